This is an optimization exercise on Yosys and OpenROAD, whose aim is small area and a short achievable clock period, not a production implementation. RTL that was checked went through simulation tests only; none was proved equivalent to the original. The runs stand in the order in which they began. Some may have run side by side, so a run need not build on the results above it, and the first need not be the original design. Some runs may be left out. An edit can pass the tests and still lose a function that they never use. The RTL of runs 6, 7, 13, 18 and 25 was laid out without a check of its function. Power and IR drop assume default switching activity.

[flow/run.sh]
#!/bin/bash
# synth_recipe.tcl (not shown) runs the flow's synth.tcl, then flattens the netlist and writes it again
# the make line also repeats each setting of config.mk as NAME=value (left out here)
make -C /OpenROAD-flow-scripts/flow DESIGN_CONFIG=/design/flow/config.mk WORK_HOME=/design/flow/orfs CLKGATE_MAP_FILE= SYNTH_SCRIPT=/design/flow/synth_recipe.tcl finish
[flow/config.mk]
export PLATFORM = sky130hd
export DESIGN_NAME = pipelined_fpadder
export DESIGN_NICKNAME = pipelined_fpadder
export VERILOG_FILES = /design/flow/design.v
export SDC_FILE = /design/flow/constraint.sdc
export NUM_CORES = 4
export LEC_CHECK = 0
export CAP_MARGIN = 20
export CORE_MARGIN = 2
export CORE_UTILIZATION = 40
export SETUP_SLACK_MARGIN = 0.3
export SLEW_MARGIN = 20
[flow/constraint.sdc]
create_clock -name core_clock -period 7.0 [get_ports {clk}]
set_input_delay 1.4000 -clock core_clock [delete_from_list [all_inputs] [get_ports {clk}]]
set_output_delay 1.4000 -clock core_clock [all_outputs]
set_load 0.01 [all_outputs]
[flow/design.v]
`timescale 1ns / 1ps
module fadd_align (a,b,sub,s_is_nan,s_is_inf,inf_nan_frac,sign,temp_exp,
op_sub,large_frac24,small_frac24);  
	input [15:0] a,b;
	input sub;
	output [10:0] small_frac24;
	output [10:0] large_frac24;
	output [9:0] inf_nan_frac;
	output [4:0] temp_exp;
	output s_is_nan;
	output s_is_inf;
	output sign;
	output op_sub;
	wire [15:0] fp_large =  a;
	wire [15:0] fp_small =  b;
	wire fp_large_hidden_bit = |fp_large[14:10];
	wire fp_small_hidden_bit = |fp_small[14:10];
	wire [10:0] large_frac24 = {fp_large_hidden_bit,fp_large[9:0]};
	wire [10:0] small_frac24 = {fp_small_hidden_bit,fp_small[9:0]};
	assign temp_exp = fp_large[14:10]+fp_small[14:10]-15;
	assign sign =b[15] ^ a[15];
	wire fp_large_expo_is_ff = &fp_large[14:10];  
	wire fp_small_expo_is_ff = &fp_small[14:10];
	wire fp_large_frac_is_00 = ~|fp_large[9:0];  
	wire fp_small_frac_is_00 = ~|fp_small[9:0];
	wire fp_large_is_inf=fp_large_expo_is_ff & fp_large_frac_is_00;
	wire fp_small_is_inf=fp_small_expo_is_ff & fp_small_frac_is_00;
	wire fp_large_is_nan=fp_large_expo_is_ff & ~fp_large_frac_is_00;
	wire fp_small_is_nan=fp_small_expo_is_ff & ~fp_small_frac_is_00;
	assign s_is_inf = fp_large_is_inf | fp_small_is_inf;
	wire s_is_nan = fp_large_is_nan | fp_small_is_nan | ((sub ^ fp_small[15] ^ fp_large[15]) & fp_large_is_inf & fp_small_is_inf);
	wire [9:0] nan_frac = (a[8:0] > b[8:0])?	{1'b1,a[8:0]} : {1'b1,b[8:0]};
	assign inf_nan_frac = s_is_nan? nan_frac : 10'h0;
endmodule
`timescale 1ns / 1ps
module reg_align_cal (a_rm,a_is_nan,a_is_inf,a_inf_nan_frac,a_sign,a_exp,
a_op_sub,a_large_frac,a_small_frac,clk,clrn,e,c_rm,
c_is_nan,c_is_inf,c_inf_nan_frac,c_sign,c_exp,
c_op_sub,c_large_frac,c_small_frac);  
	input [10:0] a_small_frac;
	input [10:0] a_large_frac;
	input [9:0] a_inf_nan_frac;
	input [4:0] a_exp;
	input [1:0] a_rm;
	input a_is_nan, a_is_inf, a_sign, a_op_sub;
	input e;  
	input clk, clrn;  
	output reg [10:0] c_small_frac;
	output reg [10:0] c_large_frac;
	output reg [9:0] c_inf_nan_frac;
	output reg [4:0] c_exp;
	output reg [1:0] c_rm;
	output reg c_is_nan,c_is_inf,c_sign,c_op_sub;
	always @ (posedge clk or negedge clrn) begin
		if (!clrn) begin
			c_rm <= 0;
			c_is_nan <= 0;
			c_is_inf <= 0;
			c_inf_nan_frac <= 0;
			c_sign <= 0;
			c_exp <= 0;
			c_op_sub <= 0;
			c_large_frac <= 0;
			c_small_frac <= 0;
		end else if (e) begin
			c_rm <= a_rm;
			c_is_nan <= a_is_nan;
			c_is_inf <= a_is_inf;
			c_inf_nan_frac <= a_inf_nan_frac;
			c_sign <= a_sign;
			c_exp <= a_exp;
			c_op_sub <= a_op_sub;
			c_large_frac <= a_large_frac;
			c_small_frac <= a_small_frac;
		end
	end
endmodule
`timescale 1ns / 1ps
module fadd_cal (op_sub,large_frac24,small_frac27, cal_frac);  
	input [10:0] large_frac24;
	input op_sub;
	input [10:0] small_frac27;
	output [26:0] cal_frac;
	assign cal_frac=small_frac27*large_frac24;
endmodule
`timescale 1ns / 1ps
module reg_cal_norm (c_rm,c_is_nan,c_is_inf,c_inf_nan_frac,c_sign,c_exp,
c_frac,clk,clrn,e,n_rm,n_is_nan,n_is_inf,
n_inf_nan_frac,n_sign,n_exp,n_frac);  
	input [26:0] c_frac;
	input [9:0] c_inf_nan_frac;
	input [4:0] c_exp;
	input [1:0] c_rm;
	input c_is_nan, c_is_inf, c_sign;
	input e;  
	input clk, clrn;  
	output reg [26:0] n_frac;
	output reg [9:0] n_inf_nan_frac;
	output reg [4:0] n_exp;
	output reg [1:0] n_rm;
	output reg n_is_nan,n_is_inf,n_sign;
	always @ (posedge clk or negedge clrn) begin
		if (!clrn) begin
			n_rm <= 0;
			n_is_nan <= 0;
			n_is_inf <= 0;
			n_inf_nan_frac <= 0;
			n_sign <= 0;
			n_exp <= 0;
			n_frac <= 0;
		end else if (e) begin
			n_rm <= c_rm;
			n_is_nan <= c_is_nan;
			n_is_inf <= c_is_inf;
			n_inf_nan_frac <= c_inf_nan_frac;
			n_sign <= c_sign;
			n_exp <= c_exp;
			n_frac <= c_frac;
		end
	end
endmodule
`timescale 1ns / 1ps
module fadd_norm (rm,is_nan,is_inf,inf_nan_frac,sign,temp_exp,cf,s);
	input [26:0] cf;
	input [9:0] inf_nan_frac;
	input [4:0] temp_exp;
	input [1:0] rm;
	input is_nan,is_inf;
	input sign;
	output [15:0] s;
	wire [13:0] f3,f2,f1,f0;
	wire [14:0] cal_frac= cf[21:7];
	wire [3:0] zeros;
	assign zeros[3] = ~|cal_frac[13:6];  
	assign f3 = zeros[3]? {cal_frac[5:0],8'b0} : cal_frac[13:0];
	assign zeros[2] = ~|f3[13:10];  
	assign f2 = zeros[2]? {f3[9:0], 4'b0} : f3;
	assign zeros[1] = ~|f2[13:12];  
	assign f1 = zeros[1]? {f2[11:0], 2'b0} : f2;
	assign zeros[0] = ~f1[13];  
	assign f0 = zeros[0]? {f1[12:0], 1'b0} : f1;
	reg [13:0] frac0;
	reg [4:0] exp0;
	always @ * begin
		if (cal_frac[14]) begin
			frac0 = cal_frac[14:1];  
			exp0 = temp_exp + 5'h1;  
		end 
		else begin
			if ((temp_exp > zeros) && (f0[13])) begin  
				exp0 = temp_exp - zeros;
				frac0 = f0;  
			end
			else begin  
				exp0 = 0;
				if (temp_exp != 0)  
					frac0 = cal_frac[13:0] << (temp_exp - 5'h1);
				else frac0 = cal_frac[13:0];
			end
		end
	end
	wire frac_plus_1 =  
	~rm[1] & ~rm[0] & frac0[2] & (frac0[1] | frac0[0]) |
	~rm[1] & ~rm[0] & frac0[2] & ~frac0[1] & ~frac0[0] & frac0[3] |
	~rm[1] & rm[0] & (frac0[2] | frac0[1] | frac0[0]) & sign |
	rm[1] & ~rm[0] & (frac0[2] | frac0[1] | frac0[0]) & ~sign;
	wire [11:0] frac_round = {1'b0,frac0[13:3]} + frac_plus_1;
	wire [4:0] exponent = frac_round[11]? exp0 + 5'h1  : exp0 ;
	wire overflow = &exp0 | &exponent;
	assign s = final_result(overflow, rm, sign, is_nan, is_inf, exponent, frac_round[9:0], inf_nan_frac);
	function [15:0] final_result;
		input overflow;
		input [1:0] rm;
		input sign, is_nan, is_inf;
		input [4:0] exponent;
		input [9:0] fraction, inf_nan_frac;
		casex ({overflow, rm, sign, is_nan, is_inf})
			6'b1_00_x_0_x : final_result = {sign,5'h1f,10'h0};  
			6'b1_01_0_0_x : final_result = {sign,5'h1e,10'h3ff};  
			6'b1_01_1_0_x : final_result = {sign,5'h1f,10'h0};  
			6'b1_10_0_0_x : final_result = {sign,5'h1f,10'h0};  
			6'b1_10_1_0_x : final_result = {sign,5'h1e,10'h3ff};  
			6'b1_11_x_0_x : final_result = {sign,5'h1e,10'h3ff};  
			6'b0_xx_x_0_0 : final_result = {sign,exponent,fraction};  
			6'bx_xx_x_1_x : final_result = {1'b1,5'h1f,inf_nan_frac};  
			6'bx_xx_x_0_1 : final_result = {sign,5'h1f,inf_nan_frac};  
			default : final_result = {sign,5'h0,10'h0};  
		endcase
	endfunction
endmodule
`timescale 1ns / 1ps
module pipelined_fpadder (a,b,sub,rm,s,clk,clrn,e);  
	input clk, clrn;  
	input [15:0] a, b;  
	input [1:0] rm;  
	input sub;  
	input e;  
	output [15:0] s;  
	wire [10:0] a_small_frac;
	wire [10:0] a_large_frac;
	wire [9:0] a_inf_nan_frac;
	wire [4:0] a_exp;
	wire a_is_nan,a_is_inf;
	wire a_sign;
	wire a_op_sub;
	fadd_align alignment (a,b,sub,a_is_nan,a_is_inf,a_inf_nan_frac,a_sign,
	a_exp,a_op_sub,a_large_frac,a_small_frac);
	wire [10:0] c_small_frac;
	wire [10:0] c_large_frac;
	wire [9:0] c_inf_nan_frac;
	wire [4:0] c_exp;
	wire [1:0] c_rm;
	wire c_is_nan,c_is_inf;
	wire c_sign;
	wire c_op_sub;
	reg_align_cal reg_ac (rm,a_is_nan,a_is_inf,a_inf_nan_frac,a_sign,a_exp,
	a_op_sub,a_large_frac,a_small_frac,clk,clrn,e,
	c_rm,c_is_nan,c_is_inf,c_inf_nan_frac,c_sign,
	c_exp,c_op_sub,c_large_frac,c_small_frac);
	wire [26:0] c_frac;
	fadd_cal calculation (c_op_sub,c_large_frac,c_small_frac,c_frac);
	wire [26:0] n_frac;
	wire [9:0] n_inf_nan_frac;
	wire [4:0] n_exp;
	wire [1:0] n_rm;
	wire n_is_nan,n_is_inf;
	wire n_sign;
	reg_cal_norm reg_cn (c_rm,c_is_nan,c_is_inf,c_inf_nan_frac,c_sign,c_exp,
	c_frac,clk,clrn,e,n_rm,n_is_nan,n_is_inf,
	n_inf_nan_frac,n_sign,n_exp,n_frac);
	fadd_norm normalization (n_rm,n_is_nan,n_is_inf,n_inf_nan_frac,n_sign,
	n_exp,n_frac,s);
endmodule
==> results.cfg, run 1 <==
[min_path]
worstHoldStart = reg_ac.c_inf_nan_frac[8]
hold_class = reg -> reg
min_to = reg_ac.c_inf_nan_frac[8]
hold_depth = 1

[synthesis]
yosysSeqAreaShare_pct = 18.87
synth_seq_cells = 75
synth_area_per_cell_sq_um = 8.810
synth_edf_count = 0
ys.flop_type = dfrtp_1
yosysWarningCount = 3
syn_area_sq_um = 9947
async_flop_share_pct = 100.0
synth_cell_types = 81
syn_inst = 1129

[global_route]
antenna_found_initial = 0
grt_pass1_vias = 8474
grt_pass1_wl_um = 46180
grt.total_usage_pct = 22.11
grt_max_degree = 76
gr-total-overflow = 0

[clocking]
cts.sinks = 75
tritoncts = built
cts_buffer_depth = 2
cts_root_buffer = clkbuf_16
insertion_delay_ns = 0.34
clkTransAtPathRegs_ns = 0.07
cts.hold.buffers_added = 0
cts_buffers = 9
htree_num_levels = 3

[cells_and_area]
final_area_sq_um = 11850
mostFrequentLayoutCells = inv_1, nand2_1, fa_1
area_delta_synth_final_pct = 19.14
final_nets = 1402
n_antenna_cell = 0
final_common_cell = inv_1
fin_cells = 1529
drive_gt1_share_pct = 20.08

[timing]
setup_viol = 0
hold_viol = 0
max_slew_margin_pct = 35.65
period_needed_ns = 6.634
max_freq_ghz = 0.1507
period_share_pct = 94.77
slew_violations = 0
rsz0062_at_grt = yes
clock_skew_ns = 0.006351
final.setup.tns_ns = 0
max_slew.worst_pin.slew_ns = 0.9652

[job]
maxCapViolCount = 0

[die]
start_util_pct = 40.78
die_area_sq_um = 26150
core_area_sq_um = 24390
die_h_um = 161.7
num_rows = 57
io_pins = 54
die_x_um = 161.7

[place]
place_area_sq_um = 10910
place.gp.congestion = 0.9624
dp_hpwl_um = 21780
placedCellCount = 1477
port_buffers = 53

[setup_path]
worst_path_max_delay_cell = dfrtp_2
r2r-end = reg_cn.n_frac[20]
end_kind = output pin
critPathMaxFanout = 5
reg2reg_depth = 19
critPathMaxStageDelay_ns = 0.46
crit_top_cell = buf_6
start_kind = flip-flop
r2r_slack_ns = 1.27
crit_required_ns = 5.60
cp.arrival_ns = 5.23
r2r_start = reg_ac.c_large_frac[10]
crit_type = reg -> out

[route]
wl_um = 28570
vias = 8696
antenna_left = 0
viasPerCell = 5.687
drc = 0
wire_per_inst_um = 18.69
drtIter0Drc = 524
drt_first_pass_iters = 5

[run_status]
status = complete, no violations
[logic make-up after synthesis]
group	after synthesis	synth area share, %
AO/OA/AOI/OAI	222	15.66
XOR/XNOR	35	3.082
adder cells (fa/ha/maj)	164	26.74
buffers and inverters	213	8.516
flip-flops	75	18.87
multiplexers	76	9.811
AND/OR/NAND/NOR	344	17.32
[cell usage after synthesis, types with 4 or more instances]
cell | n | area [sq um]
mux2_2 | 42 | 473.0
o31a_1 | 4 | 35.03
nor3_1 | 23 | 115.1
fa_1 | 81 | 1622
o21ai_0 | 40 | 200.2
a21o_1 | 5 | 37.54
and3_1 | 9 | 56.30
and2_1 | 54 | 337.8
xnor2_1 | 27 | 236.5
o22ai_1 | 5 | 31.28
nand3_1 | 24 | 120.1
mux2i_1 | 21 | 210.2
a221oi_1 | 11 | 96.34
or4_1 | 4 | 30.03
dfrtp_1 | 75 | 1877
o211ai_1 | 5 | 37.54
a31oi_1 | 11 | 68.82
or3_1 | 8 | 50.05
o21a_1 | 13 | 97.59
nand4_1 | 8 | 50.05
inv_1 | 132 | 495.5
a211oi_1 | 14 | 105.1
o2bb2ai_1 | 9 | 78.83
nor2b_1 | 6 | 37.54
buf_2 | 16 | 80.08
o31ai_1 | 10 | 75.07
mux4_2 | 13 | 292.8
o21ai_1 | 5 | 25.02
xor2_1 | 8 | 70.07
nand2_1 | 118 | 442.9
a41oi_1 | 4 | 35.03
a21oi_1 | 43 | 215.2
a2bb2oi_1 | 4 | 35.03
clkbuf_1 | 55 | 206.5
nor4_1 | 11 | 68.82
nor2_1 | 58 | 217.7
ha_1 | 83 | 1039
[worst max-delay path, delay by kind of cell, from the launching register on]
| family | cells | cell delay, ns |
|---|---|---|
| AOI/OAI and AO/OA | 11 | 1.73 |
| and+or+nand+nor | 7 | 1.53 |
| buffers and inverters | 5 | 0.75 |
| DFF | 1 | 0.46 |
| adders and majority gates | 2 | 0.41 |
[timing repair]
action,CTS,global route
gates cloned,0,2
pin swaps,9,30
setup endpoints to repair,15,15
gates resized for setup,70,58
buffers inserted,13,20
[cell type report]
| type | instances | area [sq um] |
|---|---|---|
| sequential | 75 | 1886 |
| fill | 2360 | 12540 |
| timing repair buffer | 139 | 1155 |
| clock inverter | 7 | 82.58 |
| tap | 324 | 405.4 |
| multi-input combinational | 842 | 7599 |
| clock buffer | 9 | 225.2 |
| inverter | 133 | 499.2 |
[worst max path at each step]
stage | end | cells after the start | startpoint
after detailed placement | s[1] | 23 | reg_cn.n_frac[16]
after floorplan | s[0] | 26 | reg_cn.n_frac[13]
after CTS | s[8] | 24 | reg_cn.n_frac[18]
after global routing | s[8] | 25 | reg_cn.n_frac[16]
final | s[8] | 25 | reg_cn.n_frac[10]
after global placement | s[8] | 24 | reg_cn.n_frac[16]
[through the flow]
stage                     setup slack [ns]  utilization, %  hold slack, ns
after global routing                0.1013           48.59          0.5122
after floorplan                     0.3631               -          0.4492
after global placement              0.2321           44.73          0.4669
after CTS                           0.2478           46.86          0.4917
after detailed placement           0.09249           44.73          0.4738
final                               0.3664           48.59          0.4877
[state kept, by name (all words and copies together), names as in the netlist]
name and cells:
reg_cn.n_frac 15, reg_ac.c_large_frac 11, reg_ac.c_small_frac 11, reg_cn.n_inf_nan_frac 10
reg_ac.c_inf_nan_frac 9, reg_ac.c_exp 5, reg_cn.n_exp 5, reg_ac.c_rm 2
reg_cn.n_rm 2, reg_ac.c_is_inf 1, reg_ac.c_is_nan 1, reg_ac.c_sign 1
reg_cn.n_is_inf 1, reg_cn.n_sign 1
[metal layers]
metal  vias up  track usage (%)  routed length [um]
met5         -                0                   0
met4         0            7.160                 762
met3        69            2.503                1571
met1      4275            32.00               13170
met2       300            34.75               13080
li1       4052                -                   -
Power of run 1 is not shown: the default activity estimate is doubtful for this run.
==> inputs of run 2 (changes only) <==
==> flow/design.v (replaced) <==
`timescale 1ns / 1ps
module pipelined_fpadder (a,b,sub,rm,s,clk,clrn,e);
	input clk, clrn;
	input [15:0] a, b;
	input [1:0] rm;
	input sub;
	input e;
	output reg [15:0] s;
	wire [4:0] ea = a[14:10];
	wire [4:0] eb = b[14:10];
	wire ha = |ea;
	wire hb = |eb;
	wire [10:0] ma = {ha, a[9:0]};
	wire [10:0] mb = {hb, b[9:0]};
	wire [4:0] ee = ea + eb + 5'd17;           
	wire a_ff = &ea, b_ff = &eb;
	wire a_f0 = ~|a[9:0], b_f0 = ~|b[9:0];
	wire a_inf = a_ff & a_f0, b_inf = b_ff & b_f0;
	wire a_nan = a_ff & ~a_f0, b_nan = b_ff & ~b_f0;
	wire is_inf = a_inf | b_inf;
	wire is_nan = a_nan | b_nan | ((sub ^ a[15] ^ b[15]) & a_inf & b_inf);
	wire [8:0] nan9 = (a[8:0] > b[8:0]) ? a[8:0] : b[8:0];
	function [3:0] lzc11;
		input [10:0] m;
		integer i;
		begin
			lzc11 = 4'd11;
			for (i = 0; i <= 10; i = i + 1)
				if (m[i]) lzc11 = 4'd10 - i;
		end
	endfunction
	wire [3:0] la = lzc11(ma);
	wire [3:0] lb = lzc11(mb);
	wire [4:0] ll = la + lb;                   
	wire [4:0] mm = (ee == 5'd0) ? 5'd1 : ee;  
	wire ll_lt = ll < mm;
	wire [4:0] sh = ll_lt ? ll : mm;           
	wire [3:0] sa = (sh < {1'b0, la}) ? sh[3:0] : la;
	wire [4:0] sb5 = sh - {1'b0, sa};
	wire [3:0] sb = sb5[3:0];
	wire [10:0] ma_s = ma << sa;
	wire [10:0] mb_s = mb << sb;
	wire [3:0] shc = (sh > 5'd15) ? 4'd15 : sh[3:0];
	wire [4:0] eb1 = ee + 5'd1 - sh;
	reg [10:0] r_ma, r_mb;
	reg [4:0] r_eb;
	reg [3:0] r_sh;
	reg [1:0] r_rm;
	reg r_sign, r_x, r_nan, r_inf;
	always @(posedge clk or negedge clrn) begin
		if (!clrn) begin
			r_ma <= 0; r_mb <= 0; r_eb <= 0; r_sh <= 0; r_rm <= 0;
			r_sign <= 0; r_x <= 0; r_nan <= 0; r_inf <= 0;
		end else if (e) begin
			r_ma <= is_nan ? {2'b0, nan9} : ma_s;
			r_mb <= mb_s;
			r_eb <= eb1;
			r_sh <= shc;
			r_rm <= rm;
			r_sign <= a[15] ^ b[15];
			r_x <= ll_lt;
			r_nan <= is_nan;
			r_inf <= is_inf;
		end
	end
	wire [21:0] p = r_ma * r_mb;
	wire [14:0] msk = ~((15'h1 << r_sh) - 15'h1);
	wire [14:0] t = p[21:7] & msk;
	wire d = r_x & ~t[14];
	wire [13:0] f0 = d ? t[13:0] : t[14:1];
	wire rne = ~r_rm[1] & ~r_rm[0];
	wire rup = (~r_rm[1] & r_rm[0] & r_sign) | (r_rm[1] & ~r_rm[0] & ~r_sign);
	wire grs = f0[2] | f0[1] | f0[0];
	wire plus1 = rne & f0[2] & (f0[1] | f0[0] | f0[3]) | rup & grs;
	wire [11:0] fr = {1'b0, f0[13:3]} + plus1;
	wire cout = fr[11];
	wire [4:0] x0 = r_eb - d;
	wire [4:0] expo = f0[13] ? x0 + cout : 5'd0;
	wire ovf = f0[13] & ((&x0) | (&expo));
	wire [15:0] res =
		r_nan ? {1'b1, 5'h1f, 1'b1, r_ma[8:0]} :
		ovf ? ((rne | rup) ? {r_sign, 5'h1f, 10'h0} : {r_sign, 5'h1e, 10'h3ff}) :
		r_inf ? {r_sign, 5'h1f, 10'h0} :
		{r_sign, expo, fr[9:0]};
	always @(posedge clk or negedge clrn) begin
		if (!clrn) s <= 0;
		else if (e) s <= res;
	end
endmodule
==> run 2 against run 1 <==
Net effect:
- the layout now fails its checks (negative setup slack)
- die area down 2.2%
- global-route usage grew 0.93 points
- non-clock buffer count is 240 higher
- sequential share of layout area down 6.5 points
- final cell count is 21% higher
- first-iteration DRC count up 4.8%
- worst setup slack got worse by 2.5 ns
- synthesized cell count up 6.3%
- register-to-register slack lost 3.4 ns
- clock skew grew 0.0021 ns
- critical path depth up 12
- critical path type is now reg -> reg
- largest cell class unchanged
==> results.cfg, run 2 <==
[timing]
hold_viol = 0
max_freq_ghz = 0.1097
period_share_pct = 130.2
period_needed_ns = 9.114
slew_violations = 0
setup_ws_ns = -2.114
clock_skew_ns = 0.008488
rsz0062_at_grt = yes
setup_viol = 26
max_slew.worst_pin.slew_ns = 1.062
max_slew_margin_pct = 29.19

[die]
die_x_um = 159.9
core_area_sq_um = 24110
num_rows = 57
io_pins = 54
die_area_sq_um = 25580
die_h_um = 159.9
start_util_pct = 40.35

[synthesis]
synth_top_area_cell = fa_1
syn_inst = 1200
synth_seq_cells = 53
yosysSeqAreaShare_pct = 13.64
synth_top_family_by_area = adder cells
syn_area_sq_um = 9726
synth_commonest_cells = inv_1, nand2_1, ha_1
synthMuxAreaShare_pct = 5.815
synth_area_per_cell_sq_um = 8.105
synth-compound-area-share_pct = 17.38
synthSimpleGateAreaFrac_pct = 20.75
synth_cell_types = 84
yosysWarningCount = 1
synth_top_area_share_pct = 17.08
synth.most_common_cell = inv_1
synth_edf_count = 0
synth_area_leaders = fa_1, dfrtp_1, ha_1
synth_xor_area_share_pct = 3.512
yosys.area_share.adder_pct = 30.08
async_flop_share_pct = 100.0
ys.flop_type = dfrtp_1

[route]
drc = 0
vias = 9754
wl_um = 30150
drtIter0Drc = 549
antenna_left = 0
drt_first_pass_iters = 5
wire_per_inst_um = 16.23
viasPerCell = 5.253

[run_status]
status = complete, but fails checks
so_faults = negative setup slack

[cells_and_area]
final_common_cell = buf_4
drive_gt1_share_pct = 36.79
area_delta_synth_final_pct = 46.51
top_regs = s (16), r_ma (11), r_mb (11)
final_area_sq_um = 14250
n_antenna_cell = 0
regMostFlops = s
final_nets = 1754
mostFrequentLayoutCells = buf_4, inv_1, nand2_1
largest_reg_flops = 16

[setup_path]
critical_path_depth = 37
cp_top_family = adder cells
crit_top_cell = fa_1
crit_type = reg -> reg
critPathMaxStageDelay_ns = 0.57
crit_required_ns = 7.19
cp.arrival_ns = 9.31
critPathMaxFanout = 7
start_kind = flip-flop
path_buf_inv = 3
reg2reg_depth = 37
worst_path_max_delay_cell = fa_2
end_kind = flip-flop

[global_route]
grt.total_usage_pct = 23.05
antenna_found_initial = 0
gr-total-overflow = 0
grt_pass1_wl_um = 48110
grt_max_degree = 70
grt_pass1_vias = 9601

[clocking]
cts_root_buffer = clkbuf_16
cts.sinks = 53
tritoncts = built
cts.hold.buffers_added = 0
htree_num_levels = 2
insertion_delay_ns = 0.30
cts_buffer_depth = 2
cts_buffers = 5
clkTransAtPathRegs_ns = 0.08

[place]
dp_hpwl_um = 23400
place_area_sq_um = 12440
place.gp.congestion = 0.9226
port_buffers = 53

[min_path]
hold_class = reg -> reg
hold_depth = 1

[job]
maxCapViolCount = 0
run 2: cell types whose count changed in the layout (fill, tap and decap cells not counted), moves of 11 or more:
cell,delta
ha_4,+15
nor3_1,-13
nand2_1,-11
buf_6,+37
dfrtp_1,-32
mux4_2,-11
mux2_2,-35
clkdlybuf4s50_1,-15
a21o_1,+14
and2_1,+15
inv_1,+25
buf_4,+201
nor2_1,+15
run 2: area by class of cell:
class	instances	area [sq um]
tap	324	405.4
clock buffer	5	125.1
sequential	53	1348
clock inverter	3	26.28
inverter	171	650.6
fill	2174	9857
multi-input combinational	922	8546
timing repair buffer	379	3148
run 2: worst reg2reg max path: cells and delay by family, from the launching register on:
family / cells / cell delay, ns
buffers and inverters: 3 / 0.14
AO/OA/AOI/OAI: 11 / 1.70
adder cells (fa/ha/maj): 9 / 3.30
flip-flops: 1 / 0.46
AND/OR/NAND/NOR: 13 / 3.16
XOR/XNOR: 1 / 0.29
run 2: routing by layer:
metal	track usage, %	vias to the layer above	routed length [um]
met5	0	-	0
met4	6.634	0	845
met3	1.506	47	1096
met2	40.55	235	14820
met1	30.61	4722	13380
li1	-	4750	-
run 2: logic make-up (layout without fill, tap and decap cells):
family | after synthesis | in the layout
AO/OA/AOI/OAI | 247 | 248
AND/OR/NAND/NOR | 404 | 404
XOR/XNOR | 35 | 35
flip-flops | 53 | 53
multiplexers | 51 | 51
buffers and inverters | 226 | 558
adder cells (fa/ha/maj) | 184 | 184
run 2: path summary, 6_finish.rpt:
path                          from       end  slack, ns
min in group asynchronous     clrn     s[15]       1.20
max reg2reg                r_mb[4]      s[7]      -2.11
min reg2reg                   s[0]      s[0]       0.50
max                        r_mb[4]      s[7]      -2.11
min                           s[0]      s[0]       0.50
max in group asynchronous     clrn  r_mb[10]       5.30
run 2: what timing repair did:
| action | in CTS | in global routing |
|---|---|---|
| cloned | 1 | 0 |
| buffers inserted | 70 | 26 |
| endpoints found under the setup margin | 37 | 37 |
| pin swaps | 94 | 86 |
| resized for setup | 200 | 127 |
run 2: through the flow:
stage	worst slack [ns]	TNS, ns	util, %	std cells	hold slack [ns]
2_1_floorplan	-2.354	-33.81	-	1200	0.4984
3_3_place_gp	-2.262	-47.17	51.60	1752	0.4734
3_5_place_dp	-2.547	-52.41	51.60	1752	0.4869
4_1_cts	-2.076	-30.13	56.58	1831	0.5085
5_1_grt	-2.470	-39.24	59.11	1857	0.5180
6_report	-2.114	-31.07	59.11	1857	0.5003
Power of run 2 is left out: the tool's default activity adds up to more than one toggle a clock period on the data nets, which glitch-free logic cannot reach.
==> inputs of run 3 (changes only) <==
--- a/flow/design.v
+++ b/flow/design.v
@@ -1,2 +1,345 @@
+module fp_mul11 (x, y, c);
+	input [10:0] x, y;
+	output [14:0] c;
+	wire pp0_0 = ~(x[0] & y[0]);
+	wire pp0_1 = ~(x[0] & y[1]);
+	wire pp0_2 = ~(x[0] & y[2]);
+	wire pp0_3 = ~(x[0] & y[3]);
+	wire pp0_4 = ~(x[0] & y[4]);
+	wire pp0_5 = ~(x[0] & y[5]);
+	wire pp0_6 = ~(x[0] & y[6]);
+	wire pp0_7 = ~(x[0] & y[7]);
+	wire pp0_8 = ~(x[0] & y[8]);
+	wire pp0_9 = ~(x[0] & y[9]);
+	wire pp0_10 = ~(x[0] & y[10]);
+	wire pp1_0 = ~(x[1] & y[0]);
+	wire pp1_1 = ~(x[1] & y[1]);
+	wire pp1_2 = ~(x[1] & y[2]);
+	wire pp1_3 = ~(x[1] & y[3]);
+	wire pp1_4 = ~(x[1] & y[4]);
+	wire pp1_5 = ~(x[1] & y[5]);
+	wire pp1_6 = ~(x[1] & y[6]);
+	wire pp1_7 = ~(x[1] & y[7]);
+	wire pp1_8 = ~(x[1] & y[8]);
+	wire pp1_9 = ~(x[1] & y[9]);
+	wire pp1_10 = ~(x[1] & y[10]);
+	wire pp2_0 = ~(x[2] & y[0]);
+	wire pp2_1 = ~(x[2] & y[1]);
+	wire pp2_2 = ~(x[2] & y[2]);
+	wire pp2_3 = ~(x[2] & y[3]);
+	wire pp2_4 = ~(x[2] & y[4]);
+	wire pp2_5 = ~(x[2] & y[5]);
+	wire pp2_6 = ~(x[2] & y[6]);
+	wire pp2_7 = ~(x[2] & y[7]);
+	wire pp2_8 = ~(x[2] & y[8]);
+	wire pp2_9 = ~(x[2] & y[9]);
+	wire pp2_10 = ~(x[2] & y[10]);
+	wire pp3_0 = ~(x[3] & y[0]);
+	wire pp3_1 = ~(x[3] & y[1]);
+	wire pp3_2 = ~(x[3] & y[2]);
+	wire pp3_3 = ~(x[3] & y[3]);
+	wire pp3_4 = ~(x[3] & y[4]);
+	wire pp3_5 = ~(x[3] & y[5]);
+	wire pp3_6 = ~(x[3] & y[6]);
+	wire pp3_7 = ~(x[3] & y[7]);
+	wire pp3_8 = ~(x[3] & y[8]);
+	wire pp3_9 = ~(x[3] & y[9]);
+	wire pp3_10 = ~(x[3] & y[10]);
+	wire pp4_0 = ~(x[4] & y[0]);
+	wire pp4_1 = ~(x[4] & y[1]);
+	wire pp4_2 = ~(x[4] & y[2]);
+	wire pp4_3 = ~(x[4] & y[3]);
+	wire pp4_4 = ~(x[4] & y[4]);
+	wire pp4_5 = ~(x[4] & y[5]);
+	wire pp4_6 = ~(x[4] & y[6]);
+	wire pp4_7 = ~(x[4] & y[7]);
+	wire pp4_8 = ~(x[4] & y[8]);
+	wire pp4_9 = ~(x[4] & y[9]);
+	wire pp4_10 = ~(x[4] & y[10]);
+	wire pp5_0 = ~(x[5] & y[0]);
+	wire pp5_1 = ~(x[5] & y[1]);
+	wire pp5_2 = ~(x[5] & y[2]);
+	wire pp5_3 = ~(x[5] & y[3]);
+	wire pp5_4 = ~(x[5] & y[4]);
+	wire pp5_5 = ~(x[5] & y[5]);
+	wire pp5_6 = ~(x[5] & y[6]);
+	wire pp5_7 = ~(x[5] & y[7]);
+	wire pp5_8 = ~(x[5] & y[8]);
+	wire pp5_9 = ~(x[5] & y[9]);
+	wire pp5_10 = ~(x[5] & y[10]);
+	wire pp6_0 = ~(x[6] & y[0]);
+	wire pp6_1 = ~(x[6] & y[1]);
+	wire pp6_2 = ~(x[6] & y[2]);
+	wire pp6_3 = ~(x[6] & y[3]);
+	wire pp6_4 = ~(x[6] & y[4]);
+	wire pp6_5 = ~(x[6] & y[5]);
+	wire pp6_6 = ~(x[6] & y[6]);
+	wire pp6_7 = ~(x[6] & y[7]);
+	wire pp6_8 = ~(x[6] & y[8]);
+	wire pp6_9 = ~(x[6] & y[9]);
+	wire pp6_10 = ~(x[6] & y[10]);
+	wire pp7_0 = ~(x[7] & y[0]);
+	wire pp7_1 = ~(x[7] & y[1]);
+	wire pp7_2 = ~(x[7] & y[2]);
+	wire pp7_3 = ~(x[7] & y[3]);
+	wire pp7_4 = ~(x[7] & y[4]);
+	wire pp7_5 = ~(x[7] & y[5]);
+	wire pp7_6 = ~(x[7] & y[6]);
+	wire pp7_7 = ~(x[7] & y[7]);
+	wire pp7_8 = ~(x[7] & y[8]);
+	wire pp7_9 = ~(x[7] & y[9]);
+	wire pp7_10 = ~(x[7] & y[10]);
+	wire pp8_0 = ~(x[8] & y[0]);
+	wire pp8_1 = ~(x[8] & y[1]);
+	wire pp8_2 = ~(x[8] & y[2]);
+	wire pp8_3 = ~(x[8] & y[3]);
+	wire pp8_4 = ~(x[8] & y[4]);
+	wire pp8_5 = ~(x[8] & y[5]);
+	wire pp8_6 = ~(x[8] & y[6]);
+	wire pp8_7 = ~(x[8] & y[7]);
+	wire pp8_8 = ~(x[8] & y[8]);
+	wire pp8_9 = ~(x[8] & y[9]);
+	wire pp8_10 = ~(x[8] & y[10]);
+	wire pp9_0 = ~(x[9] & y[0]);
+	wire pp9_1 = ~(x[9] & y[1]);
+	wire pp9_2 = ~(x[9] & y[2]);
+	wire pp9_3 = ~(x[9] & y[3]);
+	wire pp9_4 = ~(x[9] & y[4]);
+	wire pp9_5 = ~(x[9] & y[5]);
+	wire pp9_6 = ~(x[9] & y[6]);
+	wire pp9_7 = ~(x[9] & y[7]);
+	wire pp9_8 = ~(x[9] & y[8]);
+	wire pp9_9 = ~(x[9] & y[9]);
+	wire pp9_10 = ~(x[9] & y[10]);
+	wire pp10_0 = ~(x[10] & y[0]);
+	wire pp10_1 = ~(x[10] & y[1]);
+	wire pp10_2 = ~(x[10] & y[2]);
+	wire pp10_3 = ~(x[10] & y[3]);
+	wire pp10_4 = ~(x[10] & y[4]);
+	wire pp10_5 = ~(x[10] & y[5]);
+	wire pp10_6 = ~(x[10] & y[6]);
+	wire pp10_7 = ~(x[10] & y[7]);
+	wire pp10_8 = ~(x[10] & y[8]);
+	wire pp10_9 = ~(x[10] & y[9]);
+	wire pp10_10 = ~(x[10] & y[10]);
+	wire s1 = pp0_9 ^ pp1_8;
+	wire k2 = ~(pp0_9 | pp1_8);
+	wire s3, k4;
+	fp_fa us3 (pp0_10, pp1_9, pp2_8, s3, k4);
+	wire s5 = pp3_7 ^ pp4_6;
+	wire k6 = ~(pp3_7 | pp4_6);
+	wire s7, k8;
+	fp_fa us7 (pp1_10, pp2_9, pp3_8, s7, k8);
+	wire s9 = pp4_7 ^ pp5_6;
+	wire k10 = ~(pp4_7 | pp5_6);
+	wire s11, k12;
+	fp_fa us11 (pp2_10, pp3_9, pp4_8, s11, k12);
+	wire s13 = pp0_6 ^ pp1_5;
+	wire k14 = ~(pp0_6 | pp1_5);
+	wire s15, k16;
+	fp_fa us15 (pp0_7, pp1_6, pp2_5, s15, k16);
+	wire s17 = pp3_4 ^ pp4_3;
+	wire k18 = ~(pp3_4 | pp4_3);
+	wire s19, k20;
+	fp_fa us19 (pp0_8, pp1_7, pp2_6, s19, k20);
+	wire s21, k22;
+	fp_fa us21 (pp3_5, pp4_4, pp5_3, s21, k22);
+	wire s23 = pp6_2 ^ pp7_1;
+	wire k24 = ~(pp6_2 | pp7_1);
+	wire s25, k26;
+	fp_fa us25 (pp2_7, pp3_6, pp4_5, s25, k26);
+	wire s27, k28;
+	fp_fa us27 (pp5_4, pp6_3, pp7_2, s27, k28);
+	wire n29 = ~s1;
+	wire s30, k31;
+	fp_fa us30 (n29, pp8_1, pp9_0, s30, k31);
+	wire s32, k33;
+	fp_fa us32 (s3, pp5_5, pp6_4, s32, k33);
+	wire s34, k35;
+	fp_fa us34 (pp7_3, pp8_2, pp9_1, s34, k35);
+	wire n36 = ~pp10_0;
+	wire s37, k38;
+	fp_fa us37 (k2, s5, n36, s37, k38);
+	wire s39, k40;
+	fp_fa us39 (k4, s7, pp6_5, s39, k40);
+	wire s41, k42;
+	fp_fa us41 (pp7_4, pp8_3, pp9_2, s41, k42);
+	wire n43 = ~pp10_1;
+	wire s44, k45;
+	fp_fa us44 (k6, s9, n43, s44, k45);
+	wire s46, k47;
+	fp_fa us46 (k8, s11, pp5_7, s46, k47);
+	wire s48, k49;
+	fp_fa us48 (pp6_6, pp7_5, pp8_4, s48, k49);
+	wire n50 = ~k10;
+	wire s51, k52;
+	fp_fa us51 (n50, pp9_3, pp10_2, s51, k52);
+	wire s53, k54;
+	fp_fa us53 (k12, pp3_10, pp4_9, s53, k54);
+	wire s55, k56;
+	fp_fa us55 (pp5_8, pp6_7, pp7_6, s55, k56);
+	wire s57, k58;
+	fp_fa us57 (pp8_5, pp9_4, pp10_3, s57, k58);
+	wire s59, k60;
+	fp_fa us59 (pp4_10, pp5_9, pp6_8, s59, k60);
+	wire s61, k62;
+	fp_fa us61 (pp7_7, pp8_6, pp9_5, s61, k62);
+	wire s63, k64;
+	fp_fa us63 (pp5_10, pp6_9, pp7_8, s63, k64);
+	wire s65 = pp0_4 ^ pp1_3;
+	wire k66 = ~(pp0_4 | pp1_3);
+	wire s67, k68;
+	fp_fa us67 (pp0_5, pp1_4, pp2_3, s67, k68);
+	wire s69 = pp3_2 ^ pp4_1;
+	wire k70 = ~(pp3_2 | pp4_1);
+	wire s71, k72;
+	fp_fa us71 (pp2_4, pp3_3, pp4_2, s71, k72);
+	wire n73 = ~s13;
+	wire s74, k75;
+	fp_fa us74 (n73, pp5_1, pp6_0, s74, k75);
+	wire s76, k77;
+	fp_fa us76 (s15, pp5_2, pp6_1, s76, k77);
+	wire n78 = ~pp7_0;
+	wire s79, k80;
+	fp_fa us79 (k14, s17, n78, s79, k80);
+	wire s81, k82;
+	fp_fa us81 (k16, s19, s21, s81, k82);
+	wire n83 = ~pp8_0;
+	wire s84, k85;
+	fp_fa us84 (k18, s23, n83, s84, k85);
+	wire s86, k87;
+	fp_fa us86 (k20, k22, s25, s86, k87);
+	wire n88 = ~k24;
+	wire s89, k90;
+	fp_fa us89 (n88, s27, s30, s89, k90);
+	wire s91, k92;
+	fp_fa us91 (k26, k28, k31, s91, k92);
+	wire n93 = ~s37;
+	wire s94, k95;
+	fp_fa us94 (s32, s34, n93, s94, k95);
+	wire s96, k97;
+	fp_fa us96 (k33, k35, s39, s96, k97);
+	wire n98 = ~s41;
+	wire s99, k100;
+	fp_fa us99 (k38, n98, s44, s99, k100);
+	wire s101, k102;
+	fp_fa us101 (k40, k42, s46, s101, k102);
+	wire n103 = ~k45;
+	wire s104, k105;
+	fp_fa us104 (n103, s48, s51, s104, k105);
+	wire s106, k107;
+	fp_fa us106 (k47, k49, k52, s106, k107);
+	wire s108, k109;
+	fp_fa us108 (s53, s55, s57, s108, k109);
+	wire s110, k111;
+	fp_fa us110 (k54, k56, k58, s110, k111);
+	wire s112, k113;
+	fp_fa us112 (s59, s61, pp10_4, s112, k113);
+	wire s114, k115;
+	fp_fa us114 (k60, k62, s63, s114, k115);
+	wire s116, k117;
+	fp_fa us116 (pp8_7, pp9_6, pp10_5, s116, k117);
+	wire s118, k119;
+	fp_fa us118 (k64, pp6_10, pp7_9, s118, k119);
+	wire s120, k121;
+	fp_fa us120 (pp8_8, pp9_7, pp10_6, s120, k121);
+	wire s122, k123;
+	fp_fa us122 (pp7_10, pp8_9, pp9_8, s122, k123);
+	wire s124 = pp0_3 ^ pp1_2;
+	wire k125 = ~(pp0_3 | pp1_2);
+	wire s126, k127;
+	fp_fa us126 (pp2_2, pp3_1, pp4_0, s126, k127);
+	wire n128 = ~s67;
+	wire s129, k130;
+	fp_fa us129 (k66, n128, s69, s129, k130);
+	wire s131, k132;
+	fp_fa us131 (k68, s71, s74, s131, k132);
+	wire s133, k134;
+	fp_fa us133 (k72, k75, s76, s133, k134);
+	wire n135 = ~k80;
+	wire s136, k137;
+	fp_fa us136 (k77, n135, s81, s136, k137);
+	wire s138, k139;
+	fp_fa us138 (k82, s86, s89, s138, k139);
+	wire s140, k141;
+	fp_fa us140 (k87, k90, s91, s140, k141);
+	wire s142, k143;
+	fp_fa us142 (k92, k95, s96, s142, k143);
+	wire s144, k145;
+	fp_fa us144 (k97, s101, s104, s144, k145);
+	wire s146, k147;
+	fp_fa us146 (k102, k105, s106, s146, k147);
+	wire s148, k149;
+	fp_fa us148 (k107, k109, s110, s148, k149);
+	wire s150, k151;
+	fp_fa us150 (k111, k113, s114, s150, k151);
+	wire s152, k153;
+	fp_fa us152 (k115, k117, s118, s152, k153);
+	wire s154, k155;
+	fp_fa us154 (k119, k121, s122, s154, k155);
+	wire s156, k157;
+	fp_fa us156 (k123, pp8_10, pp9_9, s156, k157);
+	wire s158 = pp0_2 ^ pp1_1;
+	wire k159 = ~(pp0_2 | pp1_1);
+	wire n160 = ~s124;
+	wire s161, k162;
+	fp_fa us161 (n160, pp2_1, pp3_0, s161, k162);
+	wire n163 = ~s126;
+	wire s164, k165;
+	fp_fa us164 (k125, n163, s65, s164, k165);
+	wire n166 = ~s129;
+	wire s167, k168;
+	fp_fa us167 (k127, n166, pp5_0, s167, k168);
+	wire n169 = ~s131;
+	wire s170, k171;
+	fp_fa us170 (k130, n169, k70, s170, k171);
+	wire n172 = ~s79;
+	wire s173, k174;
+	fp_fa us173 (k132, s133, n172, s173, k174);
+	wire n175 = ~s84;
+	wire s176, k177;
+	fp_fa us176 (k134, s136, n175, s176, k177);
+	wire n178 = ~k85;
+	wire s179, k180;
+	fp_fa us179 (k137, s138, n178, s179, k180);
+	wire s181, k182;
+	fp_fa us181 (k139, s140, s94, s181, k182);
+	wire n183 = ~s99;
+	wire s184, k185;
+	fp_fa us184 (k141, s142, n183, s184, k185);
+	wire n186 = ~k100;
+	wire s187, k188;
+	fp_fa us187 (k143, s144, n186, s187, k188);
+	wire s189, k190;
+	fp_fa us189 (k145, s146, s108, s189, k190);
+	wire s191, k192;
+	fp_fa us191 (k147, s148, s112, s191, k192);
+	wire s193, k194;
+	fp_fa us193 (k149, s150, s116, s193, k194);
+	wire s195, k196;
+	fp_fa us195 (k151, s152, s120, s195, k196);
+	wire s197, k198;
+	fp_fa us197 (k153, s154, pp10_7, s197, k198);
+	wire s199, k200;
+	fp_fa us199 (k155, s156, pp10_8, s199, k200);
+	wire s201, k202;
+	fp_fa us201 (k157, pp9_10, pp10_9, s201, k202);
+	wire [21:0] ra = {1'b0, ~k202, ~k200, ~k198, ~k196, ~k194, ~k192, ~k190, ~k188, ~k185, ~k182, ~k180, ~k177, ~k174, k171, ~k168, k165, ~k162, k159, s158, ~pp0_1, ~pp0_0};
+	wire [21:0] rb = {1'b0, ~pp10_10, ~s201, ~s199, ~s197, ~s195, ~s193, ~s191, ~s189, ~s187, ~s184, ~s181, ~s179, ~s176, ~s173, s170, ~s167, s164, ~s161, ~pp2_0, ~pp1_0, 1'b0};
+	wire [21:0] full = ra + rb;
+	assign c = full[21:7];
+endmodule
+module fp_fa (a, b, c, s, co);
+	input a, b, c;
+	output s, co;
+	assign s = a ^ b ^ c;
+	assign co = (a & b) | (a & c) | (b & c);
+endmodule
+module fp_ha (a, b, s, co);
+	input a, b;
+	output s, co;
+	assign s = a ^ b;
+	assign co = a & b;
+endmodule
 `timescale 1ns / 1ps
 module pipelined_fpadder (a,b,sub,rm,s,clk,clrn,e);
@@ -32,16 +375,13 @@
 	wire [3:0] la = lzc11(ma);
 	wire [3:0] lb = lzc11(mb);
-	wire [4:0] ll = la + lb;                   
+	wire [4:0] ll = la + lb;
 	wire [4:0] mm = (ee == 5'd0) ? 5'd1 : ee;  
 	wire ll_lt = ll < mm;
 	wire [4:0] sh = ll_lt ? ll : mm;           
-	wire [3:0] sa = (sh < {1'b0, la}) ? sh[3:0] : la;
-	wire [4:0] sb5 = sh - {1'b0, sa};
-	wire [3:0] sb = sb5[3:0];
-	wire [10:0] ma_s = ma << sa;
-	wire [10:0] mb_s = mb << sb;
 	wire [3:0] shc = (sh > 5'd15) ? 4'd15 : sh[3:0];
 	wire [4:0] eb1 = ee + 5'd1 - sh;
-	reg [10:0] r_ma, r_mb;
+	wire [14:0] c;
+	fp_mul11 mul (.x(ma), .y(mb), .c(c));
+	reg [14:0] r_c;
 	reg [4:0] r_eb;
 	reg [3:0] r_sh;
@@ -50,11 +390,10 @@
 	always @(posedge clk or negedge clrn) begin
 		if (!clrn) begin
-			r_ma <= 0; r_mb <= 0; r_eb <= 0; r_sh <= 0; r_rm <= 0;
+			r_c <= 0; r_eb <= 0; r_sh <= 0; r_rm <= 0;
 			r_sign <= 0; r_x <= 0; r_nan <= 0; r_inf <= 0;
 		end else if (e) begin
-			r_ma <= is_nan ? {2'b0, nan9} : ma_s;
-			r_mb <= mb_s;
-			r_eb <= eb1;
-			r_sh <= shc;
+			r_c <= c;
+			r_eb <= is_nan ? nan9[8:4] : eb1;    
+			r_sh <= is_nan ? nan9[3:0] : shc;
 			r_rm <= rm;
 			r_sign <= a[15] ^ b[15];
@@ -64,7 +403,5 @@
 		end
 	end
-	wire [21:0] p = r_ma * r_mb;
-	wire [14:0] msk = ~((15'h1 << r_sh) - 15'h1);
-	wire [14:0] t = p[21:7] & msk;
+	wire [14:0] t = r_c << r_sh;
 	wire d = r_x & ~t[14];
 	wire [13:0] f0 = d ? t[13:0] : t[14:1];
@@ -79,5 +416,5 @@
 	wire ovf = f0[13] & ((&x0) | (&expo));
 	wire [15:0] res =
-		r_nan ? {1'b1, 5'h1f, 1'b1, r_ma[8:0]} :
+		r_nan ? {1'b1, 5'h1f, 1'b1, r_eb, r_sh} :
 		ovf ? ((rne | rup) ? {r_sign, 5'h1f, 10'h0} : {r_sign, 5'h1e, 10'h3ff}) :
 		r_inf ? {r_sign, 5'h1f, 10'h0} :
--- a/flow/config.mk
+++ b/flow/config.mk
@@ -11,2 +11,3 @@
 export SETUP_SLACK_MARGIN = 0.3
 export SLEW_MARGIN = 20
+export SYNTH_HIERARCHICAL = 1
==> run 3 against run 2 <==
Net effect:
- now clean on timing, DRC and antenna
- worst setup slack better by 2.7 ns
- critical path depth down 21
- sequential share of layout area up 3.1 points
- fmax up 41%
- sequential cell count down 7
- non-clock buffer count down 289
- register-to-register slack better by 3.1 ns
- synthesized area down 17%
- critical endpoint is now r_c[14]
==> results.cfg, run 3 <==
[synthesis]
synth-compound-area-share_pct = 15.09
synth_cell_types = 79
synth.most_common_cell = nand2_1
yosys.area_share.adder_pct = 30.68
synth_seq_cells = 46
synthMuxAreaShare_pct = 9.522
synth_commonest_cells = nand2_1, inv_1, fa_1
synth_edf_count = 0
synthSimpleGateAreaFrac_pct = 18.97
yosysWarningCount = 7
ys.flop_type = dfrtp_1
synth_area_per_cell_sq_um = 8.722
syn_area_sq_um = 8068
synth_top_area_share_pct = 20.60
async_flop_share_pct = 100.0
syn_inst = 925
synth_top_family_by_area = adder cells
synth_xor_area_share_pct = 4.017
synth_top_area_cell = fa_1
synth_area_leaders = fa_1, dfrtp_1, ha_1
yosysSeqAreaShare_pct = 14.27

[clocking]
cts_buffer_depth = 2
cts_root_buffer = clkbuf_16
cts_buffers = 5
htree_num_levels = 2
tritoncts = built
clkTransAtPathRegs_ns = 0.07
insertion_delay_ns = 0.30
cts.sinks = 46

[route]
drc = 0
drtIter0Drc = 400
antenna_left = 0
viasPerCell = 5.423
vias = 6719
drt_first_pass_iters = 5
wire_per_inst_um = 16.52
wl_um = 20460

[pwr]
combPwrFrac_pct = 75.0
power.share.clock_pct = 8.6
p_int_uw = 1683
swShare_pct = 46.63
power_density_nw_per_um2 = 343.1
peakVddDrop_v = 0.0002233
p_seq_share_pct = 16.4
p_switching_uw = 1471
p_leak_uw = 0.004108

[setup_path]
crit_required_ns = 7.18
start_kind = input port
r2r-end = s[8]
reg2reg_depth = 24
r2r_start = r_sh[1]
critPathMaxFanout = 6
cp.arrival_ns = 6.63
crit_type = in -> reg
r2r_slack_ns = 1.03
end_kind = flip-flop

[place]
placedCellCount = 1229
place_area_sq_um = 8941
dp_hpwl_um = 16110
place.gp.congestion = 0.8893
dp_slack_ns = -0.09112
port_buffers = 53

[die]
die_x_um = 146.0
io_pins = 54
core_area_sq_um = 19650
die_area_sq_um = 21320
start_util_pct = 41.05
die_h_um = 146.0
num_rows = 51

[timing]
max_slew.worst_pin.slew_ns = 1.008
clock_skew_ns = 0.009679
setup_ws_ns = 0.5466
setup_viol = 0
period_share_pct = 92.19
slew_violations = 0
period_needed_ns = 6.453
rsz0062_at_grt = no
max_slew_margin_pct = 32.80
max_freq_ghz = 0.1550
hold_viol = 0

[cells_and_area]
final_common_cell = nand2_1
top_regs = s (16), r_c (15), r_eb (5)
largest_reg_flops = 16
n_antenna_cell = 0
nFillCells = 1962
fin_cells = 1239
regMostFlops = s
regArea_sq_um = 1151
final_area_sq_um = 9194
drive_gt1_share_pct = 13.24
multiInputGateArea_sq_um = 6369
area_delta_synth_final_pct = 13.96
final_nets = 1159
mostFrequentLayoutCells = nand2_1, inv_1, fa_1

[job]
maxCapViolCount = 0

[min_path]
worstHoldStart = s[10]
hold_class = reg -> reg
hold_depth = 1
min_to = s[10]

[global_route]
grt_pass1_vias = 6775
grt_max_degree = 71
grt_pass1_wl_um = 34400
grt.total_usage_pct = 19.51
gr-total-overflow = 0
antenna_found_initial = 0

[run_status]
status = complete, no violations
-- run 3: changes by cell type after synthesis, moves of 23 or more --
| cell | delta |
|---|---|
| o21ai_0 | -25 |
| and2_1 | -49 |
| ha_1 | -36 |
| nand2_1 | +23 |
| inv_1 | -75 |
| nor2_1 | -26 |
-- run 3: per-module statistics from Yosys, one instance, submodules excluded --
module / area, sq um / times used
fp_fa: 20.02 / 80
fp_mul11: 1670 / 1
pipelined_fpadder: 4796 / 1
-- run 3: cells by family after synthesis --
family | count (synthesis)
flops | 46
compound gates | 170
fa+ha+maj | 148
buf+inv | 145
xor+xnor | 37
simple gates | 319
mux | 60
-- run 3: worst max path at each step --
stage,startpoint,end,slack (ns),cells past startpoint
after floorplan,b[14],r_c[14],0.64,18
after global placement,b[14],r_c[14],0.08,18
after detailed placement,b[14],r_c[14],-0.09,18
after CTS,b[14],r_c[14],0.34,18
after global routing,a[3],r_eb[4],0.30,23
final,b[8],r_c[14],0.55,16
-- run 3: power by group through the flow --
| stage | clock, uW | combinational, uW | sequential, uW |
|---|---|---|---|
| 2_1_floorplan | 0 | 1790 | 474 |
| 3_3_place_gp | 0 | 2300 | 520 |
| 3_5_place_dp | 0 | 2330 | 521 |
| 4_1_cts | 276 | 2350 | 516 |
| 5_1_grt | 288 | 2660 | 538 |
| 6_report | 270 | 2360 | 519 |
-- run 3: area by class of cell --
cell class                 instances  area share (%)
tap                              265           3.606
sequential                        46           12.52
clock inverter                     2          0.4083
clock buffer                       6           1.402
timing repair buffer              90           8.873
multi-input combinational        734           69.27
inverter                          96           3.919
-- run 3: critical path: stages --
cell	delay, ns
clkdlybuf4s50_1	0.64
nand2_1	0.13
fa_1	0.53
fa_1	0.55
fa_1	0.44
fa_1	0.52
fa_1	0.52
inv_1	0.04
ha_1	0.28
a221oi_1	0.28
o21ai_1	0.12
a21oi_2	0.22
o22ai_4	0.10
a311o_2	0.42
a21o_1	0.18
mux2_2	0.25
-- run 3: timing repair --
item                                    CTS  global route
buffers inserted                          0             2
gates cloned                              0             0
hold buffers                              0             0
pin swaps                                 0             5
endpoints found under the setup margin    3             7
resized for setup                         2            18
-- run 3: per-layer routing --
metal  wire length [um]  global-route usage (%)  vias up  part of all wire (%)
met4                223                   4.029        0                   1.1
met3                960                   1.719       18                   4.7
met1               9826                   28.43     3282                    48
met5                  0                       0        -                     0
li1                   -                       -     3237                     -
met2               9454                   31.86      182                    46
-- run 3: through the flow --
stage / hold WS (ns) / util (%) / TNS (ns) / power [uW]
2_1_floorplan: 0.4767 / - / 0 / 2259
3_3_place_gp: 0.4670 / 45.49 / 0 / 2820
3_5_place_dp: 0.4836 / 45.49 / -0.1878 / 2851
4_1_cts: 0.4988 / 46.38 / 0 / 3140
5_1_grt: 0.5203 / 46.78 / 0 / 3487
6_report: 0.4894 / 46.78 / 0 / 3154
==> inputs of run 4 (changes only) <==
--- a/flow/config.mk
+++ b/flow/config.mk
@@ -6,8 +6,9 @@
 export NUM_CORES = 4
 export LEC_CHECK = 0
+export ABC_CLOCK_PERIOD_IN_PS = 4000
 export CAP_MARGIN = 20
 export CORE_MARGIN = 2
 export CORE_UTILIZATION = 40
-export SETUP_SLACK_MARGIN = 0.3
+export SETUP_SLACK_MARGIN = 2.5
 export SLEW_MARGIN = 20
 export SYNTH_HIERARCHICAL = 1
==> run 4 against run 3 <==
Net effect:
- still clean
- non-clock buffer count up 72
- via count up 6.2%
- die area unchanged
- sequential power about the same
- hold slack worse by 0.0019 ns
- final cell count up 5.8%
- clock power up 2%
- critical path depth up 3
- synthesized cell count unchanged
- critical path type unchanged
- critical endpoint unchanged
- largest power group unchanged
==> results.cfg, run 4 <==
[cells_and_area]
area_delta_synth_final_pct = 30.46
regArea_sq_um = 1157
regMostFlops = s
final_common_cell = nand2_1
final_nets = 1231
mostFrequentLayoutCells = nand2_1, inv_1, buf_4
multiInputGateArea_sq_um = 7084
n_antenna_cell = 0
nFillCells = 1851
fin_cells = 1311
drive_gt1_share_pct = 32.41
largest_reg_flops = 16
top_regs = s (16), r_c (15), r_eb (5)

[setup_path]
reg2reg_depth = 25
crit_type = in -> reg
critPathMaxFanout = 4
end_kind = flip-flop
r2r_start = r_sh[0]
start_kind = input port
r2r_slack_ns = 1.92
r2r-end = s[8]
cp.arrival_ns = 6.09
crit_required_ns = 7.18

[timing]
setup_ws_ns = 1.086
rsz0062_at_grt = yes
slew_violations = 0
clock_skew_ns = 0.008992
max_slew.worst_pin.slew_ns = 0.8423
max_freq_ghz = 0.1691
hold_viol = 0
final.setup.tns_ns = 0
period_share_pct = 84.49
period_needed_ns = 5.914
setup_viol = 0
max_slew_margin_pct = 43.84

[route]
viasPerCell = 5.442
antenna_left = 0
vias = 7135
drc = 0
wl_um = 22250
drtIter0Drc = 432
drt_first_pass_iters = 5
wire_per_inst_um = 16.97

[pwr]
peakVddDrop_v = 0.0002541
p_leak_uw = 0.004580
power.total_uw = 3848
power_density_nw_per_um2 = 365.6

[synthesis]
yosysSeqAreaShare_pct = 14.27
synth_commonest_cells = nand2_1, inv_1, fa_1
synth_cell_types = 79
synth_area_leaders = fa_1, dfrtp_1, ha_1
async_flop_share_pct = 100.0
synth_seq_cells = 46
yosysWarningCount = 7
syn_area_sq_um = 8068
synth_edf_count = 0
ys.flop_type = dfrtp_1
synth.most_common_cell = nand2_1
syn_inst = 925
synth_area_per_cell_sq_um = 8.722
synth_top_area_share_pct = 20.60
synth_top_area_cell = fa_1

[clocking]
cts_buffer_depth = 2
cts_root_buffer = clkbuf_16
htree_num_levels = 2
clkTransAtPathRegs_ns = 0.07
cts.sinks = 46
insertion_delay_ns = 0.30
cts_buffers = 5
tritoncts = built

[die]
core_area_sq_um = 19650
die_x_um = 146.0
die_h_um = 146.0
die_area_sq_um = 21320
io_pins = 54
start_util_pct = 41.05
num_rows = 51

[global_route]
grt_max_degree = 71
grt_pass1_wl_um = 36000
grt.total_usage_pct = 20.55
antenna_found_initial = 0
grt_pass1_vias = 7032
gr-total-overflow = 0

[place]
dp_slack_ns = 0.3095
placedCellCount = 1228
place.gp.congestion = 0.8860
port_buffers = 53
dp_hpwl_um = 16930

[min_path]
min_to = s[10]
hold_class = reg -> reg
worstHoldStart = s[10]
hold_depth = 1

[run_status]
status = complete, no violations

[job]
maxCapViolCount = 0
## run 4: cell count changes in the layout (fill, tap and decap cells not counted), sizes merged
cell           before  now
clkdlybuf4s50      44   21
clkdlybuf4s15       0    2
dlymetal6s2s        7    0
dlygate4sd2         0    3
clkbuf              6   11
clkinv              0    2
clkinvlp            1    0
buf                39  130
## run 4: per-layer routing
layer	track usage (%)	vias up	share of wire [%]	wire (um)
met4	3.786	0	1.6	353
met5	0	-	0	0
met3	1.875	33	4.3	968
met1	30.12	3520	46	10340
li1	-	3384	-	-
met2	33.51	198	48	10590
## run 4: per-module statistics from Yosys, one instance, submodules excluded
module | copies in the design | cells inside
fp_fa | 80 | 1
pipelined_fpadder | 1 | 552
fp_mul11 | 1 | 293
## run 4: cells by family after synthesis
logic type	after synthesis	synth area share, %
AO/OA/AOI/OAI	170	15.09
buffers and inverters	145	7.460
multiplexers	60	9.522
XOR/XNOR	37	4.017
flip-flops	46	14.27
adder cells (fa/ha/maj)	148	30.68
AND/OR/NAND/NOR	319	18.97
## run 4: how the worst max path moves through the flow
stage / startpoint / endpoint / slack [ns] / cells after the start
floorplan: b[10] / r_c[13] / 0.99 / 18
global placement: b[11] / r_c[14] / 0.38 / 18
detailed placement: b[11] / r_c[14] / 0.31 / 18
CTS: b[14] / r_c[14] / 1.05 / 18
global route: b[11] / r_c[14] / 0.93 / 19
finish: b[11] / r_c[14] / 1.09 / 19
## run 4: timing repair
action | CTS | global route
hold buffers | 0 | 0
gates resized for setup | 182 | 79
pin swaps | 54 | 79
buffers inserted | 45 | 30
setup endpoints to repair | 40 | 38
## run 4: per-stage QoR
step / hold WS, ns / instance area (sq um) / util, %
after floorplan: 0.4779 / 8468 / -
after global placement: 0.4668 / 9236 / 47.00
after detailed placement: 0.4710 / 9236 / 47.00
after CTS: 0.4891 / 10010 / 50.95
after global routing: 0.5198 / 10530 / 53.55
final: 0.4875 / 10530 / 53.55
## run 4: report_power, final
| part | internal, uW | switching (uW) | total, uW |
|---|---|---|---|
| Clock | 169 | 106 | 275 |
| Combinational | 1570 | 1490 | 3050 |
| Sequential | 380 | 139 | 519 |
| Total | 2120 | 1730 | 3850 |
## run 4: critical path: stages
cell and delay (ns):
buf_8 0.10, nor3_4 0.19, nand2_2 0.09, buf_6 0.14, nand2_4 0.05, fa_2 0.45, fa_2 0.50, fa_2 0.54
fa_2 0.44, fa_1 0.50, inv_2 0.05, ha_4 0.17, a221oi_2 0.23, o21ai_1 0.11, a21oi_2 0.22, o22ai_4 0.11
a311o_2 0.39, a21o_1 0.16, mux2_4 0.25
## run 4: cell type report
cell class | count | area share, %
flip-flops and latches | 46 | 11.00
well taps | 265 | 3.150
inverters | 96 | 3.543
clock inverters | 3 | 0.4161
repair buffers | 162 | 13.40
multi-input cells | 734 | 67.31
clock buffers | 5 | 1.189
==> inputs of run 5 (changes only) <==
--- a/flow/config.mk
+++ b/flow/config.mk
@@ -6,9 +6,8 @@
 export NUM_CORES = 4
 export LEC_CHECK = 0
-export ABC_CLOCK_PERIOD_IN_PS = 4000
 export CAP_MARGIN = 20
 export CORE_MARGIN = 2
 export CORE_UTILIZATION = 40
-export SETUP_SLACK_MARGIN = 2.5
+export SETUP_SLACK_MARGIN = 1.5
 export SLEW_MARGIN = 20
 export SYNTH_HIERARCHICAL = 1
==> run 5 against run 4 <==
Net effect:
- final cell count shrank 2.4%
- clock skew is essentially flat
- critical path depth unchanged
- routed wire length is 3.7% lower
- non-clock buffer count is 32 lower
- highest routed layer unchanged
==> results.cfg, run 5 <==
[run_status]
status = complete, no violations

[die]
die_x_um = 146.0
num_rows = 51
io_pins = 54
start_util_pct = 41.05
die_area_sq_um = 21320
die_h_um = 146.0
core_area_sq_um = 19650

[route]
drc = 0
drtIter0Drc = 384
vias = 6902
wl_um = 21440
drt_first_pass_iters = 5
wire_per_inst_um = 16.76
antenna_left = 0
viasPerCell = 5.396

[global_route]
grt_use_met1_pct = 28.09
grt_pass1_wl_um = 35570
use_met2_pct = 34.43
grt.total_usage_pct = 20.10
antenna_found_initial = 0
grt_pass1_vias = 7161
gr-total-overflow = 0
grtUsageMet3_pct = 1.656
busiest_layer = met2
grt_max_degree = 71

[place]
dp_hpwl_um = 16320
placedCellCount = 1226
place.gp.congestion = 0.8768
port_buffers = 53
dp_slack_ns = 0.3238

[min_path]
hold_depth = 1
worstHoldStart = s[10]
min_to = s[10]
hold_class = reg -> reg

[setup_path]
end_kind = flip-flop
critPathMaxFanout = 4
startpoint = b[11]
reg2reg_depth = 24
r2r_slack_ns = 1.49
r2r-end = s[8]
cp.arrival_ns = 6.15
r2r_start = r_sh[3]
crit_required_ns = 7.18
crit_type = in -> reg
start_kind = input port

[cells_and_area]
final_nets = 1199
regMostFlops = s
top_regs = s (16), r_c (15), r_eb (5)
multiInputGateArea_sq_um = 6694
mostFrequentLayoutCells = nand2_1, inv_1, fa_1
nFillCells = 1944
largest_reg_flops = 16
regArea_sq_um = 1156
final_common_cell = nand2_1
area_delta_synth_final_pct = 21.91
fin_cells = 1279
n_antenna_cell = 0
drive_gt1_share_pct = 25.25

[timing]
max_slew_margin_pct = 46.25
period_share_pct = 85.33
clock_skew_ns = 0.009253
slew_violations = 0
final.setup.tns_ns = 0
max_freq_ghz = 0.1674
setup_ws_ns = 1.027
period_needed_ns = 5.973
rsz0062_at_grt = yes
setup_viol = 0
max_slew.worst_pin.slew_ns = 0.8015
hold_viol = 0
whs_ns = 0.4853

[synthesis]
synth_top_area_share_pct = 20.60
synth.most_common_cell = nand2_1
ys.flop_type = dfrtp_1
synth_area_leaders = fa_1, dfrtp_1, ha_1
synth_top_area_cell = fa_1
yosysWarningCount = 7
synth_cell_types = 79
synth_edf_count = 0
synth_seq_cells = 46
syn_inst = 925
synth_commonest_cells = nand2_1, inv_1, fa_1
async_flop_share_pct = 100.0
syn_area_sq_um = 8068
synth_area_per_cell_sq_um = 8.722
yosysSeqAreaShare_pct = 14.27

[job]
maxCapViolCount = 0

[clocking]
cts.sinks = 46
cts_root_buffer = clkbuf_16
cts_buffer_depth = 2
clkTransAtPathRegs_ns = 0.07
htree_num_levels = 2
cts.hold.buffers_added = 0
insertion_delay_ns = 0.29
tritoncts = built
cts_buffers = 5

[pwr]
power.total_uw = 3548
peakVddDrop_v = 0.0002689
power_density_nw_per_um2 = 360.7
p_leak_uw = 0.004335
[run 5: report_power, final]
part	switching, uW	internal, uW	total (uW)
Sequential	141	380	521
Combinational	1360	1390	2750
Clock	106	169	275
Total	1610	1940	3550
[run 5: worst max path at each step]
| stage | endpoint | slack (ns) |
|---|---|---|
| global placement | r_c[14] | 0.39 |
| finish | r_c[14] | 1.03 |
| floorplan | r_c[13] | 0.99 |
| global route | r_c[14] | 0.81 |
| CTS | r_c[14] | 0.98 |
| detailed placement | r_c[14] | 0.32 |
[run 5: critical path, stage by stage]
cell	delay [ns]
buf_8	0.10
nor3_4	0.20
nand2_2	0.13
buf_4	0.16
nand2_2	0.07
fa_2	0.43
fa_1	0.41
fa_2	0.59
fa_2	0.45
fa_1	0.51
inv_1	0.04
ha_2	0.19
a221oi_2	0.24
o21ai_1	0.12
a21oi_2	0.22
o22ai_4	0.11
a311o_2	0.39
a21o_1	0.16
mux2_4	0.25
[run 5: cell families (layout without fill, tap and decap cells)]
kind of cell	Yosys count	in the layout	synth area share, %
DFF	46	46	14.27
AOI/OAI and AO/OA	170	170	15.09
buffers and inverters	145	234	7.460
adders and majority gates	148	148	30.68
muxes	60	60	9.522
xor gates and xnor gates	37	37	4.017
and+or+nand+nor	319	319	18.97
[run 5: per-layer routing]
layer | up-vias | share of wire (%)
met4 | 0 | 1.5
li1 | 3310 | -
met5 | - | 0
met1 | 3377 | 47
met2 | 188 | 48
met3 | 27 | 3.7
[run 5: Yosys stat by module (local to each module, per instance)]
module	flip-flops and latches	area, sq um	cells inside	copies in the design
pipelined_fpadder	46	4796	552	1
fp_fa	0	20.02	1	80
fp_mul11	0	1670	293	1
[run 5: metrics by stage]
stage                     util, %  instance area, sq um
final                       50.04                  9836
after global routing        50.04                  9836
after CTS                   49.06                  9643
after detailed placement    45.96                  9034
after global placement      45.96                  9034
after floorplan                 -                  8205
[run 5: cell type report]
type                       instances  area share, %
clock buffer                       6          1.310
clock inverter                     2         0.3816
inverter                          96          3.664
multi-input combinational        734          68.06
sequential                        46          11.75
tap                              265          3.371
timing repair buffer             130          11.46
[run 5: what timing repair did]
action,4_1_cts,5_1_grt
endpoints found under the hold margin,0,0
endpoints found under the setup margin,33,30
gates resized for setup,167,49
setup buffers,33,11
gates cloned,0,1
pin swaps,56,38
==> inputs of run 6 (changes only) <==
--- a/flow/design.v
+++ b/flow/design.v
@@ -342,4 +342,54 @@
 	assign co = a & b;
 endmodule
+module fp_norm (c, sh, x, eb, rm, sign, nan, inf, res);
+	input [14:0] c;       
+	input [3:0] sh;       
+	input x;              
+	input [4:0] eb;       
+	input [1:0] rm;
+	input sign, nan, inf;
+	output [15:0] res;
+	wire [14:0] t = c << sh;
+	wire d = x & ~t[14];
+	wire [13:0] f0 = d ? t[13:0] : t[14:1];
+	wire rne = ~rm[1] & ~rm[0];
+	wire rup = (~rm[1] & rm[0] & sign) | (rm[1] & ~rm[0] & ~sign);
+	wire plus1 = rne & f0[2] & (f0[1] | f0[0] | f0[3]) | rup & (f0[2] | f0[1] | f0[0]);
+	wire [10:0] m = f0[13:3];
+	wire [10:0] ao;       
+	assign ao[0] = 1'b1;
+	assign ao[1] = m[0];
+	wire a01 = m[0] & m[1];
+	wire a23 = m[2] & m[3];
+	wire a45 = m[4] & m[5];
+	wire a67 = m[6] & m[7];
+	wire a89 = m[8] & m[9];
+	wire a03 = a01 & a23;
+	wire a47 = a45 & a67;
+	assign ao[2] = a01;
+	assign ao[3] = a01 & m[2];
+	assign ao[4] = a03;
+	assign ao[5] = a03 & m[4];
+	assign ao[6] = a03 & a45;
+	assign ao[7] = a03 & a45 & m[6];
+	assign ao[8] = a03 & a47;
+	assign ao[9] = a03 & a47 & m[8];
+	assign ao[10] = a03 & a47 & a89;
+	wire all1 = ao[10] & m[10];
+	wire [10:0] fr = m ^ ({11{plus1}} & ao);
+	wire cout = plus1 & all1;
+	wire [4:0] ebm = eb - 5'd1;
+	wire [4:0] ebp = eb + 5'd1;
+	wire [4:0] x0 = d ? ebm : eb;
+	wire [4:0] x1 = d ? eb : ebp;
+	wire [4:0] expo = cout ? x1 : x0;
+	wire e31 = &eb, e30 = (eb == 5'd30), e00 = (eb == 5'd0);
+	wire ovf = f0[13] & (d ? (e00 | (e31 & cout)) : (e31 | (e30 & cout)));
+	wire big = ovf & ~(rne | rup);        
+	assign res =
+		nan ? {1'b1, 5'h1f, 1'b1, eb, sh} :
+		(ovf | inf) ? {sign, 4'hf, ~big, {10{big}}} :
+		{sign, f0[13] ? expo : 5'd0, fr[9:0]};
+endmodule
 `timescale 1ns / 1ps
 module pipelined_fpadder (a,b,sub,rm,s,clk,clrn,e);
@@ -403,21 +453,7 @@
 		end
 	end
-	wire [14:0] t = r_c << r_sh;
-	wire d = r_x & ~t[14];
-	wire [13:0] f0 = d ? t[13:0] : t[14:1];
-	wire rne = ~r_rm[1] & ~r_rm[0];
-	wire rup = (~r_rm[1] & r_rm[0] & r_sign) | (r_rm[1] & ~r_rm[0] & ~r_sign);
-	wire grs = f0[2] | f0[1] | f0[0];
-	wire plus1 = rne & f0[2] & (f0[1] | f0[0] | f0[3]) | rup & grs;
-	wire [11:0] fr = {1'b0, f0[13:3]} + plus1;
-	wire cout = fr[11];
-	wire [4:0] x0 = r_eb - d;
-	wire [4:0] expo = f0[13] ? x0 + cout : 5'd0;
-	wire ovf = f0[13] & ((&x0) | (&expo));
-	wire [15:0] res =
-		r_nan ? {1'b1, 5'h1f, 1'b1, r_eb, r_sh} :
-		ovf ? ((rne | rup) ? {r_sign, 5'h1f, 10'h0} : {r_sign, 5'h1e, 10'h3ff}) :
-		r_inf ? {r_sign, 5'h1f, 10'h0} :
-		{r_sign, expo, fr[9:0]};
+	wire [15:0] res;
+	fp_norm norm (.c(r_c), .sh(r_sh), .x(r_x), .eb(r_eb), .rm(r_rm), .sign(r_sign),
+		.nan(r_nan), .inf(r_inf), .res(res));
 	always @(posedge clk or negedge clrn) begin
 		if (!clrn) s <= 0;
--- a/flow/config.mk
+++ b/flow/config.mk
@@ -9,5 +9,5 @@
 export CORE_MARGIN = 2
 export CORE_UTILIZATION = 40
-export SETUP_SLACK_MARGIN = 1.5
+export SETUP_SLACK_MARGIN = 0.3
 export SLEW_MARGIN = 20
 export SYNTH_HIERARCHICAL = 1
==> run 6 against run 5 <==
Net effect:
- largest power group unchanged
- die area increased by 2.9%
- clock skew increased by 0.0030 ns
- critical path depth unchanged
- non-clock buffer count decreased by 42
- still clean
- combinational power decreased by 12%
- largest cell class unchanged
- sequential share of layout area increased by 0.42 points
- synthesized area increased by 3.0%
- power decreased by 10%
==> results.cfg, run 6 <==
[setup_path]
start_kind = input port
startpoint = b[11]
cp_top_family = adder cells
path_buf_inv = 3
reg2reg_depth = 10
r2r_slack_ns = 2.98
worst_path_max_delay_cell = fa_1
crit_top_cell = fa_1
critical_path_depth = 19
cp.arrival_ns = 6.70
crit_chain = clkdlybuf4s50_1, nor3_2, and2_4, inv_2, nand2_1, fa_1, fa_1, fa_1, fa_1, fa_1, inv_1, ha_1, a221oi_1, o21ai_1, a21oi_2, o22ai_4, a311o_2, a21o_1, mux2_2
end_kind = flip-flop
r2r_start = r_sh[1]
setup.worst_path.end = r_c[14]
crit_required_ns = 7.19
critPathMaxFanout = 4
r2r-end = s[12]
critPathMaxStageDelay_ns = 0.57
crit_type = in -> reg

[synthesis]
synth_cell_types = 90
async_flop_share_pct = 100.0
ys.flop_type = dfrtp_1
synth_top_area_cell = fa_1
synth_top_area_share_pct = 20.00
synth_commonest_cells = nand2_1, inv_1, fa_1
synth_edf_count = 0
synth_area_per_cell_sq_um = 9.022
synth_area_leaders = fa_1, dfrtp_1, ha_1
syn_inst = 921
syn_area_sq_um = 8309
synth_seq_cells = 46
yosysWarningCount = 7
yosysSeqAreaShare_pct = 13.85
synth.most_common_cell = nand2_1

[timing]
hold_viol = 0
max_freq_ghz = 0.1536
clock_skew_ns = 0.01228
slew_violations = 0
max_slew.worst_pin.slew_ns = 0.8435
period_share_pct = 93.02
period_needed_ns = 6.511
rsz0062_at_grt = yes
final.setup.tns_ns = 0
whs_ns = 0.5069
setup_viol = 0
max_slew_margin_pct = 43.77

[die]
die_area_sq_um = 21940
num_rows = 52
core_area_sq_um = 20300
io_pins = 54
die_h_um = 148.1
start_util_pct = 40.93
die_x_um = 148.1

[global_route]
grt_max_degree = 50
grt.total_usage_pct = 19.46
grt_pass1_wl_um = 34940
gr-total-overflow = 0
antenna_found_initial = 0
grt_pass1_vias = 6864

[route]
drt_first_pass_iters = 5
wire_per_inst_um = 16.77
wl_met1_um = 10210
wl_um = 20850
viasPerCell = 5.484
routed.top_layer = met4
drtIter0Drc = 285
antenna_left = 0
dr_wl_met2_um = 9699
wl_met3_um = 724
drc = 0
vias = 6817

[cells_and_area]
mostFrequentLayoutCells = nand2_1, inv_1, fa_1
final_area_sq_um = 9453
largest_reg_flops = 16
nFillCells = 1991
drive_gt1_share_pct = 16.24
final_common_cell = nand2_1
top_regs = s (16), r_c (15), r_eb (5)
regMostFlops = s
area_delta_synth_final_pct = 13.76
final_nets = 1157
n_antenna_cell = 0

[place]
port_buffers = 53
place.gp.congestion = 0.8712
dp_hpwl_um = 16190
place_area_sq_um = 9191

[min_path]
hold_class = reg -> reg

[clocking]
insertion_delay_ns = 0.30
cts_buffer_depth = 2
clkTransAtPathRegs_ns = 0.08
cts_buffers = 5
cts.sinks = 46
cts_root_buffer = clkbuf_16
tritoncts = built
htree_num_levels = 2

[job]
maxCapViolCount = 0

[pwr]
peakVddDrop_v = 0.0002043
power_density_nw_per_um2 = 337.5
p_leak_uw = 0.004144

[run_status]
status = complete, no violations
[run 6: changes by cell type in the layout (fill, tap and decap cells not counted), moves of 7 or more]
cell             previous run  this run
buf_4                      61        36
clkdlybuf4s50_1            21        46
buf_6                      19         0
mux2_2                     26        43
buf_2                      12         1
nor3_1                      6        17
a221o_1                     1        10
mux2i_1                    18        27
ha_1                       55        63
nand2_1                   135       127
fa_1                       70        77
fa_2                       13         6
ha_4                        8         1
inv_2                       9         2
[run 6: layout make-up]
class	instances	area, sq um	area share, %
Inverter	89	334.1	3.534
Sequential cell	46	1151	12.18
Multi-Input combinational cell	742	6685	70.72
Timing Repair Buffer	88	798.3	8.445
Tap cell	270	337.8	3.574
Clock inverter	3	21.27	0.2250
Clock buffer	5	125.1	1.324
[run 6: cell families (layout without fill, tap and decap cells)]
logic type	after synthesis	after routing	synth area share (%)
adder cells (fa/ha/maj)	149	149	29.89
buffers and inverters	133	185	6.716
AND/OR/NAND/NOR	307	307	18.13
XOR/XNOR	35	35	3.780
AO/OA/AOI/OAI	167	167	14.94
flip-flops	46	46	13.85
multiplexers	84	84	12.69
[run 6: how the worst min path moves through the flow]
stage / start / depth (start not counted) / endpoint
after global placement: s[12] / 1 / s[12]
after global routing: s[10] / 1 / s[10]
final: s[3] / 1 / s[3]
after CTS: s[10] / 1 / s[10]
after floorplan: r_sh[0] / 2 / r_sh[0]
after detailed placement: s[10] / 1 / s[10]
[run 6: modules after synthesis (local to each module, per instance)]
module             copies in the design  area [sq um]  flip-flops and latches
fp_norm                               1          1859                       0
fp_fa                                80         20.02                       0
fp_mul11                              1          1670                       0
pipelined_fpadder                     1          3178                      46
[run 6: routing by layer]
metal  vias up  global-route usage (%)
met5         -                       0
met4         0                   4.143
met3        17                   1.411
met2       161                   31.90
met1      3356                   28.45
li1       3283                       -
[run 6: stage by stage]
stage | worst slack [ns] | cells | utilization (%) | total power (uW)
final | 0.4887 | 1243 | 46.57 | 3191
after global placement | 0.09696 | 1233 | 45.28 | 2905
after floorplan | 0.5235 | 921 | - | 2320
after global routing | 0.2780 | 1243 | 46.57 | 3541
after detailed placement | 0.03881 | 1233 | 45.28 | 2917
after CTS | 0.3582 | 1241 | 46.00 | 3178
[run 6: repair_timing]
item                                    in CTS  in global routing
hold buffers                                 0                  0
resized for setup                            0                 26
endpoints found under the setup margin       0                  8
setup buffers                                0                  2
[run 6: power breakdown]
group          switching [uW]  internal, uW
Combinational            1250          1180
Sequential                139           377
Clock                     111           133
==> inputs of run 7 (changes only) <==
--- a/flow/design.v
+++ b/flow/design.v
@@ -1,5 +1,6 @@
-module fp_mul11 (x, y, c);
+module fp_mul11 (x, y, s_hi, k_hi, cin);
 	input [10:0] x, y;
-	output [14:0] c;
+	output [14:0] s_hi, k_hi;
+	output cin;
 	wire pp0_0 = ~(x[0] & y[0]);
 	wire pp0_1 = ~(x[0] & y[1]);
@@ -123,210 +124,190 @@
 	wire pp10_9 = ~(x[10] & y[9]);
 	wire pp10_10 = ~(x[10] & y[10]);
-	wire s1 = pp0_9 ^ pp1_8;
-	wire k2 = ~(pp0_9 | pp1_8);
+	wire s1 = ~(pp0_9 ^ pp1_8);
+	wire k2 = pp0_9 | pp1_8;
 	wire s3, k4;
 	fp_fa us3 (pp0_10, pp1_9, pp2_8, s3, k4);
-	wire s5 = pp3_7 ^ pp4_6;
-	wire k6 = ~(pp3_7 | pp4_6);
+	wire s5 = ~(pp3_7 ^ pp4_6);
+	wire k6 = pp3_7 | pp4_6;
 	wire s7, k8;
 	fp_fa us7 (pp1_10, pp2_9, pp3_8, s7, k8);
-	wire s9 = pp4_7 ^ pp5_6;
-	wire k10 = ~(pp4_7 | pp5_6);
+	wire s9 = ~(pp4_7 ^ pp5_6);
+	wire k10 = pp4_7 | pp5_6;
 	wire s11, k12;
 	fp_fa us11 (pp2_10, pp3_9, pp4_8, s11, k12);
-	wire s13 = pp0_6 ^ pp1_5;
-	wire k14 = ~(pp0_6 | pp1_5);
+	wire s13 = ~(pp0_6 ^ pp1_5);
+	wire k14 = pp0_6 | pp1_5;
 	wire s15, k16;
 	fp_fa us15 (pp0_7, pp1_6, pp2_5, s15, k16);
-	wire s17 = pp3_4 ^ pp4_3;
-	wire k18 = ~(pp3_4 | pp4_3);
+	wire s17 = ~(pp3_4 ^ pp4_3);
+	wire k18 = pp3_4 | pp4_3;
 	wire s19, k20;
 	fp_fa us19 (pp0_8, pp1_7, pp2_6, s19, k20);
 	wire s21, k22;
 	fp_fa us21 (pp3_5, pp4_4, pp5_3, s21, k22);
-	wire s23 = pp6_2 ^ pp7_1;
-	wire k24 = ~(pp6_2 | pp7_1);
+	wire s23 = ~(pp6_2 ^ pp7_1);
+	wire k24 = pp6_2 | pp7_1;
 	wire s25, k26;
-	fp_fa us25 (pp2_7, pp3_6, pp4_5, s25, k26);
+	fp_fa us25 (s1, pp2_7, pp3_6, s25, k26);
 	wire s27, k28;
-	fp_fa us27 (pp5_4, pp6_3, pp7_2, s27, k28);
-	wire n29 = ~s1;
-	wire s30, k31;
-	fp_fa us30 (n29, pp8_1, pp9_0, s30, k31);
-	wire s32, k33;
-	fp_fa us32 (s3, pp5_5, pp6_4, s32, k33);
-	wire s34, k35;
-	fp_fa us34 (pp7_3, pp8_2, pp9_1, s34, k35);
-	wire n36 = ~pp10_0;
+	fp_fa us27 (pp4_5, pp5_4, pp6_3, s27, k28);
+	wire s29, k30;
+	fp_fa us29 (pp7_2, pp8_1, pp9_0, s29, k30);
+	wire s31, k32;
+	fp_fa us31 (k2, s3, s5, s31, k32);
+	wire s33, k34;
+	fp_fa us33 (pp5_5, pp6_4, pp7_3, s33, k34);
+	wire s35, k36;
+	fp_fa us35 (pp8_2, pp9_1, pp10_0, s35, k36);
 	wire s37, k38;
-	fp_fa us37 (k2, s5, n36, s37, k38);
+	fp_fa us37 (k4, k6, s7, s37, k38);
 	wire s39, k40;
-	fp_fa us39 (k4, s7, pp6_5, s39, k40);
+	fp_fa us39 (s9, pp6_5, pp7_4, s39, k40);
 	wire s41, k42;
-	fp_fa us41 (pp7_4, pp8_3, pp9_2, s41, k42);
-	wire n43 = ~pp10_1;
-	wire s44, k45;
-	fp_fa us44 (k6, s9, n43, s44, k45);
-	wire s46, k47;
-	fp_fa us46 (k8, s11, pp5_7, s46, k47);
-	wire s48, k49;
-	fp_fa us48 (pp6_6, pp7_5, pp8_4, s48, k49);
-	wire n50 = ~k10;
+	fp_fa us41 (pp8_3, pp9_2, pp10_1, s41, k42);
+	wire s43, k44;
+	fp_fa us43 (k8, k10, s11, s43, k44);
+	wire s45, k46;
+	fp_fa us45 (pp5_7, pp6_6, pp7_5, s45, k46);
+	wire s47, k48;
+	fp_fa us47 (pp8_4, pp9_3, pp10_2, s47, k48);
+	wire s49, k50;
+	fp_fa us49 (k12, pp3_10, pp4_9, s49, k50);
 	wire s51, k52;
-	fp_fa us51 (n50, pp9_3, pp10_2, s51, k52);
+	fp_fa us51 (pp5_8, pp6_7, pp7_6, s51, k52);
 	wire s53, k54;
-	fp_fa us53 (k12, pp3_10, pp4_9, s53, k54);
+	fp_fa us53 (pp8_5, pp9_4, pp10_3, s53, k54);
 	wire s55, k56;
-	fp_fa us55 (pp5_8, pp6_7, pp7_6, s55, k56);
+	fp_fa us55 (pp4_10, pp5_9, pp6_8, s55, k56);
 	wire s57, k58;
-	fp_fa us57 (pp8_5, pp9_4, pp10_3, s57, k58);
+	fp_fa us57 (pp7_7, pp8_6, pp9_5, s57, k58);
 	wire s59, k60;
-	fp_fa us59 (pp4_10, pp5_9, pp6_8, s59, k60);
-	wire s61, k62;
-	fp_fa us61 (pp7_7, pp8_6, pp9_5, s61, k62);
+	fp_fa us59 (pp5_10, pp6_9, pp7_8, s59, k60);
+	wire s61 = ~(pp0_4 ^ pp1_3);
+	wire k62 = pp0_4 | pp1_3;
 	wire s63, k64;
-	fp_fa us63 (pp5_10, pp6_9, pp7_8, s63, k64);
-	wire s65 = pp0_4 ^ pp1_3;
-	wire k66 = ~(pp0_4 | pp1_3);
+	fp_fa us63 (pp0_5, pp1_4, pp2_3, s63, k64);
+	wire s65 = ~(pp3_2 ^ pp4_1);
+	wire k66 = pp3_2 | pp4_1;
 	wire s67, k68;
-	fp_fa us67 (pp0_5, pp1_4, pp2_3, s67, k68);
-	wire s69 = pp3_2 ^ pp4_1;
-	wire k70 = ~(pp3_2 | pp4_1);
+	fp_fa us67 (s13, pp2_4, pp3_3, s67, k68);
+	wire s69, k70;
+	fp_fa us69 (pp4_2, pp5_1, pp6_0, s69, k70);
 	wire s71, k72;
-	fp_fa us71 (pp2_4, pp3_3, pp4_2, s71, k72);
-	wire n73 = ~s13;
-	wire s74, k75;
-	fp_fa us74 (n73, pp5_1, pp6_0, s74, k75);
-	wire s76, k77;
-	fp_fa us76 (s15, pp5_2, pp6_1, s76, k77);
-	wire n78 = ~pp7_0;
+	fp_fa us71 (k14, s15, s17, s71, k72);
+	wire s73, k74;
+	fp_fa us73 (pp5_2, pp6_1, pp7_0, s73, k74);
+	wire s75, k76;
+	fp_fa us75 (k16, k18, s19, s75, k76);
+	wire s77, k78;
+	fp_fa us77 (s21, s23, pp8_0, s77, k78);
 	wire s79, k80;
-	fp_fa us79 (k14, s17, n78, s79, k80);
+	fp_fa us79 (k20, k22, k24, s79, k80);
 	wire s81, k82;
-	fp_fa us81 (k16, s19, s21, s81, k82);
-	wire n83 = ~pp8_0;
-	wire s84, k85;
-	fp_fa us84 (k18, s23, n83, s84, k85);
-	wire s86, k87;
-	fp_fa us86 (k20, k22, s25, s86, k87);
-	wire n88 = ~k24;
+	fp_fa us81 (s25, s27, s29, s81, k82);
+	wire s83, k84;
+	fp_fa us83 (k26, k28, k30, s83, k84);
+	wire s85, k86;
+	fp_fa us85 (s31, s33, s35, s85, k86);
+	wire s87, k88;
+	fp_fa us87 (k32, k34, k36, s87, k88);
 	wire s89, k90;
-	fp_fa us89 (n88, s27, s30, s89, k90);
+	fp_fa us89 (s37, s39, s41, s89, k90);
 	wire s91, k92;
-	fp_fa us91 (k26, k28, k31, s91, k92);
-	wire n93 = ~s37;
-	wire s94, k95;
-	fp_fa us94 (s32, s34, n93, s94, k95);
-	wire s96, k97;
-	fp_fa us96 (k33, k35, s39, s96, k97);
-	wire n98 = ~s41;
+	fp_fa us91 (k38, k40, k42, s91, k92);
+	wire s93, k94;
+	fp_fa us93 (s43, s45, s47, s93, k94);
+	wire s95, k96;
+	fp_fa us95 (k44, k46, k48, s95, k96);
+	wire s97, k98;
+	fp_fa us97 (s49, s51, s53, s97, k98);
 	wire s99, k100;
-	fp_fa us99 (k38, n98, s44, s99, k100);
+	fp_fa us99 (k50, k52, k54, s99, k100);
 	wire s101, k102;
-	fp_fa us101 (k40, k42, s46, s101, k102);
-	wire n103 = ~k45;
-	wire s104, k105;
-	fp_fa us104 (n103, s48, s51, s104, k105);
-	wire s106, k107;
-	fp_fa us106 (k47, k49, k52, s106, k107);
-	wire s108, k109;
-	fp_fa us108 (s53, s55, s57, s108, k109);
-	wire s110, k111;
-	fp_fa us110 (k54, k56, k58, s110, k111);
-	wire s112, k113;
-	fp_fa us112 (s59, s61, pp10_4, s112, k113);
-	wire s114, k115;
-	fp_fa us114 (k60, k62, s63, s114, k115);
-	wire s116, k117;
-	fp_fa us116 (pp8_7, pp9_6, pp10_5, s116, k117);
-	wire s118, k119;
-	fp_fa us118 (k64, pp6_10, pp7_9, s118, k119);
-	wire s120, k121;
-	fp_fa us120 (pp8_8, pp9_7, pp10_6, s120, k121);
-	wire s122, k123;
-	fp_fa us122 (pp7_10, pp8_9, pp9_8, s122, k123);
-	wire s124 = pp0_3 ^ pp1_2;
-	wire k125 = ~(pp0_3 | pp1_2);
-	wire s126, k127;
-	fp_fa us126 (pp2_2, pp3_1, pp4_0, s126, k127);
-	wire n128 = ~s67;
+	fp_fa us101 (s55, s57, pp10_4, s101, k102);
+	wire s103, k104;
+	fp_fa us103 (k56, k58, s59, s103, k104);
+	wire s105, k106;
+	fp_fa us105 (pp8_7, pp9_6, pp10_5, s105, k106);
+	wire s107, k108;
+	fp_fa us107 (k60, pp6_10, pp7_9, s107, k108);
+	wire s109, k110;
+	fp_fa us109 (pp8_8, pp9_7, pp10_6, s109, k110);
+	wire s111, k112;
+	fp_fa us111 (pp7_10, pp8_9, pp9_8, s111, k112);
+	wire s113 = ~(pp0_3 ^ pp1_2);
+	wire k114 = pp0_3 | pp1_2;
+	wire s115, k116;
+	fp_fa us115 (s61, pp2_2, pp3_1, s115, k116);
+	wire s117, k118;
+	fp_fa us117 (k62, s63, s65, s117, k118);
+	wire s119, k120;
+	fp_fa us119 (k64, k66, s67, s119, k120);
+	wire s121, k122;
+	fp_fa us121 (k68, k70, s71, s121, k122);
+	wire s123, k124;
+	fp_fa us123 (k72, k74, s75, s123, k124);
+	wire s125, k126;
+	fp_fa us125 (k76, k78, s79, s125, k126);
+	wire s127, k128;
+	fp_fa us127 (k80, k82, s83, s127, k128);
 	wire s129, k130;
-	fp_fa us129 (k66, n128, s69, s129, k130);
+	fp_fa us129 (k84, k86, s87, s129, k130);
 	wire s131, k132;
-	fp_fa us131 (k68, s71, s74, s131, k132);
+	fp_fa us131 (k88, k90, s91, s131, k132);
 	wire s133, k134;
-	fp_fa us133 (k72, k75, s76, s133, k134);
-	wire n135 = ~k80;
-	wire s136, k137;
-	fp_fa us136 (k77, n135, s81, s136, k137);
-	wire s138, k139;
-	fp_fa us138 (k82, s86, s89, s138, k139);
-	wire s140, k141;
-	fp_fa us140 (k87, k90, s91, s140, k141);
-	wire s142, k143;
-	fp_fa us142 (k92, k95, s96, s142, k143);
-	wire s144, k145;
-	fp_fa us144 (k97, s101, s104, s144, k145);
-	wire s146, k147;
-	fp_fa us146 (k102, k105, s106, s146, k147);
-	wire s148, k149;
-	fp_fa us148 (k107, k109, s110, s148, k149);
-	wire s150, k151;
-	fp_fa us150 (k111, k113, s114, s150, k151);
-	wire s152, k153;
-	fp_fa us152 (k115, k117, s118, s152, k153);
-	wire s154, k155;
-	fp_fa us154 (k119, k121, s122, s154, k155);
-	wire s156, k157;
-	fp_fa us156 (k123, pp8_10, pp9_9, s156, k157);
-	wire s158 = pp0_2 ^ pp1_1;
-	wire k159 = ~(pp0_2 | pp1_1);
-	wire n160 = ~s124;
+	fp_fa us133 (k92, k94, s95, s133, k134);
+	wire s135, k136;
+	fp_fa us135 (k96, k98, s99, s135, k136);
+	wire s137, k138;
+	fp_fa us137 (k100, k102, s103, s137, k138);
+	wire s139, k140;
+	fp_fa us139 (k104, k106, s107, s139, k140);
+	wire s141, k142;
+	fp_fa us141 (k108, k110, s111, s141, k142);
+	wire s143, k144;
+	fp_fa us143 (k112, pp8_10, pp9_9, s143, k144);
+	wire s145 = ~(pp0_2 ^ pp1_1);
+	wire k146 = pp0_2 | pp1_1;
+	wire s147, k148;
+	fp_fa us147 (s113, pp2_1, pp3_0, s147, k148);
+	wire s149, k150;
+	fp_fa us149 (k114, s115, pp4_0, s149, k150);
+	wire s151, k152;
+	fp_fa us151 (k116, s117, pp5_0, s151, k152);
+	wire s153, k154;
+	fp_fa us153 (k118, s119, s69, s153, k154);
+	wire s155, k156;
+	fp_fa us155 (k120, s121, s73, s155, k156);
+	wire s157, k158;
+	fp_fa us157 (k122, s123, s77, s157, k158);
+	wire s159, k160;
+	fp_fa us159 (k124, s125, s81, s159, k160);
 	wire s161, k162;
-	fp_fa us161 (n160, pp2_1, pp3_0, s161, k162);
-	wire n163 = ~s126;
-	wire s164, k165;
-	fp_fa us164 (k125, n163, s65, s164, k165);
-	wire n166 = ~s129;
+	fp_fa us161 (k126, s127, s85, s161, k162);
+	wire s163, k164;
+	fp_fa us163 (k128, s129, s89, s163, k164);
+	wire s165, k166;
+	fp_fa us165 (k130, s131, s93, s165, k166);
 	wire s167, k168;
-	fp_fa us167 (k127, n166, pp5_0, s167, k168);
-	wire n169 = ~s131;
-	wire s170, k171;
-	fp_fa us170 (k130, n169, k70, s170, k171);
-	wire n172 = ~s79;
+	fp_fa us167 (k132, s133, s97, s167, k168);
+	wire s169, k170;
+	fp_fa us169 (k134, s135, s101, s169, k170);
+	wire s171, k172;
+	fp_fa us171 (k136, s137, s105, s171, k172);
 	wire s173, k174;
-	fp_fa us173 (k132, s133, n172, s173, k174);
-	wire n175 = ~s84;
-	wire s176, k177;
-	fp_fa us176 (k134, s136, n175, s176, k177);
-	wire n178 = ~k85;
+	fp_fa us173 (k138, s139, s109, s173, k174);
+	wire s175, k176;
+	fp_fa us175 (k140, s141, pp10_7, s175, k176);
+	wire s177, k178;
+	fp_fa us177 (k142, s143, pp10_8, s177, k178);
 	wire s179, k180;
-	fp_fa us179 (k137, s138, n178, s179, k180);
-	wire s181, k182;
-	fp_fa us181 (k139, s140, s94, s181, k182);
-	wire n183 = ~s99;
-	wire s184, k185;
-	fp_fa us184 (k141, s142, n183, s184, k185);
-	wire n186 = ~k100;
-	wire s187, k188;
-	fp_fa us187 (k143, s144, n186, s187, k188);
-	wire s189, k190;
-	fp_fa us189 (k145, s146, s108, s189, k190);
-	wire s191, k192;
-	fp_fa us191 (k147, s148, s112, s191, k192);
-	wire s193, k194;
-	fp_fa us193 (k149, s150, s116, s193, k194);
-	wire s195, k196;
-	fp_fa us195 (k151, s152, s120, s195, k196);
-	wire s197, k198;
-	fp_fa us197 (k153, s154, pp10_7, s197, k198);
-	wire s199, k200;
-	fp_fa us199 (k155, s156, pp10_8, s199, k200);
-	wire s201, k202;
-	fp_fa us201 (k157, pp9_10, pp10_9, s201, k202);
-	wire [21:0] ra = {1'b0, ~k202, ~k200, ~k198, ~k196, ~k194, ~k192, ~k190, ~k188, ~k185, ~k182, ~k180, ~k177, ~k174, k171, ~k168, k165, ~k162, k159, s158, ~pp0_1, ~pp0_0};
-	wire [21:0] rb = {1'b0, ~pp10_10, ~s201, ~s199, ~s197, ~s195, ~s193, ~s191, ~s189, ~s187, ~s184, ~s181, ~s179, ~s176, ~s173, s170, ~s167, s164, ~s161, ~pp2_0, ~pp1_0, 1'b0};
-	wire [21:0] full = ra + rb;
-	assign c = full[21:7];
+	fp_fa us179 (k144, pp9_10, pp10_9, s179, k180);
+	wire [21:0] ra = {1'b0, ~k180, ~k178, ~k176, ~k174, ~k172, ~k170, ~k168, ~k166, ~k164, ~k162, ~k160, ~k158, ~k156, ~k154, ~k152, ~k150, ~k148, ~k146, ~s145, ~pp0_1, ~pp0_0};
+	wire [21:0] rb = {1'b0, ~pp10_10, ~s179, ~s177, ~s175, ~s173, ~s171, ~s169, ~s167, ~s165, ~s163, ~s161, ~s159, ~s157, ~s155, ~s153, ~s151, ~s149, ~s147, ~pp2_0, ~pp1_0, 1'b0};
+	wire [7:0] lo = ra[6:0] + rb[6:0];
+	assign cin = lo[7];
+	assign s_hi = ra[21:7];
+	assign k_hi = rb[21:7];
 endmodule
 module fp_fa (a, b, c, s, co);
@@ -431,7 +412,9 @@
 	wire [3:0] shc = (sh > 5'd15) ? 4'd15 : sh[3:0];
 	wire [4:0] eb1 = ee + 5'd1 - sh;
-	wire [14:0] c;
-	fp_mul11 mul (.x(ma), .y(mb), .c(c));
-	reg [14:0] r_c;
+	wire [14:0] ps, pk;
+	wire pcin;
+	fp_mul11 mul (.x(ma), .y(mb), .s_hi(ps), .k_hi(pk), .cin(pcin));
+	reg [13:0] r_ps, r_pk;
+	reg r_cin;
 	reg [4:0] r_eb;
 	reg [3:0] r_sh;
@@ -440,8 +423,10 @@
 	always @(posedge clk or negedge clrn) begin
 		if (!clrn) begin
-			r_c <= 0; r_eb <= 0; r_sh <= 0; r_rm <= 0;
+			r_ps <= 0; r_pk <= 0; r_cin <= 0; r_eb <= 0; r_sh <= 0; r_rm <= 0;
 			r_sign <= 0; r_x <= 0; r_nan <= 0; r_inf <= 0;
 		end else if (e) begin
-			r_c <= c;
+			r_ps <= ps[13:0];    
+			r_pk <= pk[13:0];
+			r_cin <= pcin;
 			r_eb <= is_nan ? nan9[8:4] : eb1;    
 			r_sh <= is_nan ? nan9[3:0] : shc;
@@ -453,4 +438,5 @@
 		end
 	end
+	wire [14:0] r_c = r_ps + r_pk + r_cin;
 	wire [15:0] res;
 	fp_norm norm (.c(r_c), .sh(r_sh), .x(r_x), .eb(r_eb), .rm(r_rm), .sign(r_sign),
==> run 7 against run 6 <==
Net effect:
- synthesized area is 6.2% higher
- clock-buffer cell count is 6 higher
- die area is 6.1% higher
- sequential power is 13% higher
- power is 23% higher
- register-to-register slack worse by 1.8 ns
- clock skew is 0.0030 ns lower
- non-clock buffer count is 6 lower
- final cell count is 2.9% higher
- via count is 2.6% higher
- sequential cell count is 14 higher
- largest cell class unchanged
==> results.cfg, run 7 <==
[clocking]
cts_buffer_depth = 2
cts_root_buffer = clkbuf_16
cts.sinks = 60
htree_num_levels = 3
clkTransAtPathRegs_ns = 0.05
tritoncts = built
insertion_delay_ns = 0.34
cts_buffers = 9
cts.hold.buffers_added = 0

[cells_and_area]
top_regs = s (16), r_pk (14), r_ps (14)
final_util_pct = 45.73
final_common_cell = nand2_1
n_antenna_cell = 0
mostFrequentLayoutCells = nand2_1, inv_1, fa_1
final_nets = 1180
area_delta_synth_final_pct = 12.70
regMostFlops = s
nFillCells = 2143
drive_gt1_share_pct = 13.61
largest_reg_flops = 16

[die]
io_pins = 54
die_area_sq_um = 23270
die_x_um = 152.6
num_rows = 54
core_area_sq_um = 21760
die_h_um = 152.6
start_util_pct = 40.57

[setup_path]
crit_type = in -> reg
crit_required_ns = 7.25
start_kind = input port
end_kind = flip-flop
cp.arrival_ns = 6.56
critPathMaxFanout = 8

[global_route]
grt_pass1_wl_um = 36920
grt_pass1_vias = 7163
grt.total_usage_pct = 19.51
gr-total-overflow = 0
antenna_found_initial = 0
grt_max_degree = 66

[timing]
period_share_pct = 90.18
max_freq_ghz = 0.1584
slew_violations = 0
hold_viol = 0
setup_viol = 0
final.setup.tns_ns = 0
setup_ws_ns = 0.6871
max_slew.worst_pin.slew_ns = 0.8810
clock_skew_ns = 0.009295
max_slew_margin_pct = 40.95
period_needed_ns = 6.313
rsz0062_at_grt = no

[synthesis]
syn_area_sq_um = 8827
yosysWarningCount = 7
synth_area_per_cell_sq_um = 9.302
syn_inst = 949

[pwr]
p_leak_uw = 0.004340
power_density_nw_per_um2 = 393.8
peakVddDrop_v = 0.0001693

[route]
viasPerCell = 5.469
vias = 6995
antenna_left = 0
drtIter0Drc = 337
wire_per_inst_um = 17.27
drt_first_pass_iters = 4
drc = 0
wl_um = 22090

[place]
port_buffers = 53
dp_hpwl_um = 17070
place.gp.congestion = 0.8520
dp_slack_ns = 0.3207

[min_path]
hold_class = reg -> reg

[run_status]
status = complete, no violations

[job]
maxCapViolCount = 0
[run 7: area by class of cell]
type,count,area (sq um),share of cell area [%]
Clock buffer,11,242.7,2.440
Multi-Input combinational cell,739,6696,67.31
Timing Repair Buffer,82,738.2,7.420
Clock inverter,5,36.28,0.3647
Tap cell,280,350.3,3.522
Sequential cell,60,1501,15.09
Inverter,102,382.9,3.849
[run 7: worst paths after layout]
| kind | start | to | slack, ns | cells past startpoint |
|---|---|---|---|---|
| setup / recovery | b[0] | r_eb[4] | 0.69 | 27 |
| hold / removal | s[8] | s[8] | 0.50 | 1 |
| setup reg to reg | r_ps[0] | s[13] | 1.19 | 19 |
| hold reg to reg | s[8] | s[8] | 0.50 | 1 |
| max in group asynchronous | clrn | s[10] | 5.26 | 2 |
| min in group asynchronous | clrn | r_ps[1] | 1.21 | 2 |
[run 7: layer usage]
metal / wire length, um / GRT usage [%] / vias up
li1: - / - / 3389
met1: 10470 / 26.95 / 3444
met2: 10670 / 33.10 / 136
met3: 595 / 1.763 / 26
met4: 349 / 5.203 / 0
met5: 0 / 0 / -
[run 7: repair_timing]
item                       4_1_cts  5_1_grt
hold endpoints to repair         0        0
buffers inserted                 0        1
gates resized for setup          0        1
setup endpoints to repair        0        1
[run 7: power breakdown]
part	internal, uW	switching (uW)	total, uW	leakage (uW)
logic	1320	1600	2920	0.00349
clock network	249	164	413	0.000128
registers	476	108	584	0.000725
total	2050	1870	3920	0.00434
[run 7: through the flow]
stage                     hold WS (ns)  cells  instance area (sq um)  power, uW
after global routing            0.5210   1279                   9948       4289
after floorplan                 0.4668    949                   8827       2756
after detailed placement        0.4946   1262                   9657       3498
after CTS                       0.5070   1278                   9936       3936
after global placement          0.4890   1262                   9657       3467
final                           0.5024   1279                   9948       3918
[run 7: worst max-delay path, stage by stage]
cell and delay, ns:
clkdlybuf4s50_1 0.47, nor2b_1 0.12, o21ai_0 0.08, a21oi_1 0.16, o21ai_0 0.09, a21oi_1 0.17
nor2_1 0.06, ha_1 0.20, fa_1 0.40, a21o_1 0.19, a21oi_1 0.18, inv_1 0.14
ha_1 0.38, and3_4 0.23, and3_1 0.23, o31ai_4 0.12, nand2_4 0.13, mux2_1 0.34
ha_1 0.21, inv_1 0.07, ha_1 0.22, a21o_1 0.18, a21oi_1 0.16, xnor2_1 0.15
nand2_1 0.08, o32a_1 0.31, o211ai_1 0.08
==> inputs of run 8 (changes only) <==
--- a/flow/design.v
+++ b/flow/design.v
@@ -127,13 +127,13 @@
 	wire k2 = pp0_9 | pp1_8;
 	wire s3, k4;
-	fp_fa us3 (pp0_10, pp1_9, pp2_8, s3, k4);
-	wire s5 = ~(pp3_7 ^ pp4_6);
-	wire k6 = pp3_7 | pp4_6;
+	fp_fa us3 (pp1_9, pp2_8, pp3_7, s3, k4);
+	wire s5 = ~(pp4_6 ^ pp5_5);
+	wire k6 = pp4_6 | pp5_5;
 	wire s7, k8;
-	fp_fa us7 (pp1_10, pp2_9, pp3_8, s7, k8);
-	wire s9 = ~(pp4_7 ^ pp5_6);
-	wire k10 = pp4_7 | pp5_6;
+	fp_fa us7 (pp2_9, pp3_8, pp4_7, s7, k8);
+	wire s9 = ~(pp5_6 ^ pp6_5);
+	wire k10 = pp5_6 | pp6_5;
 	wire s11, k12;
-	fp_fa us11 (pp2_10, pp3_9, pp4_8, s11, k12);
+	fp_fa us11 (pp3_9, pp4_8, pp5_7, s11, k12);
 	wire s13 = ~(pp0_6 ^ pp1_5);
 	wire k14 = pp0_6 | pp1_5;
@@ -149,39 +149,39 @@
 	wire k24 = pp6_2 | pp7_1;
 	wire s25, k26;
-	fp_fa us25 (s1, pp2_7, pp3_6, s25, k26);
+	fp_fa us25 (pp2_7, pp3_6, pp4_5, s25, k26);
 	wire s27, k28;
-	fp_fa us27 (pp4_5, pp5_4, pp6_3, s27, k28);
+	fp_fa us27 (pp5_4, pp6_3, pp7_2, s27, k28);
 	wire s29, k30;
-	fp_fa us29 (pp7_2, pp8_1, pp9_0, s29, k30);
+	fp_fa us29 (pp8_1, pp9_0, s1, s29, k30);
 	wire s31, k32;
-	fp_fa us31 (k2, s3, s5, s31, k32);
+	fp_fa us31 (pp6_4, pp7_3, pp8_2, s31, k32);
 	wire s33, k34;
-	fp_fa us33 (pp5_5, pp6_4, pp7_3, s33, k34);
+	fp_fa us33 (pp9_1, k2, s5, s33, k34);
 	wire s35, k36;
-	fp_fa us35 (pp8_2, pp9_1, pp10_0, s35, k36);
+	fp_fa us35 (pp0_10, pp10_0, s3, s35, k36);
 	wire s37, k38;
-	fp_fa us37 (k4, k6, s7, s37, k38);
+	fp_fa us37 (pp7_4, pp8_3, pp9_2, s37, k38);
 	wire s39, k40;
-	fp_fa us39 (s9, pp6_5, pp7_4, s39, k40);
+	fp_fa us39 (k6, s9, pp1_10, s39, k40);
 	wire s41, k42;
-	fp_fa us41 (pp8_3, pp9_2, pp10_1, s41, k42);
+	fp_fa us41 (pp10_1, k4, s7, s41, k42);
 	wire s43, k44;
-	fp_fa us43 (k8, k10, s11, s43, k44);
+	fp_fa us43 (pp6_6, pp7_5, pp8_4, s43, k44);
 	wire s45, k46;
-	fp_fa us45 (pp5_7, pp6_6, pp7_5, s45, k46);
+	fp_fa us45 (pp9_3, k10, pp2_10, s45, k46);
 	wire s47, k48;
-	fp_fa us47 (pp8_4, pp9_3, pp10_2, s47, k48);
+	fp_fa us47 (pp10_2, k8, s11, s47, k48);
 	wire s49, k50;
-	fp_fa us49 (k12, pp3_10, pp4_9, s49, k50);
+	fp_fa us49 (pp4_9, pp5_8, pp6_7, s49, k50);
 	wire s51, k52;
-	fp_fa us51 (pp5_8, pp6_7, pp7_6, s51, k52);
+	fp_fa us51 (pp7_6, pp8_5, pp9_4, s51, k52);
 	wire s53, k54;
-	fp_fa us53 (pp8_5, pp9_4, pp10_3, s53, k54);
+	fp_fa us53 (pp3_10, pp10_3, k12, s53, k54);
 	wire s55, k56;
-	fp_fa us55 (pp4_10, pp5_9, pp6_8, s55, k56);
+	fp_fa us55 (pp5_9, pp6_8, pp7_7, s55, k56);
 	wire s57, k58;
-	fp_fa us57 (pp7_7, pp8_6, pp9_5, s57, k58);
+	fp_fa us57 (pp8_6, pp9_5, pp4_10, s57, k58);
 	wire s59, k60;
-	fp_fa us59 (pp5_10, pp6_9, pp7_8, s59, k60);
+	fp_fa us59 (pp6_9, pp7_8, pp8_7, s59, k60);
 	wire s61 = ~(pp0_4 ^ pp1_3);
 	wire k62 = pp0_4 | pp1_3;
@@ -191,117 +191,117 @@
 	wire k66 = pp3_2 | pp4_1;
 	wire s67, k68;
-	fp_fa us67 (s13, pp2_4, pp3_3, s67, k68);
+	fp_fa us67 (pp2_4, pp3_3, pp4_2, s67, k68);
 	wire s69, k70;
-	fp_fa us69 (pp4_2, pp5_1, pp6_0, s69, k70);
+	fp_fa us69 (pp5_1, pp6_0, s13, s69, k70);
 	wire s71, k72;
-	fp_fa us71 (k14, s15, s17, s71, k72);
+	fp_fa us71 (pp5_2, pp6_1, pp7_0, s71, k72);
 	wire s73, k74;
-	fp_fa us73 (pp5_2, pp6_1, pp7_0, s73, k74);
+	fp_fa us73 (k14, s17, s15, s73, k74);
 	wire s75, k76;
-	fp_fa us75 (k16, k18, s19, s75, k76);
+	fp_fa us75 (pp8_0, k18, s23, s75, k76);
 	wire s77, k78;
-	fp_fa us77 (s21, s23, pp8_0, s77, k78);
+	fp_fa us77 (k16, s19, s21, s77, k78);
 	wire s79, k80;
-	fp_fa us79 (k20, k22, k24, s79, k80);
+	fp_fa us79 (k24, k20, k22, s79, k80);
 	wire s81, k82;
 	fp_fa us81 (s25, s27, s29, s81, k82);
 	wire s83, k84;
-	fp_fa us83 (k26, k28, k30, s83, k84);
+	fp_fa us83 (k26, k28, s31, s83, k84);
 	wire s85, k86;
-	fp_fa us85 (s31, s33, s35, s85, k86);
+	fp_fa us85 (k30, s33, s35, s85, k86);
 	wire s87, k88;
-	fp_fa us87 (k32, k34, k36, s87, k88);
+	fp_fa us87 (k32, s37, k34, s87, k88);
 	wire s89, k90;
-	fp_fa us89 (s37, s39, s41, s89, k90);
+	fp_fa us89 (s39, k36, s41, s89, k90);
 	wire s91, k92;
-	fp_fa us91 (k38, k40, k42, s91, k92);
+	fp_fa us91 (k38, s43, k40, s91, k92);
 	wire s93, k94;
-	fp_fa us93 (s43, s45, s47, s93, k94);
+	fp_fa us93 (s45, k42, s47, s93, k94);
 	wire s95, k96;
-	fp_fa us95 (k44, k46, k48, s95, k96);
+	fp_fa us95 (k44, s49, s51, s95, k96);
 	wire s97, k98;
-	fp_fa us97 (s49, s51, s53, s97, k98);
+	fp_fa us97 (k46, k48, s53, s97, k98);
 	wire s99, k100;
-	fp_fa us99 (k50, k52, k54, s99, k100);
+	fp_fa us99 (pp10_4, k50, k52, s99, k100);
 	wire s101, k102;
-	fp_fa us101 (s55, s57, pp10_4, s101, k102);
+	fp_fa us101 (s55, s57, k54, s101, k102);
 	wire s103, k104;
-	fp_fa us103 (k56, k58, s59, s103, k104);
+	fp_fa us103 (pp9_6, pp5_10, pp10_5, s103, k104);
 	wire s105, k106;
-	fp_fa us105 (pp8_7, pp9_6, pp10_5, s105, k106);
+	fp_fa us105 (k56, s59, k58, s105, k106);
 	wire s107, k108;
-	fp_fa us107 (k60, pp6_10, pp7_9, s107, k108);
+	fp_fa us107 (pp7_9, pp8_8, pp9_7, s107, k108);
 	wire s109, k110;
-	fp_fa us109 (pp8_8, pp9_7, pp10_6, s109, k110);
+	fp_fa us109 (pp6_10, pp10_6, k60, s109, k110);
 	wire s111, k112;
-	fp_fa us111 (pp7_10, pp8_9, pp9_8, s111, k112);
+	fp_fa us111 (pp8_9, pp9_8, pp7_10, s111, k112);
 	wire s113 = ~(pp0_3 ^ pp1_2);
 	wire k114 = pp0_3 | pp1_2;
 	wire s115, k116;
-	fp_fa us115 (s61, pp2_2, pp3_1, s115, k116);
+	fp_fa us115 (pp2_2, pp3_1, pp4_0, s115, k116);
 	wire s117, k118;
-	fp_fa us117 (k62, s63, s65, s117, k118);
+	fp_fa us117 (pp5_0, k62, s65, s117, k118);
 	wire s119, k120;
-	fp_fa us119 (k64, k66, s67, s119, k120);
+	fp_fa us119 (k66, k64, s67, s119, k120);
 	wire s121, k122;
-	fp_fa us121 (k68, k70, s71, s121, k122);
+	fp_fa us121 (k68, s71, k70, s121, k122);
 	wire s123, k124;
-	fp_fa us123 (k72, k74, s75, s123, k124);
+	fp_fa us123 (k72, s75, k74, s123, k124);
 	wire s125, k126;
 	fp_fa us125 (k76, k78, s79, s125, k126);
 	wire s127, k128;
-	fp_fa us127 (k80, k82, s83, s127, k128);
+	fp_fa us127 (k80, s83, k82, s127, k128);
 	wire s129, k130;
-	fp_fa us129 (k84, k86, s87, s129, k130);
+	fp_fa us129 (k84, s87, k86, s129, k130);
 	wire s131, k132;
-	fp_fa us131 (k88, k90, s91, s131, k132);
+	fp_fa us131 (k88, s91, k90, s131, k132);
 	wire s133, k134;
-	fp_fa us133 (k92, k94, s95, s133, k134);
+	fp_fa us133 (s95, k92, k94, s133, k134);
 	wire s135, k136;
-	fp_fa us135 (k96, k98, s99, s135, k136);
+	fp_fa us135 (k96, s99, k98, s135, k136);
 	wire s137, k138;
-	fp_fa us137 (k100, k102, s103, s137, k138);
+	fp_fa us137 (s103, k100, s105, s137, k138);
 	wire s139, k140;
-	fp_fa us139 (k104, k106, s107, s139, k140);
+	fp_fa us139 (s107, k104, s109, s139, k140);
 	wire s141, k142;
-	fp_fa us141 (k108, k110, s111, s141, k142);
+	fp_fa us141 (pp10_7, k108, s111, s141, k142);
 	wire s143, k144;
-	fp_fa us143 (k112, pp8_10, pp9_9, s143, k144);
+	fp_fa us143 (pp9_9, pp8_10, pp10_8, s143, k144);
 	wire s145 = ~(pp0_2 ^ pp1_1);
 	wire k146 = pp0_2 | pp1_1;
 	wire s147, k148;
-	fp_fa us147 (s113, pp2_1, pp3_0, s147, k148);
+	fp_fa us147 (pp2_1, pp3_0, s113, s147, k148);
 	wire s149, k150;
-	fp_fa us149 (k114, s115, pp4_0, s149, k150);
+	fp_fa us149 (k114, s61, s115, s149, k150);
 	wire s151, k152;
-	fp_fa us151 (k116, s117, pp5_0, s151, k152);
+	fp_fa us151 (k116, s63, s117, s151, k152);
 	wire s153, k154;
-	fp_fa us153 (k118, s119, s69, s153, k154);
+	fp_fa us153 (k118, s69, s119, s153, k154);
 	wire s155, k156;
-	fp_fa us155 (k120, s121, s73, s155, k156);
+	fp_fa us155 (k120, s73, s121, s155, k156);
 	wire s157, k158;
-	fp_fa us157 (k122, s123, s77, s157, k158);
+	fp_fa us157 (s77, k122, s123, s157, k158);
 	wire s159, k160;
-	fp_fa us159 (k124, s125, s81, s159, k160);
+	fp_fa us159 (s81, k124, s125, s159, k160);
 	wire s161, k162;
-	fp_fa us161 (k126, s127, s85, s161, k162);
+	fp_fa us161 (k126, s85, s127, s161, k162);
 	wire s163, k164;
-	fp_fa us163 (k128, s129, s89, s163, k164);
+	fp_fa us163 (s89, k128, s129, s163, k164);
 	wire s165, k166;
-	fp_fa us165 (k130, s131, s93, s165, k166);
+	fp_fa us165 (s93, k130, s131, s165, k166);
 	wire s167, k168;
-	fp_fa us167 (k132, s133, s97, s167, k168);
+	fp_fa us167 (s97, k132, s133, s167, k168);
 	wire s169, k170;
-	fp_fa us169 (k134, s135, s101, s169, k170);
+	fp_fa us169 (s101, k134, s135, s169, k170);
 	wire s171, k172;
-	fp_fa us171 (k136, s137, s105, s171, k172);
+	fp_fa us171 (k102, s137, k136, s171, k172);
 	wire s173, k174;
-	fp_fa us173 (k138, s139, s109, s173, k174);
+	fp_fa us173 (k106, s139, k138, s173, k174);
 	wire s175, k176;
-	fp_fa us175 (k140, s141, pp10_7, s175, k176);
+	fp_fa us175 (k110, s141, k140, s175, k176);
 	wire s177, k178;
-	fp_fa us177 (k142, s143, pp10_8, s177, k178);
+	fp_fa us177 (s143, k112, k142, s177, k178);
 	wire s179, k180;
-	fp_fa us179 (k144, pp9_10, pp10_9, s179, k180);
+	fp_fa us179 (pp9_10, pp10_9, k144, s179, k180);
 	wire [21:0] ra = {1'b0, ~k180, ~k178, ~k176, ~k174, ~k172, ~k170, ~k168, ~k166, ~k164, ~k162, ~k160, ~k158, ~k156, ~k154, ~k152, ~k150, ~k148, ~k146, ~s145, ~pp0_1, ~pp0_0};
 	wire [21:0] rb = {1'b0, ~pp10_10, ~s179, ~s177, ~s175, ~s173, ~s171, ~s169, ~s167, ~s165, ~s163, ~s161, ~s159, ~s157, ~s155, ~s153, ~s151, ~s149, ~s147, ~pp2_0, ~pp1_0, 1'b0};
@@ -395,21 +395,41 @@
 	wire is_nan = a_nan | b_nan | ((sub ^ a[15] ^ b[15]) & a_inf & b_inf);
 	wire [8:0] nan9 = (a[8:0] > b[8:0]) ? a[8:0] : b[8:0];
-	function [3:0] lzc11;
-		input [10:0] m;
-		integer i;
+	function [3:0] lz10;
+		input [9:0] f;
+		reg [15:0] g;
+		reg [7:0] h8;
+		reg [3:0] h4;
+		reg [1:0] h2;
+		reg z8, z4, z2;
 		begin
-			lzc11 = 4'd11;
-			for (i = 0; i <= 10; i = i + 1)
-				if (m[i]) lzc11 = 4'd10 - i;
+			g = {f, 6'b111111};
+			z8 = ~|g[15:8];
+			h8 = z8 ? g[7:0] : g[15:8];
+			z4 = ~|h8[7:4];
+			h4 = z4 ? h8[3:0] : h8[7:4];
+			z2 = ~|h4[3:2];
+			h2 = z2 ? h4[1:0] : h4[3:2];
+			lz10 = {z8, z4, z2, ~h2[1]};
 		end
 	endfunction
-	wire [3:0] la = lzc11(ma);
-	wire [3:0] lb = lzc11(mb);
-	wire [4:0] ll = la + lb;
-	wire [4:0] mm = (ee == 5'd0) ? 5'd1 : ee;  
-	wire ll_lt = ll < mm;
-	wire [4:0] sh = ll_lt ? ll : mm;           
-	wire [3:0] shc = (sh > 5'd15) ? 4'd15 : sh[3:0];
-	wire [4:0] eb1 = ee + 5'd1 - sh;
+	wire [3:0] za = lz10(a[9:0]);
+	wire [3:0] zb = lz10(b[9:0]);
+	wire ez = ~|ee;
+	wire [4:0] mm = {ee[4:1], ee[0] | ez};     
+	wire [3:0] mc = mm[4] ? 4'd15 : mm[3:0];
+	wire [3:0] zs = ha ? zb : za;
+	wire [4:0] l1 = {1'b0, zs} + 5'd1;
+	wire x1 = l1 < mm;
+	wire [3:0] sh1 = x1 ? l1[3:0] : mc;
+	wire [4:0] eb_1 = x1 ? ee - {1'b0, zs} : {4'd0, ~ez};
+	wire [4:0] zz = {1'b0, za} + {1'b0, zb};
+	wire x2 = zz < 5'd15;
+	wire [3:0] sh2 = (zz > 5'd13) ? 4'd15 : zz[3:0] + 4'd2;
+	wire [4:0] eb_2 = x2 ? 5'd16 - zz : 5'd1;
+	wire both = ~ha & ~hb;
+	wire none = ha & hb;
+	wire ll_lt = none | (both ? x2 : x1);
+	wire [3:0] shc = none ? 4'd0 : both ? sh2 : sh1;
+	wire [4:0] eb1 = none ? ee + 5'd1 : both ? eb_2 : eb_1;
 	wire [14:0] ps, pk;
 	wire pcin;
@@ -438,5 +458,6 @@
 		end
 	end
-	wire [14:0] r_c = r_ps + r_pk + r_cin;
+	wire [15:0] r_cw = {1'b0, r_ps, r_cin} + {1'b0, r_pk, r_cin};   
+	wire [14:0] r_c = r_cw[15:1];
 	wire [15:0] res;
 	fp_norm norm (.c(r_c), .sh(r_sh), .x(r_x), .eb(r_eb), .rm(r_rm), .sign(r_sign),
==> run 8 against run 7 <==
Net effect:
- power down 1.6%
- worst setup slack better by 0.53 ns
- final cell count up 3.1%
- critical path type unchanged
- sequential share of layout area down 0.29 points
- largest cell class unchanged
- hold slack better by 0.0032 ns
- synthesized cell count up 5.6%
- sequential power down 3%
- combinational power down 3%
- clock-buffer cell count up 2
- fmax up 9.2%
==> results.cfg, run 8 <==
[route]
vias = 7534
drc = 0
drtIter0Drc = 526
drt_first_pass_iters = 7
antenna_left = 0
wire_per_inst_um = 17.95
wl_um = 23680
viasPerCell = 5.712

[pwr]
p_leak_uw = 0.004374
power_density_nw_per_um2 = 380.0
peakVddDrop_v = 0.0001825

[clocking]
cts.hold.buffers_added = 0
cts_buffers = 9
cts.sinks = 60
tritoncts = built
clkTransAtPathRegs_ns = 0.06
cts_root_buffer = clkbuf_16
cts_resized = 0
cts_buffer_depth = 2
insertion_delay_ns = 0.34
htree_num_levels = 3
post_cts_buffers = 0

[timing]
clock_skew_ns = 0.008275
slew_violations = 0
hold_viol = 0
max_slew.worst_pin.slew_ns = 1.026
final.setup.tns_ns = 0
rsz0062_at_grt = no
setup_ws_ns = 1.219
period_needed_ns = 5.781
period_share_pct = 82.58
max_freq_ghz = 0.1730
setup_viol = 0
max_slew_margin_pct = 31.48

[cells_and_area]
final_common_cell = nand2_1
regMostFlops = s
drive_gt1_share_pct = 12.09
mostFrequentLayoutCells = nand2_1, inv_1, fa_1
n_antenna_cell = 0
largest_reg_flops = 16
area_delta_synth_final_pct = 11.13
top_regs = s (16), r_pk (14), r_ps (14)
final_nets = 1219

[synthesis]
synth_area_per_cell_sq_um = 9.112
syn_inst = 1002
syn_area_sq_um = 9130
yosysWarningCount = 7

[setup_path]
end_kind = flip-flop
cp.arrival_ns = 6.02
crit_type = in -> reg
critPathMaxFanout = 18
start_kind = input port
crit_required_ns = 7.24

[die]
die_x_um = 155.1
die_h_um = 155.1
die_area_sq_um = 24050
core_area_sq_um = 22500
start_util_pct = 40.57
num_rows = 55
io_pins = 54

[place]
place.gp.congestion = 0.8940
dp_slack_ns = 0.9552
port_buffers = 53
dp_hpwl_um = 18130

[global_route]
grt_pass1_vias = 7696
grt.total_usage_pct = 20.47
grt_max_degree = 61
grt_use_met1_pct = 29.03
grt_pass1_wl_um = 39590
grtUsageMet3_pct = 2.145
use_met2_pct = 33.52
antenna_found_initial = 0
busiest_layer = met2
gr-total-overflow = 0

[run_status]
status = complete, no violations

[min_path]
hold_class = reg -> reg

[job]
maxCapViolCount = 0
## run 8: cell count changes in the layout (fill, tap and decap cells not counted), moves of 5 or more
cell     change
nand3_1      +5
nand2_1     +12
nor2_1       +5
o22ai_1      +5
ha_1         +5
buf_4       -19
a21oi_1      +9
nor3_1       +6
xnor2_1     +10
## run 8: path summary, 6_finish.rpt
| check | start | endpoint | slack, ns | cells past startpoint |
|---|---|---|---|---|
| min in group asynchronous | clrn | r_pk[0] | 1.22 | 2 |
| worst min-delay path | s[2] | s[2] | 0.51 | 1 |
| worst max-delay path | a[4] | r_eb[4] | 1.22 | 17 |
| max in group asynchronous | clrn | s[4] | 5.23 | 2 |
| worst min register to register | s[2] | s[2] | 0.51 | 1 |
| worst max register to register | r_pk[0] | s[13] | 1.42 | 18 |
## run 8: cell type report
class | count | area, sq um
Timing Repair Buffer | 63 | 595.6
Fill cell | 2122 | 12360
Inverter | 99 | 371.6
Clock buffer | 13 | 260.3
Sequential cell | 60 | 1501
Multi-Input combinational cell | 796 | 7017
Tap cell | 285 | 356.6
Clock inverter | 3 | 43.79
## run 8: per-layer routing
layer  vias up  part of all wire [%]
met4         0                   1.3
met5         -                     0
li1       3532                     -
met2       186                    47
met3        20                   4.0
met1      3796                    48
## run 8: stage by stage
step | std cells | power [uW] | instance area, sq um | util [%] | hold slack (ns)
2_1_floorplan | 1002 | 2679 | 9130 | - | 0.4484
3_3_place_gp | 1303 | 3357 | 9842 | 43.74 | 0.4909
3_5_place_dp | 1303 | 3380 | 9842 | 43.74 | 0.4953
4_1_cts | 1319 | 3863 | 10150 | 45.09 | 0.5082
5_1_grt | 1319 | 4213 | 10150 | 45.09 | 0.5229
6_report | 1319 | 3856 | 10150 | 45.09 | 0.5056
## run 8: worst max-delay path: stages
cell	delay [ns]
clkdlybuf4s50_1	0.80
nor4b_1	0.49
nor4_1	0.10
o31ai_1	0.53
nor2_1	0.07
o21bai_1	0.24
ha_1	0.25
xnor2_1	0.26
ha_1	0.30
a21o_1	0.18
a21o_1	0.17
a21oi_1	0.34
o31a_1	0.24
nand3b_2	0.17
o32ai_1	0.18
a21oi_1	0.11
o221ai_1	0.19
## run 8: power breakdown
| part | switching (uW) | internal [uW] |
|---|---|---|
| clock network | 161 | 296 |
| registers | 95.4 | 471 |
| logic | 1560 | 1280 |
| total | 1810 | 2040 |
==> inputs of run 9 (changes only) <==
--- a/flow/config.mk
+++ b/flow/config.mk
@@ -6,4 +6,5 @@
 export NUM_CORES = 4
 export LEC_CHECK = 0
+export ABC_AREA = 1
 export CAP_MARGIN = 20
 export CORE_MARGIN = 2
==> run 9 against run 8 <==
Net effect:
- sequential cell count unchanged
- synthesized area increased by 2.0%
- still clean
- critical path type unchanged
- combinational power decreased by 28%
- die area increased by 1.9%
- final area increased by 1.1%
- clock power decreased by 3%
- critical path depth increased by 9
- largest cell class unchanged
==> results.cfg, run 9 <==
[timing]
whs_ns = 0.4654
rsz0062_at_grt = no
slew_violations = 0
clock_skew_ns = 0.01282
max_slew_margin_pct = 33.74
max_freq_ghz = 0.1859
setup_viol = 0
period_share_pct = 76.85
hold_viol = 0
period_needed_ns = 5.379
max_slew.worst_pin.slew_ns = 0.9925
final.setup.tns_ns = 0

[clocking]
cts_buffer_depth = 2
post_cts_buffers = 0
cts.hold.buffers_added = 0
cts_root_buffer = clkbuf_16
htree_num_levels = 3
cts_resized = 0
cts_buffers = 9
clkTransAtPathRegs_ns = 0.06
insertion_delay_ns = 0.33
cts.sinks = 60
tritoncts = built

[global_route]
grt_use_met1_pct = 29.34
grt_pass1_vias = 8225
grt_max_degree = 63
grt.total_usage_pct = 20.71
use_met2_pct = 34.61
busiest_layer = met2
grtUsageMet3_pct = 1.689
gr-total-overflow = 0
grt_pass1_wl_um = 40850
antenna_found_initial = 0

[route]
viasPerCell = 4.978
drc = 0
vias = 8383
antenna_left = 0
drt_first_pass_iters = 5
wl_um = 24350
drtIter0Drc = 594
wire_per_inst_um = 14.46

[cells_and_area]
drive_gt1_share_pct = 6.637
regArea_sq_um = 1501
final_nets = 1556
final_common_cell = nand2_1
largest_reg_flops = 16
top_regs = s (16), r_pk (14), r_ps (14)
nFillCells = 2400
regMostFlops = s
mostFrequentLayoutCells = nand2_1, inv_1, nand3_1
area_delta_synth_final_pct = 10.17
n_antenna_cell = 0
multiInputGateArea_sq_um = 6785

[pwr]
p_leak_uw = 0.005318
peakVddDrop_v = 0.0001444
power_density_nw_per_um2 = 294.8

[die]
core_area_sq_um = 22780
die_area_sq_um = 24520
die_x_um = 156.6
num_rows = 55
start_util_pct = 40.88
die_h_um = 156.6
io_pins = 54

[synthesis]
syn_inst = 1351
syn_area_sq_um = 9311
yosysWarningCount = 7
synth_area_per_cell_sq_um = 6.892

[setup_path]
r2r_slack_ns = 2.34
worst_path_max_delay_cell = clkdlybuf4s50_1
critPathMaxStageDelay_ns = 0.79
crit_top_cell = nand2_1
startpoint = b[3]
end_kind = flip-flop
start_kind = input port
r2r-end = s[12]
crit_required_ns = 7.23
setup.worst_path.end = r_eb[0]
critPathMaxFanout = 15
reg2reg_depth = 28
r2r_start = r_pk[1]
cp.arrival_ns = 5.61
crit_type = in -> reg

[place]
place.gp.congestion = 0.9133
port_buffers = 53
dp_hpwl_um = 19230

[job]
maxCapViolCount = 0

[run_status]
status = complete, no violations

[min_path]
hold_class = reg -> reg
## run 9: changes by cell type in the layout (fill, tap and decap cells not counted), sizes merged, moves of 12 or more
cell   delta
nand2   +379
inv      +83
nand3    +81
mux2     -51
mux2i    -34
and2     -28
o21ai    +22
xnor2    -18
xor2     +18
nand4    +17
nor2     +17
nor3     -15
mux4     -12
## run 9: worst min path at each step
stage,startpoint,end,slack [ns],cells past startpoint
3_5_place_dp,s[7],s[7],0.46,2
5_1_grt,s[9],s[9],0.49,2
2_1_floorplan,r_pk[10],r_pk[10],0.45,2
6_report,s[15],s[15],0.47,2
3_3_place_gp,s[3],s[3],0.45,2
4_1_cts,s[1],s[1],0.47,2
## run 9: area by class of cell
class,count,share of cell area (%)
well taps,313,3.818
flip-flops and latches,60,14.64
repair buffers,62,5.732
inverters,183,6.745
clock buffers,9,2.195
multi-input cells,1050,66.14
clock inverters,7,0.7318
## run 9: layer usage
metal	part of all wire [%]	up-vias	wire length [um]
met2	46	226	11260
li1	-	4256	-
met3	4.1	24	1007
met5	0	-	0
met4	1.5	0	354
met1	48	3877	11730
## run 9: critical path: cells and delay by family
family          cells  cell delay (ns)
buf+inv             3             0.98
fa+ha+maj           2             0.48
xor+xnor            1             0.13
compound gates      3             0.95
simple gates       17             1.66
## run 9: stage by stage
step                util (%)  setup WS [ns]  total power, uW  cell area, sq um  instances
floorplan                  -          2.605             2111              9311       1351
global placement       43.72          1.382             2569              9958       1668
detailed placement     43.72          1.328             2589              9958       1668
CTS                    45.04          1.675             3046             10260       1684
global route           45.04          1.104             3390             10260       1684
finish                 45.04          1.621             3024             10260       1684
## run 9: report_power, final
group | internal (uW) | leakage, uW | total, uW | switching [uW]
registers | 460 | 0.000742 | 547 | 87.6
logic | 778 | 0.00443 | 2030 | 1260
clock network | 277 | 0.000150 | 443 | 166
total | 1510 | 0.00532 | 3020 | 1510
==> inputs of run 10 (changes only) <==
--- a/flow/config.mk
+++ b/flow/config.mk
@@ -9,5 +9,5 @@
 export CAP_MARGIN = 20
 export CORE_MARGIN = 2
-export CORE_UTILIZATION = 40
+export CORE_UTILIZATION = 60
 export SETUP_SLACK_MARGIN = 0.3
 export SLEW_MARGIN = 20
==> run 10 against run 9 <==
Net effect:
- routed wire length fell by 6.5%
- via count rose by 1.0%
- combinational power barely moved
- final cell count fell by 7.7%
- die area fell by 33%
- largest cell class unchanged
- critical endpoint unchanged
==> results.cfg, run 10 <==
[cells_and_area]
area_delta_synth_final_pct = 8.210
mostFrequentLayoutCells = nand2_1, inv_1, nand3_1
top_regs = s (16), r_pk (14), r_ps (14)
final_common_cell = nand2_1
nFillCells = 1416
n_antenna_cell = 0
final_nets = 1552
drive_gt1_share_pct = 6.291
largest_reg_flops = 16
regMostFlops = s
final_util_pct = 66.28

[timing]
rsz0062_at_grt = no
setup_viol = 0
max_freq_ghz = 0.1853
setup_ws_ns = 1.605
final.setup.tns_ns = 0
hold_viol = 0
max_slew_margin_pct = 35.81
max_slew.worst_pin.slew_ns = 0.9614
slew_violations = 0
period_needed_ns = 5.395
clock_skew_ns = 0.009089
period_share_pct = 77.08

[die]
core_area_sq_um = 15200
die_h_um = 128.6
num_rows = 45
die_area_sq_um = 16530
die_x_um = 128.6
start_util_pct = 61.25
io_pins = 54

[setup_path]
end_kind = flip-flop
r2r_start = r_ps[1]
crit_required_ns = 7.23
r2r-end = s[11]
crit_type = in -> reg
critPathMaxFanout = 15
cp.arrival_ns = 5.62
start_kind = input port
reg2reg_depth = 28
r2r_slack_ns = 2.17

[synthesis]
yosysWarningCount = 7
synth_area_per_cell_sq_um = 6.892
syn_area_sq_um = 9311
syn_inst = 1351

[global_route]
use_met2_pct = 47.09
gr-total-overflow = 0
grt.total_usage_pct = 29.11
grt_max_degree = 63
grt_pass1_wl_um = 38870
busiest_layer = met2
antenna_found_initial = 0
grt_use_met1_pct = 42.24
grtUsageMet3_pct = 3.035
grt_pass1_vias = 8139

[clocking]
post_cts_buffers = 0
cts.hold.buffers_added = 0
tritoncts = built
clkTransAtPathRegs_ns = 0.06
insertion_delay_ns = 0.33
cts.sinks = 60
cts_root_buffer = clkbuf_16
cts_resized = 0
htree_num_levels = 3
cts_buffer_depth = 2
cts_buffers = 9

[route]
drt_first_pass_iters = 5
viasPerCell = 5.445
drtIter0Drc = 725
antenna_left = 0
wire_per_inst_um = 14.64
vias = 8467
wl_um = 22770
drc = 0

[place]
dp_hpwl_um = 17950
place.gp.congestion = 0.9390
port_buffers = 53
dp_slack_ns = 1.317

[min_path]
hold_class = reg -> reg
worstHoldStart = s[4]
hold_depth = 2
min_to = s[4]

[run_status]
status = complete, no violations

[job]
maxCapViolCount = 0

[pwr]
p_leak_uw = 0.005287
peakVddDrop_v = 0.0001473
power_density_nw_per_um2 = 301.4
[run 10: cell count changes in the layout (fill, tap and decap cells not counted), sizes merged]
cell      change
buf           -4
clkinv        -4
clkinvlp      +3
clkbuf        +2
inv           -1
[run 10: power breakdown]
group	switching [uW]	total [uW]	internal [uW]	leakage [uW]
Combinational	1260	2040	781	0.00441
Sequential	90.9	551	460	0.000742
Clock	163	449	286	0.000138
Total	1510	3040	1530	0.00529
[run 10: critical path: stages]
cell             delay, ns
clkdlybuf4s50_1       0.74
nor2_2                0.31
nand2_2               0.10
nor2_4                0.21
nand2_1               0.08
nand2_1               0.09
nor2_2                0.06
a21oi_4               0.16
nand2_2               0.10
nand2_1               0.07
nand2_1               0.08
inv_1                 0.11
ha_1                  0.17
xor2_1                0.13
inv_1                 0.07
ha_1                  0.31
a21oi_1               0.16
nor2_1                0.05
a211oi_1              0.66
nand2_2               0.17
nand2_1               0.10
nand3_1               0.07
nand2_1               0.07
nand2_1               0.04
nand2_1               0.06
nand2_1               0.05
[run 10: worst max-delay path by stage]
stage | startpoint | endpoint | slack, ns
floorplan | a[7] | r_eb[0] | 2.61
global placement | a[5] | r_eb[0] | 1.39
detailed placement | a[7] | r_eb[0] | 1.32
CTS | a[7] | r_eb[0] | 1.67
global route | a[5] | r_eb[0] | 1.12
finish | a[7] | r_eb[0] | 1.60
[run 10: stage by stage]
stage / power [uW] / cells / hold slack [ns] / instance area (sq um)
final: 3036 / 1555 / 0.4657 / 10080
after global routing: 3389 / 1555 / 0.4895 / 10080
after CTS: 3038 / 1555 / 0.4716 / 10080
after detailed placement: 2575 / 1539 / 0.4583 / 9772
after global placement: 2547 / 1539 / 0.4538 / 9772
after floorplan: 2111 / 1351 / 0.4459 / 9311
[run 10: layout make-up]
class | instances | area, sq um | area share [%]
well taps | 188 | 235.2 | 2.335
flip-flops and latches | 60 | 1501 | 14.90
multi-input cells | 1050 | 6785 | 67.34
clock buffers | 11 | 242.7 | 2.409
repair buffers | 58 | 558.0 | 5.538
clock inverters | 5 | 61.31 | 0.6085
inverters | 183 | 691.9 | 6.867
[run 10: routing by layer]
layer	wire [um]	up-vias
met4	387	0
li1	-	4245
met5	0	-
met2	10300	260
met3	1194	29
met1	10890	3933
==> inputs of run 11 (changes only) <==
--- a/flow/design.v
+++ b/flow/design.v
@@ -419,8 +419,8 @@
 	wire [3:0] mc = mm[4] ? 4'd15 : mm[3:0];
 	wire [3:0] zs = ha ? zb : za;
-	wire [4:0] l1 = {1'b0, zs} + 5'd1;
-	wire x1 = l1 < mm;
-	wire [3:0] sh1 = x1 ? l1[3:0] : mc;
-	wire [4:0] eb_1 = x1 ? ee - {1'b0, zs} : {4'd0, ~ez};
+	wire [5:0] dd = {1'b0, ee} - {2'b0, zs};  
+	wire x1 = ~dd[5] & |dd[4:1];               
+	wire [3:0] sh1 = x1 ? zs + 4'd1 : mc;
+	wire [4:0] eb_1 = x1 ? dd[4:0] : {4'd0, ~ez};
 	wire [4:0] zz = {1'b0, za} + {1'b0, zb};
 	wire x2 = zz < 5'd15;
@@ -441,9 +441,11 @@
 	reg [1:0] r_rm;
 	reg r_sign, r_x, r_nan, r_inf;
+	reg r_v;
 	always @(posedge clk or negedge clrn) begin
-		if (!clrn) begin
-			r_ps <= 0; r_pk <= 0; r_cin <= 0; r_eb <= 0; r_sh <= 0; r_rm <= 0;
-			r_sign <= 0; r_x <= 0; r_nan <= 0; r_inf <= 0;
-		end else if (e) begin
+		if (!clrn) r_v <= 0;
+		else if (e) r_v <= 1'b1;
+	end
+	always @(posedge clk) begin
+		if (e) begin
 			r_ps <= ps[13:0];    
 			r_pk <= pk[13:0];
@@ -463,7 +465,8 @@
 	fp_norm norm (.c(r_c), .sh(r_sh), .x(r_x), .eb(r_eb), .rm(r_rm), .sign(r_sign),
 		.nan(r_nan), .inf(r_inf), .res(res));
+	wire [15:0] res_v = res & {16{r_v}};
 	always @(posedge clk or negedge clrn) begin
 		if (!clrn) s <= 0;
-		else if (e) s <= res;
+		else if (e) s <= res_v;
 	end
 endmodule
==> flow/flow/run.sh (new file) <==
#!/bin/bash
# The standard layout, with plain buffers (not delay buffers) on the ports.
set -euo pipefail
bash standard.sh "BUFFER_PORTS_ARGS=-buffer_cell sky130_fd_sc_hd__buf_1" finish > make_finish.log 2>&1
==> flow/standard.sh (new file) <==
#!/bin/bash
# synth_recipe.tcl (not shown) runs the flow's synth.tcl, then flattens the netlist and writes it again
# the make line also repeats each setting of config.mk as NAME=value (left out here)
make -C /OpenROAD-flow-scripts/flow DESIGN_CONFIG=/design/flow/config.mk WORK_HOME=/design/flow/orfs CLKGATE_MAP_FILE= SYNTH_SCRIPT=/design/flow/synth_recipe.tcl "${@:-finish}"
--- a/flow/config.mk
+++ b/flow/config.mk
@@ -9,5 +9,5 @@
 export CAP_MARGIN = 20
 export CORE_MARGIN = 2
-export CORE_UTILIZATION = 60
+export CORE_UTILIZATION = 40
 export SETUP_SLACK_MARGIN = 0.3
 export SLEW_MARGIN = 20
removed: flow/run.sh
==> run 11 against run 10 <==
Net effect:
- largest cell class unchanged
- synthesized area shrank 3.1%
- fmax grew 11%
- final cell count shrank 2.2%
==> results.cfg, run 11 <==
[setup_path]
critPathMaxStageDelay_ns = 0.59
start_kind = input port
r2r_start = r_ps[0]
crit_type = in -> reg
end_kind = flip-flop
cp.arrival_ns = 4.92
r2r-end = s[12]
crit_required_ns = 7.07
r2r_slack_ns = 2.31
crit_top_cell = nand2_1
crit_chain = buf_1, nor2_1, nand2_2, nor2_4, nor3_1, nand3_1, and2_1, nand2_1, inv_1, ha_1, inv_1, fa_1, or2_2, nor3_1, nor2_4, a21oi_1, nand2_1, nand2_1, o21ai_0
worst_path_max_delay_cell = buf_1
reg2reg_depth = 26
critPathMaxFanout = 15

[cells_and_area]
top_regs = s (16), r_pk (14), r_ps (14)
final_common_cell = nand2_1
largest_reg_flops = 16
mostFrequentLayoutCells = nand2_1, inv_1, nand3_1
final_util_pct = 43.63
area_delta_synth_final_pct = 6.141
nFillCells = 2263
n_antenna_cell = 0
final_nets = 1422
regMostFlops = s
drive_gt1_share_pct = 6.527

[timing]
hold_viol = 0
setup_viol = 0
max_slew.worst_pin.slew_ns = 0.9280
max_slew_margin_pct = 38.14
period_share_pct = 69.26
slew_violations = 0
setup_ws_ns = 2.152
max_freq_ghz = 0.2063
clock_skew_ns = 0.01017
rsz0062_at_grt = no
final.setup.tns_ns = 0
period_needed_ns = 4.848

[die]
num_rows = 54
die_h_um = 154.2
die_area_sq_um = 23780
start_util_pct = 41.11
die_x_um = 154.2
io_pins = 54
core_area_sq_um = 21960

[pwr]
peakVddDrop_v = 0.0001229
power_density_nw_per_um2 = 277.6
power.total_uw = 2660
p_leak_uw = 0.004625

[min_path]
hold_depth = 2
hold_class = reg -> reg
min_to = s[11]
worstHoldStart = s[11]

[route]
drtIter0Drc = 466
viasPerCell = 5.131
vias = 7805
antenna_left = 0
wl_um = 21760
drt_first_pass_iters = 5
wire_per_inst_um = 14.31
drc = 0

[run_status]
status = complete, no violations

[clocking]
cts.hold.buffers_added = 0
cts_root_buffer = clkbuf_16
cts.sinks = 61
cts_resized = 0
htree_num_levels = 3
clkTransAtPathRegs_ns = 0.05
cts_buffer_depth = 2
cts_buffers = 9
insertion_delay_ns = 0.33
post_cts_buffers = 0
tritoncts = built

[job]
maxCapViolCount = 0

[place]
dp_slack_ns = 1.845
dp_hpwl_um = 17260
port_buffers = 53
place.gp.congestion = 0.8822

[synthesis]
syn_area_sq_um = 9026
syn_inst = 1220
yosysWarningCount = 7
synth_area_per_cell_sq_um = 7.398

[global_route]
grt_pass1_wl_um = 36400
grt.total_usage_pct = 18.88
grt_max_degree = 38
antenna_found_initial = 0
gr-total-overflow = 0
grt_pass1_vias = 7426
==> run 11: cell type report <==
type	count	area (sq um)	share of cell area [%]
Sequential cell	61	1747	18.23
Timing Repair Buffer	55	215.2	2.246
Inverter	175	666.9	6.961
Tap cell	280	350.3	3.657
Multi-Input combinational cell	934	6304	65.80
Clock buffer	13	281.5	2.938
Clock inverter	3	16.27	0.1698
==> run 11: critical path, delay by kind of cell <==
family | cells | cell delay, ns
AO/OA/AOI/OAI | 2 | 0.24
AND/OR/NAND/NOR | 12 | 1.89
buffers and inverters | 3 | 0.70
adder cells (fa/ha/maj) | 2 | 0.68
==> run 11: where the power goes <==
group | switching [uW] | internal, uW
registers | 55.0 | 519
logic | 1040 | 610
clock network | 153 | 279
total | 1250 | 1410
==> run 11: worst max-delay path by stage <==
stage,from,slack (ns),to,cells past startpoint
finish,a[5],2.15,r_eb[3],19
global route,a[5],1.82,r_eb[3],19
CTS,a[5],2.19,r_eb[3],19
detailed placement,a[5],1.84,r_eb[3],19
global placement,b[5],1.98,r_eb[3],24
floorplan,a[6],2.79,r_eb[3],22
==> run 11: metal layers <==
metal  vias to the layer above  share of wire (%)  GRT usage, %
met5                         -                  0             0
met1                      3658                 48         26.77
li1                       3906                  -             -
met3                        28                5.3         2.662
met4                         0                1.6         5.207
met2                       213                 45         30.32
==> run 11: through the flow <==
stage	cell area, sq um	hold slack [ns]	instances
after floorplan	9026	0.5157	1220
after global placement	9283	0.4626	1505
after detailed placement	9283	0.4635	1505
after CTS	9580	0.4781	1521
after global routing	9580	0.4985	1521
final	9580	0.4746	1521
==> inputs of run 12 (changes only) <==
==> flow/run.sh (new file) <==
#!/bin/bash
# synth_recipe.tcl (not shown) runs the flow's synth.tcl, then flattens the netlist and writes it again
# the make line also repeats each setting of config.mk as NAME=value (left out here)
make -C /OpenROAD-flow-scripts/flow DESIGN_CONFIG=/design/flow/config.mk WORK_HOME=/design/flow/orfs CLKGATE_MAP_FILE= SYNTH_SCRIPT=/design/flow/synth_recipe.tcl finish
removed: flow/flow/run.sh
removed: flow/standard.sh
==> run 12 against run 11 <==
Net effect:
- global-route usage increased by 0.42 points
- via count down 0.69%
- fmax fell by 7.1%
- worst setup slack got worse by 0.37 ns
- clock power fell by 4.9%
- sequential share of layout area fell by 0.57 points
- synthesized cell count is the same
- synthesized area unchanged
- final cell count did not move
- final area rose by 3.2%
- sequential power barely moved
- sequential cell count is the same
- critical path type unchanged
==> results.cfg, run 12 <==
[clocking]
cts_root_buffer = clkbuf_16
cts_resized = 0
cts_buffers = 9
cts.sinks = 61
clkTransAtPathRegs_ns = 0.05
post_cts_buffers = 0
tritoncts = built
cts.hold.buffers_added = 0
cts_buffer_depth = 2
htree_num_levels = 3
insertion_delay_ns = 0.32

[pwr]
peakVddDrop_v = 0.0001175
power_density_nw_per_um2 = 271.5
p_leak_uw = 0.004753
p_switching_uw = 1253
p_int_uw = 1432
combPwrFrac_pct = 63.3
power.share.clock_pct = 15.3
p_seq_share_pct = 21.4
swShare_pct = 46.66

[cells_and_area]
mostFrequentLayoutCells = nand2_1, inv_1, nand3_1
final_common_cell = nand2_1
area_delta_synth_final_pct = 9.537
top_regs = s (16), r_pk (14), r_ps (14)
regMostFlops = s
fin_cells = 1521
n_antenna_cell = 0
largest_reg_flops = 16
final_area_sq_um = 9887
drive_gt1_share_pct = 6.366
final_nets = 1422
final_util_pct = 45.03

[timing]
clock_skew_ns = 0.007290
max_freq_ghz = 0.1916
slew_violations = 0
setup_ws_ns = 1.780
max_slew.worst_pin.slew_ns = 0.7834
rsz0062_at_grt = no
final.setup.tns_ns = 0
setup_viol = 0
period_share_pct = 74.58
max_slew_margin_pct = 47.61
period_needed_ns = 5.220
hold_viol = 0

[setup_path]
start_kind = input port
critPathMaxStageDelay_ns = 0.76
setup.worst_path.end = r_eb[3]
worst_path_max_delay_cell = clkdlybuf4s50_1
cp.arrival_ns = 5.28
crit_top_cell = nand2_1
crit_required_ns = 7.06
r2r_slack_ns = 2.35
crit_chain = clkdlybuf4s50_1, nor2_2, nand2_2, nor2_4, a21oi_2, nand3_1, and2_1, nand2_1, inv_1, ha_1, inv_1, fa_1, inv_1, nand2_1, nand2_1, inv_1, or2_2, nor3_1, nor2_4, a21oi_1, nand2_1, nand2_1, o21ai_0
startpoint = a[7]
end_kind = flip-flop
reg2reg_depth = 26
r2r_start = r_ps[0]
crit_type = in -> reg
r2r-end = s[11]
critPathMaxFanout = 15

[route]
wire_per_inst_um = 14.38
antenna_left = 0
viasPerCell = 5.096
vias = 7751
wl_met3_um = 841
wl_um = 21880
drt_first_pass_iters = 5
drc = 0
routed.top_layer = met4
drtIter0Drc = 371
dr_wl_met2_um = 10080
wl_met1_um = 10660

[job]
maxCapViolCount = 0

[die]
start_util_pct = 41.11
die_x_um = 154.2
io_pins = 54
die_h_um = 154.2
die_area_sq_um = 23780
core_area_sq_um = 21960
num_rows = 54

[min_path]
hold_depth = 2
hold_class = reg -> reg
worstHoldStart = s[5]

[synthesis]
synth_area_per_cell_sq_um = 7.398
syn_area_sq_um = 9026
syn_inst = 1220
yosysWarningCount = 7

[place]
placedCellCount = 1505
dp_slack_ns = 1.497
place_area_sq_um = 9608
port_buffers = 53
dp_hpwl_um = 17240
place.gp.congestion = 0.9157

[global_route]
grt_pass1_vias = 7733
grt_pass1_wl_um = 37580
antenna_found_initial = 0
grt_max_degree = 33
gr-total-overflow = 0
grt.total_usage_pct = 19.30

[run_status]
status = complete, no violations
-- run 12: how the worst min path moves through the flow --
stage,end
6_report,s[5]
5_1_grt,s[6]
4_1_cts,s[2]
3_5_place_dp,s[2]
3_3_place_gp,s[11]
2_1_floorplan,s[10]
-- run 12: critical path: cells and delay by family --
kind | cells | cell delay (ns)
AND/OR/NAND/NOR | 13 | 1.94
buffers and inverters | 5 | 1.01
adder cells (fa/ha/maj) | 2 | 0.55
AO/OA/AOI/OAI | 3 | 0.36
-- run 12: per-layer routing --
layer	vias to the layer above	track usage (%)
met5	-	0
met4	0	5.118
met3	19	2.270
met2	190	31.54
met1	3645	27.32
li1	3897	-
-- run 12: power groups by stage --
stage / Sequential (uW) / Clock, uW / Combinational, uW
6_report: 575 / 411 / 1700
5_1_grt: 589 / 442 / 1980
4_1_cts: 575 / 424 / 1720
3_5_place_dp: 581 / 0 / 1710
3_3_place_gp: 581 / 0 / 1690
2_1_floorplan: 566 / 0 / 1340
-- run 12: cell type report --
type | count | area, sq um
Clock inverter | 3 | 17.52
Inverter | 175 | 666.9
Sequential cell | 61 | 1747
Fill cell | 2241 | 12070
Timing Repair Buffer | 55 | 540.5
Tap cell | 280 | 350.3
Multi-Input combinational cell | 934 | 6304
Clock buffer | 13 | 261.5
-- run 12: per-stage QoR --
stage	power, uW	hold WS (ns)
3_5_place_dp	2290	0.4659
5_1_grt	3013	0.5048
4_1_cts	2718	0.4808
6_report	2685	0.4748
2_1_floorplan	1905	0.5157
3_3_place_gp	2274	0.4652
==> inputs of run 13 (changes only) <==
--- a/flow/design.v
+++ b/flow/design.v
@@ -323,9 +323,10 @@
 	assign co = a & b;
 endmodule
-module fp_norm (c, sh, x, eb, rm, sign, nan, inf, res);
+module fp_norm (c, sh, x, eb, pay, rm, sign, nan, inf, res);
 	input [14:0] c;       
 	input [3:0] sh;       
 	input x;              
 	input [4:0] eb;       
+	input [8:0] pay;      
 	input [1:0] rm;
 	input sign, nan, inf;
@@ -369,5 +370,5 @@
 	wire big = ovf & ~(rne | rup);        
 	assign res =
-		nan ? {1'b1, 5'h1f, 1'b1, eb, sh} :
+		nan ? {1'b1, 5'h1f, 1'b1, pay} :
 		(ovf | inf) ? {sign, 4'hf, ~big, {10{big}}} :
 		{sign, f0[13] ? expo : 5'd0, fr[9:0]};
@@ -415,21 +416,7 @@
 	wire [3:0] za = lz10(a[9:0]);
 	wire [3:0] zb = lz10(b[9:0]);
-	wire ez = ~|ee;
-	wire [4:0] mm = {ee[4:1], ee[0] | ez};     
-	wire [3:0] mc = mm[4] ? 4'd15 : mm[3:0];
-	wire [3:0] zs = ha ? zb : za;
-	wire [5:0] dd = {1'b0, ee} - {2'b0, zs};  
-	wire x1 = ~dd[5] & |dd[4:1];               
-	wire [3:0] sh1 = x1 ? zs + 4'd1 : mc;
-	wire [4:0] eb_1 = x1 ? dd[4:0] : {4'd0, ~ez};
-	wire [4:0] zz = {1'b0, za} + {1'b0, zb};
-	wire x2 = zz < 5'd15;
-	wire [3:0] sh2 = (zz > 5'd13) ? 4'd15 : zz[3:0] + 4'd2;
-	wire [4:0] eb_2 = x2 ? 5'd16 - zz : 5'd1;
 	wire both = ~ha & ~hb;
 	wire none = ha & hb;
-	wire ll_lt = none | (both ? x2 : x1);
-	wire [3:0] shc = none ? 4'd0 : both ? sh2 : sh1;
-	wire [4:0] eb1 = none ? ee + 5'd1 : both ? eb_2 : eb_1;
+	wire [4:0] zv = both ? {1'b0, za} + {1'b0, zb} : {1'b0, ha ? zb : za};
 	wire [14:0] ps, pk;
 	wire pcin;
@@ -437,8 +424,9 @@
 	reg [13:0] r_ps, r_pk;
 	reg r_cin;
-	reg [4:0] r_eb;
-	reg [3:0] r_sh;
+	reg [4:0] r_e;      
+	reg [4:0] r_z;      
+	reg r_none, r_both;
 	reg [1:0] r_rm;
-	reg r_sign, r_x, r_nan, r_inf;
+	reg r_sign, r_nan, r_inf;
 	reg r_v;
 	always @(posedge clk or negedge clrn) begin
@@ -451,9 +439,10 @@
 			r_pk <= pk[13:0];
 			r_cin <= pcin;
-			r_eb <= is_nan ? nan9[8:4] : eb1;    
-			r_sh <= is_nan ? nan9[3:0] : shc;
+			r_e <= is_nan ? {1'b0, nan9[8:5]} : ee;
+			r_z <= is_nan ? nan9[4:0] : zv;
+			r_none <= none;
+			r_both <= both;
 			r_rm <= rm;
 			r_sign <= a[15] ^ b[15];
-			r_x <= ll_lt;
 			r_nan <= is_nan;
 			r_inf <= is_inf;
@@ -462,6 +451,19 @@
 	wire [15:0] r_cw = {1'b0, r_ps, r_cin} + {1'b0, r_pk, r_cin};   
 	wire [14:0] r_c = r_cw[15:1];
+	wire ez = ~|r_e;
+	wire [3:0] mc = r_e[4] ? 4'd15 : {r_e[3:1], r_e[0] | ez};    
+	wire [5:0] dd = {1'b0, r_e} - {1'b0, r_z};    
+	wire x1 = ~dd[5] & |dd[4:1];
+	wire [3:0] sh1 = x1 ? r_z[3:0] + 4'd1 : mc;
+	wire [4:0] eb_1 = x1 ? dd[4:0] : {4'd0, ~ez};
+	wire x2 = r_z < 5'd15;                       
+	wire [3:0] sh2 = (r_z > 5'd13) ? 4'd15 : r_z[3:0] + 4'd2;
+	wire [4:0] eb_2 = x2 ? 5'd16 - r_z : 5'd1;
+	wire r_x = r_none | (r_both ? x2 : x1);
+	wire [3:0] r_sh = r_none ? 4'd0 : r_both ? sh2 : sh1;
+	wire [4:0] r_eb = r_none ? r_e + 5'd1 : r_both ? eb_2 : eb_1;
+	wire [8:0] r_pay = {r_e[3:0], r_z};
 	wire [15:0] res;
-	fp_norm norm (.c(r_c), .sh(r_sh), .x(r_x), .eb(r_eb), .rm(r_rm), .sign(r_sign),
+	fp_norm norm (.c(r_c), .sh(r_sh), .x(r_x), .eb(r_eb), .pay(r_pay), .rm(r_rm), .sign(r_sign),
 		.nan(r_nan), .inf(r_inf), .res(res));
 	wire [15:0] res_v = res & {16{r_v}};
==> flow/flow/run.sh (new file) <==
#!/bin/bash
# The standard layout, with plain buffers (not delay buffers) on the ports.
set -euo pipefail
bash standard.sh "BUFFER_PORTS_ARGS=-buffer_cell sky130_fd_sc_hd__buf_1" finish > make_finish.log 2>&1
==> flow/standard.sh (new file) <==
#!/bin/bash
# synth_recipe.tcl (not shown) runs the flow's synth.tcl, then flattens the netlist and writes it again
# the make line also repeats each setting of config.mk as NAME=value (left out here)
make -C /OpenROAD-flow-scripts/flow DESIGN_CONFIG=/design/flow/config.mk WORK_HOME=/design/flow/orfs CLKGATE_MAP_FILE= SYNTH_SCRIPT=/design/flow/synth_recipe.tcl "${@:-finish}"
removed: flow/run.sh
==> run 13 against run 12 <==
Net effect:
- power rose by 11%
- synthesized area up 1.4%
- largest power group unchanged
- clock power increased by 3%
- critical endpoint is now s[11]
- hold slack worse by 0.0016 ns
- fmax hardly changed
- worst setup slack worse by 0.0014 ns
- via count grew 1.1%
- still clean
- sequential power grew 3%
==> results.cfg, run 13 <==
[run_status]
status = complete, no violations

[timing]
slew_violations = 0
max_slew_margin_pct = 34.32
period_share_pct = 74.60
max_slew.worst_pin.slew_ns = 0.9852
max_freq_ghz = 0.1915
clock_skew_ns = 0.01119
hold_viol = 0
final.setup.tns_ns = 0
setup_viol = 0
rsz0062_at_grt = no
period_needed_ns = 5.222

[global_route]
antenna_found_initial = 0
gr-total-overflow = 0
grt_pass1_vias = 7795
grt_pass1_wl_um = 38380
grt.total_usage_pct = 19.76
grt_max_degree = 39

[setup_path]
critPathMaxStageDelay_ns = 0.44
critPathMaxFanout = 19
crit_type = reg -> reg
end_kind = flip-flop
crit_required_ns = 7.28
cp.arrival_ns = 5.50
start_kind = flip-flop
worst_path_max_delay_cell = edfxtp_1

[clocking]
post_cts_buffers = 0
cts.hold.buffers_added = 0
cts_buffer_depth = 2
cts_resized = 0
cts_buffers = 9
insertion_delay_ns = 0.34
cts_root_buffer = clkbuf_16
htree_num_levels = 3
cts.sinks = 63
tritoncts = built
clkTransAtPathRegs_ns = 0.06

[min_path]
hold_class = reg -> reg

[route]
wire_per_inst_um = 14.73
viasPerCell = 5.150
drt_first_pass_iters = 5
vias = 7833
wl_um = 22410
antenna_left = 0
drc = 0
drtIter0Drc = 590

[die]
io_pins = 54
die_x_um = 155.3
core_area_sq_um = 22570
die_h_um = 155.3
start_util_pct = 40.54
die_area_sq_um = 24100
num_rows = 55

[cells_and_area]
final_nets = 1419
drive_gt1_share_pct = 8.091
mostFrequentLayoutCells = nand2_1, inv_1, nand3_1
nFillCells = 2322
final_common_cell = nand2_1
area_delta_synth_final_pct = 6.235
top_regs = s (16), r_pk (14), r_ps (14)
regMostFlops = s
largest_reg_flops = 16
n_antenna_cell = 0

[synthesis]
syn_area_sq_um = 9151
syn_inst = 1210
yosysWarningCount = 7
synth_area_per_cell_sq_um = 7.563

[pwr]
power.total_uw = 2973
power_density_nw_per_um2 = 305.8
p_leak_uw = 0.004675
peakVddDrop_v = 0.0001651

[place]
dp_hpwl_um = 17640
port_buffers = 53
place.gp.congestion = 0.9439

[job]
maxCapViolCount = 0
-- run 13: final timing paths --
path | from | end | slack [ns] | depth (start not counted)
max | r_e[0] | s[11] | 1.78 | 31
min | s[9] | s[9] | 0.47 | 2
max reg2reg | r_e[0] | s[11] | 1.78 | 31
min reg2reg | s[9] | s[9] | 0.47 | 2
max in group asynchronous | clrn | s[12] | 5.26 | 1
min in group asynchronous | clrn | r_v | 1.18 | 1
-- run 13: area by class of cell --
cell class	instances	area (sq um)	area share [%]
repair buffers	59	245.2	2.523
inverters	181	694.4	7.143
clock buffers	11	254.0	2.613
clock inverters	5	30.03	0.3089
multi-input cells	917	6335	65.16
well taps	285	356.6	3.668
flip-flops and latches	63	1807	18.58
-- run 13: through the flow --
stage	setup WS [ns]	hold WS [ns]	util, %	cell area (sq um)	std cells
finish	1.778	0.4732	43.07	9722	1521
global route	1.116	0.4979	43.07	9722	1521
CTS	1.798	0.4807	43.07	9722	1521
detailed placement	1.804	0.4642	41.81	9438	1505
global placement	1.983	0.4647	41.81	9438	1505
floorplan	2.799	0.5157	-	9151	1210
-- run 13: layer usage --
metal	GRT usage [%]	routed length, um	up-vias
li1	-	-	3928
met1	26.52	10480	3687
met2	33.10	10560	183
met3	2.618	853	35
met4	6.597	516	0
met5	0	0	-
-- run 13: report_power, final --
part           internal, uW  switching, uW  leakage [uW]
combinational           703           1260       0.00388
sequential              537           53.4      0.000650
clock                   260            162      0.000145
total                  1500           1470       0.00467
-- run 13: critical path, delay by kind of cell, from the launching register on --
family | cells | cell delay [ns]
AO/OA/AOI/OAI | 2 | 0.37
XOR/XNOR | 1 | 0.15
adder cells (fa/ha/maj) | 2 | 0.57
buffers and inverters | 5 | 0.96
flip-flops | 1 | 0.44
AND/OR/NAND/NOR | 21 | 2.69
==> inputs of run 14 (changes only) <==
==> flow/design.v: back to that of run 11 <==
--- a/flow/config.mk
+++ b/flow/config.mk
@@ -10,5 +10,5 @@
 export CORE_MARGIN = 2
 export CORE_UTILIZATION = 40
-export SETUP_SLACK_MARGIN = 0.3
+export SETUP_SLACK_MARGIN = 1.5
 export SLEW_MARGIN = 20
 export SYNTH_HIERARCHICAL = 1
==> run 14 against run 13 <==
Net effect:
- routed wire length fell by 2.9%
- worst setup slack gained 0.37 ns
- die area fell by 1.3%
- clock power is 2% higher
- synthesized area shrank 1.4%
- final cell count is the same
- core utilization increased by 0.56 points
- clock skew decreased by 0.0010 ns
- via count shrank 0.36%
- clock-buffer cell count is 2 higher
- sequential cell count fell by 2
- critical endpoint is now r_eb[3]
- largest cell class unchanged
==> results.cfg, run 14 <==
[pwr]
p_int_uw = 1408
power_density_nw_per_um2 = 277.6
p_switching_uw = 1252
power.share.clock_pct = 16.2
peakVddDrop_v = 0.0001229
swShare_pct = 47.07
p_leak_uw = 0.004625
combPwrFrac_pct = 62.2
p_seq_share_pct = 21.6
power.total_uw = 2660

[min_path]
min_to = s[11]
hold_depth = 2
worstHoldStart = s[11]
hold_class = reg -> reg

[clocking]
cts.hold.buffers_added = 0
post_cts_buffers = 0
tritoncts = built
htree_num_levels = 3
cts_buffer_depth = 2
cts.sinks = 61
cts_root_buffer = clkbuf_16
insertion_delay_ns = 0.33
cts_buffers = 9
cts_resized = 0
clkTransAtPathRegs_ns = 0.05

[job]
maxCapViolCount = 0

[die]
die_x_um = 154.2
core_area_sq_um = 21960
die_h_um = 154.2
io_pins = 54
start_util_pct = 41.11
num_rows = 54
die_area_sq_um = 23780

[cells_and_area]
regMostFlops = s
final_nets = 1422
mostFrequentLayoutCells = nand2_1, inv_1, nand3_1
largest_reg_flops = 16
drive_gt1_share_pct = 6.527
nFillCells = 2263
fin_cells = 1521
final_common_cell = nand2_1
top_regs = s (16), r_pk (14), r_ps (14)
n_antenna_cell = 0
area_delta_synth_final_pct = 6.141
final_util_pct = 43.63

[timing]
period_needed_ns = 4.848
hold_viol = 0
setup_viol = 0
rsz0062_at_grt = no
clock_skew_ns = 0.01017
whs_ns = 0.4746
max_slew.worst_pin.slew_ns = 0.9280
max_freq_ghz = 0.2063
final.setup.tns_ns = 0
max_slew_margin_pct = 38.14
period_share_pct = 69.26
slew_violations = 0

[place]
port_buffers = 53
dp_hpwl_um = 17260
place.gp.congestion = 0.8822
placedCellCount = 1505

[route]
drt_first_pass_iters = 5
drtIter0Drc = 466
drc = 0
wire_per_inst_um = 14.31
viasPerCell = 5.131
antenna_left = 0
wl_um = 21760
vias = 7805

[setup_path]
r2r_start = r_ps[0]
r2r-end = s[12]
crit_type = in -> reg
reg2reg_depth = 26
start_kind = input port
r2r_slack_ns = 2.31
crit_required_ns = 7.07
critPathMaxFanout = 15
end_kind = flip-flop
cp.arrival_ns = 4.92

[global_route]
grt_pass1_wl_um = 36400
antenna_found_initial = 0
grt.total_usage_pct = 18.88
grt_pass1_vias = 7426
gr-total-overflow = 0
grt_max_degree = 38

[synthesis]
synth_area_per_cell_sq_um = 7.398
syn_inst = 1220
syn_area_sq_um = 9026
yosysWarningCount = 7

[run_status]
status = complete, no violations
[run 14: cell count changes in the layout (fill, tap and decap cells not counted), moves of 4 or more]
cell | before | now
nand2_1 | 354 | 382
xor2_1 | 22 | 26
buf_4 | 6 | 2
o21ai_1 | 11 | 7
nand3_1 | 102 | 113
nand2_2 | 20 | 13
a21oi_1 | 52 | 48
nor2_1 | 55 | 63
o21ai_0 | 28 | 34
and2_1 | 0 | 4
nor2_2 | 8 | 2
[run 14: through the flow]
step	instance area [sq um]	setup slack [ns]
6_report	9580	2.152
5_1_grt	9580	1.815
4_1_cts	9580	2.189
3_5_place_dp	9283	1.845
3_3_place_gp	9283	1.978
2_1_floorplan	9026	2.789
[run 14: cell type report]
class | instances | area [sq um] | share of cell area, %
multi-input cells | 934 | 6304 | 65.80
clock inverters | 3 | 16.27 | 0.1698
clock buffers | 13 | 281.5 | 2.938
inverters | 175 | 666.9 | 6.961
well taps | 280 | 350.3 | 3.657
flip-flops and latches | 61 | 1747 | 18.23
repair buffers | 55 | 215.2 | 2.246
[run 14: worst max path at each step]
stage | from | to | slack [ns] | cells after the start
2_1_floorplan | a[6] | r_eb[3] | 2.79 | 22
3_3_place_gp | b[5] | r_eb[3] | 1.98 | 24
3_5_place_dp | a[5] | r_eb[3] | 1.84 | 19
4_1_cts | a[5] | r_eb[3] | 2.19 | 19
5_1_grt | a[5] | r_eb[3] | 1.82 | 19
6_report | a[5] | r_eb[3] | 2.15 | 19
[run 14: routing by layer]
metal  track usage (%)  vias up  share of wire, %
met2             30.32      213                45
met4             5.207        0               1.6
met1             26.77     3658                48
met5                 0        -                 0
li1                  -     3906                 -
met3             2.662       28               5.3
[run 14: power groups by stage]
stage                     clock network, uW  logic, uW  registers [uW]
final                                   432       1650             574
after global routing                    456       1920             586
after CTS                               443       1670             575
after detailed placement                  0       1660             581
after global placement                    0       1650             580
after floorplan                           0       1340             566
[run 14: critical path: stages]
cell and delay (ns):
buf_1 0.59, nor2_1 0.14, nand2_2 0.12, nor2_4 0.07
nor3_1 0.24, nand3_1 0.16, and2_1 0.20, nand2_1 0.06
inv_1 0.04, ha_1 0.19, inv_1 0.07, fa_1 0.49
or2_2 0.36, nor3_1 0.34, nor2_4 0.07, a21oi_1 0.16
nand2_1 0.07, nand2_1 0.06, o21ai_0 0.08
==> inputs of run 15 (changes only) <==
--- a/flow/config.mk
+++ b/flow/config.mk
@@ -10,5 +10,5 @@
 export CORE_MARGIN = 2
 export CORE_UTILIZATION = 40
-export SETUP_SLACK_MARGIN = 1.5
+export SETUP_SLACK_MARGIN = 3.5
 export SLEW_MARGIN = 20
 export SYNTH_HIERARCHICAL = 1
==> run 15 against run 14 <==
Net effect:
- power up 28%
- worst setup slack improved by 0.71 ns
- sequential share of layout area shrank 4.0 points
- die area did not move
- largest cell class unchanged
==> results.cfg, run 15 <==
[clocking]
cts.hold.buffers_added = 0
cts_buffers = 9
tritoncts = built
clkTransAtPathRegs_ns = 0.06
insertion_delay_ns = 0.34
cts.sinks = 61
htree_num_levels = 3
cts_root_buffer = clkbuf_16
cts_buffer_depth = 2

[setup_path]
start_kind = input port
critPathMaxFanout = 8
worst_path_max_delay_cell = fa_2
crit_chain = buf_12, nor2_4, nand2_2, nor2_4, a21oi_4, nand2_2, inv_2, nand3_4, nand2_2, inv_2, ha_4, inv_2, fa_2, buf_6, o21ai_1, a21oi_1, inv_1, nor2_4, inv_1, nor2_4, nand3_2, nand3_2, nand2_1, nand2_1
critPathMaxStageDelay_ns = 0.36
crit_type = in -> reg
cp.arrival_ns = 4.22
crit_required_ns = 7.08
end_kind = flip-flop
crit_top_cell = nor2_4

[pwr]
power.total_uw = 3393
swShare_pct = 46.51
p_seq_share_pct = 17.5
p_leak_uw = 0.005663
p_switching_uw = 1578
combPwrFrac_pct = 69.4
peakVddDrop_v = 0.0001690
p_int_uw = 1815
power_density_nw_per_um2 = 275.9
power.share.clock_pct = 13.0

[place]
place.gp.congestion = 0.8369
dp_hpwl_um = 17370
port_buffers = 53

[route]
drtIter0Drc = 522
drc = 0
vias = 8674
antenna_left = 0
routed.top_layer = met4
wl_um = 26740
dr_wl_met2_um = 13000
wire_per_inst_um = 16.25
wl_met3_um = 1389
wl_met1_um = 11470
drt_first_pass_iters = 5
viasPerCell = 5.270

[timing]
rsz0062_at_grt = yes
period_share_pct = 59.06
setup_viol = 0
slew_violations = 0
max_slew.worst_pin.slew_ns = 0.9423
period_needed_ns = 4.134
max_freq_ghz = 0.2419
clock_skew_ns = 0.01309
final.setup.tns_ns = 0
hold_viol = 0
max_slew_margin_pct = 37.18

[cells_and_area]
final_nets = 1547
top_regs = s (16), r_pk (14), r_ps (14)
n_antenna_cell = 0
mostFrequentLayoutCells = nand2_1, inv_1, buf_4
nFillCells = 1906
drive_gt1_share_pct = 34.26
largest_reg_flops = 16
regArea_sq_um = 1747
area_delta_synth_final_pct = 36.28
final_common_cell = nand2_1
multiInputGateArea_sq_um = 7631
regMostFlops = s

[synthesis]
syn_area_sq_um = 9026
syn_inst = 1220
yosysWarningCount = 7
synth_area_per_cell_sq_um = 7.398

[global_route]
antenna_found_initial = 0
gr-total-overflow = 0
grt_max_degree = 43
grt_pass1_vias = 8874
grt_pass1_wl_um = 42970
grt.total_usage_pct = 22.35

[run_status]
status = complete, no violations

[die]
die_area_sq_um = 23780
core_area_sq_um = 21960
io_pins = 54
start_util_pct = 41.11
die_x_um = 154.2
num_rows = 54
die_h_um = 154.2

[job]
maxCapViolCount = 0

[min_path]
hold_class = reg -> reg
run 15: metal layers:
metal	GRT usage [%]	vias up
li1	-	4181
met1	29.03	4129
met2	38.20	289
met3	2.774	75
met4	8.634	0
met5	0	-
run 15: what timing repair did:
action / in CTS / in global routing
setup buffers: 88 / 31
cloned: 6 / 0
pin swaps: 114 / 121
endpoints found under the setup margin: 50 / 45
gates resized for setup: 272 / 125
hold endpoints to repair: 0 / 0
run 15: final timing paths:
| kind | from | end | slack (ns) | depth (start not counted) |
|---|---|---|---|---|
| max in group asynchronous | clrn | s[12] | 5.24 | 1 |
| setup / recovery | a[6] | r_eb[2] | 2.87 | 24 |
| hold reg to reg | s[1] | s[1] | 0.47 | 2 |
| hold / removal | s[1] | s[1] | 0.47 | 2 |
| setup reg to reg | r_pk[1] | s[6] | 3.05 | 25 |
| min in group asynchronous | clrn | s[3] | 1.17 | 1 |
run 15: metrics by stage:
stage	worst slack, ns	std cells	instance area [sq um]	utilization, %	hold WS, ns
after floorplan	2.936	1220	9423	-	0.5157
after global placement	2.106	1505	9557	43.52	0.4632
after detailed placement	2.016	1505	9557	43.52	0.4636
after CTS	3.083	1615	11560	52.66	0.4763
after global routing	2.756	1646	12300	56.02	0.4892
final	2.866	1646	12300	56.02	0.4684
run 15: power groups by stage:
stage	combinational (uW)	sequential (uW)	clock (uW)
2_1_floorplan	1410	574	0
3_5_place_dp	1730	592	0
5_1_grt	2640	606	464
6_report	2360	595	442
4_1_cts	2060	592	450
3_3_place_gp	1710	590	0
run 15: final cells by class:
class                   count  share of cell area [%]
clock inverters             7                  0.6103
clock buffers               9                   1.831
well taps                 280                   2.848
multi-input cells         939                   62.04
flip-flops and latches     61                   14.20
repair buffers            175                   12.87
inverters                 175                   5.605
run 15: worst max-delay path, delay by kind of cell:
kind / cells / cell delay [ns]
buf+inv: 7 / 0.64
simple gates: 12 / 1.18
compound gates: 3 / 0.48
fa+ha+maj: 2 / 0.50
==> inputs of run 16 (changes only) <==
--- a/flow/config.mk
+++ b/flow/config.mk
@@ -10,5 +10,5 @@
 export CORE_MARGIN = 2
 export CORE_UTILIZATION = 40
-export SETUP_SLACK_MARGIN = 3.5
+export SETUP_SLACK_MARGIN = 3.0
 export SLEW_MARGIN = 20
 export SYNTH_HIERARCHICAL = 1
==> run 16 against run 15 <==
Net effect:
- still clean
- via count decreased by 5.3%
- synthesized area is the same
- final area down 6.9%
- clock-buffer cell count up 3
- global-route usage down 2.6 points
- sequential share of layout area rose by 1.0 points
- power decreased by 6.0%
- critical endpoint is now r_eb[3]
==> results.cfg, run 16 <==
[run_status]
status = complete, no violations

[synthesis]
syn_area_sq_um = 9026
yosysWarningCount = 7
syn_inst = 1220
synth_area_per_cell_sq_um = 7.398

[clocking]
cts_buffer_depth = 2
cts.sinks = 61
cts_root_buffer = clkbuf_16
tritoncts = built
htree_num_levels = 3
clkTransAtPathRegs_ns = 0.06
cts_buffers = 9
insertion_delay_ns = 0.34
cts.hold.buffers_added = 0

[route]
vias = 8213
drtIter0Drc = 616
viasPerCell = 5.136
drc = 0
antenna_left = 0
drt_first_pass_iters = 5
wire_per_inst_um = 15.52
wl_um = 24820

[global_route]
antenna_found_initial = 0
grt_pass1_vias = 7761
grt_max_degree = 43
grt.total_usage_pct = 19.76
grt_pass1_wl_um = 38120
gr-total-overflow = 0

[setup_path]
critPathMaxFanout = 4
crit_required_ns = 7.09
crit_type = in -> reg
start_kind = input port
cp.arrival_ns = 4.14
end_kind = flip-flop

[die]
die_area_sq_um = 23780
io_pins = 54
die_h_um = 154.2
core_area_sq_um = 21960
die_x_um = 154.2
start_util_pct = 41.11
num_rows = 54

[cells_and_area]
mostFrequentLayoutCells = nand2_1, inv_1, nand3_1
drive_gt1_share_pct = 25.63
n_antenna_cell = 0
regMostFlops = s
final_nets = 1500
largest_reg_flops = 16
area_delta_synth_final_pct = 26.93
final_common_cell = nand2_1
top_regs = s (16), r_pk (14), r_ps (14)

[pwr]
p_leak_uw = 0.005347
combPwrFrac_pct = 68.1
p_switching_uw = 1498
power.share.clock_pct = 13.2
power_density_nw_per_um2 = 278.3
swShare_pct = 47.00
peakVddDrop_v = 0.0001597
p_int_uw = 1690
p_seq_share_pct = 18.7

[timing]
period_share_pct = 57.85
slew_violations = 0
hold_viol = 0
max_slew_margin_pct = 40.99
clock_skew_ns = 0.01509
max_slew.worst_pin.slew_ns = 0.8852
final.setup.tns_ns = 0
period_needed_ns = 4.050
max_freq_ghz = 0.2469
whs_ns = 0.4685
rsz0062_at_grt = yes
setup_viol = 0

[place]
place.gp.congestion = 0.8319
port_buffers = 53
dp_hpwl_um = 17400

[job]
maxCapViolCount = 0

[min_path]
hold_class = reg -> reg
## run 16: cell type report
class | count | area (sq um)
tap | 280 | 350.3
timing repair buffer | 127 | 1134
clock buffer | 12 | 257.7
fill | 2031 | 10500
clock inverter | 4 | 31.28
sequential | 61 | 1747
inverter | 175 | 681.9
multi-input combinational | 940 | 7256
## run 16: critical path: stages
cell	delay, ns
buf_12	0.11
nor2_4	0.11
nand2_2	0.09
nor2_4	0.23
a21oi_4	0.11
nand3_2	0.13
and2_4	0.18
and2_4	0.15
ha_4	0.14
inv_2	0.04
fa_2	0.35
inv_2	0.06
nand2_2	0.04
nand2_2	0.08
inv_2	0.05
or2_4	0.27
nor3_4	0.21
nor2_4	0.07
a21oi_2	0.14
nand2_1	0.07
nand2_1	0.06
o21ai_1	0.06
## run 16: what timing repair did
action                                  in CTS  in global routing
pin swaps                                   24                 94
cloned                                       4                  2
resized for setup                          122                187
endpoints found under the hold margin        0                  0
setup buffers                               19                 53
endpoints found under the setup margin      41                 32
## run 16: metal layers
layer | global-route usage (%) | part of all wire [%] | routed length [um] | up-vias
met1 | 28.01 | 45 | 11220 | 3854
met5 | 0 | 0 | 0 | -
met4 | 5.741 | 1.6 | 389 | 0
met2 | 32.46 | 49 | 12060 | 247
li1 | - | - | - | 4079
met3 | 1.709 | 4.7 | 1158 | 33
## run 16: through the flow
step / total power (uW) / cells / setup slack [ns] / cell area (sq um) / utilization, %
2_1_floorplan: 1930 / 1220 / 2.931 / 9221 / -
3_5_place_dp: 2265 / 1505 / 2.032 / 9422 / 42.91
6_report: 3188 / 1599 / 2.950 / 11460 / 52.18
4_1_cts: 2868 / 1544 / 3.001 / 10300 / 46.92
5_1_grt: 3507 / 1599 / 2.753 / 11460 / 52.18
3_3_place_gp: 2247 / 1505 / 2.090 / 9422 / 42.91
## run 16: power groups by stage
stage | Clock, uW | Sequential (uW) | Combinational, uW
finish | 422 | 596 | 2170
global route | 444 | 609 | 2450
CTS | 428 | 585 | 1850
floorplan | 0 | 566 | 1360
global placement | 0 | 580 | 1670
detailed placement | 0 | 581 | 1680
## run 16: final timing paths
check	startpoint	endpoint	slack (ns)	cells after the start
worst max register to register	r_pk[4]	s[2]	3.02	28
worst max-delay path	b[5]	r_eb[3]	2.95	22
min in group asynchronous	clrn	s[4]	1.16	1
worst min register to register	s[4]	s[4]	0.47	2
worst min-delay path	s[4]	s[4]	0.47	2
max in group asynchronous	clrn	s[13]	5.30	1
==> inputs of run 17 (changes only) <==
--- a/flow/config.mk
+++ b/flow/config.mk
@@ -10,5 +10,5 @@
 export CORE_MARGIN = 2
 export CORE_UTILIZATION = 40
-export SETUP_SLACK_MARGIN = 3.0
+export SETUP_SLACK_MARGIN = 2.5
 export SLEW_MARGIN = 20
 export SYNTH_HIERARCHICAL = 1
==> run 17 against run 16 <==
Net effect:
- still clean on timing, DRC and antenna
- clock skew is 0.0058 ns lower
- sequential share of layout area is 2.6 points higher
- power is 15% lower
- clock-buffer cell count is 1 higher
- register-to-register slack worse by 0.12 ns
- non-clock buffer count is 68 lower
==> results.cfg, run 17 <==
[clocking]
clkTransAtPathRegs_ns = 0.05
htree_num_levels = 3
cts_root_buffer = clkbuf_16
cts_buffer_depth = 2
cts.hold.buffers_added = 0
cts.sinks = 61
tritoncts = built
cts_buffers = 9
insertion_delay_ns = 0.33

[timing]
period_share_pct = 61.32
period_needed_ns = 4.292
hold_viol = 0
clock_skew_ns = 0.009327
rsz0062_at_grt = no
max_slew.worst_pin.slew_ns = 0.8812
final.setup.tns_ns = 0
slew_violations = 0
setup_viol = 0
max_freq_ghz = 0.2330
max_slew_margin_pct = 41.25

[die]
start_util_pct = 41.11
die_area_sq_um = 23780
die_h_um = 154.2
io_pins = 54
core_area_sq_um = 21960
die_x_um = 154.2
num_rows = 54

[pwr]
peakVddDrop_v = 0.0001237
p_leak_uw = 0.004737
power.share.clock_pct = 15.8
p_switching_uw = 1284
power_density_nw_per_um2 = 277.2
combPwrFrac_pct = 63.0
power.total_uw = 2718
p_int_uw = 1434
p_seq_share_pct = 21.1
swShare_pct = 47.25

[cells_and_area]
final_nets = 1428
final_common_cell = nand2_1
drive_gt1_share_pct = 9.783
multiInputGateArea_sq_um = 6437
final_area_sq_um = 9807
mostFrequentLayoutCells = nand2_1, inv_1, nand3_1
n_antenna_cell = 0
largest_reg_flops = 16
regMostFlops = s
regArea_sq_um = 1747
top_regs = s (16), r_pk (14), r_ps (14)
nFillCells = 2242
area_delta_synth_final_pct = 8.650

[setup_path]
start_kind = input port
end_kind = flip-flop
crit_required_ns = 7.08
cp.arrival_ns = 4.37
crit_type = in -> reg
critPathMaxFanout = 13

[global_route]
gr-total-overflow = 0
grt_pass1_wl_um = 36390
antenna_found_initial = 0
grt_max_degree = 38
grt.total_usage_pct = 18.88
grt_pass1_vias = 7432

[route]
antenna_left = 0
drtIter0Drc = 532
viasPerCell = 5.109
wire_per_inst_um = 14.46
wl_um = 22090
vias = 7801
drt_first_pass_iters = 5
drc = 0

[place]
place.gp.congestion = 0.8822
place_area_sq_um = 9283
dp_hpwl_um = 17260
port_buffers = 53

[min_path]
hold_class = reg -> reg

[synthesis]
yosysWarningCount = 7
synth_area_per_cell_sq_um = 7.398
syn_area_sq_um = 9026
syn_inst = 1220

[job]
maxCapViolCount = 0

[run_status]
status = complete, no violations
==> run 17: cell type report <==
class / count / area share, %
timing repair buffer: 59 / 3.113
clock buffer: 13 / 2.871
multi-input combinational: 936 / 65.64
clock inverter: 3 / 0.1659
tap: 280 / 3.572
sequential: 61 / 17.81
inverter: 175 / 6.826
==> run 17: final timing paths <==
check,startpoint,end,slack (ns),depth (start not counted)
min in group asynchronous,clrn,s[5],1.17,1
hold / removal,s[11],s[11],0.47,2
hold reg to reg,s[11],s[11],0.47,2
setup / recovery,b[1],r_sh[3],2.71,18
max in group asynchronous,clrn,s[15],5.29,1
setup reg to reg,r_ps[2],s[12],2.90,28
==> run 17: critical path, stage by stage <==
cell	delay, ns
buf_1	0.63
a21oi_1	0.21
and2_1	0.21
nand3_1	0.14
nand2_1	0.14
ha_1	0.26
fa_1	0.41
nor2_1	0.12
a211oi_1	0.06
nand2b_2	0.20
nand3_2	0.09
nand2_4	0.08
nor2_4	0.17
inv_4	0.06
nand2_1	0.05
nand2_1	0.05
nand2_1	0.05
nand2_1	0.04
==> run 17: what timing repair did <==
item / CTS / global route
resized for setup: 18 / 56
setup endpoints to repair: 25 / 25
buffers inserted: 0 / 4
gates cloned: 0 / 2
endpoints found under the hold margin: 0 / 0
pin swaps: 0 / 3
==> run 17: power groups by stage <==
stage	clock (uW)	sequential, uW	combinational (uW)
2_1_floorplan	0	566	1340
6_report	431	575	1710
3_3_place_gp	0	580	1650
5_1_grt	456	587	1980
4_1_cts	443	575	1670
3_5_place_dp	0	581	1660
==> run 17: per-stage QoR <==
| step | util [%] | worst slack [ns] | hold WS, ns | std cells |
|---|---|---|---|---|
| after floorplan | - | 2.789 | 0.5157 | 1220 |
| after detailed placement | 42.27 | 1.845 | 0.4635 | 1505 |
| final | 44.66 | 2.708 | 0.4748 | 1527 |
| after global routing | 44.66 | 2.513 | 0.4985 | 1527 |
| after CTS | 43.76 | 2.501 | 0.4781 | 1521 |
| after global placement | 42.27 | 1.978 | 0.4626 | 1505 |
==> run 17: per-layer routing <==
layer  up-vias  share of wire, %  global-route usage (%)
li1       3928                 -                       -
met1      3659                48                   26.72
met2       185                46                   30.39
met3        29               4.2                   2.662
met4         0               1.8                   5.207
met5         -                 0                       0
==> inputs of run 18 (changes only) <==
--- a/flow/design.v
+++ b/flow/design.v
@@ -1,6 +1,6 @@
-module fp_mul11 (x, y, s_hi, k_hi, cin);
+module fp_mul11 (x, y, s_hn, k_hn, ncin);
 	input [10:0] x, y;
-	output [14:0] s_hi, k_hi;
-	output cin;
+	output [14:0] s_hn, k_hn;
+	output ncin;
 	wire pp0_0 = ~(x[0] & y[0]);
 	wire pp0_1 = ~(x[0] & y[1]);
@@ -304,10 +304,12 @@
 	wire s179, k180;
 	fp_fa us179 (pp9_10, pp10_9, k144, s179, k180);
+	wire [21:0] na = {1'b1, k180, k178, k176, k174, k172, k170, k168, k166, k164, k162, k160, k158, k156, k154, k152, k150, k148, k146, s145, pp0_1, pp0_0};
+	wire [21:0] nb = {1'b1, pp10_10, s179, s177, s175, s173, s171, s169, s167, s165, s163, s161, s159, s157, s155, s153, s151, s149, s147, pp2_0, pp1_0, 1'b1};
+	wire [7:0] lo = na[6:0] + nb[6:0] + 1'b1;
+	assign ncin = lo[7];
+	assign s_hn = na[21:7];
+	assign k_hn = nb[21:7];
 	wire [21:0] ra = {1'b0, ~k180, ~k178, ~k176, ~k174, ~k172, ~k170, ~k168, ~k166, ~k164, ~k162, ~k160, ~k158, ~k156, ~k154, ~k152, ~k150, ~k148, ~k146, ~s145, ~pp0_1, ~pp0_0};
 	wire [21:0] rb = {1'b0, ~pp10_10, ~s179, ~s177, ~s175, ~s173, ~s171, ~s169, ~s167, ~s165, ~s163, ~s161, ~s159, ~s157, ~s155, ~s153, ~s151, ~s149, ~s147, ~pp2_0, ~pp1_0, 1'b0};
-	wire [7:0] lo = ra[6:0] + rb[6:0];
-	assign cin = lo[7];
-	assign s_hi = ra[21:7];
-	assign k_hi = rb[21:7];
 endmodule
 module fp_fa (a, b, c, s, co);
@@ -432,9 +434,9 @@
 	wire [3:0] shc = none ? 4'd0 : both ? sh2 : sh1;
 	wire [4:0] eb1 = none ? ee + 5'd1 : both ? eb_2 : eb_1;
-	wire [14:0] ps, pk;
-	wire pcin;
-	fp_mul11 mul (.x(ma), .y(mb), .s_hi(ps), .k_hi(pk), .cin(pcin));
-	reg [13:0] r_ps, r_pk;
-	reg r_cin;
+	wire [14:0] psn, pkn;
+	wire pncin;
+	fp_mul11 mul (.x(ma), .y(mb), .s_hn(psn), .k_hn(pkn), .ncin(pncin));
+	reg [13:0] r_sn, r_kn;
+	reg r_ncin;
 	reg [4:0] r_eb;
 	reg [3:0] r_sh;
@@ -448,7 +450,7 @@
 	always @(posedge clk) begin
 		if (e) begin
-			r_ps <= ps[13:0];    
-			r_pk <= pk[13:0];
-			r_cin <= pcin;
+			r_sn <= psn[13:0];    
+			r_kn <= pkn[13:0];
+			r_ncin <= pncin;
 			r_eb <= is_nan ? nan9[8:4] : eb1;    
 			r_sh <= is_nan ? nan9[3:0] : shc;
@@ -460,6 +462,6 @@
 		end
 	end
-	wire [15:0] r_cw = {1'b0, r_ps, r_cin} + {1'b0, r_pk, r_cin};   
-	wire [14:0] r_c = r_cw[15:1];
+	wire [15:0] r_cw = {1'b0, r_sn, r_ncin} + {1'b0, r_kn, r_ncin};
+	wire [14:0] r_c = ~r_cw[15:1];
 	wire [15:0] res;
 	fp_norm norm (.c(r_c), .sh(r_sh), .x(r_x), .eb(r_eb), .rm(r_rm), .sign(r_sign),
==> flow/flow/run.sh (replaced) <==
#!/bin/bash
# The standard layout, with plain buffers (not delay buffers) on the ports,
# and without the buffers that synthesis's ABC put in.
set -euo pipefail
bash standard.sh "BUFFER_PORTS_ARGS=-buffer_cell sky130_fd_sc_hd__buf_1" REMOVE_ABC_BUFFERS=1 finish > make_finish.log 2>&1
==> run 18 against run 17 <==
Net effect:
- still clean on timing, DRC and antenna
- die area is 0.25% higher
- core utilization rose by 0.49 points
- clock skew is 0.00095 ns lower
==> results.cfg, run 18 <==
[setup_path]
r2r_slack_ns = 2.62
critPathMaxFanout = 5
cp.arrival_ns = 4.60
crit_top_cell = nand2_1
crit_required_ns = 7.22
end_kind = flip-flop
start_kind = flip-flop
crit_type = reg -> reg
worst_path_max_delay_cell = edfxtp_1
critPathMaxStageDelay_ns = 0.43

[clocking]
cts.sinks = 61
cts_buffers = 9
htree_num_levels = 3
cts_root_buffer = clkbuf_16
tritoncts = built
insertion_delay_ns = 0.33
cts.hold.buffers_added = 0
cts_buffer_depth = 2
clkTransAtPathRegs_ns = 0.05

[route]
drc = 0
vias = 7852
wire_per_inst_um = 14.80
viasPerCell = 5.142
drt_first_pass_iters = 7
antenna_left = 0
drtIter0Drc = 559
wl_um = 22590

[cells_and_area]
multiInputGateArea_sq_um = 6690
final_nets = 1423
fin_cells = 1527
final_util_pct = 45.15
final_common_cell = nand2_1
nFillCells = 2257
regArea_sq_um = 1747
drive_gt1_share_pct = 14.90
area_delta_synth_final_pct = 11.93
mostFrequentLayoutCells = nand2_1, inv_1, nand3_1
regMostFlops = s
largest_reg_flops = 16
n_antenna_cell = 0
top_regs = s (16), r_kn (14), r_sn (14)

[pwr]
p_int_uw = 1512
p_leak_uw = 0.004755
p_seq_share_pct = 20.2
power_density_nw_per_um2 = 284.5
peakVddDrop_v = 0.0001559
swShare_pct = 47.53
power.share.clock_pct = 13.9
combPwrFrac_pct = 65.9
p_switching_uw = 1370

[synthesis]
syn_inst = 1208
yosysWarningCount = 7
syn_area_sq_um = 9049
synth_area_per_cell_sq_um = 7.491

[run_status]
status = complete, no violations

[timing]
clock_skew_ns = 0.008373
slew_violations = 0
period_share_pct = 62.56
period_needed_ns = 4.380
rsz0062_at_grt = yes
final.setup.tns_ns = 0
max_slew_margin_pct = 41.49
setup_viol = 0
hold_viol = 0
max_slew.worst_pin.slew_ns = 0.8777
max_freq_ghz = 0.2283

[global_route]
grt_pass1_vias = 7458
grt_pass1_wl_um = 36180
antenna_found_initial = 0
gr-total-overflow = 0
grt_max_degree = 57
grt.total_usage_pct = 18.59

[place]
dp_hpwl_um = 16750
placedCellCount = 1478
port_buffers = 53
place.gp.congestion = 0.8968

[min_path]
hold_class = reg -> reg

[die]
core_area_sq_um = 22430
die_area_sq_um = 23840
num_rows = 55
start_util_pct = 40.33
die_x_um = 154.4
io_pins = 54
die_h_um = 154.4

[job]
maxCapViolCount = 0
-- run 18: worst paths after layout --
check,from,to,cells past startpoint
hold reg to reg,s[1],s[1],2
setup / recovery,r_ncin,s[10],30
min in group asynchronous,clrn,s[5],1
max in group asynchronous,clrn,s[11],1
setup reg to reg,r_ncin,s[10],30
hold / removal,s[1],s[1],2
-- run 18: layout make-up --
type                       count  share of cell area [%]
clock buffer                  12                   2.434
clock inverter                 4                  0.2224
inverter                     146                   5.497
multi-input combinational    928                   66.05
sequential                    61                   17.25
tap                          285                   3.521
timing repair buffer          91                   5.028
-- run 18: routing by layer --
layer | wire, um | global-route usage, %
met3 | 981 | 1.429
met1 | 10210 | 25.09
met5 | 0 | 0
met2 | 10910 | 31.74
met4 | 485 | 6.217
-- run 18: timing repair --
action,CTS,global route
gates cloned,2,3
pin swaps,0,49
setup endpoints to repair,25,25
resized for setup,15,95
setup buffers,0,28
-- run 18: worst max-delay path: cells and delay by family, from the launching register on --
| family | cells | cell delay (ns) |
|---|---|---|
| adders and majority gates | 1 | 0.43 |
| DFF | 1 | 0.43 |
| xor gates and xnor gates | 1 | 0.19 |
| and+or+nand+nor | 22 | 2.25 |
| AOI/OAI and AO/OA | 6 | 0.99 |
-- run 18: through the flow --
step | setup WS, ns | power (uW) | hold slack (ns) | cell area (sq um)
finish | 2.621 | 2882 | 0.4769 | 10130
global route | 2.322 | 3190 | 0.5021 | 10130
global placement | 2.013 | 2184 | 0.4654 | 9171
CTS | 2.529 | 2648 | 0.4798 | 9502
detailed placement | 1.924 | 2203 | 0.4645 | 9171
floorplan | 2.780 | 1817 | 0.5157 | 8539
-- run 18: power by group through the flow --
stage	logic (uW)	clock network (uW)	registers (uW)
floorplan	1240	0	579
global placement	1600	0	582
detailed placement	1620	0	584
CTS	1660	413	579
global route	2170	429	595
finish	1900	400	582
==> inputs of run 19 (changes only) <==
--- a/flow/design.v
+++ b/flow/design.v
@@ -325,9 +325,10 @@
 	assign co = a & b;
 endmodule
-module fp_norm (c, sh, x, eb, rm, sign, nan, inf, res);
+module fp_norm (c, sh, x, eb, pay, rm, sign, nan, inf, res);
 	input [14:0] c;       
 	input [3:0] sh;       
 	input x;              
 	input [4:0] eb;       
+	input [8:0] pay;      
 	input [1:0] rm;
 	input sign, nan, inf;
@@ -371,5 +372,5 @@
 	wire big = ovf & ~(rne | rup);        
 	assign res =
-		nan ? {1'b1, 5'h1f, 1'b1, eb, sh} :
+		nan ? {1'b1, 5'h1f, 1'b1, pay} :
 		(ovf | inf) ? {sign, 4'hf, ~big, {10{big}}} :
 		{sign, f0[13] ? expo : 5'd0, fr[9:0]};
@@ -417,21 +418,7 @@
 	wire [3:0] za = lz10(a[9:0]);
 	wire [3:0] zb = lz10(b[9:0]);
-	wire ez = ~|ee;
-	wire [4:0] mm = {ee[4:1], ee[0] | ez};     
-	wire [3:0] mc = mm[4] ? 4'd15 : mm[3:0];
-	wire [3:0] zs = ha ? zb : za;
-	wire [5:0] dd = {1'b0, ee} - {2'b0, zs};  
-	wire x1 = ~dd[5] & |dd[4:1];               
-	wire [3:0] sh1 = x1 ? zs + 4'd1 : mc;
-	wire [4:0] eb_1 = x1 ? dd[4:0] : {4'd0, ~ez};
-	wire [4:0] zz = {1'b0, za} + {1'b0, zb};
-	wire x2 = zz < 5'd15;
-	wire [3:0] sh2 = (zz > 5'd13) ? 4'd15 : zz[3:0] + 4'd2;
-	wire [4:0] eb_2 = x2 ? 5'd16 - zz : 5'd1;
-	wire both = ~ha & ~hb;
-	wire none = ha & hb;
-	wire ll_lt = none | (both ? x2 : x1);
-	wire [3:0] shc = none ? 4'd0 : both ? sh2 : sh1;
-	wire [4:0] eb1 = none ? ee + 5'd1 : both ? eb_2 : eb_1;
+	wire [3:0] la = ha ? 4'd0 : za + 4'd1;
+	wire [3:0] lb = hb ? 4'd0 : zb + 4'd1;
+	wire [4:0] ll = la + lb;
 	wire [14:0] psn, pkn;
 	wire pncin;
@@ -439,8 +426,8 @@
 	reg [13:0] r_sn, r_kn;
 	reg r_ncin;
-	reg [4:0] r_eb;
-	reg [3:0] r_sh;
+	reg [4:0] r_e;
+	reg [4:0] r_ll;
 	reg [1:0] r_rm;
-	reg r_sign, r_x, r_nan, r_inf;
+	reg r_sign, r_nan, r_inf;
 	reg r_v;
 	always @(posedge clk or negedge clrn) begin
@@ -453,9 +440,8 @@
 			r_kn <= pkn[13:0];
 			r_ncin <= pncin;
-			r_eb <= is_nan ? nan9[8:4] : eb1;    
-			r_sh <= is_nan ? nan9[3:0] : shc;
+			r_e <= is_nan ? nan9[8:4] : ee;      
+			r_ll <= is_nan ? {1'b0, nan9[3:0]} : ll;
 			r_rm <= rm;
 			r_sign <= a[15] ^ b[15];
-			r_x <= ll_lt;
 			r_nan <= is_nan;
 			r_inf <= is_inf;
@@ -465,5 +451,11 @@
 	wire [14:0] r_c = ~r_cw[15:1];
 	wire [15:0] res;
-	fp_norm norm (.c(r_c), .sh(r_sh), .x(r_x), .eb(r_eb), .rm(r_rm), .sign(r_sign),
+	wire ez = ~|r_e;
+	wire [4:0] mm = {r_e[4:1], r_e[0] | ez};   
+	wire r_x = r_ll < mm;
+	wire [4:0] shu = r_x ? r_ll : mm;
+	wire [3:0] r_sh = shu[4] ? 4'd15 : shu[3:0];
+	wire [4:0] r_eb = r_e + 5'd1 - {1'b0, r_sh};
+	fp_norm norm (.c(r_c), .sh(r_sh), .x(r_x), .eb(r_eb), .pay({r_e, r_ll[3:0]}), .rm(r_rm), .sign(r_sign),
 		.nan(r_nan), .inf(r_inf), .res(res));
 	wire [15:0] res_v = res & {16{r_v}};
==> flow/flow/run.sh (replaced) <==
#!/bin/bash
# The standard layout, with plain buffers (not delay buffers) on the ports.
set -euo pipefail
bash standard.sh "BUFFER_PORTS_ARGS=-buffer_cell sky130_fd_sc_hd__buf_1" finish > make_finish.log 2>&1
==> run 19 against run 18 <==
Net effect:
- still clean on timing, DRC and antenna
- register-to-register slack better by 0.13 ns
- global-route usage is 0.37 points lower
- synthesized cell count down 5.0%
- first-iteration DRC count is 0.54% higher
- clock power up 26%
==> results.cfg, run 19 <==
[timing]
slew_violations = 0
final.setup.tns_ns = 0
period_needed_ns = 4.269
max_slew.worst_pin.slew_ns = 0.9415
max_slew_margin_pct = 37.23
hold_viol = 0
setup_viol = 0
rsz0062_at_grt = no
period_share_pct = 60.99
clock_skew_ns = 0.006157
max_freq_ghz = 0.2342

[die]
start_util_pct = 40.39
core_area_sq_um = 21690
die_area_sq_um = 23100
io_pins = 54
num_rows = 54
die_x_um = 152.0
die_h_um = 152.0

[route]
wl_um = 21200
antenna_left = 0
drc = 0
drtIter0Drc = 562
drt_first_pass_iters = 5
wire_per_inst_um = 14.53
viasPerCell = 5.117
vias = 7465

[setup_path]
end_kind = flip-flop
critPathMaxFanout = 14
start_kind = input port
crit_type = in -> reg
crit_required_ns = 7.05
cp.arrival_ns = 4.32

[clocking]
cts_buffer_depth = 2
cts_root_buffer = clkbuf_16
htree_num_levels = 3
tritoncts = built
clkTransAtPathRegs_ns = 0.05
cts.hold.buffers_added = 0
cts_buffers = 9
cts.sinks = 61
insertion_delay_ns = 0.34

[cells_and_area]
final_common_cell = nand2_1
regMostFlops = s
top_regs = s (16), r_kn (14), r_sn (14)
final_area_sq_um = 9687
mostFrequentLayoutCells = nand2_1, inv_1, nand3_1
area_delta_synth_final_pct = 10.58
largest_reg_flops = 16
n_antenna_cell = 0
final_util_pct = 44.66
final_nets = 1363
drive_gt1_share_pct = 12.98

[pwr]
power.total_uw = 3679
combPwrFrac_pct = 70.6
power_density_nw_per_um2 = 379.8
p_leak_uw = 0.004612
p_int_uw = 1854
p_seq_share_pct = 15.7
swShare_pct = 49.62
peakVddDrop_v = 0.0001575
power.share.clock_pct = 13.7
p_switching_uw = 1826

[synthesis]
syn_inst = 1147
synth_area_per_cell_sq_um = 7.637
yosysWarningCount = 7
syn_area_sq_um = 8760

[min_path]
hold_class = reg -> reg

[place]
place.gp.congestion = 0.8255
place_area_sq_um = 8838
dp_hpwl_um = 15610
port_buffers = 53

[global_route]
grt_max_degree = 36
grt_pass1_wl_um = 34730
grt_pass1_vias = 7180
antenna_found_initial = 0
grt.total_usage_pct = 18.22
gr-total-overflow = 0

[job]
maxCapViolCount = 0

[run_status]
status = complete, no violations
run 19: stage by stage:
stage | setup WS [ns] | hold slack [ns] | cells
4_1_cts | 2.503 | 0.4795 | 1432
3_5_place_dp | 1.871 | 0.4638 | 1409
6_report | 2.731 | 0.4656 | 1459
3_3_place_gp | 2.003 | 0.4630 | 1409
5_1_grt | 2.417 | 0.4944 | 1459
2_1_floorplan | 2.729 | 0.5157 | 1147
run 19: worst paths after layout:
kind,start,to,slack [ns],depth (start not counted)
max in group asynchronous,clrn,s[4],5.24,1
hold / removal,s[5],s[5],0.47,2
setup reg to reg,r_e[2],s[13],2.75,25
min in group asynchronous,clrn,r_v,1.18,1
setup / recovery,b[2],r_ll[4],2.73,16
hold reg to reg,s[5],s[5],0.47,2
run 19: layout make-up:
class / count / area, sq um
Inverter: 139 / 548.0
Clock buffer: 10 / 229.0
Clock inverter: 6 / 111.4
Tap cell: 280 / 350.3
Sequential cell: 61 / 1747
Timing Repair Buffer: 85 / 470.5
Timing Repair inverter: 2 / 12.51
Fill cell: 2163 / 12000
Multi-Input combinational cell: 876 / 6218
run 19: repair_timing:
action | CTS | global route
endpoints found under the setup margin | 15 | 25
resized for setup | 9 | 64
gates cloned | 1 | 6
buffers inserted | 6 | 21
pin swaps | 2 | 21
endpoints found under the hold margin | 0 | 0
run 19: worst max-delay path, stage by stage:
cell and delay (ns):
buf_1 0.58, nor2_1 0.14, nand3_2 0.18, inv_1 0.07, a21oi_1 0.17, nand2_1 0.07
nor2_1 0.24, a21oi_1 0.17, ha_1 0.30, inv_1 0.05, nor2_1 0.06, fa_1 0.45
nand2_1 0.07, inv_1 0.04, o21ai_0 0.18, a21oi_1 0.13
run 19: layer usage:
metal | routed length [um] | up-vias | part of all wire [%] | track usage, %
met3 | 767 | 37 | 3.6 | 1.512
li1 | - | 3700 | - | -
met4 | 634 | 0 | 3.0 | 6.943
met1 | 9727 | 3541 | 46 | 24.50
met5 | 0 | - | 0 | 0
met2 | 10070 | 187 | 48 | 30.72
run 19: power groups by stage:
stage | Combinational (uW) | Clock [uW] | Sequential [uW]
4_1_cts | 2300 | 514 | 578
5_1_grt | 2950 | 527 | 589
2_1_floorplan | 1950 | 0 | 588
6_report | 2600 | 505 | 576
3_5_place_dp | 2220 | 0 | 583
3_3_place_gp | 2200 | 0 | 581
==> inputs of run 20 (changes only) <==
--- a/flow/config.mk
+++ b/flow/config.mk
@@ -10,4 +10,5 @@
 export CORE_MARGIN = 2
 export CORE_UTILIZATION = 40
+export CTS_BUF_LIST = sky130_fd_sc_hd__clkbuf_4
 export SETUP_SLACK_MARGIN = 2.5
 export SLEW_MARGIN = 20
==> run 20 against run 19 <==
Net effect:
- still clean
- fmax is 0.50% lower
- global-route usage is 0.12 points lower
- synthesized area stayed put
- via count is 0.63% lower
==> results.cfg, run 20 <==
[run_status]
status = complete, no violations

[cells_and_area]
regArea_sq_um = 1747
largest_reg_flops = 16
drive_gt1_share_pct = 12.00
multiInputGateArea_sq_um = 6215
nFillCells = 2190
mostFrequentLayoutCells = nand2_1, inv_1, nand3_1
regMostFlops = s
area_delta_synth_final_pct = 8.584
fin_cells = 1456
final_common_cell = nand2_1
final_nets = 1359
top_regs = s (16), r_kn (14), r_sn (14)

[clocking]
tritoncts = built
htree_num_levels = 3
cts_root_buffer = clkbuf_4
cts_buffer_depth = 2
cts_buffers = 9
insertion_delay_ns = 0.44
cts.sinks = 61
clkTransAtPathRegs_ns = 0.10

[route]
drtIter0Drc = 453
wire_per_inst_um = 14.28
drc = 0
drt_first_pass_iters = 5
vias = 7418
viasPerCell = 5.095
wl_um = 20800
antenna_left = 0

[timing]
max_freq_ghz = 0.2331
rsz0062_at_grt = no
setup_viol = 0
slew_violations = 0
hold_viol = 0
final.setup.tns_ns = 0
clock_skew_ns = 0.02532
period_share_pct = 61.29
max_slew.worst_pin.slew_ns = 0.9590
max_slew_margin_pct = 36.07
setup_ws_ns = 2.710
period_needed_ns = 4.290

[global_route]
grt_pass1_vias = 7167
grt_use_met1_pct = 24.27
gr-total-overflow = 0
grt_pass1_wl_um = 34540
grtUsageMet3_pct = 2.196
busiest_layer = met2
antenna_found_initial = 1
grt_max_degree = 36
grt.total_usage_pct = 18.09
use_met2_pct = 30.65

[setup_path]
cp.arrival_ns = 4.45
start_kind = input port
end_kind = flip-flop
crit_top_cell = fa_1
critPathMaxStageDelay_ns = 0.56
crit_required_ns = 7.16
crit_chain = buf_1, nand2_1, fa_1, fa_1, fa_1, fa_1, fa_1
critPathMaxFanout = 14
crit_type = in -> reg
path_buf_inv = 1
worst_path_max_delay_cell = fa_1
cp_top_family = adder cells

[synthesis]
syn_inst = 1147
yosysWarningCount = 7
syn_area_sq_um = 8760
synth_area_per_cell_sq_um = 7.637

[place]
port_buffers = 53
place.gp.congestion = 0.8255
dp_slack_ns = 1.871
placedCellCount = 1409
dp_hpwl_um = 15610

[die]
die_area_sq_um = 23100
die_h_um = 152.0
core_area_sq_um = 21690
die_x_um = 152.0
start_util_pct = 40.39
num_rows = 54
io_pins = 54

[job]
maxCapViolCount = 0

[min_path]
hold_class = reg -> reg

[pwr]
power.total_uw = 3460
power_density_nw_per_um2 = 363.7
p_leak_uw = 0.004520
peakVddDrop_v = 0.0001397
[run 20: path summary, 6_finish.rpt]
kind                        start      end  slack [ns]  cells past startpoint
setup / recovery             b[8]  r_kn[5]        2.71                      7
hold / removal               s[5]     s[5]        0.48                      2
setup reg to reg           r_e[2]    s[13]        2.74                     25
hold reg to reg              s[5]     s[5]        0.48                      2
max in group asynchronous    clrn     s[4]        5.33                      1
min in group asynchronous    clrn    s[10]        1.07                      1
[run 20: final cells by class]
| cell class | instances | share of cell area, % |
|---|---|---|
| clock inverter | 6 | 1.171 |
| antenna | 1 | 0.02631 |
| clock buffer | 10 | 0.7893 |
| sequential | 61 | 18.36 |
| timing repair inverter | 2 | 0.1315 |
| inverter | 139 | 5.762 |
| tap | 280 | 3.683 |
| timing repair buffer | 83 | 4.736 |
| multi-input combinational | 874 | 65.34 |
[run 20: metal layers]
metal,routed length (um),vias up
met5,0,-
met4,476,0
met3,777,34
met2,9977,183
met1,9564,3504
li1,-,3697
[run 20: per-stage QoR]
stage / area [sq um] / util [%] / hold slack [ns]
2_1_floorplan: 8760 / - / 0.5157
3_3_place_gp: 8838 / 40.75 / 0.4630
3_5_place_dp: 8838 / 40.75 / 0.4638
4_1_cts: 9130 / 42.10 / 0.4920
5_1_grt: 9512 / 43.86 / 0.5110
6_report: 9512 / 43.86 / 0.4773
[run 20: worst reg2reg max path: cells and delay by family, from the launching register on]
kind | cells | cell delay (ns)
adder cells (fa/ha/maj) | 5 | 1.37
AND/OR/NAND/NOR | 10 | 1.12
buffers and inverters | 5 | 0.59
AO/OA/AOI/OAI | 4 | 0.46
flip-flops | 1 | 0.45
XOR/XNOR | 1 | 0.25
[run 20: power breakdown]
part           switching (uW)  internal [uW]  leakage (uW)
Sequential               46.6            527      0.000634
Combinational            1600            964       0.00379
Clock                     133            185     0.0000966
Total                    1780           1680       0.00452
[run 20: what timing repair did]
| action | 4_1_cts | 5_1_grt |
|---|---|---|
| pin swaps | 3 | 18 |
| setup buffers | 7 | 18 |
| gates cloned | 1 | 4 |
| hold endpoints to repair | 0 | 0 |
| setup endpoints to repair | 15 | 17 |
| hold buffers | 0 | 0 |
| resized for setup | 9 | 57 |
==> inputs of run 21 (changes only) <==
--- a/flow/config.mk
+++ b/flow/config.mk
@@ -10,6 +10,6 @@
 export CORE_MARGIN = 2
 export CORE_UTILIZATION = 40
-export CTS_BUF_LIST = sky130_fd_sc_hd__clkbuf_4
-export SETUP_SLACK_MARGIN = 2.5
+export CTS_BUF_LIST = sky130_fd_sc_hd__clkbuf_8
+export SETUP_SLACK_MARGIN = 2.8
 export SLEW_MARGIN = 20
 export SYNTH_HIERARCHICAL = 1
==> run 21 against run 20 <==
Net effect:
- still clean
- combinational power grew about 20%
- global-route usage increased by 0.14 points
- die area unchanged
- clock-buffer cell count fell by 1
- hold slack improved by 0.0027 ns
- critical path depth grew 23
- sequential cell count stayed put
- final area grew 7.2%
- core utilization rose by 3.1 points
- via count up 4.1%
- clock power decreased by 4%
- largest cell class unchanged
- largest power group unchanged
==> results.cfg, run 21 <==
[global_route]
grt_pass1_vias = 7269
gr-total-overflow = 0
grt.total_usage_pct = 18.24
grt_max_degree = 39
grt_pass1_wl_um = 35020
antenna_found_initial = 0

[setup_path]
cp_top_family = simple AND/OR/NAND/NOR gates
worst_path_max_delay_cell = edfxtp_1
crit_required_ns = 7.30
end_kind = flip-flop
reg2reg_depth = 30
critPathMaxFanout = 7
path_buf_inv = 5
r2r_slack_ns = 2.84
cp.arrival_ns = 4.46
crit_type = reg -> reg
r2r_start = r_e[2]
start_kind = flip-flop
r2r-end = s[8]
critPathMaxStageDelay_ns = 0.42
crit_top_cell = nand2_2

[cells_and_area]
final_nets = 1394
n_antenna_cell = 0
final_common_cell = nand2_1
largest_reg_flops = 16
area_delta_synth_final_pct = 16.37
mostFrequentLayoutCells = nand2_1, inv_1, fa_1
regMostFlops = s
top_regs = s (16), r_kn (14), r_sn (14)
drive_gt1_share_pct = 20.25

[timing]
period_share_pct = 59.45
max_slew_margin_pct = 39.48
rsz0062_at_grt = yes
final.setup.tns_ns = 0
clock_skew_ns = 0.01948
whs_ns = 0.4800
period_needed_ns = 4.161
setup_viol = 0
max_slew.worst_pin.slew_ns = 0.9078
slew_violations = 0
hold_viol = 0
max_freq_ghz = 0.2403

[clocking]
cts_root_buffer = clkbuf_8
insertion_delay_ns = 0.36
cts.hold.buffers_added = 0
tritoncts = built
cts.sinks = 61
cts_buffer_depth = 2
clkTransAtPathRegs_ns = 0.08
cts_buffers = 9
htree_num_levels = 3

[route]
antenna_left = 0
wl_met1_um = 10000
drc = 0
routed.top_layer = met4
dr_wl_met2_um = 10790
wl_um = 22290
drt_first_pass_iters = 8
viasPerCell = 5.183
wire_per_inst_um = 14.96
wl_met3_um = 971
vias = 7723
drtIter0Drc = 498

[place]
dp_hpwl_um = 15830
place.gp.congestion = 0.8333
port_buffers = 53

[job]
maxCapViolCount = 0

[synthesis]
yosysWarningCount = 7
syn_inst = 1147
synth_area_per_cell_sq_um = 7.637
syn_area_sq_um = 8760

[min_path]
worstHoldStart = s[12]
hold_depth = 2
min_to = s[12]
hold_class = reg -> reg

[die]
io_pins = 54
die_area_sq_um = 23100
die_h_um = 152.0
core_area_sq_um = 21690
num_rows = 54
start_util_pct = 40.39
die_x_um = 152.0

[pwr]
p_leak_uw = 0.004823
power_density_nw_per_um2 = 388.7
peakVddDrop_v = 0.0001632

[run_status]
status = complete, no violations
[run 21: timing repair]
action | CTS | global route
cloned | 0 | 4
gates resized for setup | 40 | 142
endpoints found under the setup margin | 30 | 26
buffers inserted | 6 | 56
pin swaps | 1 | 57
[run 21: how the worst max path moves through the flow]
stage          depth (start not counted)    from  slack, ns      end
3_5_place_dp                          28  r_e[4]       1.90    s[13]
5_1_grt                               30  r_e[2]       2.52     s[5]
2_1_floorplan                          8    a[3]       2.81  r_kn[6]
3_3_place_gp                          28  r_e[4]       2.03    s[13]
4_1_cts                               24  r_e[4]       2.81    s[12]
6_report                              30  r_e[2]       2.84     s[8]
[run 21: final cells by class]
| cell class | count | area [sq um] |
|---|---|---|
| multi-input cells | 874 | 6541 |
| well taps | 280 | 350.3 |
| clock inverters | 7 | 67.56 |
| inverters | 139 | 566.8 |
| fillers | 2112 | 11490 |
| repair buffers | 119 | 792.0 |
| repair inverters | 1 | 5.005 |
| flip-flops and latches | 61 | 1747 |
| clock buffers | 9 | 123.9 |
[run 21: through the flow]
step                cells  area, sq um  utilization [%]  power [uW]  worst slack [ns]
global placement     1408         8838            40.75        2788             2.028
finish               1490        10190            47.00        3962             2.839
CTS                  1430         9193            42.38        3225             2.808
global route         1490        10190            47.00        4331             2.520
floorplan            1147         8780                -        2544             2.810
detailed placement   1408         8838            40.75        2814             1.901
[run 21: worst register-to-register path, delay by kind of cell (launching register included)]
family / cells / cell delay [ns]
AOI/OAI and AO/OA: 4 / 0.57
adders and majority gates: 1 / 0.27
and+or+nand+nor: 20 / 2.19
DFF: 1 / 0.42
buffers and inverters: 5 / 0.62
[run 21: per-layer routing]
metal,vias up,track usage (%)
met5,-,0
met4,0,5.340
met3,44,1.626
met2,206,30.87
met1,3707,25.01
li1,3766,-
[run 21: where the power goes]
part	total (uW)	internal [uW]	switching, uW	leakage [uW]
clock	305	162	143	0.0000980
combinational	3080	1230	1850	0.00409
sequential	574	528	45.9	0.000634
==> inputs of run 22 (changes only) <==
--- a/flow/config.mk
+++ b/flow/config.mk
@@ -11,5 +11,5 @@
 export CORE_UTILIZATION = 40
 export CTS_BUF_LIST = sky130_fd_sc_hd__clkbuf_8
-export SETUP_SLACK_MARGIN = 2.8
+export SETUP_SLACK_MARGIN = 2.2
 export SLEW_MARGIN = 20
 export SYNTH_HIERARCHICAL = 1
==> run 22 against run 21 <==
Net effect:
- highest routed layer unchanged
- die area unchanged
- power is 15% lower
- first-iteration DRC count fell by 2.2%
- core utilization down 4.1 points
- synthesized cell count unchanged
- routed wire length decreased by 8.0%
- still clean
- worst setup slack got worse by 0.32 ns
==> results.cfg, run 22 <==
[global_route]
use_met2_pct = 30.35
antenna_found_initial = 0
grt_pass1_wl_um = 34590
gr-total-overflow = 0
grt_use_met1_pct = 24.47
grtUsageMet3_pct = 1.940
grt_max_degree = 36
busiest_layer = met2
grt.total_usage_pct = 18.09
grt_pass1_vias = 7139

[route]
drc = 0
wire_per_inst_um = 14.17
viasPerCell = 5.084
vias = 7357
drt_first_pass_iters = 6
wl_um = 20510
antenna_left = 0
drtIter0Drc = 487

[synthesis]
synth_area_per_cell_sq_um = 7.637
syn_area_sq_um = 8760
syn_inst = 1147
yosysWarningCount = 7

[setup_path]
critPathMaxStageDelay_ns = 0.61
critPathMaxFanout = 14
cp.arrival_ns = 4.56
crit_chain = buf_1, nand2_1, fa_1, fa_1, fa_1, fa_1, fa_1
crit_top_cell = fa_1
cp_top_family = adder cells
start_kind = input port
end_kind = flip-flop
crit_required_ns = 7.08
path_buf_inv = 1
crit_type = in -> reg
worst_path_max_delay_cell = buf_1

[clocking]
insertion_delay_ns = 0.35
cts_buffers = 9
cts.hold.buffers_added = 0
cts_root_buffer = clkbuf_8
htree_num_levels = 3
tritoncts = built
clkTransAtPathRegs_ns = 0.07
cts_buffer_depth = 2
cts.sinks = 61

[cells_and_area]
final_common_cell = nand2_1
mostFrequentLayoutCells = nand2_1, inv_1, nand3_1
largest_reg_flops = 16
regMostFlops = s
drive_gt1_share_pct = 8.826
top_regs = s (16), r_kn (14), r_sn (14)
n_antenna_cell = 0
final_area_sq_um = 9313
area_delta_synth_final_pct = 6.313
final_nets = 1351
fin_cells = 1447

[place]
place_area_sq_um = 8838
place.gp.congestion = 0.8255
placedCellCount = 1409
port_buffers = 53
dp_hpwl_um = 15610

[timing]
period_share_pct = 64.08
hold_viol = 0
max_slew_margin_pct = 36.08
final.setup.tns_ns = 0
slew_violations = 0
clock_skew_ns = 0.01673
period_needed_ns = 4.486
setup_viol = 0
rsz0062_at_grt = no
max_slew.worst_pin.slew_ns = 0.9588
max_freq_ghz = 0.2229

[pwr]
peakVddDrop_v = 0.0001402
power_density_nw_per_um2 = 359.6
p_leak_uw = 0.004426

[die]
die_h_um = 152.0
num_rows = 54
io_pins = 54
start_util_pct = 40.39
core_area_sq_um = 21690
die_area_sq_um = 23100
die_x_um = 152.0

[job]
maxCapViolCount = 0

[min_path]
hold_class = reg -> reg

[run_status]
status = complete, no violations
## run 22: cell count changes in the layout (fill, tap and decap cells not counted), moves of 5 or more
cell,previous run,this run
inv_2,8,3
buf_1,36,52
inv_1,126,132
buf_4,56,24
nand3_4,8,2
nand3_2,34,9
nand2_1,329,354
nand2_2,35,17
nand2_4,12,4
nand3_1,75,106
buf_2,10,0
buf_6,5,0
## run 22: worst paths after layout
| check | from | end | slack (ns) | cells past startpoint |
|---|---|---|---|---|
| setup / recovery | a[2] | r_kn[5] | 2.51 | 7 |
| hold / removal | s[15] | s[15] | 0.48 | 2 |
| setup reg to reg | r_e[2] | s[13] | 2.61 | 31 |
| hold reg to reg | s[15] | s[15] | 0.48 | 2 |
| max in group asynchronous | clrn | s[2] | 5.24 | 1 |
| min in group asynchronous | clrn | s[10] | 1.17 | 1 |
## run 22: final cells by class
class	instances	area [sq um]
clock buffers	9	123.9
repair inverters	2	12.51
repair buffers	77	380.4
fillers	2208	12380
multi-input cells	872	6042
well taps	280	350.3
clock inverters	7	115.1
flip-flops and latches	61	1747
inverters	139	541.8
## run 22: routing by layer
metal  vias to the layer above  share of wire [%]
li1                       3675                  -
met1                      3469                 46
met2                       184                 48
met3                        29                3.9
met4                         0                2.3
met5                         -                  0
## run 22: timing repair
| action | 4_1_cts | 5_1_grt |
|---|---|---|
| buffers inserted | 4 | 15 |
| pin swaps | 0 | 4 |
| resized for setup | 3 | 15 |
| setup endpoints to repair | 15 | 15 |
| cloned | 0 | 3 |
## run 22: stage by stage
stage | setup WS [ns] | util, % | hold slack, ns | total power (uW)
after floorplan | 2.729 | - | 0.5157 | 2540
after global placement | 2.003 | 40.75 | 0.4630 | 2785
after detailed placement | 1.871 | 40.75 | 0.4638 | 2800
after CTS | 2.303 | 42.03 | 0.4836 | 3210
after global routing | 2.163 | 42.94 | 0.5007 | 3742
final | 2.514 | 42.94 | 0.4772 | 3349
## run 22: where the power goes
group	internal [uW]	switching, uW	leakage [uW]
sequential	528	46.8	0.000634
combinational	892	1510	0.00367
clock	235	142	0.000121
## run 22: worst reg2reg max path, delay by kind of cell, from the launching register on
| family | cells | cell delay (ns) |
|---|---|---|
| simple gates | 21 | 2.36 |
| buf+inv | 5 | 0.83 |
| compound gates | 4 | 0.49 |
| flops | 1 | 0.39 |
| fa+ha+maj | 1 | 0.29 |
==> inputs of run 23 (changes only) <==
--- a/flow/config.mk
+++ b/flow/config.mk
@@ -11,5 +11,5 @@
 export CORE_UTILIZATION = 40
 export CTS_BUF_LIST = sky130_fd_sc_hd__clkbuf_8
-export SETUP_SLACK_MARGIN = 2.2
+export SETUP_SLACK_MARGIN = 2.5
 export SLEW_MARGIN = 20
 export SYNTH_HIERARCHICAL = 1
==> run 23 against run 22 <==
Net effect:
- clock skew rose by 0.00095 ns
- via count rose by 0.87%
- hold slack got worse by 0.0080 ns
- final area rose by 2.2%
- power rose by 4.0%
- critical path type unchanged
- critical endpoint is now r_ll[4]
- largest power group unchanged
- highest routed layer unchanged
==> results.cfg, run 23 <==
[global_route]
grt_max_degree = 36
antenna_found_initial = 0
grt_pass1_wl_um = 34700
grt_pass1_vias = 7164
gr-total-overflow = 0
grt.total_usage_pct = 18.16

[pwr]
power_density_nw_per_um2 = 366.1
p_leak_uw = 0.004534
peakVddDrop_v = 0.0001565
power.total_uw = 3483

[setup_path]
end_kind = flip-flop
crit_type = in -> reg
crit_required_ns = 7.06
worst_path_max_delay_cell = buf_1
critical_path_depth = 16
path_buf_inv = 4
crit_chain = buf_1, nor2_1, nand3_2, inv_1, a21oi_1, nand2_1, nor2_1, a21oi_1, ha_1, inv_1, nor2_1, fa_1, nand2_1, inv_1, o21ai_0, a21oi_1
critPathMaxStageDelay_ns = 0.58
start_kind = input port
cp.arrival_ns = 4.31
critPathMaxFanout = 14
cp_top_family = simple AND/OR/NAND/NOR gates
reg2reg_depth = 23

[route]
drc = 0
wl_um = 20890
routed.top_layer = met4
drtIter0Drc = 579
vias = 7421
wire_per_inst_um = 14.40
dr_wl_met2_um = 10020
wl_met1_um = 9497
antenna_left = 0
viasPerCell = 5.114
wl_met3_um = 877
drt_first_pass_iters = 5

[timing]
max_slew_margin_pct = 35.93
clock_skew_ns = 0.01767
period_needed_ns = 4.249
setup_viol = 0
period_share_pct = 60.70
slew_violations = 0
final.setup.tns_ns = 0
rsz0062_at_grt = yes
hold_viol = 0
max_freq_ghz = 0.2354
max_slew.worst_pin.slew_ns = 0.9611

[cells_and_area]
final_area_sq_um = 9514
drive_gt1_share_pct = 11.70
final_nets = 1355
area_delta_synth_final_pct = 8.613
largest_reg_flops = 16
multiInputGateArea_sq_um = 6192
top_regs = s (16), r_kn (14), r_sn (14)
n_antenna_cell = 0
nFillCells = 2194
regArea_sq_um = 1747
final_common_cell = nand2_1
regMostFlops = s
mostFrequentLayoutCells = nand2_1, inv_1, nand3_1

[clocking]
cts_buffers = 9
cts_buffer_depth = 2
htree_num_levels = 3
clkTransAtPathRegs_ns = 0.07
cts.sinks = 61
tritoncts = built
cts.hold.buffers_added = 0
cts_root_buffer = clkbuf_8
insertion_delay_ns = 0.36

[place]
place_area_sq_um = 8838
place.gp.congestion = 0.8255
port_buffers = 53
dp_hpwl_um = 15610

[min_path]
hold_class = reg -> reg
hold_depth = 2

[die]
die_x_um = 152.0
io_pins = 54
die_area_sq_um = 23100
start_util_pct = 40.39
core_area_sq_um = 21690
num_rows = 54
die_h_um = 152.0

[synthesis]
yosysWarningCount = 7
synth_area_per_cell_sq_um = 7.637
syn_area_sq_um = 8760
syn_inst = 1147

[run_status]
status = complete, no violations

[job]
maxCapViolCount = 0
run 23: cell count changes in the layout (fill, tap and decap cells not counted), moves of 2 or more:
cell | previous run | this run
clkinv_4 | 2 | 4
clkbuf_2 | 1 | 12
buf_1 | 52 | 41
a21oi_1 | 43 | 41
inv_1 | 132 | 129
nand3_1 | 106 | 98
a21oi_2 | 0 | 2
nand3_2 | 9 | 17
nand2_4 | 4 | 6
nand4_4 | 1 | 3
inv_2 | 3 | 5
run 23: final timing paths:
kind | from | slack (ns) | endpoint
max in group asynchronous | clrn | 5.24 | s[4]
max | b[5] | 2.75 | r_ll[4]
min in group asynchronous | clrn | 1.16 | s[10]
max reg2reg | r_e[2] | 2.76 | s[13]
min | s[5] | 0.47 | s[5]
min reg2reg | s[5] | 0.47 | s[5]
run 23: timing repair:
action / CTS / global route
gates resized for setup: 10 / 55
buffers inserted: 7 / 14
endpoints found under the setup margin: 15 / 23
pin swaps: 3 / 15
gates cloned: 1 / 4
run 23: where the power goes:
group / total (uW) / switching (uW) / internal, uW
combinational: 2530 / 1600 / 933
sequential: 574 / 46.4 / 528
clock: 378 / 143 / 235
run 23: metal layers:
layer / vias to the layer above / GRT usage, %
met5: - / 0
met4: 0 / 6.053
met3: 35 / 1.940
met2: 191 / 30.65
met1: 3507 / 24.47
li1: 3688 / -
run 23: cell type report:
type | count | share of cell area (%)
multi-input cells | 874 | 65.08
flip-flops and latches | 61 | 18.36
inverters | 139 | 5.760
repair buffers | 79 | 4.471
well taps | 280 | 3.682
clock buffers | 9 | 1.302
clock inverters | 7 | 1.210
repair inverters | 2 | 0.1315
run 23: through the flow:
step / instances / util, % / setup slack (ns) / hold WS [ns]
CTS: 1433 / 42.36 / 2.533 / 0.4836
global route: 1451 / 43.87 / 2.412 / 0.5007
floorplan: 1147 / - / 2.729 / 0.5157
detailed placement: 1409 / 40.75 / 1.871 / 0.4638
finish: 1451 / 43.87 / 2.751 / 0.4693
global placement: 1409 / 40.75 / 2.003 / 0.4630
run 23: worst min-delay path: cells and delay by family (launching register included):
| family | cells | cell delay, ns |
|---|---|---|
| DFF | 1 | 0.34 |
| and+or+nand+nor | 2 | 0.10 |
==> inputs of run 24 (changes only) <==
--- a/flow/config.mk
+++ b/flow/config.mk
@@ -6,5 +6,5 @@
 export NUM_CORES = 4
 export LEC_CHECK = 0
-export ABC_AREA = 1
+export ABC_AREA = 0
 export CAP_MARGIN = 20
 export CORE_MARGIN = 2
==> run 24 against run 23 <==
Net effect:
- via count decreased by 6.1%
- still clean
- core utilization increased by 1.2 points
- global-route usage increased by 0.95 points
- sequential power decreased by 1%
- highest routed layer unchanged
- die area increased by 0.76%
- non-clock buffer count increased by 22
- first-iteration DRC count decreased by 32%
- register-to-register slack got worse by 0.43 ns
- final area increased by 3.0%
==> results.cfg, run 24 <==
[timing]
final.setup.tns_ns = 0
setup_viol = 0
period_needed_ns = 4.667
rsz0062_at_grt = yes
clock_skew_ns = 0.01692
max_slew_margin_pct = 36.04
max_slew.worst_pin.slew_ns = 0.9594
hold_viol = 0
period_share_pct = 66.68
slew_violations = 0
max_freq_ghz = 0.2143

[die]
io_pins = 54
num_rows = 54
start_util_pct = 40.58
die_x_um = 152.6
core_area_sq_um = 21760
die_area_sq_um = 23280
die_h_um = 152.6

[global_route]
grt.total_usage_pct = 19.11
grt_pass1_vias = 6938
grt_pass1_wl_um = 36130
antenna_found_initial = 0
grt_max_degree = 78
gr-total-overflow = 0

[job]
maxCapViolCount = 0

[setup_path]
critPathMaxStageDelay_ns = 0.50
crit_type = reg -> reg
cp.arrival_ns = 4.87
r2r_start = r_e[1]
critPathMaxFanout = 14
start_kind = flip-flop
startpoint = r_e[1]
end_kind = flip-flop
crit_chain = inv_1, ha_1, o21ai_0, a21oi_1, o211ai_1, buf_4, nand2_2, mux2i_4, mux2_2, o21ai_0, o22ai_2, buf_4, a32o_2, buf_12, nand2_8, mux2i_1, nor3_1, a311o_1, nand3_1, o21ai_1
worst_path_max_delay_cell = mux2i_4
crit_required_ns = 7.20

[clocking]
cts_buffers = 9
clkTransAtPathRegs_ns = 0.07
insertion_delay_ns = 0.37
cts_root_buffer = clkbuf_8
cts_buffer_depth = 2
cts.sinks = 61
htree_num_levels = 3
tritoncts = built

[pwr]
power.total_uw = 3453
p_leak_uw = 0.003948
power_density_nw_per_um2 = 352.4
peakVddDrop_v = 0.0001671

[route]
antenna_left = 0
wire_per_inst_um = 17.35
drc = 0
wl_um = 21890
drtIter0Drc = 394
vias = 6969
drt_first_pass_iters = 4
viasPerCell = 5.522

[cells_and_area]
regMostFlops = s
final_nets = 1166
top_regs = s (16), r_kn (14), r_sn (14)
largest_reg_flops = 16
mostFrequentLayoutCells = nand2_1, fa_1, inv_1
multiInputGateArea_sq_um = 6641
area_delta_synth_final_pct = 11.01
n_antenna_cell = 0
regArea_sq_um = 1747
drive_gt1_share_pct = 17.31
nFillCells = 2157
final_util_pct = 45.05
final_common_cell = nand2_1

[place]
dp_hpwl_um = 15880
port_buffers = 53
place.gp.congestion = 0.8544

[min_path]
worstHoldStart = s[11]
hold_class = reg -> reg

[synthesis]
synth_area_per_cell_sq_um = 9.442
syn_area_sq_um = 8828
syn_inst = 935
yosysWarningCount = 7

[run_status]
status = complete, no violations
-- run 24: per-stage QoR --
step | setup WS [ns] | std cells | hold WS [ns] | area (sq um)
after floorplan | 2.540 | 935 | 0.5489 | 8828
after global placement | 1.472 | 1205 | 0.5074 | 8977
after detailed placement | 1.300 | 1205 | 0.5129 | 8977
after CTS | 2.315 | 1244 | 0.5254 | 9512
after global routing | 2.145 | 1262 | 0.5474 | 9801
final | 2.333 | 1262 | 0.5175 | 9801
-- run 24: timing repair --
action,4_1_cts,5_1_grt
hold buffers,0,0
resized for setup,31,50
gates cloned,1,2
pin swaps,17,20
setup buffers,22,16
endpoints found under the setup margin,15,27
-- run 24: cell type report --
| class | count | area share, % |
|---|---|---|
| clock buffers | 12 | 1.685 |
| clock inverters | 4 | 0.1787 |
| inverters | 70 | 2.745 |
| multi-input cells | 734 | 67.76 |
| flip-flops and latches | 61 | 17.82 |
| well taps | 280 | 3.575 |
| repair buffers | 101 | 6.230 |
-- run 24: power by group --
group | internal [uW] | switching (uW)
clock | 154 | 140
sequential | 519 | 47.8
combinational | 1160 | 1430
-- run 24: final timing paths --
check,cells past startpoint,end,slack [ns]
max in group asynchronous,1,s[15],5.30
max,20,s[14],2.33
max reg2reg,20,s[14],2.33
min reg2reg,2,s[11],0.52
min in group asynchronous,1,r_v,1.15
min,2,s[11],0.52
-- run 24: per-layer routing --
layer	up-vias	GRT usage, %	wire, um
met1	3452	26.14	10030
met4	0	5.203	281
met2	170	31.88	10670
li1	3320	-	-
met5	-	0	0
met3	27	2.702	912
-- run 24: critical path, delay by kind of cell, from the launching register on --
kind	cells	cell delay (ns)
adder cells (fa/ha/maj)	1	0.22
flip-flops	1	0.45
AND/OR/NAND/NOR	4	0.34
multiplexers	3	1.11
AO/OA/AOI/OAI	8	1.76
buffers and inverters	4	0.60
==> inputs of run 25 (changes only) <==
--- a/flow/design.v
+++ b/flow/design.v
@@ -325,9 +325,9 @@
 	assign co = a & b;
 endmodule
-module fp_norm (c, sh, x, eb, pay, rm, sign, nan, inf, res);
+module fp_norm (c, sh, x, ebm, eb, ebp, pay, rm, sign, nan, inf, res);
 	input [14:0] c;       
 	input [3:0] sh;       
 	input x;              
-	input [4:0] eb;       
+	input [4:0] ebm, eb, ebp;   
 	input [8:0] pay;      
 	input [1:0] rm;
@@ -363,10 +363,8 @@
 	wire [10:0] fr = m ^ ({11{plus1}} & ao);
 	wire cout = plus1 & all1;
-	wire [4:0] ebm = eb - 5'd1;
-	wire [4:0] ebp = eb + 5'd1;
 	wire [4:0] x0 = d ? ebm : eb;
 	wire [4:0] x1 = d ? eb : ebp;
 	wire [4:0] expo = cout ? x1 : x0;
-	wire e31 = &eb, e30 = (eb == 5'd30), e00 = (eb == 5'd0);
+	wire e31 = &eb, e30 = &ebp, e00 = &ebm;
 	wire ovf = f0[13] & (d ? (e00 | (e31 & cout)) : (e31 | (e30 & cout)));
 	wire big = ovf & ~(rne | rup);        
@@ -398,6 +396,6 @@
 	wire is_nan = a_nan | b_nan | ((sub ^ a[15] ^ b[15]) & a_inf & b_inf);
 	wire [8:0] nan9 = (a[8:0] > b[8:0]) ? a[8:0] : b[8:0];
-	function [3:0] lz10;
-		input [9:0] f;
+	function [3:0] lz11;
+		input [10:0] m;
 		reg [15:0] g;
 		reg [7:0] h8;
@@ -406,5 +404,5 @@
 		reg z8, z4, z2;
 		begin
-			g = {f, 6'b111111};
+			g = {m, 5'b11111};
 			z8 = ~|g[15:8];
 			h8 = z8 ? g[7:0] : g[15:8];
@@ -413,11 +411,9 @@
 			z2 = ~|h4[3:2];
 			h2 = z2 ? h4[1:0] : h4[3:2];
-			lz10 = {z8, z4, z2, ~h2[1]};
+			lz11 = {z8, z4, z2, ~h2[1]};
 		end
 	endfunction
-	wire [3:0] za = lz10(a[9:0]);
-	wire [3:0] zb = lz10(b[9:0]);
-	wire [3:0] la = ha ? 4'd0 : za + 4'd1;
-	wire [3:0] lb = hb ? 4'd0 : zb + 4'd1;
+	wire [3:0] la = lz11(ma);
+	wire [3:0] lb = lz11(mb);
 	wire [4:0] ll = la + lb;
 	wire [14:0] psn, pkn;
@@ -452,10 +448,17 @@
 	wire [15:0] res;
 	wire ez = ~|r_e;
-	wire [4:0] mm = {r_e[4:1], r_e[0] | ez};   
-	wire r_x = r_ll < mm;
-	wire [4:0] shu = r_x ? r_ll : mm;
-	wire [3:0] r_sh = shu[4] ? 4'd15 : shu[3:0];
-	wire [4:0] r_eb = r_e + 5'd1 - {1'b0, r_sh};
-	fp_norm norm (.c(r_c), .sh(r_sh), .x(r_x), .eb(r_eb), .pay({r_e, r_ll[3:0]}), .rm(r_rm), .sign(r_sign),
+	wire [5:0] dd = {1'b0, r_e} - {1'b0, r_ll};    
+	wire r_x = (~dd[5] & |dd[4:0]) | (ez & ~|r_ll);
+	wire [3:0] mc = r_e[4] ? 4'd15 : {r_e[3:1], r_e[0] | ez};
+	wire [3:0] lc = r_ll[4] ? 4'd15 : r_ll[3:0];
+	wire [3:0] r_sh = r_x ? lc : mc;
+	wire [4:0] d0 = dd[4:0];
+	wire [4:0] d1 = d0 + 5'd1;
+	wire [4:0] d2 = d0 + 5'd2;
+	wire [4:0] r_ebm = r_x ? d0 : {5{ez}};
+	wire [4:0] r_eb0 = r_x ? d1 : {4'd0, ~ez};
+	wire [4:0] r_ebp = r_x ? d2 : {3'd0, ~ez, ez};
+	fp_norm norm (.c(r_c), .sh(r_sh), .x(r_x), .ebm(r_ebm), .eb(r_eb0), .ebp(r_ebp),
+		.pay({r_e, r_ll[3:0]}), .rm(r_rm), .sign(r_sign),
 		.nan(r_nan), .inf(r_inf), .res(res));
 	wire [15:0] res_v = res & {16{r_v}};
--- a/flow/config.mk
+++ b/flow/config.mk
@@ -6,5 +6,5 @@
 export NUM_CORES = 4
 export LEC_CHECK = 0
-export ABC_AREA = 0
+export ABC_AREA = 1
 export CAP_MARGIN = 20
 export CORE_MARGIN = 2
==> run 25 against run 24 <==
Net effect:
- routed wire length up 6.2%
- sequential cell count unchanged
- critical path depth is 13 higher
- sequential power increased by 0.9%
- die area increased by 1.2%
- final cell count rose by 21%
- combinational power grew 14%
- clock skew rose by 0.0020 ns
- critical path type unchanged
- critical endpoint is now s[10]
==> results.cfg, run 25 <==
[timing]
max_slew.worst_pin.slew_ns = 0.9429
max_slew_margin_pct = 37.14
period_needed_ns = 4.449
whs_ns = 0.5137
setup_viol = 0
hold_viol = 0
clock_skew_ns = 0.01889
final.setup.tns_ns = 0
period_share_pct = 63.56
slew_violations = 0
max_freq_ghz = 0.2248
rsz0062_at_grt = yes

[clocking]
insertion_delay_ns = 0.36
clkTransAtPathRegs_ns = 0.08
cts_buffer_depth = 2
htree_num_levels = 3
cts_buffers = 9
tritoncts = built
cts.sinks = 61
cts_root_buffer = clkbuf_8

[global_route]
grt_max_degree = 78
grt_pass1_vias = 7554
grt_pass1_wl_um = 37260
grt.total_usage_pct = 19.15
gr-total-overflow = 0
antenna_found_initial = 0

[route]
wire_per_inst_um = 15.20
antenna_left = 0
drt_first_pass_iters = 5
drtIter0Drc = 495
viasPerCell = 5.150
vias = 7879
wl_um = 23250
drc = 0

[cells_and_area]
nFillCells = 2244
n_antenna_cell = 0
mostFrequentLayoutCells = nand2_1, inv_1, nand3_1
largest_reg_flops = 16
final_common_cell = nand2_1
drive_gt1_share_pct = 16.96
top_regs = s (16), r_kn (14), r_sn (14)
regMostFlops = s
final_nets = 1425
area_delta_synth_final_pct = 14.31

[setup_path]
worst_path_max_delay_cell = edfxtp_1
startpoint = r_ll[2]
critPathMaxStageDelay_ns = 0.43
crit_top_cell = nand2_2
r2r_slack_ns = 2.55
r2r_start = r_ll[2]
start_kind = flip-flop
r2r-end = s[10]
reg2reg_depth = 33
end_kind = flip-flop
crit_type = reg -> reg
cp.arrival_ns = 4.72
critPathMaxFanout = 6
setup.worst_path.end = s[10]
crit_required_ns = 7.27

[job]
maxCapViolCount = 0

[synthesis]
syn_inst = 1202
yosysWarningCount = 7
syn_area_sq_um = 8936
synth_area_per_cell_sq_um = 7.434

[min_path]
hold_class = reg -> reg

[place]
port_buffers = 53
place.gp.congestion = 0.8702
dp_hpwl_um = 16520

[die]
die_h_um = 153.5
die_x_um = 153.5
start_util_pct = 40.82
die_area_sq_um = 23550
core_area_sq_um = 21890
num_rows = 54
io_pins = 54

[pwr]
power.total_uw = 3871
p_leak_uw = 0.004660
power_density_nw_per_um2 = 379.0
peakVddDrop_v = 0.0001833

[run_status]
status = complete, no violations
-- run 25: stage by stage --
stage	std cells	instance area [sq um]	worst slack [ns]	util [%]
2_1_floorplan	1202	8936	2.729	-
3_3_place_gp	1462	8994	1.851	41.08
3_5_place_dp	1462	8994	1.721	41.08
4_1_cts	1497	9487	2.536	43.34
5_1_grt	1530	10210	2.249	46.66
6_report	1530	10210	2.551	46.66
-- run 25: worst min path at each step --
stage | from | endpoint | slack [ns] | cells past startpoint
3_5_place_dp | s[6] | s[6] | 0.51 | 2
5_1_grt | s[13] | s[13] | 0.55 | 2
4_1_cts | s[6] | s[6] | 0.53 | 2
6_report | s[5] | s[5] | 0.51 | 2
2_1_floorplan | s[0] | s[0] | 0.55 | 2
3_3_place_gp | s[7] | s[7] | 0.51 | 2
-- run 25: timing repair --
action / 4_1_cts / 5_1_grt
gates cloned: 5 / 4
buffers inserted: 14 / 29
resized for setup: 29 / 126
setup endpoints to repair: 15 / 17
hold buffers: 0 / 0
pin swaps: 6 / 48
-- run 25: area by class of cell --
type,instances,area (sq um),share of cell area (%)
Clock buffer,10,137.6,1.347
Clock inverter,6,78.83,0.7717
Inverter,141,560.5,5.488
Multi-Input combinational cell,930,6749,66.07
Sequential cell,61,1747,17.10
Tap cell,280,350.3,3.430
Timing Repair Buffer,100,575.6,5.634
Timing Repair inverter,2,16.27,0.1592
-- run 25: routing by layer --
metal	global-route usage, %	routed length, um	vias up
met5	0	0	-
met1	26.23	10540	3766
met2	32.55	11290	187
met4	4.718	474	0
li1	-	-	3890
met3	2.126	945	36
-- run 25: report_power, final --
part	leakage (uW)	internal, uW	switching [uW]	total, uW
Clock	0.000119	207	144	352
Sequential	0.000634	524	48.0	572
Combinational	0.00391	1100	1850	2950
-- run 25: critical path, delay by kind of cell, from the launching register on --
family | cells | cell delay, ns
compound gates | 2 | 0.32
fa+ha+maj | 1 | 0.29
buf+inv | 3 | 0.33
flops | 1 | 0.43
xor+xnor | 1 | 0.20
simple gates | 26 | 2.76
==> inputs of run 26 (changes only) <==
==> flow/design.v: back to that of run 19 <==
--- a/flow/config.mk
+++ b/flow/config.mk
@@ -9,6 +9,7 @@
 export CAP_MARGIN = 20
 export CORE_MARGIN = 2
-export CORE_UTILIZATION = 40
+export CORE_UTILIZATION = 65
 export CTS_BUF_LIST = sky130_fd_sc_hd__clkbuf_8
+export PLACE_DENSITY = 0.85
 export SETUP_SLACK_MARGIN = 2.5
 export SLEW_MARGIN = 20
==> run 26 against run 25 <==
Net effect:
- routed wire length down 9.5%
- sequential cell count unchanged
- clock-buffer cell count down 1
- core utilization up 23 points
- final cell count down 13%
- clock power up 2%
- fmax up 0.77%
- still clean on timing, DRC and antenna
==> results.cfg, run 26 <==
[setup_path]
critPathMaxStageDelay_ns = 0.46
critPathMaxFanout = 16
r2r-end = s[9]
critical_path_depth = 24
crit_type = reg -> reg
path_buf_inv = 5
cp.arrival_ns = 4.67
end_kind = flip-flop
startpoint = r_e[4]
worst_path_max_delay_cell = fa_1
crit_chain = inv_2, ha_1, a21oi_1, o21a_1, nand2_2, buf_4, nand2_1, o21ai_1, buf_4, ha_1, inv_1, ha_1, inv_1, fa_1, xnor2_4, and3_1, ha_1, nand4_2, nand2_4, nand3_2, nand3_1, nand3_1, nand3_1, nand2_1
crit_required_ns = 7.25
r2r_slack_ns = 2.58
r2r_start = r_e[4]
reg2reg_depth = 24
cp_top_family = adder cells
crit_top_cell = ha_1
start_kind = flip-flop

[clocking]
cts_buffer_depth = 2
clkTransAtPathRegs_ns = 0.09
tritoncts = built
cts_root_buffer = clkbuf_8
htree_num_levels = 3
cts_buffers = 9
insertion_delay_ns = 0.36
cts.sinks = 61

[cells_and_area]
largest_reg_flops = 16
regArea_sq_um = 1747
multiInputGateArea_sq_um = 6151
final_area_sq_um = 9249
final_nets = 1346
drive_gt1_share_pct = 10.76
regMostFlops = s
top_regs = s (16), r_kn (14), r_sn (14)
final_common_cell = nand2_1
area_delta_synth_final_pct = 5.585
mostFrequentLayoutCells = nand2_1, inv_1, nand3_1
nFillCells = 981
n_antenna_cell = 0
final_util_pct = 70.12

[die]
die_h_um = 120.1
die_area_sq_um = 14420
core_area_sq_um = 13190
die_x_um = 120.1
num_rows = 42
io_pins = 54
start_util_pct = 66.41

[place]
place.gp.congestion = 0.9422
port_buffers = 53
dp_hpwl_um = 15230
dp_slack_ns = 1.887
place_area_sq_um = 8693

[synthesis]
syn_inst = 1147
synth_area_per_cell_sq_um = 7.637
syn_area_sq_um = 8760
yosysWarningCount = 7

[min_path]
hold_depth = 2
min_to = s[1]
worstHoldStart = s[1]
hold_class = reg -> reg

[route]
drc = 0
viasPerCell = 5.815
wl_um = 21030
wire_per_inst_um = 15.72
vias = 7781
drt_first_pass_iters = 12
drtIter0Drc = 678
antenna_left = 0

[timing]
max_slew.worst_pin.slew_ns = 0.9122
max_freq_ghz = 0.2265
final.setup.tns_ns = 0
slew_violations = 0
max_slew_margin_pct = 39.19
hold_viol = 0
setup_viol = 0
clock_skew_ns = 0.01824
period_needed_ns = 4.415
rsz0062_at_grt = yes
setup_ws_ns = 2.585
period_share_pct = 63.07

[global_route]
grt_pass1_wl_um = 33760
grt_use_met1_pct = 38.23
antenna_found_initial = 0
gr-total-overflow = 0
grt_pass1_vias = 7335
use_met2_pct = 49.08
busiest_layer = met2
grtUsageMet3_pct = 4.087
grt.total_usage_pct = 29.12
grt_max_degree = 38

[run_status]
status = complete, no violations

[pwr]
power_density_nw_per_um2 = 375.2
power.total_uw = 3470
p_leak_uw = 0.004429
peakVddDrop_v = 0.0001923

[job]
maxCapViolCount = 0
-- run 26: worst max path at each step --
stage	end	slack (ns)
2_1_floorplan	r_kn[6]	2.73
3_3_place_gp	s[13]	2.09
4_1_cts	s[12]	2.50
6_report	s[9]	2.58
5_1_grt	s[9]	2.38
3_5_place_dp	s[12]	1.89
-- run 26: through the flow --
step / cells / hold WS (ns)
5_1_grt: 1338 / 0.5109
4_1_cts: 1321 / 0.4899
2_1_floorplan: 1147 / 0.5157
6_report: 1338 / 0.4935
3_3_place_gp: 1303 / 0.4648
3_5_place_dp: 1303 / 0.4667
-- run 26: tightest hold or removal path: stages (launching register included) --
cell and delay (ns):
dfrtp_1 0.35, nand2_1 0.06, nand2_1 0.06
-- run 26: power by group --
part	switching, uW	total, uW	internal [uW]
Combinational	1610	2530	917
Sequential	52.6	581	528
Clock	156	358	202
-- run 26: layout make-up --
class	count	share of cell area, %
repair inverters	1	0.08117
multi-input cells	874	66.50
repair buffers	71	3.774
clock buffers	9	1.339
well taps	176	2.381
inverters	139	5.966
clock inverters	7	1.069
flip-flops and latches	61	18.89
-- run 26: routing by layer --
layer	vias up	routed length, um
li1	3671	-
met5	-	0
met3	76	1719
met2	399	10290
met1	3635	8353
met4	0	673
-- run 26: what timing repair did --
| item | CTS | global route |
|---|---|---|
| hold buffers | 0 | 0 |
| resized for setup | 8 | 51 |
| setup endpoints to repair | 15 | 20 |
| pin swaps | 0 | 8 |
| hold endpoints to repair | 0 | 0 |
| buffers inserted | 2 | 13 |
| cloned | 0 | 4 |
==> inputs of run 27 (changes only) <==
--- a/flow/config.mk
+++ b/flow/config.mk
@@ -9,7 +9,7 @@
 export CAP_MARGIN = 20
 export CORE_MARGIN = 2
-export CORE_UTILIZATION = 65
+export CORE_UTILIZATION = 55
 export CTS_BUF_LIST = sky130_fd_sc_hd__clkbuf_8
-export PLACE_DENSITY = 0.85
+export PLACE_DENSITY = 0.9
 export SETUP_SLACK_MARGIN = 2.5
 export SLEW_MARGIN = 20
==> run 27 against run 26 <==
Net effect:
- worst setup slack worse by 0.21 ns
- final area rose by 3.8%
- first-iteration DRC count is 39% higher
- critical path depth rose by 8
- highest routed layer unchanged
- clock power up 2%
- synthesized cell count did not move
- sequential share of layout area fell by 0.70 points
- non-clock buffer count rose by 17
- sequential cell count unchanged
- global-route usage fell by 3.9 points
- via count grew 5.5%
==> results.cfg, run 27 <==
[run_status]
status = complete, no violations

[cells_and_area]
largest_reg_flops = 16
drive_gt1_share_pct = 14.53
area_delta_synth_final_pct = 9.627
nFillCells = 1202
mostFrequentLayoutCells = nand2_1, inv_1, nand3_1
regMostFlops = s
final_common_cell = nand2_1
fin_cells = 1393
final_nets = 1361
top_regs = s (16), r_kn (14), r_sn (14)
n_antenna_cell = 0

[min_path]
worstHoldStart = s[10]
hold_class = reg -> reg
hold_depth = 2
min_to = s[10]

[global_route]
gr-total-overflow = 0
grt_pass1_wl_um = 34310
grt_max_degree = 39
grt.total_usage_pct = 25.24
grt_pass1_vias = 7520
antenna_found_initial = 0

[pwr]
power_density_nw_per_um2 = 397.9
p_leak_uw = 0.004568
peakVddDrop_v = 0.0002151

[clocking]
cts_buffer_depth = 2
cts_buffers = 9
tritoncts = built
clkTransAtPathRegs_ns = 0.08
insertion_delay_ns = 0.35
htree_num_levels = 3
cts_root_buffer = clkbuf_8
cts.sinks = 61

[die]
die_x_um = 130.2
io_pins = 54
num_rows = 46
core_area_sq_um = 15710
start_util_pct = 55.75
die_h_um = 130.2
die_area_sq_um = 16950

[route]
antenna_left = 0
wl_um = 23300
drtIter0Drc = 945
drt_first_pass_iters = 7
vias = 8210
viasPerCell = 5.894
wire_per_inst_um = 16.72
drc = 0

[setup_path]
worst_path_max_delay_cell = edfxtp_1
critPathMaxStageDelay_ns = 0.45
r2r_start = r_e[4]
reg2reg_depth = 32
crit_top_cell = nand2_1
end_kind = flip-flop
cp.arrival_ns = 4.91
r2r_slack_ns = 2.37
r2r-end = s[6]
crit_type = reg -> reg
crit_required_ns = 7.28
critPathMaxFanout = 16
start_kind = flip-flop

[synthesis]
syn_inst = 1147
syn_area_sq_um = 8760
synth_area_per_cell_sq_um = 7.637
yosysWarningCount = 7

[timing]
hold_viol = 0
clock_skew_ns = 0.01203
setup_viol = 0
rsz0062_at_grt = yes
max_slew_margin_pct = 40.17
final.setup.tns_ns = 0
max_slew.worst_pin.slew_ns = 0.8975
period_share_pct = 66.14
max_freq_ghz = 0.2160
slew_violations = 0
setup_ws_ns = 2.370
whs_ns = 0.4925
period_needed_ns = 4.630

[place]
port_buffers = 53
dp_slack_ns = 1.891
placedCellCount = 1342
dp_hpwl_um = 15310
place.gp.congestion = 0.8960

[job]
maxCapViolCount = 0
-- run 27: stage by stage --
step | power [uW] | utilization (%) | instance area, sq um
final | 3821 | 61.12 | 9603
after global routing | 4106 | 61.12 | 9603
after CTS | 3209 | 57.35 | 9011
after detailed placement | 2785 | 55.60 | 8736
after global placement | 2703 | 55.60 | 8736
after floorplan | 2540 | - | 8760
-- run 27: where the power goes --
part           switching, uW  internal, uW  leakage, uW  total [uW]
clock                    151           212     0.000113         364
sequential              55.5           528     0.000634         584
combinational           1830          1040      0.00382        2870
total                   2040          1790      0.00457        3820
-- run 27: layout make-up --
| cell class | instances | area (sq um) | share of cell area [%] |
|---|---|---|---|
| Clock inverter | 6 | 93.84 | 0.9772 |
| Sequential cell | 61 | 1747 | 18.19 |
| Clock buffer | 10 | 137.6 | 1.433 |
| Inverter | 139 | 556.8 | 5.798 |
| Multi-Input combinational cell | 873 | 6314 | 65.75 |
| Timing Repair Buffer | 88 | 484.2 | 5.042 |
| Tap cell | 216 | 270.3 | 2.814 |
-- run 27: worst max-delay path: cells and delay by family, from the launching register on --
| family | cells | cell delay [ns] |
|---|---|---|
| compound gates | 3 | 0.59 |
| buf+inv | 7 | 0.81 |
| simple gates | 22 | 2.70 |
| flops | 1 | 0.45 |
-- run 27: worst max-delay path by stage --
stage               slack (ns)      end   start
finish                    2.37     s[6]  r_e[4]
global route              2.17    s[12]  r_e[1]
CTS                       2.55    s[13]  r_e[4]
detailed placement        1.89    s[13]  r_e[4]
global placement          2.13    s[12]  r_e[4]
floorplan                 2.73  r_kn[6]    a[3]
-- run 27: routing by layer --
| metal | track usage, % | part of all wire, % | up-vias |
|---|---|---|---|
| met4 | 10.37 | 4.9 | 0 |
| li1 | - | - | 3697 |
| met3 | 3.649 | 7.7 | 140 |
| met5 | 0 | 0 | - |
| met2 | 44.87 | 51 | 499 |
| met1 | 30.79 | 37 | 3874 |
-- run 27: timing repair --
item	CTS	global route
hold buffers	0	0
gates resized for setup	8	98
pin swaps	0	24
endpoints found under the setup margin	15	22
gates cloned	0	2
setup buffers	2	31
endpoints found under the hold margin	0	0
==> inputs of run 28 (changes only) <==
--- a/flow/config.mk
+++ b/flow/config.mk
@@ -11,5 +11,5 @@
 export CORE_UTILIZATION = 55
 export CTS_BUF_LIST = sky130_fd_sc_hd__clkbuf_8
-export PLACE_DENSITY = 0.9
+export PLACE_DENSITY = 0.75
 export SETUP_SLACK_MARGIN = 2.5
 export SLEW_MARGIN = 20
==> run 28 against run 27 <==
Net effect:
- final cell count decreased by 1.9%
- critical path depth decreased by 25
- worst setup slack improved by 0.29 ns
==> results.cfg, run 28 <==
[global_route]
busiest_layer = met2
grt_use_met1_pct = 32.58
grt_max_degree = 42
grt_pass1_wl_um = 32320
grt.total_usage_pct = 24.04
grtUsageMet3_pct = 2.911
gr-total-overflow = 0
grt_pass1_vias = 6875
antenna_found_initial = 0
use_met2_pct = 40.31

[timing]
whs_ns = 0.4800
slew_violations = 0
period_needed_ns = 4.335
final.setup.tns_ns = 0
max_slew.worst_pin.slew_ns = 0.9147
max_freq_ghz = 0.2307
setup_viol = 0
rsz0062_at_grt = yes
hold_viol = 0
max_slew_margin_pct = 39.02
period_share_pct = 61.94
clock_skew_ns = 0.01850

[cells_and_area]
drive_gt1_share_pct = 8.427
mostFrequentLayoutCells = nand2_1, inv_1, nand3_1
final_nets = 1335
n_antenna_cell = 0
top_regs = s (16), r_kn (14), r_sn (14)
largest_reg_flops = 16
nFillCells = 1433
area_delta_synth_final_pct = 3.885
regMostFlops = s
final_common_cell = nand2_1

[pwr]
swShare_pct = 51.88
power.total_uw = 3251
power_density_nw_per_um2 = 357.2
p_int_uw = 1564
combPwrFrac_pct = 71.4
power.share.clock_pct = 10.8
p_seq_share_pct = 17.7
p_leak_uw = 0.004368
p_switching_uw = 1687
peakVddDrop_v = 0.0001452

[clocking]
cts_buffers = 9
htree_num_levels = 3
cts.hold.buffers_added = 0
insertion_delay_ns = 0.36
cts_buffer_depth = 2
tritoncts = built
clkTransAtPathRegs_ns = 0.07
cts_root_buffer = clkbuf_8
cts.sinks = 61

[route]
wire_per_inst_um = 14.40
viasPerCell = 5.419
wl_um = 19680
vias = 7408
drtIter0Drc = 529
drc = 0
antenna_left = 0
drt_first_pass_iters = 5

[job]
maxCapViolCount = 0

[die]
core_area_sq_um = 15710
die_area_sq_um = 16950
die_h_um = 130.2
io_pins = 54
num_rows = 46
start_util_pct = 55.75
die_x_um = 130.2

[setup_path]
end_kind = flip-flop
critPathMaxStageDelay_ns = 0.58
r2r-end = s[12]
crit_type = in -> reg
crit_top_cell = fa_1
r2r_slack_ns = 2.78
crit_chain = buf_1, nand2_1, fa_1, fa_1, fa_1, fa_1, fa_1
critPathMaxFanout = 12
crit_required_ns = 7.07
r2r_start = r_e[4]
worst_path_max_delay_cell = fa_1
cp.arrival_ns = 4.41
reg2reg_depth = 23
start_kind = input port

[min_path]
hold_depth = 2
min_to = s[1]
worstHoldStart = s[1]
hold_class = reg -> reg

[synthesis]
yosysWarningCount = 7
syn_inst = 1147
syn_area_sq_um = 8760
synth_area_per_cell_sq_um = 7.637

[place]
place.gp.congestion = 0.9222
port_buffers = 53
dp_hpwl_um = 15110

[run_status]
status = complete, no violations
## run 28: final cells by class
type	count	area [sq um]	share of cell area, %
Clock buffer	9	123.9	1.361
Clock inverter	7	98.84	1.086
Inverter	139	544.3	5.981
Multi-Input combinational cell	872	6030	66.26
Sequential cell	61	1747	19.19
Tap cell	216	270.3	2.970
Timing Repair Buffer	63	286.5	3.149
## run 28: power groups by stage
stage	logic, uW	registers [uW]	clock network, uW
after global routing	2640	588	376
after floorplan	1950	588	0
after detailed placement	2210	585	0
after CTS	2230	577	361
after global placement	2180	582	0
final	2320	577	352
## run 28: metal layers
| metal | up-vias | wire length, um | share of wire (%) |
|---|---|---|---|
| met5 | - | 0 | 0 |
| li1 | 3652 | - | - |
| met2 | 255 | 9567 | 49 |
| met3 | 39 | 1115 | 5.7 |
| met4 | 0 | 425 | 2.2 |
| met1 | 3462 | 8570 | 44 |
## run 28: worst max-delay path by stage
stage                 from      end  slack, ns  depth (start not counted)
detailed placement  r_e[4]    s[13]       1.95                         28
finish                b[9]  r_kn[4]       2.66                          7
floorplan             a[3]  r_kn[6]       2.73                          8
CTS                 r_e[4]    s[13]       2.52                         23
global route        r_e[4]    s[12]       2.42                         32
global placement    r_e[4]    s[13]       2.07                         28
## run 28: critical path: cells and delay by family
family,cells,cell delay [ns]
AND/OR/NAND/NOR,1,0.16
adder cells (fa/ha/maj),5,2.37
buffers and inverters,1,0.47
## run 28: metrics by stage
stage	util [%]	std cells	instance area (sq um)	setup slack (ns)
after floorplan	-	1147	8760	2.729
after global placement	55.69	1344	8751	2.068
after detailed placement	55.69	1344	8751	1.949
after CTS	57.21	1361	8989	2.515
after global routing	57.92	1367	9100	2.421
final	57.92	1367	9100	2.665
## run 28: what timing repair did
action,4_1_cts,5_1_grt
gates cloned,0,1
pin swaps,0,1
endpoints found under the setup margin,15,22
gates resized for setup,5,27
setup buffers,1,5
==> inputs of run 29 (changes only) <==
--- a/flow/config.mk
+++ b/flow/config.mk
@@ -12,5 +12,5 @@
 export CTS_BUF_LIST = sky130_fd_sc_hd__clkbuf_8
 export PLACE_DENSITY = 0.75
-export SETUP_SLACK_MARGIN = 2.5
+export SETUP_SLACK_MARGIN = 2.4
 export SLEW_MARGIN = 20
 export SYNTH_HIERARCHICAL = 1
==> run 29 against run 28 <==
Net effect:
- sequential share of layout area is essentially flat
- highest routed layer unchanged
- global-route usage did not move
- final area shrank 0.19%
- sequential power about the same
- still clean
- critical path depth did not move
- critical path type unchanged
- largest cell class unchanged
- power decreased by 0.56%
- clock power about the same
- clock-buffer cell count stayed put
- die area unchanged
- combinational power hardly changed
- non-clock buffer count stayed put
==> results.cfg, run 29 <==
[place]
place_area_sq_um = 8751
place.gp.congestion = 0.9222
port_buffers = 53
dp_slack_ns = 1.949
dp_hpwl_um = 15110
placedCellCount = 1344

[setup_path]
crit_required_ns = 7.08
r2r-end = s[12]
reg2reg_depth = 23
r2r_slack_ns = 2.78
r2r_start = r_e[4]
cp.arrival_ns = 4.55
crit_type = in -> reg
end_kind = flip-flop
critPathMaxFanout = 15
start_kind = input port

[route]
vias = 7404
drtIter0Drc = 486
wl_um = 19720
viasPerCell = 5.420
drc = 0
wire_per_inst_um = 14.43
drt_first_pass_iters = 5
antenna_left = 0

[timing]
final.setup.tns_ns = 0
clock_skew_ns = 0.02019
slew_violations = 0
max_freq_ghz = 0.2238
max_slew_margin_pct = 38.45
rsz0062_at_grt = no
setup_ws_ns = 2.532
hold_viol = 0
whs_ns = 0.4800
period_share_pct = 63.83
period_needed_ns = 4.468
max_slew.worst_pin.slew_ns = 0.9233
setup_viol = 0

[synthesis]
syn_inst = 1147
syn_area_sq_um = 8760
synth_area_per_cell_sq_um = 7.637
yosysWarningCount = 7

[die]
start_util_pct = 55.75
io_pins = 54
die_x_um = 130.2
core_area_sq_um = 15710
num_rows = 46
die_h_um = 130.2
die_area_sq_um = 16950

[cells_and_area]
area_delta_synth_final_pct = 3.685
top_regs = s (16), r_kn (14), r_sn (14)
nFillCells = 1437
final_common_cell = nand2_1
final_area_sq_um = 9082
final_nets = 1334
regMostFlops = s
drive_gt1_share_pct = 7.739
fin_cells = 1366
n_antenna_cell = 0
largest_reg_flops = 16
mostFrequentLayoutCells = nand2_1, inv_1, nand3_1

[clocking]
clkTransAtPathRegs_ns = 0.08
cts_root_buffer = clkbuf_8
tritoncts = built
cts_buffers = 9
htree_num_levels = 3
cts.hold.buffers_added = 0
cts.sinks = 61
insertion_delay_ns = 0.36
cts_buffer_depth = 2

[run_status]
status = complete, no violations

[global_route]
grt_pass1_vias = 6875
gr-total-overflow = 0
grt.total_usage_pct = 24.04
grt_max_degree = 42
antenna_found_initial = 0
grt_pass1_wl_um = 32320

[min_path]
worstHoldStart = s[1]
min_to = s[1]
hold_depth = 2
hold_class = reg -> reg

[pwr]
peakVddDrop_v = 0.0001498
p_leak_uw = 0.004344
power_density_nw_per_um2 = 355.9

[job]
maxCapViolCount = 0
run 29: per-layer routing:
layer  up-vias  track usage (%)  part of all wire (%)
li1       3650                -                     -
met2       255            40.31                    48
met1      3465            32.58                    44
met3        34            2.911                   5.8
met5         -                0                     0
met4         0            7.970                   2.2
run 29: repair_timing:
action                                 in CTS  in global routing
setup endpoints to repair                  15                 17
resized for setup                           4                 18
pin swaps                                   0                  1
endpoints found under the hold margin       0                  0
setup buffers                               1                  5
run 29: power breakdown:
group	leakage [uW]	internal [uW]	total, uW	switching, uW
combinational	0.00360	828	2300	1470
sequential	0.000634	528	577	48.9
clock	0.000110	202	355	153
total	0.00434	1560	3230	1670
run 29: worst max-delay path by stage:
stage          startpoint      end  cells after the start
2_1_floorplan        a[3]  r_kn[6]                      8
3_3_place_gp       r_e[4]    s[13]                     28
3_5_place_dp       r_e[4]    s[13]                     28
4_1_cts            r_e[4]    s[13]                     27
5_1_grt            r_e[4]    s[12]                     32
6_report             a[3]  r_kn[6]                      7
run 29: per-stage QoR:
stage / power (uW) / utilization [%]
global placement: 2758 / 55.69
detailed placement: 2793 / 55.69
CTS: 3167 / 57.19
floorplan: 2540 / -
finish: 3233 / 57.80
global route: 3585 / 57.80
run 29: area by class of cell:
type / instances / area (sq um) / area share, %
timing repair buffer: 63 / 284.0 / 3.127
tap: 216 / 270.3 / 2.976
clock buffer: 9 / 123.9 / 1.364
sequential: 61 / 1747 / 19.23
clock inverter: 7 / 98.84 / 1.088
multi-input combinational: 871 / 6015 / 66.22
inverter: 139 / 544.3 / 5.993
run 29: critical path, cell delays in order:
cell	delay [ns]
buf_1	0.61
nand2_1	0.18
fa_1	0.59
fa_1	0.44
fa_1	0.39
fa_1	0.50
fa_1	0.43
==> inputs of run 30 (changes only) <==
--- a/flow/config.mk
+++ b/flow/config.mk
@@ -12,5 +12,5 @@
 export CTS_BUF_LIST = sky130_fd_sc_hd__clkbuf_8
 export PLACE_DENSITY = 0.75
-export SETUP_SLACK_MARGIN = 2.4
+export SETUP_SLACK_MARGIN = 2.6
 export SLEW_MARGIN = 20
 export SYNTH_HIERARCHICAL = 1
==> run 30 against run 29 <==
Net effect:
- worst setup slack improved by 0.21 ns
- hold slack got worse by 0.00059 ns
- synthesized cell count did not move
- clock power barely moved
- sequential cell count did not move
- fmax rose by 5.0%
- largest power group unchanged
- via count rose by 1.6%
- register-to-register slack improved by 0.03 ns
- die area did not move
- synthesized area did not move
==> results.cfg, run 30 <==
[global_route]
grt_pass1_wl_um = 32400
grt_pass1_vias = 6895
grt.total_usage_pct = 24.10
gr-total-overflow = 0
grt_max_degree = 42
antenna_found_initial = 0

[cells_and_area]
n_antenna_cell = 0
mostFrequentLayoutCells = nand2_1, inv_1, nand3_1
top_regs = s (16), r_kn (14), r_sn (14)
final_area_sq_um = 9356
final_common_cell = nand2_1
regMostFlops = s
area_delta_synth_final_pct = 6.813
drive_gt1_share_pct = 11.63
largest_reg_flops = 16
final_nets = 1345

[place]
place.gp.congestion = 0.9222
dp_hpwl_um = 15110
place_area_sq_um = 8751
dp_slack_ns = 1.949
port_buffers = 53

[route]
viasPerCell = 5.463
drt_first_pass_iters = 5
drtIter0Drc = 589
vias = 7522
wire_per_inst_um = 14.82
wl_um = 20410
drc = 0
antenna_left = 0

[setup_path]
reg2reg_depth = 28
end_kind = flip-flop
cp.arrival_ns = 4.33
start_kind = input port
crit_required_ns = 7.07
critPathMaxFanout = 15
crit_type = in -> reg

[run_status]
status = complete, no violations

[timing]
final.setup.tns_ns = 0
clock_skew_ns = 0.01999
max_slew_margin_pct = 38.29
period_needed_ns = 4.253
max_freq_ghz = 0.2351
setup_ws_ns = 2.747
setup_viol = 0
hold_viol = 0
whs_ns = 0.4795
max_slew.worst_pin.slew_ns = 0.9256
slew_violations = 0
period_share_pct = 60.76
rsz0062_at_grt = yes

[synthesis]
syn_inst = 1147
syn_area_sq_um = 8760
synth_area_per_cell_sq_um = 7.637
yosysWarningCount = 7

[clocking]
tritoncts = built
clkTransAtPathRegs_ns = 0.08
cts.sinks = 61
cts_buffer_depth = 2
insertion_delay_ns = 0.36
cts_root_buffer = clkbuf_8
cts_buffers = 9
htree_num_levels = 3
cts.hold.buffers_added = 0

[die]
io_pins = 54
die_h_um = 130.2
num_rows = 46
start_util_pct = 55.75
die_area_sq_um = 16950
die_x_um = 130.2
core_area_sq_um = 15710

[pwr]
p_leak_uw = 0.004466
peakVddDrop_v = 0.0001845
power_density_nw_per_um2 = 370.0

[job]
maxCapViolCount = 0

[min_path]
hold_depth = 2
hold_class = reg -> reg
==> run 30: cell count changes in the layout (fill, tap and decap cells not counted), sizes merged <==
cell / change
clkbuf: +9
clkinv: +1
nand3: +2
inv: -1
nand4: +1
buf: -1
==> run 30: what timing repair did <==
item	CTS	global route
pin swaps	0	18
endpoints found under the setup margin	16	28
endpoints found under the hold margin	0	0
buffers inserted	1	13
cloned	0	3
gates resized for setup	10	64
==> run 30: where the power goes <==
| group | switching (uW) | total (uW) | internal [uW] |
|---|---|---|---|
| Clock | 152 | 354 | 202 |
| Combinational | 1600 | 2530 | 930 |
| Sequential | 49.4 | 577 | 528 |
| Total | 1800 | 3460 | 1660 |
==> run 30: path summary, 6_finish.rpt <==
check                            start       to  slack (ns)
worst max-delay path             a[10]  r_kn[4]        2.75
worst min-delay path              s[1]     s[1]        0.48
worst max register to register  r_e[4]     s[7]        2.81
worst min register to register    s[1]     s[1]        0.48
max in group asynchronous         clrn     s[3]        5.28
min in group asynchronous         clrn    s[12]        1.15
==> run 30: metal layers <==
layer | vias up | track usage (%) | wire length [um]
met4 | 0 | 8.096 | 417
met2 | 274 | 40.50 | 10010
met3 | 40 | 2.952 | 1187
li1 | 3683 | - | -
met5 | - | 0 | 0
met1 | 3525 | 32.53 | 8795
==> run 30: final cells by class <==
class,instances,area (sq um)
clock buffer,9,123.9
clock inverter,7,98.84
fill,1389,6356
inverter,139,559.3
multi-input combinational,874,6198
sequential,61,1747
tap,216,270.3
timing repair buffer,71,359.1
==> run 30: worst max-delay path: stages <==
cell and delay, ns:
buf_1 0.10, nor3_1 0.20, nand3_1 0.52, nand2_1 0.29
fa_1 0.48, fa_1 0.39, fa_1 0.51, fa_1 0.44
==> run 30: per-stage QoR <==
| step | util [%] | power (uW) | cells |
|---|---|---|---|
| after floorplan | - | 2540 | 1147 |
| after global placement | 55.69 | 2758 | 1344 |
| after detailed placement | 55.69 | 2793 | 1344 |
| after CTS | 57.32 | 3178 | 1361 |
| after global routing | 59.55 | 3807 | 1377 |
| final | 59.55 | 3462 | 1377 |
==> inputs of run 31 (changes only) <==
==> flow/flow/run.sh (replaced) <==
#!/bin/bash
# The standard layout, with plain buffers (not delay buffers) on the ports.
set -euo pipefail
bash standard.sh "BUFFER_PORTS_ARGS=-buffer_cell sky130_fd_sc_hd__buf_2" finish > make_finish.log 2>&1
--- a/flow/config.mk
+++ b/flow/config.mk
@@ -12,5 +12,5 @@
 export CTS_BUF_LIST = sky130_fd_sc_hd__clkbuf_8
 export PLACE_DENSITY = 0.75
-export SETUP_SLACK_MARGIN = 2.6
+export SETUP_SLACK_MARGIN = 2.5
 export SLEW_MARGIN = 20
 export SYNTH_HIERARCHICAL = 1
==> run 31 against run 30 <==
Net effect:
- still clean on timing, DRC and antenna
- core utilization down 0.84 points
- sequential cell count unchanged
- first-iteration DRC count down 21%
- clock power about the same
- clock skew down 0.0062 ns
- sequential share of layout area up 0.27 points
- combinational power down 5%
- power down 3.6%
- global-route usage up 1.0 points
- sequential power about the same
- critical path depth unchanged
- critical endpoint unchanged
- highest routed layer unchanged
==> results.cfg, run 31 <==
[setup_path]
critPathMaxStageDelay_ns = 0.53
crit_chain = buf_2, nor3_1, nand3_1, nand2_1, fa_1, fa_1, fa_1, fa_1
crit_required_ns = 7.08
cp.arrival_ns = 4.36
crit_type = in -> reg
start_kind = input port
r2r_slack_ns = 2.88
reg2reg_depth = 29
worst_path_max_delay_cell = fa_1
crit_top_cell = fa_1
critPathMaxFanout = 15
end_kind = flip-flop

[die]
die_h_um = 130.2
num_rows = 46
die_x_um = 130.2
die_area_sq_um = 16950
core_area_sq_um = 15710
io_pins = 54
start_util_pct = 55.75

[route]
wire_per_inst_um = 14.71
drtIter0Drc = 463
drc = 0
wl_um = 20160
drt_first_pass_iters = 5
viasPerCell = 5.453
vias = 7470
antenna_left = 0

[cells_and_area]
area_delta_synth_final_pct = 5.299
largest_reg_flops = 16
fin_cells = 1370
drive_gt1_share_pct = 13.00
regMostFlops = s
final_nets = 1338
final_area_sq_um = 9224
top_regs = s (16), r_kn (14), r_sn (14)
mostFrequentLayoutCells = nand2_1, inv_1, nand3_1
n_antenna_cell = 0
final_common_cell = nand2_1

[place]
placedCellCount = 1342
port_buffers = 53
dp_hpwl_um = 15430
place.gp.congestion = 0.9105
place_area_sq_um = 8801

[global_route]
grt.total_usage_pct = 25.13
antenna_found_initial = 0
gr-total-overflow = 0
grt_pass1_vias = 7158
grt_max_degree = 43
grt_pass1_wl_um = 33750

[clocking]
cts_root_buffer = clkbuf_8
tritoncts = built
cts.sinks = 61
clkTransAtPathRegs_ns = 0.07
htree_num_levels = 3
cts_buffer_depth = 2
insertion_delay_ns = 0.36
cts_buffers = 9

[timing]
final.setup.tns_ns = 0
slew_violations = 0
max_freq_ghz = 0.2340
setup_viol = 0
max_slew_margin_pct = 51.74
max_slew.worst_pin.slew_ns = 0.7219
clock_skew_ns = 0.01377
hold_viol = 0
rsz0062_at_grt = no
period_share_pct = 61.04
period_needed_ns = 4.273

[pwr]
combPwrFrac_pct = 72.1
p_leak_uw = 0.004505
p_switching_uw = 1722
peakVddDrop_v = 0.0001737
power.share.clock_pct = 10.6
power_density_nw_per_um2 = 361.8
swShare_pct = 51.59
p_seq_share_pct = 17.3
p_int_uw = 1616

[synthesis]
syn_area_sq_um = 8760
synth_area_per_cell_sq_um = 7.637
yosysWarningCount = 7
syn_inst = 1147

[job]
maxCapViolCount = 0

[min_path]
hold_class = reg -> reg
hold_depth = 2

[run_status]
status = complete, no violations
-- run 31: routing by layer --
metal	up-vias	routed length [um]	track usage [%]
li1	3646	-	-
met1	3484	8545	32.60
met2	277	9441	41.30
met3	63	1408	4.305
met4	0	763	11.64
met5	-	0	0
-- run 31: worst paths after layout --
check                        from  endpoint
max in group asynchronous    clrn      s[2]
min in group asynchronous    clrn       r_v
max reg2reg                r_e[4]     s[12]
min                          s[1]      s[1]
max                         a[10]   r_kn[4]
min reg2reg                  s[1]      s[1]
-- run 31: metrics by stage --
step	utilization (%)	power, uW	hold slack (ns)	worst slack (ns)
finish	58.70	3338	0.4759	2.727
detailed placement	56.01	2816	0.4610	1.893
global placement	56.01	2768	0.4586	2.047
floorplan	-	2540	0.5157	2.729
CTS	57.67	3211	0.4816	2.566
global route	58.70	3702	0.5110	2.479
-- run 31: cell type report --
class	instances	area (sq um)
tap	216	270.3
timing repair buffer	66	364.1
clock buffer	9	123.9
multi-input combinational	872	6071
sequential	61	1747
clock inverter	7	98.84
fill	1419	6489
inverter	139	549.3
-- run 31: worst max-delay path: cells and delay by family --
| family | cells | cell delay [ns] |
|---|---|---|
| adder cells (fa/ha/maj) | 4 | 1.87 |
| buffers and inverters | 1 | 0.11 |
| AND/OR/NAND/NOR | 3 | 0.98 |
-- run 31: power by group through the flow --
stage / Sequential (uW) / Clock, uW / Combinational, uW
floorplan: 588 / 0 / 1950
global placement: 581 / 0 / 2190
detailed placement: 584 / 0 / 2230
CTS: 578 / 362 / 2270
global route: 589 / 377 / 2740
finish: 578 / 355 / 2410
-- run 31: repair_timing --
| item | CTS | global route |
|---|---|---|
| hold buffers | 0 | 0 |
| endpoints found under the hold margin | 0 | 0 |
| gates resized for setup | 6 | 26 |
| buffers inserted | 3 | 8 |
| pin swaps | 0 | 2 |
| setup endpoints to repair | 15 | 15 |
| cloned | 0 | 1 |

re-timing with driven ports:
Ports are ideal in the flow. The routed layouts listed here were re-timed in OpenROAD.
Step 1 sets driving cells, clkbuf_16 on the clock port and buf_2 on the other inputs (assumed; they add their load-dependent delay and slew).
Step 2 adds t to the input delays and takes it off the output delays; t is the mean of the earliest and latest rising clock arrival at the registers after step 1. Input paths then give back, and output paths get back, about the clock's delay inside the block.
Slacks: ideal ports / drivers / drivers and shift; pairs: ideal ports / drivers.
run	shift t [ns]	setup WS [ns]	worst setup path at the end	latest minus earliest clock arrival (ns)
run 1	0.383	0.366 / 0.324 / 0.707	register to output	0.009 / 0.008
run 2	0.336	-2.114 / -2.114 / -2.114	register to register	0.009 / 0.009
run 3	0.328	0.547 / 0.561 / 0.233	input to register	0.009 / 0.010
run 4	0.328	1.086 / 1.085 / 0.757	input to register	0.009 / 0.009
run 5	0.329	1.027 / 1.023 / 0.695	input to register	0.009 / 0.009
run 6	0.330	0.489 / 0.502 / 0.172	input to register	0.013 / 0.013
run 7	0.371	0.687 / 0.697 / 0.325	input to register	0.011 / 0.011
run 8	0.376	1.219 / 1.237 / 0.862	input to register	0.011 / 0.011
run 9	0.368	1.621 / 1.639 / 1.271	input to register	0.013 / 0.013
run 10	0.369	1.605 / 1.621 / 1.251	input to register	0.009 / 0.009
run 11	0.366	2.152 / 2.164 / 1.798	input to register	0.010 / 0.011
run 12	0.365	1.780 / 1.802 / 1.437	input to register	0.007 / 0.007
run 13	0.373	1.778 / 1.778 / 1.778	register to register	0.011 / 0.011
run 14	0.366	2.152 / 2.164 / 1.798	input to register	0.010 / 0.011
run 15	0.376	2.866 / 2.845 / 2.470	input to register	0.013 / 0.013
run 16	0.366	2.950 / 2.940 / 2.573	input to register	0.015 / 0.015
run 17	0.366	2.708 / 2.718 / 2.351	input to register	0.009 / 0.009
run 18	0.367	2.621 / 2.621 / 2.357	input to register	0.008 / 0.008
run 19	0.378	2.731 / 2.750 / 2.372	input to register	0.007 / 0.007
run 20	0.457	2.710 / 2.713 / 2.256	input to register	0.026 / 0.025
run 21	0.387	2.839 / 2.839 / 2.559	input to register	0.019 / 0.019
run 22	0.386	2.514 / 2.529 / 2.143	input to register	0.016 / 0.017
run 23	0.385	2.751 / 2.760 / 2.375	input to register	0.018 / 0.017
run 24	0.389	2.333 / 2.333 / 2.249	input to register	0.029 / 0.029
run 25	0.395	2.551 / 2.551 / 2.199	input to register	0.019 / 0.019
run 26	0.380	2.585 / 2.585 / 2.331	input to register	0.019 / 0.020
run 27	0.383	2.370 / 2.370 / 2.227	input to register	0.015 / 0.015
run 28	0.384	2.665 / 2.677 / 2.294	input to register	0.019 / 0.019
run 29	0.386	2.532 / 2.543 / 2.157	input to register	0.020 / 0.020
run 30	0.385	2.747 / 2.763 / 2.379	input to register	0.021 / 0.021
run 31	0.389	2.727 / 2.743 / 2.354	input to register	0.014 / 0.014
The setup slack of run 20, which loses most, moves by +0.003 ns with the drivers and by -0.454 ns with both steps.
